What follows belongs to an exercise in optimizing a design on an open flow for small area, a short achievable clock period and few clock cycles per item; a production flow would make more cautious choices.
Only simulation tests tie the RTL to the original design; equivalence was not proved.
Runs are listed by start time; runs that overlapped did not see each other's results, and the first one shown may already differ from the original design.
The series may have gaps, and a smaller design here may also do less where the tests do not look.

===== design.v =====
module multiplierBlock #(
    parameter int WIDTH = 16,
    parameter int N = 3
)(
    input  logic [N*WIDTH-1:0]   a,
    input  logic [N*WIDTH-1:0]   b,
    output logic [2*WIDTH-1:0]   dot
);
logic signed [WIDTH-1:0]   x [N];
logic signed [WIDTH-1:0]   y [N];
logic signed [2*WIDTH-1:0] p [N];
always_comb begin
    for (int k = 0; k < N; k++) begin
        x[k] = a[k*WIDTH +: WIDTH];
        y[k] = b[k*WIDTH +: WIDTH];
        p[k] = x[k] * y[k];
    end
    dot = p[0] + p[1] + p[2];
end
endmodule
module systolicArray #(
    parameter int WIDTH = 16,
    parameter int N = 3
) (
    input  logic [N*N*WIDTH-1:0]   matrixA,
    input  logic [N*N*WIDTH-1:0]   matrixB,
    output logic [N*N*2*WIDTH-1:0] product
);
genvar i, j;
generate
    for (i = 0; i < N; i = i + 1) begin : row_loop
        for (j = 0; j < N; j = j + 1) begin : col_loop
            multiplierBlock #(
                .WIDTH(WIDTH),
                .N(N)
            ) mb (
                .a   (matrixA[i*N*WIDTH +: N*WIDTH]),
                .b   ({matrixB[(2*N+j)*WIDTH +: WIDTH], matrixB[(1*N+j)*WIDTH +: WIDTH], matrixB[(0*N+j)*WIDTH +: WIDTH]}),
                .dot (product[(i*N+j)*2*WIDTH +: 2*WIDTH])
            );
        end
    end
endgenerate
endmodule
module dataOrchestrator;
endmodule
module matrixMultiplierSmall #(
    parameter int WIDTH = 16,
    parameter int N = 3
)(
    input  logic        clk,
    input  logic        rst_n,
    input  logic        start,
    input  logic [N*N*WIDTH-1:0] matrixA,
    input  logic [N*N*WIDTH-1:0] matrixB,
    output logic [N*N*2*WIDTH-1:0] resultMatrix,
    output logic        done
);
    logic [N*N*2*WIDTH-1:0] product;
    systolicArray #(
        .WIDTH(WIDTH),
        .N(N)
    ) systolicArr (
        .matrixA (matrixA),
        .matrixB (matrixB),
        .product (product)
    );
    always_ff @(posedge clk) begin
        done <= start & rst_n;
        if (start)
            resultMatrix <= product;
    end
endmodule

===== run.sh =====
#!/bin/bash
# synth_recipe.tcl (not shown) runs the flow's synth.tcl, then flattens the netlist and writes it again
# the make line also repeats each setting of config.mk as NAME=value (left out here)
make -C /OpenROAD-flow-scripts/flow DESIGN_CONFIG=/design/flow/config.mk WORK_HOME=/design/flow/orfs CLKGATE_MAP_FILE= SYNTH_SCRIPT=/design/flow/synth_recipe.tcl finish

===== config.mk =====
export PLATFORM = sky130hd
export DESIGN_NAME = matrixMultiplierSmall
export DESIGN_NICKNAME = matrixMultiplierSmall
export VERILOG_FILES = /design/flow/design.v
export SDC_FILE = /design/flow/constraint.sdc
export NUM_CORES = 4
export LEC_CHECK = 0
export CAP_MARGIN = 20
export CORE_MARGIN = 2
export CORE_UTILIZATION = 40
export PLACE_DENSITY = 0.6
export SLEW_MARGIN = 20

===== constraint.sdc =====
create_clock -name core_clock -period 8.0 [get_ports {clk}]
set_input_delay 1.6000 -clock core_clock [delete_from_list [all_inputs] [get_ports {clk}]]
set_output_delay 1.6000 -clock core_clock [all_outputs]
set_load 0.01 [all_outputs]

==> results of run 1 <==
[what timing repair did]
action	in CTS	in global routing
buffers inserted	236	84
setup endpoints to repair	159	170
cloned	49	3
pin swaps	492	312
resized for setup	1001	327
[how the worst min path moves through the flow]
stage               slack [ps]  depth (start not counted)          endpoint  start
finish                    1180                          1  resultMatrix[84]  start
global route              1160                          1  resultMatrix[84]  start
CTS                       1170                          1  resultMatrix[85]  start
detailed placement        2060                          1  resultMatrix[85]  start
global placement          2050                          1  resultMatrix[84]  start
floorplan                 1710                          0   resultMatrix[0]  start
[cell usage after synthesis (4+ instances only)]
library cell / number / area share, %
sky130_fd_sc_hd__o21a_1: 35 / 0.094
sky130_fd_sc_hd__o211ai_1: 12 / 0.032
sky130_fd_sc_hd__buf_1: 10 / 0.013
sky130_fd_sc_hd__a31o_2: 9 / 0.028
sky130_fd_sc_hd__nor2_1: 196 / 0.26
sky130_fd_sc_hd__a21boi_0: 4 / 0.011
sky130_fd_sc_hd__o31ai_1: 4 / 0.011
sky130_fd_sc_hd__ha_1: 1764 / 7.9
sky130_fd_sc_hd__a221oi_1: 4 / 0.013
sky130_fd_sc_hd__or3_1: 13 / 0.029
sky130_fd_sc_hd__xnor2_1: 488 / 1.5
sky130_fd_sc_hd__o21bai_1: 41 / 0.11
sky130_fd_sc_hd__a21oi_1: 170 / 0.31
sky130_fd_sc_hd__a211o_1: 14 / 0.044
sky130_fd_sc_hd__a21o_1: 90 / 0.24
sky130_fd_sc_hd__fa_1: 8085 / 58
sky130_fd_sc_hd__clkbuf_1: 1431 / 1.9
sky130_fd_sc_hd__o21ai_0: 96 / 0.17
sky130_fd_sc_hd__nor3_1: 38 / 0.068
sky130_fd_sc_hd__edfxtp_1: 288 / 3.1
sky130_fd_sc_hd__a311oi_1: 5 / 0.016
sky130_fd_sc_hd__a2111oi_0: 4 / 0.013
sky130_fd_sc_hd__a211oi_1: 27 / 0.073
sky130_fd_sc_hd__inv_1: 9397 / 13
sky130_fd_sc_hd__and3_1: 22 / 0.049
sky130_fd_sc_hd__and2_1: 2985 / 6.7
sky130_fd_sc_hd__a31oi_1: 23 / 0.052
sky130_fd_sc_hd__nand4_1: 7 / 0.016
sky130_fd_sc_hd__nor2b_1: 158 / 0.36
sky130_fd_sc_hd__or2_2: 6 / 0.013
sky130_fd_sc_hd__nand2_1: 3578 / 4.8
sky130_fd_sc_hd__nand2b_1: 236 / 0.53
sky130_fd_sc_hd__xor2_1: 85 / 0.27
sky130_fd_sc_hd__nand3_1: 35 / 0.063
sky130_fd_sc_hd__or4_1: 4 / 0.011
[per-stage QoR]
step                      std cells  worst slack, ps  area (µm²)  util, %  hold slack, ps
after floorplan               29430            -1002      285300        -            1713
after global placement        40850            -2051      319700    46.08            2049
after detailed placement      40850            -2095      319700    46.08            2058
after CTS                     41200           -797.9      328400    47.34            1172
after global routing          41320           -883.4      330300    47.61            1162
final                         41360           -774.8      330400    47.62            1183
[layout make-up]
type / count / area (µm²)
fillers: 65000 / 363400
clock buffers: 47 / 1176
repair buffers: 3958 / 39550
inverters: 9400 / 35310
flip-flops and latches: 289 / 8668
well taps: 9240 / 11560
clock inverters: 37 / 312.8
multi-input cells: 18300 / 233600
diodes: 83 / 207.7
[per-layer routing]
metal | share of wire, % | track usage (%) | vias up
met4 | 5.8 | 12.07 | 34
li1 | - | - | 85970
met1 | 40 | 34.72 | 104900
met3 | 7.5 | 4.906 | 1277
met2 | 47 | 43.02 | 5760
met5 | 0.024 | 0 | -
[flip-flops by register name, summed over array words and instances (netlist names)]
register	count
resultMatrix	288
done	1
[logic make-up after synthesis]
family	share of synthesized area, %
multiplexers	0.003596
flip-flops	3.114
XOR/XNOR	1.803
buffers and inverters	14.62
AO/OA/AOI/OAI	1.408
AND/OR/NAND/NOR	12.97
adder cells (fa/ha/maj)	66.08
[cells in the final DEF, fill, tap and decap left out, types with 99 or more instances in the layout]
cell type / synthesis / layout
sky130_fd_sc_hd__and2_1: 2985 / 2902
sky130_fd_sc_hd__buf_12: 0 / 510
sky130_fd_sc_hd__buf_2: 0 / 163
sky130_fd_sc_hd__buf_4: 0 / 2636
sky130_fd_sc_hd__buf_6: 0 / 203
sky130_fd_sc_hd__clkdlybuf4s50_1: 0 / 290
sky130_fd_sc_hd__edfxtp_1: 288 / 288
sky130_fd_sc_hd__fa_1: 8085 / 7854
sky130_fd_sc_hd__fa_2: 0 / 231
sky130_fd_sc_hd__ha_1: 1764 / 1653
sky130_fd_sc_hd__ha_4: 0 / 99
sky130_fd_sc_hd__inv_1: 9397 / 9242
sky130_fd_sc_hd__inv_2: 0 / 149
sky130_fd_sc_hd__nand2_1: 3578 / 3479
sky130_fd_sc_hd__nand2b_1: 236 / 235
sky130_fd_sc_hd__nor2_1: 196 / 180
sky130_fd_sc_hd__nor2b_1: 158 / 149
sky130_fd_sc_hd__xnor2_1: 488 / 461
==> summary.txt, run 1 <==
Run status
  • Result of the run: complete, but fails checks
  • Reasons for failing layout checks: negative setup slack

Drt
  • Vias: between 150k and 200k
  • First-pass detailed-route iteration total: 8
  • WL per Instance: 21.92 µm
  • Via density per instance: 4.787
  • Antenna violation net count after detailed routing: 0
  • Drt initial violations: between 10,000 and 15,000
  • Total wirelength of the detailed-routed design: 906.3 mm
  • DR DRC count: 0

STA
  • Period utilisation layout: 109.7%
  • Total negative slack for setup checks: -46,180 ps
  • Transition time at the pin with the least slew margin: 1117 ps
  • F_max: 114.0 MHz
  • Pins over their slew limit: 0
  • Unrepaired setup endpoints after global routing: true
  • Post-layout minimum cycle time: just under 9000 ps
  • Slack of the critical path: -774.8 ps
  • Number of failing hold endpoints at the final stage: 0
  • Max-Slew Margin vs Limit: about a quarter
  • Setup-violating endpoint count in the final report: about 140

CTS
  • Root buffer cell: sky130_fd_sc_hd__clkbuf_16
  • Clock slew at the register clock pins of the worst setup and hold paths: 60 ps
  • Count of H-tree levels built during CTS: 2
  • Clk sinks: 289
  • CTS tree: built
  • Clock buffer count from CTS: 45
  • CTS hold repair buffers: 0
  • Maximum root-to-sink buffer count: 3

Finish
  • Fraction of layout cells with a size suffix above 1: ~15%
  • Number of nets in the finished design: around 42,000
  • Layout-stage area growth over the synthesis result: 18.69%

GRT
  • Via count of the first global-routing pass: around 220k
  • Largest net degree at the start of global routing: roughly 80
  • Initial antenna violation count: between 100 and 150
  • First-pass GRT wire length: between 1000 and 1500 mm
  • Total GRT Usage: about a quarter
  • GR Overflow Total: 0

Floorplan
  • DIE WIDTH: between 800 and 900 µm
  • Placeable Area: 0.6938 mm²
  • Number of rows created at floorplan: between 300 and 400
  • Floorplan die area: 0.7026 mm²
  • Initial Util: about two fifths
  • Number of I/O pins: 580
  • Floorplan die height: roughly 840 µm

Worst setup path
  • Type of the worst setup path: input port to register
  • Critical path fanouts, max: 9
  • CP delay by family, top: adder cells
  • Slowest stage delay, CP: 570 ps
  • Buffering stage count on the worst path with inverters included: 7
  • Capturing instance or port of the critical path: resultMatrix[158]
  • Kind of end point of the critical path: register
  • Arrival time worst endpoint: 9350 ps
  • Startpoint type of the worst setup path: input port
  • CP required: 8580 ps
  • Critical path launch point: matrixB[115]
  • Most repeated library cell on the critical path: sky130_fd_sc_hd__fa_1
  • Path length in cells of the critical path: 28
  • Critical Path Slowest Stage Cell: sky130_fd_sc_hd__fa_1

Placed design
  • Routability Congestion: between 0.9 and 1
  • Port buffer count: just under 600
  • Detailed-placement wirelength estimate: 796.3 mm

Yosys
  • Synthesized area: 0.2783 mm²
  • Number of warnings reported in the yosys synthesis log: 5
  • Gate Count Post-Synth: approximately 29,000
  • Share of the yosys chip area belonging to registers: a little over 3%
  • Number of enable-type register cells in the synthesized netlist: about 290
  • Async set-reset flop share out of synthesis: 0%
  • Number of library cell types mapped by synthesis: 79
  • Average size of a mapped cell: approximately 9.5 µm²
  • Post-synth top flop: sky130_fd_sc_hd__edfxtp_1
  • Register bit total from synthesis: 289

Job
  • Max-capacitance violation count: 0

Worst hold path
  • Hold WC Path Type: input port to register
Testbench counts, summed over its fixed seeds: cycles 1,608, items 1,600.
Power of run 1 is left out: the tool's default activity adds up to more than one toggle a clock period on the data nets, which glitch-free logic cannot reach.
--- run 2: outline of the changes from run 1 ---
design.v: 73 -> 2871 lines; modules unchanged: 2
  multiplierBlock: edited, 20 -> 2751 lines, shown in part
  boothEnc: new, 8 lines
  boothXor: new, 6 lines
  boothSel: new, 6 lines
  boothSelN: new, 6 lines
  fullAdder: new, 7 lines
  halfAdder: new, 7 lines
  halfAdderOne: new, 7 lines
  systolicArray: edited, 24 -> 44 lines
==> module multiplierBlock, changes in run 2, first 128 of 2762 lines <==
@@ -3,18 +3,2749 @@
     parameter int N = 3
 )(
     input  logic [N*WIDTH-1:0]   a,
-    input  logic [N*WIDTH-1:0]   b,
+    input  logic [N*WIDTH/2-1:0] one,
+    input  logic [N*WIDTH/2-1:0] two,
+    input  logic [N*WIDTH/2-1:0] neg,
+    input  logic [N*WIDTH/2-1:0] b2,
     output logic [2*WIDTH-1:0]   dot
 );
-logic signed [WIDTH-1:0]   x [N];
-logic signed [WIDTH-1:0]   y [N];
-logic signed [2*WIDTH-1:0] p [N];
-always_comb begin
-    for (int k = 0; k < N; k++) begin
-        x[k] = a[k*WIDTH +: WIDTH];
-        y[k] = b[k*WIDTH +: WIDTH];
-        p[k] = x[k] * y[k];
-    end
-    dot = p[0] + p[1] + p[2];
-end
+wire t1;
+wire t2;
+wire t3;
+wire t4;
+wire t5;
+wire t6;
+wire t7;
+wire t8;
+wire t9;
+wire t10;
+wire t11;
+wire t12;
+wire t13;
+wire t14;
+wire t15;
+wire t16;
+wire p17;
+wire p18;
+wire p19;
+wire p20;
+wire p21;
+wire p22;
+wire p23;
+wire p24;
+wire p25;
+wire p26;
+wire p27;
+wire p28;
+wire p29;
+wire p30;
+wire p31;
+wire p32;
+wire p33;
+wire t34;
+wire t35;
+wire t36;
+wire t37;
+wire t38;
+wire t39;
+wire t40;
+wire t41;
+wire t42;
+wire t43;
+wire t44;
+wire t45;
+wire t46;
+wire t47;
+wire t48;
+wire t49;
+wire p50;
+wire p51;
+wire p52;
+wire p53;
+wire p54;
+wire p55;
+wire p56;
+wire p57;
+wire p58;
+wire p59;
+wire p60;
+wire p61;
+wire p62;
+wire p63;
+wire p64;
+wire p65;
+wire p66;
+wire t67;
+wire t68;
+wire t69;
+wire t70;
+wire t71;
+wire t72;
+wire t73;
+wire t74;
+wire t75;
+wire t76;
+wire t77;
+wire t78;
+wire t79;
+wire t80;
+wire t81;
+wire t82;
+wire p83;
+wire p84;
+wire p85;
+wire p86;
+wire p87;
+wire p88;
+wire p89;
+wire p90;
+wire p91;
+wire p92;
+wire p93;
+wire p94;
+wire p95;
+wire p96;
+wire p97;
+wire p98;
+wire p99;
+wire t100;
+wire t101;
+wire t102;
+wire t103;
+wire t104;
+wire t105;
+wire t106;
==> module boothEnc as of run 2 <==
module boothEnc (
    input  logic b2, b1, b0,
    output logic one, two, neg
);
assign one = b1 ^ b0;
assign two = (b2 & ~b1 & ~b0) | (~b2 & b1 & b0);
assign neg = b2 & ~(b1 & b0);
endmodule
==> module boothXor as of run 2 <==
module boothXor (
    input  logic a, neg,
    output logic t
);
assign t = a ^ neg;
endmodule
==> module boothSel as of run 2 <==
module boothSel (
    input  logic one, two, x, y,
    output logic p
);
assign p = (one & x) | (two & y);
endmodule
==> module boothSelN as of run 2 <==
module boothSelN (
    input  logic one, two, x, y,
    output logic p
);
assign p = ~((one & x) | (two & y));
endmodule
==> module fullAdder as of run 2 <==
module fullAdder (
    input  logic x, y, z,
    output logic s, c
);
assign s = x ^ y ^ z;
assign c = (x & y) | (x & z) | (y & z);
endmodule
==> module halfAdder as of run 2 <==
module halfAdder (
    input  logic x, y,
    output logic s, c
);
assign s = x ^ y;
assign c = x & y;
endmodule
==> module halfAdderOne as of run 2 <==
module halfAdderOne (
    input  logic x, y,
    output logic s, c
);
assign s = ~(x ^ y);
assign c = x | y;
endmodule
==> module systolicArray as of run 2 <==
module systolicArray #(
    parameter int WIDTH = 16,
    parameter int N = 3
) (
    input  logic [N*N*WIDTH-1:0]   matrixA,
    input  logic [N*N*WIDTH-1:0]   matrixB,
    output logic [N*N*2*WIDTH-1:0] product
);
localparam int D = WIDTH / 2;    
logic [N*N*D-1:0] one, two, neg, b2;
genvar i, j, k, d;
generate
    for (k = 0; k < N; k = k + 1) begin : enc_row
        for (j = 0; j < N; j = j + 1) begin : enc_col
            for (d = 0; d < D; d = d + 1) begin : enc_digit
                assign b2[(k*N+j)*D + d] = matrixB[(k*N+j)*WIDTH + 2*d + 1];
                boothEnc be (
                    .b2  (matrixB[(k*N+j)*WIDTH + 2*d + 1]),
                    .b1  (matrixB[(k*N+j)*WIDTH + 2*d]),
                    .b0  (d == 0 ? 1'b0 : matrixB[(k*N+j)*WIDTH + 2*d - 1]),
                    .one (one[(k*N+j)*D + d]),
                    .two (two[(k*N+j)*D + d]),
                    .neg (neg[(k*N+j)*D + d])
                );
            end
        end
    end
    for (i = 0; i < N; i = i + 1) begin : row_loop
        for (j = 0; j < N; j = j + 1) begin : col_loop
            multiplierBlock #(
                .WIDTH(WIDTH),
                .N(N)
            ) mb (
                .a   (matrixA[i*N*WIDTH +: N*WIDTH]),
                .one ({one[(2*N+j)*D +: D], one[(1*N+j)*D +: D], one[(0*N+j)*D +: D]}),
                .two ({two[(2*N+j)*D +: D], two[(1*N+j)*D +: D], two[(0*N+j)*D +: D]}),
                .neg ({neg[(2*N+j)*D +: D], neg[(1*N+j)*D +: D], neg[(0*N+j)*D +: D]}),
                .b2  ({b2[(2*N+j)*D +: D], b2[(1*N+j)*D +: D], b2[(0*N+j)*D +: D]}),
                .dot (product[(i*N+j)*2*WIDTH +: 2*WIDTH])
            );
        end
    end
endgenerate
endmodule
--- a/config.mk
+++ b/config.mk
@@ -10,3 +10,4 @@
 export CORE_UTILIZATION = 40
 export PLACE_DENSITY = 0.6
 export SLEW_MARGIN = 20
+export SYNTH_HIERARCHICAL = 1
==> summary.txt, run 2 <==
Floorplan
  • Number of rows created at floorplan: 230
  • Initial Util: approximately 40%
  • Number of I/O pins: a little under 600
  • DIE WIDTH: 632.6 µm
  • Floorplan die area: between 0.4 and 0.5 mm²
  • Floorplan die height: ~630 µm
  • Placeable Area: between 0.3 and 0.4 mm²

Finish
  • Filler-free cell count of the finished design: ~23,000
  • Fraction of layout cells with a size suffix above 1: 28.94%
  • Flip-flop count of the largest register, all copies and words added: ~290
  • Most used cells in the layout excluding fill and tap cells: sky130_fd_sc_hd__buf_4, sky130_fd_sc_hd__xor2_1, sky130_fd_sc_hd__a22o_1, sky130_fd_sc_hd__fa_1, sky130_fd_sc_hd__buf_12
  • Largest registers: resultMatrix: 288 flops, done: 1 flops
  • Register name with the most flops: resultMatrix
  • Layout fillers: roughly 35,000
  • Layout-stage area growth over the synthesis result: 34.67%
  • Commonest non-fill, non-tap cell in the layout: sky130_fd_sc_hd__buf_4
  • Number of nets in the finished design: approximately 22,000

STA
  • Setup-violating endpoint count in the final report: 15
  • Post-layout minimum cycle time: 8130 ps
  • Pins over their slew limit: 0
  • Unrepaired setup endpoints after global routing: true
  • Slack of the critical path: -129.8 ps
  • Transition time at the pin with the least slew margin: ~1100 ps
  • F_max: roughly 120 MHz
  • Max-Slew Margin vs Limit: a little over a quarter
  • Number of failing hold endpoints at the final stage: 0
  • Period utilisation layout: 101.6%

CTS
  • Root buffer cell: sky130_fd_sc_hd__clkbuf_16
  • Clk sinks: about 290
  • Clock buffer count from CTS: 45
  • CTS tree: built
  • Count of H-tree levels built during CTS: 2
  • Clock slew at the register clock pins of the worst setup and hold paths: around 80 ps
  • Maximum root-to-sink buffer count: 3

GRT
  • M3 GR Usage: approximately a quarter
  • GR Overflow Total: 0
  • Total GRT Usage: roughly half
  • Fraction of met1 tracks used by global routing: between 60% and 70%
  • GR peak layer: met1
  • Initial antenna violation count: 90
  • Met2 Usage GRT: approximately 58%
  • Via count of the first global-routing pass: around 150k
  • First-pass GRT wire length: 1321 mm
  • Largest net degree at the start of global routing: between 100 and 150

Yosys
  • Top post-synthesis cells by area: sky130_fd_sc_hd__fa_1, sky130_fd_sc_hd__xor2_1, sky130_fd_sc_hd__a22o_1
  • Number of enable-type register cells in the synthesized netlist: approximately 290
  • Most frequent cell after synthesis: sky130_fd_sc_hd__xor2_1
  • Post-synth top flop: sky130_fd_sc_hd__edfxtp_1
  • Yosys top cell area share: 42.29%
  • Number of warnings reported in the yosys synthesis log: 7
  • Register bit total from synthesis: a little under 300
  • Gate Count Post-Synth: 13,290
  • Async set-reset flop share out of synthesis: 0%
  • Synthesized area: about 0.16 mm²
  • Average size of a mapped cell: approximately 12 µm²
  • Number of library cell types mapped by synthesis: 51
  • Commonest cells post-synth: sky130_fd_sc_hd__xor2_1, sky130_fd_sc_hd__a22o_1, sky130_fd_sc_hd__fa_1
  • Biggest area consumer among synthesized cells: sky130_fd_sc_hd__fa_1
  • Share of the yosys chip area belonging to registers: under 10%

Drt
  • Vias: 155,000
  • First-pass detailed-route iteration total: 9
  • Antenna violation net count after detailed routing: 0
  • Via density per instance: approximately 6.6
  • WL per Instance: ~43 µm
  • Total wirelength of the detailed-routed design: about 1000 mm
  • DR DRC count: 0
  • Drt initial violations: 26,100

Placed design
  • Detailed-placement wirelength estimate: between 800 and 900 mm
  • Dpl cells: between 20,000 and 25,000
  • Port buffer count: 579
  • Routability Congestion: 1.138

Worst setup path
  • Kind of end point of the critical path: register
  • Type of the worst setup path: input port to register
  • Startpoint type of the worst setup path: input port
  • Critical path fanouts, max: 8
  • CP required: between 8000 and 9000 ps
  • Arrival time worst endpoint: ~8700 ps

Run status
  • Result of the run: complete, but fails checks
  • Reasons for failing layout checks: negative setup slack

Job
  • Max-capacitance violation count: 0

Worst hold path
  • Hold WC Path Type: input port to register
## run 2: what timing repair did
item	4_1_cts	5_1_grt
gates resized for setup	153	375
hold buffers	0	0
pin swaps	37	118
buffers inserted	48	48
gates cloned	2	8
endpoints found under the setup margin	128	123
## run 2: final timing paths
path              cells past startpoint          from  slack (ps)                end
setup / recovery                     24  matrixB[104]        -130  resultMatrix[113]
hold / removal                        1         start        1260   resultMatrix[84]
## run 2: logic make-up after synthesis
family                     share of synthesized area [%]
AOI/OAI and AO/OA                                  24.87
xor gates and xnor gates                           20.60
adders and majority gates                          45.93
buffers and inverters                             0.3919
DFF                                                5.484
muxes                                            0.06412
other                                           0.002373
and+or+nand+nor                                    2.669
## run 2: through the flow
stage / hold WS [ps] / setup TNS (ps) / worst slack [ps] / util, % / cell area [µm²]
after floorplan: 1713 / 0 / 9.154 / - / 158900
after global routing: 1295 / -339.3 / -76.66 / 54.15 / 212700
after detailed placement: 2088 / -170050 / -2154 / 52.79 / 207400
after global placement: 2076 / -169490 / -2453 / 52.79 / 207400
final: 1264 / -480.1 / -129.8 / 54.18 / 212800
after CTS: 1261 / 0 / 0.1421 / 53.51 / 210200
## run 2: cell type report
type	instances	area (µm²)	share of cell area [%]
clock inverters	31	366.6	0.1722
flip-flops and latches	289	8668	4.073
diodes	98	245.2	0.1152
inverters	99	371.6	0.1746
repair buffers	4745	43870	20.61
multi-input cells	12860	151600	71.23
clock buffers	51	1191	0.5596
well taps	5220	6531	3.069
## run 2: Yosys stat by module, one instance, submodules excluded, excerpt
| module | times used | area (µm²) | cells | flops+latches |
|---|---|---|---|---|
| matrixMultiplierSmall | 1 | 8675 | 290 | 289 |
| boothEnc | 72 | 41.29 | 5 | 0 |
| halfAdderOne | 9 | 27.53 | 5 | 0 |
| fullAdder | 3330 | 20.02 | 1 | 0 |
| boothSelN | 216 | 12.51 | 1 | 0 |
| halfAdder | 117 | 12.51 | 1 | 0 |
| boothSel | 3456 | 8.758 | 1 | 0 |
| boothXor | 3456 | 8.758 | 1 | 0 |
## run 2: routing by layer
layer	vias to the layer above	routed length [µm]	part of all wire, %
met5	-	1778	0.18
met4	76	60590	6.1
met3	1613	169700	17
met2	13190	348100	35
met1	80680	420600	42
li1	59420	-	-
## run 2: critical path: stages
cell and delay, ps:
sky130_fd_sc_hd__clkdlybuf4s50_1 490, sky130_fd_sc_hd__buf_4 180, sky130_fd_sc_hd__ha_4 440, sky130_fd_sc_hd__buf_6 200
sky130_fd_sc_hd__a22o_1 180, sky130_fd_sc_hd__fa_2 480, sky130_fd_sc_hd__fa_1 560, sky130_fd_sc_hd__fa_2 470
sky130_fd_sc_hd__fa_2 380, sky130_fd_sc_hd__fa_1 520, sky130_fd_sc_hd__fa_2 660, sky130_fd_sc_hd__ha_4 240
sky130_fd_sc_hd__ha_1 290, sky130_fd_sc_hd__nand4_1 100, sky130_fd_sc_hd__buf_4 200, sky130_fd_sc_hd__a211oi_2 60
sky130_fd_sc_hd__o31a_1 180, sky130_fd_sc_hd__buf_12 180, sky130_fd_sc_hd__nor2_2 420, sky130_fd_sc_hd__nand2_1 150
sky130_fd_sc_hd__buf_4 170, sky130_fd_sc_hd__a31oi_1 270, sky130_fd_sc_hd__xnor2_1 120, sky130_fd_sc_hd__buf_4 140
Testbench counts for the RTL of run 2, summed over its fixed seeds: cycles 1,608, items 1,600.
Power of run 2 is left out for the same reason.
==> run 3, diff against run 2 <==
==> flow/run.sh (new file) <==
#!/bin/bash
# The standard layout, with the ports buffered by buf_4 cells instead of the
# slow delay buffers buffer_ports picks by default.
set -e
cp standard.sh standard.sh.txt
echo "export BUFFER_PORTS_ARGS = -buffer_cell sky130_fd_sc_hd__buf_4" >> "$FLOW_CONFIG"
bash standard.sh > standard.log 2>&1
==> standard.sh (new file) <==
#!/bin/bash
# synth_recipe.tcl (not shown) runs the flow's synth.tcl, then flattens the netlist and writes it again
# the make line also repeats each setting of config.mk as NAME=value (left out here)
make -C /OpenROAD-flow-scripts/flow DESIGN_CONFIG=/design/flow/config.mk WORK_HOME=/design/flow/orfs CLKGATE_MAP_FILE= SYNTH_SCRIPT=/design/flow/synth_recipe.tcl "${@:-finish}"
--- a/config.mk
+++ b/config.mk
@@ -11,3 +11,4 @@
 export PLACE_DENSITY = 0.6
 export SLEW_MARGIN = 20
 export SYNTH_HIERARCHICAL = 1
+export BUFFER_PORTS_ARGS = -buffer_cell sky130_fd_sc_hd__buf_4
removed: run.sh
==> summary.txt, run 3 <==
Run status
  • Result of the run: complete, but fails checks
  • Reasons for failing layout checks: negative setup slack

STA
  • Total negative slack for setup checks: -1246 ps
  • Period utilisation layout: 102.2%
  • F_max: about 120 MHz
  • Transition time at the pin with the least slew margin: 1174 ps
  • Slack of the critical path: -172.7 ps
  • Number of failing hold endpoints at the final stage: 0
  • Pins over their slew limit: 0
  • Setup-violating endpoint count in the final report: 18
  • Max-Slew Margin vs Limit: roughly 21%
  • Post-layout minimum cycle time: ~8200 ps

Yosys
  • Number of enable-type register cells in the synthesized netlist: 288
  • Number of library cell types mapped by synthesis: 51
  • Yosys top cell area share: a little over two fifths
  • Synthesized area: approximately 0.16 mm²
  • Async set-reset flop share out of synthesis: 0%
  • Register bit total from synthesis: 289
  • Post-synth top flop: sky130_fd_sc_hd__edfxtp_1
  • Biggest area consumer among synthesized cells: sky130_fd_sc_hd__fa_1
  • Average size of a mapped cell: ~12 µm²
  • Most frequent cell after synthesis: sky130_fd_sc_hd__xor2_1
  • Top post-synthesis cells by area: sky130_fd_sc_hd__fa_1, sky130_fd_sc_hd__xor2_1, sky130_fd_sc_hd__a22o_1
  • Gate Count Post-Synth: about 13,000
  • Share of the yosys chip area belonging to registers: 5.484%
  • Number of warnings reported in the yosys synthesis log: 7
  • Commonest cells post-synth: sky130_fd_sc_hd__xor2_1, sky130_fd_sc_hd__a22o_1, sky130_fd_sc_hd__fa_1

Floorplan
  • Initial Util: between 40% and 50%
  • Floorplan die height: 632.6 µm
  • Placeable Area: 0.3928 mm²
  • Number of I/O pins: 580
  • DIE WIDTH: 632.6 µm
  • Number of rows created at floorplan: between 200 and 250
  • Floorplan die area: between 0.4 and 0.5 mm²

Drt
  • Total wirelength of the detailed-routed design: roughly 960 mm
  • Vias: 153,000
  • First-pass detailed-route iteration total: 6
  • Antenna violation net count after detailed routing: 0
  • Via density per instance: 6.600
  • Drt initial violations: between 20,000 and 30,000
  • DR DRC count: 0
  • WL per Instance: 41.21 µm

Job
  • Max-capacitance violation count: 0

Finish
  • Most used cells in the layout excluding fill and tap cells: sky130_fd_sc_hd__buf_4, sky130_fd_sc_hd__xor2_1, sky130_fd_sc_hd__a22o_1, sky130_fd_sc_hd__fa_1, sky130_fd_sc_hd__buf_12
  • Flip-flop count of the largest register, all copies and words added: 288
  • Fraction of layout cells with a size suffix above 1: 29.27%
  • Number of nets in the finished design: around 22,000
  • Commonest non-fill, non-tap cell in the layout: sky130_fd_sc_hd__buf_4
  • Register name with the most flops: resultMatrix
  • Largest registers: resultMatrix: 288 flops, done: 1 flops
  • Layout-stage area growth over the synthesis result: 31.78%
  • Filler-free cell count of the finished design: roughly 23,000

GRT
  • Total GRT Usage: between 40% and 50%
  • Largest net degree at the start of global routing: roughly 110
  • Initial antenna violation count: 74
  • First-pass GRT wire length: ~1300 mm
  • GR Overflow Total: 0
  • Via count of the first global-routing pass: ~150k

Worst setup path
  • Startpoint type of the worst setup path: input port
  • CP required: roughly 8600 ps
  • Arrival time worst endpoint: approximately 8700 ps
  • Kind of end point of the critical path: register
  • Critical path fanouts, max: 11
  • Type of the worst setup path: input port to register

CTS
  • Clock slew at the register clock pins of the worst setup and hold paths: about 60 ps
  • Clk sinks: around 290
  • Maximum root-to-sink buffer count: 3
  • Count of H-tree levels built during CTS: 2
  • Clock buffer count from CTS: 46
  • CTS tree: built
  • Root buffer cell: sky130_fd_sc_hd__clkbuf_16
  • CTS hold repair buffers: 0

Worst hold path
  • Worst Hold Path EP: done
  • Hold path startpoint: rst_n
  • Hold WC Path Type: input port to register
  • Count of cells along the worst hold path: 2

Placed design
  • Detailed-placement wirelength estimate: between 800 and 900 mm
  • Dpl cells: 23,020
  • Routability Congestion: between 1 and 1.5
  • Port buffer count: 579
run 3: cell counts after synthesis:
No cell type changed its count.
run 3: per-layer routing:
metal,share of wire [%],up-vias,global-route usage [%]
met5,0.084,-,0.8092
met4,6.9,46,25.98
met3,16,1683,23.69
met2,35,13120,56.14
met1,41,79140,65.97
li1,-,59050,-
run 3: worst max path at each step:
stage | slack [ps] | cells past startpoint | endpoint | from
6_report | -170 | 20 | resultMatrix[112] | matrixB[49]
5_1_grt | -40 | 23 | resultMatrix[159] | matrixB[21]
4_1_cts | 0.03 | 26 | resultMatrix[125] | matrixB[101]
3_5_place_dp | -1450 | 23 | resultMatrix[155] | matrixB[121]
3_3_place_gp | -1850 | 24 | resultMatrix[255] | matrixA[102]
2_1_floorplan | 9 | 19 | resultMatrix[125] | matrixB[48]
run 3: critical path: stages:
cell	delay (ps)
sky130_fd_sc_hd__buf_4	120
sky130_fd_sc_hd__buf_4	160
sky130_fd_sc_hd__buf_12	190
sky130_fd_sc_hd__buf_4	350
sky130_fd_sc_hd__xor2_1	340
sky130_fd_sc_hd__a22o_1	230
sky130_fd_sc_hd__fa_1	450
sky130_fd_sc_hd__fa_2	780
sky130_fd_sc_hd__fa_2	500
sky130_fd_sc_hd__fa_1	620
sky130_fd_sc_hd__fa_1	650
sky130_fd_sc_hd__ha_1	360
sky130_fd_sc_hd__ha_1	350
sky130_fd_sc_hd__buf_4	270
sky130_fd_sc_hd__nand3_1	170
sky130_fd_sc_hd__buf_4	160
sky130_fd_sc_hd__o21ai_0	630
sky130_fd_sc_hd__buf_4	220
sky130_fd_sc_hd__nand2_1	60
sky130_fd_sc_hd__xnor2_1	440
run 3: cells by family (layout without fill, tap and decap cells):
logic type / count (synthesis) / count (layout) / synth area share [%]
muxes: 9 / 9 / 0.06412
and+or+nand+nor: 802 / 802 / 2.669
xor gates and xnor gates: 3717 / 3717 / 20.60
other: 1 / 82 / 0.002373
AOI/OAI and AO/OA: 4509 / 4509 / 24.87
buffers and inverters: 162 / 4760 / 0.3919
adders and majority gates: 3798 / 3798 / 45.93
DFF: 289 / 289 / 5.484
run 3: layout make-up:
cell class / count / area [µm²]
diodes: 55 / 137.6
clock buffers: 54 / 1245
clock inverters: 29 / 286.5
fillers: 35470 / 184500
inverters: 99 / 371.6
multi-input cells: 12860 / 150300
flip-flops and latches: 289 / 8668
well taps: 5220 / 6531
repair buffers: 4578 / 40750
run 3: metrics by stage:
stage | setup slack (ps) | hold WS, ps | util, % | area (µm²)
after CTS | 0.02665 | 985.9 | 52.72 | 207100
after global placement | -1848 | 1801 | 52.26 | 205300
after floorplan | 9.154 | 1713 | - | 158900
after global routing | -37.47 | 1025 | 52.99 | 208200
after detailed placement | -1450 | 1809 | 52.28 | 205400
final | -172.7 | 1038 | 53.02 | 208300
run 3: what timing repair did:
| item | in CTS | in global routing |
|---|---|---|
| cloned | 0 | 2 |
| endpoints found under the setup margin | 52 | 108 |
| resized for setup | 32 | 176 |
| pin swaps | 4 | 25 |
| buffers inserted | 5 | 22 |
run 3: per-module statistics from Yosys (local to each module, per instance), excerpt:
module / cell area (µm²) / flip-flops and latches / times used
matrixMultiplierSmall: 8675 / 289 / 1
boothEnc: 41.29 / 0 / 72
boothSelN: 12.51 / 0 / 216
boothXor: 8.758 / 0 / 3456
halfAdder: 12.51 / 0 / 117
fullAdder: 20.02 / 0 / 3330
boothSel: 8.758 / 0 / 3456
halfAdderOne: 27.53 / 0 / 9
Power of run 3 is left out for the same reason.
--- run 4: outline of the changes from run 3 ---
design.v: 2871 -> 3415 lines; modules unchanged: 5
  multiplierBlock: edited, 2751 -> 3276 lines, shown in part
  boothEnc: edited, 8 -> 8 lines
  boothSelN: edited, 6 -> 6 lines
  boothSel: edited, 6 -> 6 lines
  gpA: new, 7 lines
  gA: new, 6 lines
  gpO: new, 7 lines
  gO: new, 6 lines
  systolicArray: edited, 44 -> 44 lines
  removed: halfAdderOne
==> module multiplierBlock, changes in run 4, first 117 of 2300 lines <==
@@ -3,9 +3,9 @@
     parameter int N = 3
 )(
     input  logic [N*WIDTH-1:0]   a,
-    input  logic [N*WIDTH/2-1:0] one,
-    input  logic [N*WIDTH/2-1:0] two,
-    input  logic [N*WIDTH/2-1:0] neg,
+    input  logic [N*WIDTH/2-1:0] onen,
+    input  logic [N*WIDTH/2-1:0] twon,
+    input  logic [N*WIDTH/2-1:0] lsbn,
     input  logic [N*WIDTH/2-1:0] b2,
     output logic [2*WIDTH-1:0]   dot
 );
@@ -1569,6 +1569,319 @@
 wire c1558;
 wire s1559;
 wire c1560;
+wire s1561;
+wire c1562;
+wire s1563;
+wire c1564;
+wire s1565;
+wire c1566;
+wire s1567;
+wire c1568;
+wire s1569;
+wire c1570;
+wire s1571;
+wire c1572;
+wire k1573;
+wire pp1574;
+wire k1575;
+wire pp1576;
+wire k1577;
+wire pp1578;
+wire k1579;
+wire pp1580;
+wire k1581;
+wire pp1582;
+wire k1583;
+wire pp1584;
+wire k1585;
+wire pp1586;
+wire k1587;
+wire pp1588;
+wire k1589;
+wire pp1590;
+wire k1591;
+wire pp1592;
+wire k1593;
+wire pp1594;
+wire k1595;
+wire pp1596;
+wire k1597;
+wire pp1598;
+wire k1599;
+wire pp1600;
+wire k1601;
+wire pp1602;
+wire k1603;
+wire pp1604;
+wire k1605;
+wire pp1606;
+wire k1607;
+wire pp1608;
+wire k1609;
+wire pp1610;
+wire k1611;
+wire pp1612;
+wire k1613;
+wire pp1614;
+wire k1615;
+wire pp1616;
+wire k1617;
+wire pp1618;
+wire k1619;
+wire pp1620;
+wire k1621;
+wire pp1622;
+wire k1623;
+wire pp1624;
+wire G1625;
+wire i1626;
+wire P1627;
+wire i1628;
+wire G1629;
+wire i1630;
+wire P1631;
+wire i1632;
+wire G1633;
+wire i1634;
+wire P1635;
+wire i1636;
+wire G1637;
+wire i1638;
+wire P1639;
+wire i1640;
+wire G1641;
+wire P1642;
+wire i1643;
+wire G1644;
+wire P1645;
+wire G1646;
+wire P1647;
+wire G1648;
+wire P1649;
+wire G1650;
+wire P1651;
+wire G1652;
+wire P1653;
+wire G1654;
+wire P1655;
+wire G1656;
+wire P1657;
+wire G1658;
+wire P1659;
+wire G1660;
==> module boothEnc as of run 4 <==
module boothEnc (
    input  logic b2, b1, b0,
    output logic onen, twon, lsbn
);
assign onen = ~(b1 ^ b0);
assign twon = ~((b2 & ~b1 & ~b0) | (~b2 & b1 & b0));
assign lsbn = ~b2 & (b1 | b0);
endmodule
==> module boothSelN as of run 4 <==
module boothSelN (
    input  logic onen, twon, x, y,
    output logic p
);
assign p = ~((onen | x) & (twon | y));
endmodule
==> module boothSel as of run 4 <==
module boothSel (
    input  logic onen, twon, x, y,
    output logic p
);
assign p = (onen | x) & (twon | y);
endmodule
==> module gpA as of run 4 <==
module gpA (
    input  logic gh, ph, gl, pl,
    output logic g, p
);
assign g = ~(gh | (ph & gl));
assign p = ~(ph & pl);
endmodule
==> module gA as of run 4 <==
module gA (
    input  logic gh, ph, gl,
    output logic g
);
assign g = ~(gh | (ph & gl));
endmodule
==> module gpO as of run 4 <==
module gpO (
    input  logic gh, ph, gl, pl,
    output logic g, p
);
assign g = ~(gh & (ph | gl));
assign p = ~(ph | pl);
endmodule
==> module gO as of run 4 <==
module gO (
    input  logic gh, ph, gl,
    output logic g
);
assign g = ~(gh & (ph | gl));
endmodule
==> module systolicArray as of run 4 <==
module systolicArray #(
    parameter int WIDTH = 16,
    parameter int N = 3
) (
    input  logic [N*N*WIDTH-1:0]   matrixA,
    input  logic [N*N*WIDTH-1:0]   matrixB,
    output logic [N*N*2*WIDTH-1:0] product
);
localparam int D = WIDTH / 2;    
logic [N*N*D-1:0] onen, twon, lsbn, b2;
genvar i, j, k, d;
generate
    for (k = 0; k < N; k = k + 1) begin : enc_row
        for (j = 0; j < N; j = j + 1) begin : enc_col
            for (d = 0; d < D; d = d + 1) begin : enc_digit
                assign b2[(k*N+j)*D + d] = matrixB[(k*N+j)*WIDTH + 2*d + 1];
                boothEnc be (
                    .b2  (matrixB[(k*N+j)*WIDTH + 2*d + 1]),
                    .b1  (matrixB[(k*N+j)*WIDTH + 2*d]),
                    .b0  (d == 0 ? 1'b0 : matrixB[(k*N+j)*WIDTH + 2*d - 1]),
                    .onen (onen[(k*N+j)*D + d]),
                    .twon (twon[(k*N+j)*D + d]),
                    .lsbn (lsbn[(k*N+j)*D + d])
                );
            end
        end
    end
    for (i = 0; i < N; i = i + 1) begin : row_loop
        for (j = 0; j < N; j = j + 1) begin : col_loop
            multiplierBlock #(
                .WIDTH(WIDTH),
                .N(N)
            ) mb (
                .a   (matrixA[i*N*WIDTH +: N*WIDTH]),
                .onen ({onen[(2*N+j)*D +: D], onen[(1*N+j)*D +: D], onen[(0*N+j)*D +: D]}),
                .twon ({twon[(2*N+j)*D +: D], twon[(1*N+j)*D +: D], twon[(0*N+j)*D +: D]}),
                .lsbn ({lsbn[(2*N+j)*D +: D], lsbn[(1*N+j)*D +: D], lsbn[(0*N+j)*D +: D]}),
                .b2  ({b2[(2*N+j)*D +: D], b2[(1*N+j)*D +: D], b2[(0*N+j)*D +: D]}),
                .dot (product[(i*N+j)*2*WIDTH +: 2*WIDTH])
            );
        end
    end
endgenerate
endmodule
--- a/config.mk
+++ b/config.mk
@@ -8,7 +8,9 @@
 export CAP_MARGIN = 20
 export CORE_MARGIN = 2
 export CORE_UTILIZATION = 40
+export GPL_TIMING_DRIVEN = 0
 export PLACE_DENSITY = 0.6
+export SETUP_SLACK_MARGIN = 0.3
 export SLEW_MARGIN = 20
 export SYNTH_HIERARCHICAL = 1
 export BUFFER_PORTS_ARGS = -buffer_cell sky130_fd_sc_hd__buf_4
==> summary.txt, run 4 <==
Drt
  • Antenna violation net count after detailed routing: 0
  • Total wirelength of the detailed-routed design: approximately 800 mm
  • WL per Instance: ~39 µm
  • DR DRC count: 0
  • Drt initial violations: around 22,000
  • Topmost layer with routed signal wires: met5
  • Met2 wire length: between 300 and 400 mm
  • Via density per instance: slightly above 7
  • Met3 wirelength from detailed routing: 123.1 mm
  • First-pass detailed-route iteration total: 17
  • Vias: between 100k and 150k
  • Met1 Wirelength: 258.1 mm

Run status
  • Result of the run: complete, no violations

Yosys
  • Share of the synthesized area in compound gates (AO/OA/AOI/OAI): 21.25%
  • Share of synthesized cell area in and, or, nand and nor gates: under 10%
  • Register bit total from synthesis: ~290
  • Most frequent cell after synthesis: sky130_fd_sc_hd__xor2_1
  • Number of enable-type register cells in the synthesized netlist: roughly 290
  • Number of library cell types mapped by synthesis: 20
  • Async set-reset flop share out of synthesis: 0%
  • Post-synth top flop: sky130_fd_sc_hd__edfxtp_1
  • Gate Count Post-Synth: 14,090
  • Commonest cells post-synth: sky130_fd_sc_hd__xor2_1, sky130_fd_sc_hd__fa_1, sky130_fd_sc_hd__o22ai_1
  • Multiplexer fraction of the synthesized cell area: 0%
  • Synthesized area: roughly 0.15 mm²
  • Yosys top cell area share: 45.50%
  • Number of warnings reported in the yosys synthesis log: 7
  • Share of the yosys chip area belonging to registers: under 10%
  • Main combinational cell family by area after synthesis: adder cells
  • Parity-gate share of the synthesized area counting xor and xnor cells: about a fifth
  • Post-Synth Adder-Cell Area: 48.06%
  • Top post-synthesis cells by area: sky130_fd_sc_hd__fa_1, sky130_fd_sc_hd__xor2_1, sky130_fd_sc_hd__o22ai_1
  • Average size of a mapped cell: ~11 µm²
  • Biggest area consumer among synthesized cells: sky130_fd_sc_hd__fa_1

Worst setup path
  • CP required: between 8000 and 9000 ps
  • Critical path launch point: matrixB[65]
  • Kind of end point of the critical path: register
  • Arrival time worst endpoint: ~8300 ps
  • Critical path fanouts, max: 29
  • Startpoint type of the worst setup path: input port
  • Capturing instance or port of the critical path: resultMatrix[60]
  • Type of the worst setup path: input port to register

Floorplan
  • Initial Util: between 40% and 50%
  • Floorplan die height: between 600 and 700 µm
  • Placeable Area: ~0.38 mm²
  • Number of I/O pins: between 500 and 600
  • Number of rows created at floorplan: 227
  • DIE WIDTH: between 600 and 700 µm
  • Floorplan die area: slightly below 0.4 mm²

Finish
  • Seq. cell area: around 0.0087 mm²
  • Flip-flop count of the largest register, all copies and words added: roughly 290
  • Layout-stage area growth over the synthesis result: 17.65%
  • Most used cells in the layout excluding fill and tap cells: sky130_fd_sc_hd__xor2_1, sky130_fd_sc_hd__fa_1, sky130_fd_sc_hd__o22ai_1, sky130_fd_sc_hd__buf_4, sky130_fd_sc_hd__a21oi_2
  • Commonest non-fill, non-tap cell in the layout: sky130_fd_sc_hd__xor2_1
  • Largest registers: resultMatrix: 288 flops, done: 1 flops
  • Area of the multi-input gates: 0.1468 mm²
  • Post-Route Utilization: ~47%
  • Fraction of layout cells with a size suffix above 1: roughly 17%
  • Register name with the most flops: resultMatrix
  • Layout fillers: 35,580
  • Number of nets in the finished design: ~20,000

CTS
  • Count of H-tree levels built during CTS: 2
  • CTS tree: built
  • Root buffer cell: sky130_fd_sc_hd__clkbuf_16
  • CTS hold repair buffers: 0
  • Clock slew at the register clock pins of the worst setup and hold paths: roughly 60 ps
  • Clk sinks: slightly below 300
  • Maximum root-to-sink buffer count: 3
  • Clock buffer count from CTS: 38

GRT
  • Total GRT Usage: between 30% and 40%
  • First-pass GRT wire length: approximately 1100 mm
  • Via count of the first global-routing pass: ~150k
  • GR Overflow Total: 0
  • Initial antenna violation count: a little over 40
  • Largest net degree at the start of global routing: 89

STA
  • Period utilisation layout: between 90% and 100%
  • Post-layout minimum cycle time: 7797 ps
  • Setup-violating endpoint count in the final report: 0
  • Number of failing hold endpoints at the final stage: 0
  • Unrepaired setup endpoints after global routing: true
  • F_max: approximately 130 MHz
  • Pins over their slew limit: 0
  • Post-route worst hold slack: about 1100 ps
  • Transition time at the pin with the least slew margin: about 1100 ps
  • Max-Slew Margin vs Limit: 28.84%

Worst hold path
  • Count of cells along the worst hold path: 2
  • Hold WC Path Type: input port to register

Placed design
  • Detailed-placement wirelength estimate: about 540 mm
  • Port buffer count: about 580
  • Routability Congestion: approximately 1.0

Job
  • Max-capacitance violation count: 0
run 4: cell count changes in the layout (fill, tap and decap cells not counted), moves of 216 or more:
cell	before	now
sky130_fd_sc_hd__a22o_1	3455	0
sky130_fd_sc_hd__a22oi_2	216	0
sky130_fd_sc_hd__nand2_1	243	496
sky130_fd_sc_hd__o21ai_2	2	390
sky130_fd_sc_hd__o22a_1	0	216
sky130_fd_sc_hd__nor2_1	98	472
sky130_fd_sc_hd__o22ai_1	8	3443
sky130_fd_sc_hd__buf_4	4024	772
sky130_fd_sc_hd__buf_12	483	96
sky130_fd_sc_hd__a21oi_2	6	589
sky130_fd_sc_hd__buf_16	0	216
run 4: through the flow:
step,setup WS [ps],cells,cell area [µm²],setup TNS [ps]
floorplan,305.2,14240,155500,0
global placement,-3141,19860,166200,-483680
detailed placement,-2371,20050,171400,-336180
CTS,231.2,20420,177600,0
global route,212.8,20590,181200,0
finish,202.9,20610,181200,0
run 4: cell families after synthesis:
group                    Yosys count
flip-flops                       289
buffers and inverters            342
AND/OR/NAND/NOR                 1135
AO/OA/AOI/OAI                   4779
other                             10
XOR/XNOR                        3717
adder cells (fa/ha/maj)         3816
run 4: per-layer routing:
metal	GRT usage, %	vias to the layer above
met3	17.79	4573
met5	0.4075	-
met4	31.74	36
met1	42.99	73010
met2	56.71	13510
li1	-	54400
run 4: final cells by class:
| type | instances | area share (%) |
|---|---|---|
| Buffer | 18 | 0.07456 |
| Antenna cell | 30 | 0.04142 |
| Timing Repair Buffer | 1164 | 8.728 |
| Multi-Input combinational cell | 13610 | 80.98 |
| Sequential cell | 289 | 4.783 |
| Timing Repair inverter | 64 | 0.2582 |
| Clock inverter | 22 | 0.1374 |
| Clock buffer | 45 | 0.5392 |
| Inverter | 324 | 0.9796 |
| Tap cell | 5038 | 3.478 |
run 4: critical path, cell delays in order:
cell and delay, ps:
sky130_fd_sc_hd__buf_16 200, sky130_fd_sc_hd__inv_1 120, sky130_fd_sc_hd__ha_4 310, sky130_fd_sc_hd__buf_12 130, sky130_fd_sc_hd__clkinvlp_2 780, sky130_fd_sc_hd__o22ai_1 520
sky130_fd_sc_hd__fa_1 530, sky130_fd_sc_hd__fa_1 490, sky130_fd_sc_hd__fa_1 490, sky130_fd_sc_hd__fa_1 450, sky130_fd_sc_hd__fa_1 560, sky130_fd_sc_hd__fa_1 410
sky130_fd_sc_hd__ha_1 400, sky130_fd_sc_hd__nand2_1 140, sky130_fd_sc_hd__nor2_1 290, sky130_fd_sc_hd__nand2_1 120, sky130_fd_sc_hd__o21ai_1 320, sky130_fd_sc_hd__a21oi_2 160
sky130_fd_sc_hd__xor2_1 180
run 4: Yosys stat by module (local to each module, per instance), excerpt:
module / area [µm²] / cells inside / flops+latches
gpO: 12.51 / 2 / 0
boothEnc: 45.04 / 8 / 0
gpA: 12.51 / 2 / 0
boothXor: 8.758 / 1 / 0
boothSel: 8.758 / 1 / 0
fullAdder: 20.02 / 1 / 0
halfAdder: 12.51 / 1 / 0
gO: 5.005 / 1 / 0
gA: 8.758 / 1 / 0
boothSelN: 6.256 / 1 / 0
matrixMultiplierSmall: 8675 / 290 / 289
run 4: repair_timing:
action	CTS	global route
resized for setup	439	277
cloned	84	52
setup endpoints to repair	226	183
setup buffers	219	100
pin swaps	16	36
run 4: worst min path at each step:
stage / from / end / slack, ps
2_1_floorplan: start / resultMatrix[0] / 1710
3_3_place_gp: rst_n / done / 1800
3_5_place_dp: rst_n / done / 1810
4_1_cts: rst_n / done / 1050
5_1_grt: rst_n / done / 1080
6_report: rst_n / done / 1090
Testbench counts for the RTL of run 4, summed over its fixed seeds: cycles 1,608, items 1,600.
Power of run 4 is left out for the same reason.
## Run 5: large edit since run 4, in outline
design.v: 3415 -> 3488 lines; modules unchanged: 12
  multiplierBlock: edited, 3276 -> 3369 lines, shown in part
  systolicArray: edited, 44 -> 24 lines
==> module multiplierBlock, changes in run 5, first 137 of 4517 lines <==
@@ -3,15 +3,12 @@
     parameter int N = 3
 )(
     input  logic [N*WIDTH-1:0]   a,
-    input  logic [N*WIDTH/2-1:0] onen,
-    input  logic [N*WIDTH/2-1:0] twon,
-    input  logic [N*WIDTH/2-1:0] lsbn,
-    input  logic [N*WIDTH/2-1:0] b2,
+    input  logic [N*WIDTH-1:0]   b,
     output logic [2*WIDTH-1:0]   dot
 );
-wire t1;
-wire t2;
-wire t3;
+wire onen1;
+wire twon2;
+wire lsbn3;
 wire t4;
 wire t5;
 wire t6;
@@ -25,9 +22,9 @@
 wire t14;
 wire t15;
 wire t16;
-wire p17;
-wire p18;
-wire p19;
+wire t17;
+wire t18;
+wire t19;
 wire p20;
 wire p21;
 wire p22;
@@ -42,12 +39,12 @@
 wire p31;
 wire p32;
 wire p33;
-wire t34;
-wire t35;
-wire t36;
-wire t37;
-wire t38;
-wire t39;
+wire p34;
+wire p35;
+wire p36;
+wire onen37;
+wire twon38;
+wire lsbn39;
 wire t40;
 wire t41;
 wire t42;
@@ -58,12 +55,12 @@
 wire t47;
 wire t48;
 wire t49;
-wire p50;
-wire p51;
-wire p52;
-wire p53;
-wire p54;
-wire p55;
+wire t50;
+wire t51;
+wire t52;
+wire t53;
+wire t54;
+wire t55;
 wire p56;
 wire p57;
 wire p58;
@@ -75,15 +72,15 @@
 wire p64;
 wire p65;
 wire p66;
-wire t67;
-wire t68;
-wire t69;
-wire t70;
-wire t71;
-wire t72;
-wire t73;
-wire t74;
-wire t75;
+wire p67;
+wire p68;
+wire p69;
+wire p70;
+wire p71;
+wire p72;
+wire onen73;
+wire twon74;
+wire lsbn75;
 wire t76;
 wire t77;
 wire t78;
@@ -91,15 +88,15 @@
 wire t80;
 wire t81;
 wire t82;
-wire p83;
-wire p84;
-wire p85;
-wire p86;
-wire p87;
-wire p88;
-wire p89;
-wire p90;
-wire p91;
+wire t83;
+wire t84;
+wire t85;
+wire t86;
+wire t87;
+wire t88;
+wire t89;
+wire t90;
+wire t91;
 wire p92;
 wire p93;
 wire p94;
@@ -108,171 +105,171 @@
 wire p97;
 wire p98;
 wire p99;
-wire t100;
-wire t101;
-wire t102;
-wire t103;
-wire t104;
-wire t105;
-wire t106;
-wire t107;
-wire t108;
-wire t109;
-wire t110;
-wire t111;
==> module systolicArray as of run 5 <==
module systolicArray #(
    parameter int WIDTH = 16,
    parameter int N = 3
) (
    input  logic [N*N*WIDTH-1:0]   matrixA,
    input  logic [N*N*WIDTH-1:0]   matrixB,
    output logic [N*N*2*WIDTH-1:0] product
);
genvar i, j;
generate
    for (i = 0; i < N; i = i + 1) begin : row_loop
        for (j = 0; j < N; j = j + 1) begin : col_loop
            multiplierBlock #(
                .WIDTH(WIDTH),
                .N(N)
            ) mb (
                .a   (matrixA[i*N*WIDTH +: N*WIDTH]),
                .b   ({matrixB[(2*N+j)*WIDTH +: WIDTH], matrixB[(1*N+j)*WIDTH +: WIDTH], matrixB[(0*N+j)*WIDTH +: WIDTH]}),
                .dot (product[(i*N+j)*2*WIDTH +: 2*WIDTH])
            );
        end
    end
endgenerate
endmodule
==> summary.txt, run 5 <==
Run status
  • Result of the run: complete, no violations

Worst hold path
  • Hold WC Path Type: input port to register
  • Count of cells along the worst hold path: 2

Worst setup path
  • Startpoint type of the worst setup path: input port
  • Slowest stage delay, CP: around 1100 ps
  • Critical path fanouts, max: 17
  • Most repeated library cell on the critical path: sky130_fd_sc_hd__fa_1
  • Critical Path Slowest Stage Cell: sky130_fd_sc_hd__xor2_1
  • CP delay by family, top: adder cells
  • Buffering stage count on the worst path with inverters included: 2
  • Type of the worst setup path: input port to register
  • Critical-path cell list: buf_4 -> nor2_1 -> a21oi_2 -> o22ai_1 -> fa_1 -> fa_1 -> fa_1 -> fa_1 -> fa_1 -> fa_1 -> fa_1 -> inv_1 -> a21oi_2 -> o21ai_2 -> a21oi_2 -> xor2_1
  • Kind of end point of the critical path: register
  • Path length in cells of the critical path: 16
  • CP required: around 8400 ps
  • Arrival time worst endpoint: approximately 8000 ps

STA
  • Number of failing hold endpoints at the final stage: 0
  • Post-route worst hold slack: 1058 ps
  • Max-Slew Margin vs Limit: under 10%
  • Setup-violating endpoint count in the final report: 0
  • Period utilisation layout: a little over nine tenths
  • Slack of the critical path: 318.8 ps
  • Pins over their slew limit: 0
  • Unrepaired setup endpoints after global routing: true
  • F_max: between 100 and 150 MHz
  • Post-layout minimum cycle time: a little under 8000 ps
  • Transition time at the pin with the least slew margin: approximately 1400 ps

Floorplan
  • Placeable Area: approximately 0.40 mm²
  • Floorplan die area: between 0.4 and 0.5 mm²
  • Number of rows created at floorplan: between 200 and 250
  • Initial Util: 40.20%
  • Floorplan die height: 637.6 µm
  • Number of I/O pins: between 500 and 600
  • DIE WIDTH: 637.6 µm

Drt
  • Vias: ~140k
  • WL per Instance: 31.62 µm
  • Total wirelength of the detailed-routed design: around 700 mm
  • Via density per instance: roughly 6.5
  • Antenna violation net count after detailed routing: 0
  • Drt initial violations: between 15,000 and 20,000
  • First-pass detailed-route iteration total: 6
  • DR DRC count: 0

CTS
  • Clock slew at the register clock pins of the worst setup and hold paths: around 60 ps
  • CTS tree: built
  • Root buffer cell: sky130_fd_sc_hd__clkbuf_16
  • Clock buffer count from CTS: 41
  • Count of H-tree levels built during CTS: 2
  • Maximum root-to-sink buffer count: 3
  • Clk sinks: 289

Finish
  • Most used cells in the layout excluding fill and tap cells: sky130_fd_sc_hd__xor2_1, sky130_fd_sc_hd__fa_1, sky130_fd_sc_hd__o22ai_1, sky130_fd_sc_hd__buf_4, sky130_fd_sc_hd__nor2_1
  • Layout-stage area growth over the synthesis result: 14.94%
  • Commonest non-fill, non-tap cell in the layout: sky130_fd_sc_hd__xor2_1
  • Number of nets in the finished design: about 21,000
  • Flip-flop count of the largest register, all copies and words added: approximately 290
  • Register name with the most flops: resultMatrix
  • Fraction of layout cells with a size suffix above 1: approximately 17%
  • Largest registers: resultMatrix: 288 flops, done: 1 flops

Yosys
  • Async set-reset flop share out of synthesis: 0%
  • Share of the yosys chip area belonging to registers: between 5 and 6%
  • Gate Count Post-Synth: between 15,000 and 20,000
  • Yosys top cell area share: between 40 and 50%
  • Biggest area consumer among synthesized cells: sky130_fd_sc_hd__fa_1
  • Number of warnings reported in the yosys synthesis log: 7
  • Number of enable-type register cells in the synthesized netlist: 288
  • Number of library cell types mapped by synthesis: 20
  • Top post-synthesis cells by area: sky130_fd_sc_hd__fa_1, sky130_fd_sc_hd__xor2_1, sky130_fd_sc_hd__o22ai_1
  • Average size of a mapped cell: between 10 and 15 µm²
  • Commonest cells post-synth: sky130_fd_sc_hd__xor2_1, sky130_fd_sc_hd__fa_1, sky130_fd_sc_hd__o22ai_1
  • Most frequent cell after synthesis: sky130_fd_sc_hd__xor2_1
  • Register bit total from synthesis: between 200 and 300
  • Post-synth top flop: sky130_fd_sc_hd__edfxtp_1
  • Synthesized area: 0.1606 mm²

GRT
  • Total GRT Usage: 32.53%
  • First-pass GRT wire length: a little under 1000 mm
  • GR Overflow Total: 0
  • Via count of the first global-routing pass: 144,800
  • Largest net degree at the start of global routing: between 80 and 90
  • Initial antenna violation count: 42

Placed design
  • Worst-case setup slack after placement: -1821 ps
  • Detailed-placement wirelength estimate: 534.3 mm
  • Routability Congestion: about 0.99
  • Port buffer count: 579

Job
  • Max-capacitance violation count: 0
-- run 5: repair_timing --
item                                    CTS  global route
setup buffers                            78           482
pin swaps                                 0             8
gates cloned                              3            24
resized for setup                       326           372
endpoints found under the setup margin  185           164
hold buffers                              0             0
-- run 5: modules after synthesis, one instance, submodules excluded, a selection --
module	flip-flops and latches	cells	times used
boothSel	0	1	216
matrixMultiplierSmall	289	290	1
gA	0	1	135
gpA	0	2	468
fullAdder	0	1	3501
boothXor	0	1	3456
halfAdder	0	1	243
gpO	0	2	378
boothSelN	0	1	3456
boothEnc	0	8	216
gO	0	1	54
-- run 5: cell families (layout without fill, tap and decap cells) --
group | after synthesis | after routing | share of synthesized area, %
xor+xnor | 3717 | 3717 | 20.28
buf+inv | 774 | 2095 | 1.852
flops | 289 | 289 | 5.399
other cells | 18 | 251 | 0.04208
compound gates | 4923 | 4923 | 20.84
fa+ha+maj | 3960 | 3960 | 47.23
simple gates | 1567 | 1567 | 4.366
-- run 5: area by class of cell --
cell class | instances | area (µm²)
Clock inverter | 25 | 261.5
Fill cell | 38300 | 214900
Multi-Input combinational cell | 14380 | 152300
Sequential cell | 289 | 8668
Tap cell | 5265 | 6588
Antenna cell | 35 | 87.58
Timing Repair Buffer | 1247 | 11920
Clock buffer | 49 | 1077
Buffer | 18 | 135.1
Inverter | 756 | 3521
-- run 5: final timing paths --
path	from	end	slack (ps)
setup / recovery	matrixB[0]	resultMatrix[8]	320
hold / removal	rst_n	done	1060
-- run 5: stage by stage --
| stage | utilization, % | cells | cell area [µm²] | TNS (ps) |
|---|---|---|---|---|
| finish | 46.20 | 22070 | 184600 | 0 |
| CTS | 44.54 | 21530 | 177900 | 0 |
| global route | 46.20 | 22060 | 184500 | 0 |
| global placement | 43.12 | 21290 | 172200 | -344680 |
| floorplan | - | 15450 | 161300 | 0 |
| detailed placement | 43.63 | 21370 | 174300 | -191150 |
-- run 5: routing by layer --
metal  global-route usage [%]  wire length (µm)
met5                        0               296
met4                    16.99             49070
met3                    9.826             84730
met2                    49.41            302500
met1                    41.75            261300
Testbench counts for the RTL of run 5, summed over its fixed seeds: cycles 1,608, items 1,600.
Power of run 5 is left out for the same reason.
==> run 6, diff against run 5 <==
--- a/config.mk
+++ b/config.mk
@@ -10,7 +10,7 @@
 export CORE_UTILIZATION = 40
 export GPL_TIMING_DRIVEN = 0
 export PLACE_DENSITY = 0.6
-export SETUP_SLACK_MARGIN = 0.3
+export SETUP_SLACK_MARGIN = 0.6
 export SLEW_MARGIN = 20
 export SYNTH_HIERARCHICAL = 1
 export BUFFER_PORTS_ARGS = -buffer_cell sky130_fd_sc_hd__buf_4
==> summary.txt, run 6 <==
Run status
  • Result of the run: complete, no violations

Job
  • Max-capacitance violation count: 0

Finish
  • Commonest non-fill, non-tap cell in the layout: sky130_fd_sc_hd__xor2_1
  • Most used cells in the layout excluding fill and tap cells: sky130_fd_sc_hd__xor2_1, sky130_fd_sc_hd__fa_1, sky130_fd_sc_hd__o22ai_1, sky130_fd_sc_hd__buf_4, sky130_fd_sc_hd__nor2_1
  • Number of nets in the finished design: 21,380
  • Largest registers: resultMatrix: 288 flops, done: 1 flops
  • Register name with the most flops: resultMatrix
  • Filler-free cell count of the finished design: ~22,000
  • Fraction of layout cells with a size suffix above 1: about 21%
  • Flip-flop count of the largest register, all copies and words added: 288
  • Layout-stage area growth over the synthesis result: 19.44%

CTS
  • Clk sinks: between 200 and 300
  • Clock buffer count from CTS: 42
  • Root buffer cell: sky130_fd_sc_hd__clkbuf_16
  • Maximum root-to-sink buffer count: 3
  • CTS tree: built
  • Count of H-tree levels built during CTS: 2
  • Clock slew at the register clock pins of the worst setup and hold paths: roughly 60 ps

Yosys
  • Number of enable-type register cells in the synthesized netlist: about 290
  • Share of the yosys chip area belonging to registers: 5.399%
  • Synthesized area: around 0.16 mm²
  • Biggest area consumer among synthesized cells: sky130_fd_sc_hd__fa_1
  • Register bit total from synthesis: approximately 290
  • Yosys top cell area share: a little over two fifths
  • Average size of a mapped cell: around 11 µm²
  • Commonest cells post-synth: sky130_fd_sc_hd__xor2_1, sky130_fd_sc_hd__fa_1, sky130_fd_sc_hd__o22ai_1
  • Top post-synthesis cells by area: sky130_fd_sc_hd__fa_1, sky130_fd_sc_hd__xor2_1, sky130_fd_sc_hd__o22ai_1
  • Post-synth top flop: sky130_fd_sc_hd__edfxtp_1
  • Async set-reset flop share out of synthesis: 0%
  • Gate Count Post-Synth: 15,250
  • Number of warnings reported in the yosys synthesis log: 7
  • Most frequent cell after synthesis: sky130_fd_sc_hd__xor2_1
  • Number of library cell types mapped by synthesis: 20

GRT
  • First-pass GRT wire length: ~1000 mm
  • Largest net degree at the start of global routing: 85
  • Total GRT Usage: approximately a third
  • GR Overflow Total: 0
  • Via count of the first global-routing pass: approximately 150k
  • Initial antenna violation count: just over 40

STA
  • Post-layout minimum cycle time: 7488 ps
  • Unrepaired setup endpoints after global routing: true
  • Transition time at the pin with the least slew margin: ~1200 ps
  • F_max: approximately 130 MHz
  • Period utilisation layout: 93.60%
  • Setup-violating endpoint count in the final report: 0
  • Pins over their slew limit: 0
  • Max-Slew Margin vs Limit: roughly 18%
  • Number of failing hold endpoints at the final stage: 0
  • Slack of the critical path: between 500 and 600 ps

Worst setup path
  • Arrival time worst endpoint: just under 8000 ps
  • Most repeated library cell on the critical path: sky130_fd_sc_hd__fa_1
  • CP delay by family, top: adder cells
  • Critical Path Slowest Stage Cell: sky130_fd_sc_hd__xnor2_1
  • Startpoint type of the worst setup path: input port
  • Critical-path cell list: buf_16 -> inv_1 -> ha_1 -> clkinvlp_4 -> buf_4 -> o22ai_1 -> fa_1 -> fa_1 -> fa_1 -> fa_1 -> fa_1 -> fa_1 -> fa_1 -> ha_1 -> a21oi_2 -> o21ai_2 -> a21oi_2 -> o21ai_2 -> xnor2_1
  • Critical path fanouts, max: 18
  • Slowest stage delay, CP: 760 ps
  • Kind of end point of the critical path: register
  • Buffering stage count on the worst path with inverters included: 4
  • CP required: 8410 ps
  • Type of the worst setup path: input port to register

Drt
  • Met3 wirelength from detailed routing: between 90 and 100 mm
  • Via density per instance: 6.573
  • Antenna violation net count after detailed routing: 0
  • Drt initial violations: ~19,000
  • WL per Instance: roughly 33 µm
  • Met2 wire length: 319.5 mm
  • DR DRC count: 0
  • Topmost layer with routed signal wires: met5
  • Met1 Wirelength: ~260 mm
  • Vias: around 150k
  • First-pass detailed-route iteration total: 10
  • Total wirelength of the detailed-routed design: ~740 mm

Placed design
  • Routability Congestion: ~0.99
  • Worst-case setup slack after placement: -1642 ps
  • Detailed-placement wirelength estimate: roughly 530 mm
  • Dpl cells: 21,320
  • Port buffer count: just under 600

Floorplan
  • Initial Util: 40.20%
  • Placeable Area: approximately 0.4 mm²
  • DIE WIDTH: around 640 µm
  • Floorplan die area: 0.4065 mm²
  • Number of I/O pins: 580
  • Floorplan die height: approximately 640 µm
  • Number of rows created at floorplan: roughly 230

Worst hold path
  • Hold WC Path Type: input port to register
[run 6: cell counts after synthesis]
Identical to the previous run, type by type.
[run 6: routing by layer]
layer,vias up,track usage (%)
met1,74580,41.30
li1,58740,-
met2,11230,51.78
met5,-,0.09453
met4,67,21.86
met3,2903,11.46
[run 6: modules after synthesis, one instance, submodules excluded, excerpt]
module / cell area [µm²] / cells inside / times used / flops+latches
boothEnc: 45.04 / 8 / 216 / 0
boothSel: 8.758 / 1 / 216 / 0
boothSelN: 6.256 / 1 / 3456 / 0
boothXor: 8.758 / 1 / 3456 / 0
fullAdder: 20.02 / 1 / 3501 / 0
gA: 8.758 / 1 / 135 / 0
gO: 5.005 / 1 / 54 / 0
gpA: 12.51 / 2 / 468 / 0
gpO: 12.51 / 2 / 378 / 0
halfAdder: 12.51 / 1 / 243 / 0
matrixMultiplierSmall: 8675 / 290 / 1 / 289
[run 6: repair_timing]
action / 4_1_cts / 5_1_grt
gates cloned: 36 / 60
setup buffers: 606 / 337
endpoints found under the hold margin: 0 / 0
pin swaps: 25 / 59
resized for setup: 717 / 553
hold buffers: 0 / 0
endpoints found under the setup margin: 217 / 179
[run 6: worst paths after layout]
kind,startpoint,cells past startpoint,endpoint
hold / removal,rst_n,2,done
setup / recovery,matrixB[1],19,resultMatrix[11]
[run 6: metrics by stage]
step	hold WS, ps	area, µm²	TNS [ps]	util, %
after global routing	1029	191800	0	48.01
after CTS	999.0	185100	0	46.34
after detailed placement	1821	173500	-218340	43.44
after floorplan	1713	161900	0	-
final	1066	191800	0	48.01
after global placement	1807	172800	-261810	43.27
[run 6: kinds of logic (layout without fill, tap and decap cells)]
group	Yosys count	in the layout	synth area share (%)
buffers and inverters	774	2495	1.852
AO/OA/AOI/OAI	4923	4923	20.84
AND/OR/NAND/NOR	1567	1567	4.366
XOR/XNOR	3717	3717	20.28
flip-flops	289	289	5.399
adder cells (fa/ha/maj)	3960	3960	47.23
other	18	228	0.04208
[run 6: cell type report]
class | count | area (µm²)
antenna | 12 | 30.03
buffer | 18 | 135.1
timing repair inverter | 14 | 82.58
sequential | 289 | 8668
clock buffer | 50 | 1081
fill | 37350 | 207600
multi-input combinational | 14380 | 154500
clock inverter | 28 | 296.5
tap | 5265 | 6588
inverter | 756 | 3649
timing repair buffer | 1629 | 16760
Power of run 6 is left out for the same reason.
==> run 7, diff against run 6 <==
--- a/design.v
+++ b/design.v
@@ -1650,77 +1650,77 @@
 wire c1642;
 wire s1643;
 wire c1644;
-wire k1645;
-wire pp1646;
-wire k1647;
-wire pp1648;
-wire k1649;
-wire pp1650;
-wire k1651;
-wire pp1652;
-wire k1653;
-wire pp1654;
-wire k1655;
-wire pp1656;
-wire k1657;
-wire pp1658;
-wire k1659;
-wire pp1660;
-wire k1661;
-wire pp1662;
-wire k1663;
-wire pp1664;
-wire k1665;
-wire pp1666;
-wire k1667;
-wire pp1668;
-wire k1669;
-wire pp1670;
-wire k1671;
-wire pp1672;
-wire k1673;
-wire pp1674;
-wire k1675;
-wire pp1676;
-wire k1677;
-wire pp1678;
-wire k1679;
-wire pp1680;
-wire k1681;
-wire pp1682;
-wire k1683;
-wire pp1684;
-wire k1685;
-wire pp1686;
-wire k1687;
-wire pp1688;
-wire k1689;
-wire pp1690;
-wire k1691;
-wire pp1692;
-wire k1693;
-wire pp1694;
-wire k1695;
-wire pp1696;
+wire kn1645;
+wire pn1646;
+wire kn1647;
+wire pn1648;
+wire kn1649;
+wire pn1650;
+wire kn1651;
+wire pn1652;
+wire kn1653;
+wire pn1654;
+wire kn1655;
+wire pn1656;
+wire kn1657;
+wire pn1658;
+wire kn1659;
+wire pn1660;
+wire kn1661;
+wire pn1662;
+wire kn1663;
+wire pn1664;
+wire kn1665;
+wire pn1666;
+wire kn1667;
+wire pn1668;
+wire kn1669;
+wire pn1670;
+wire kn1671;
+wire pn1672;
+wire kn1673;
+wire pn1674;
+wire kn1675;
+wire pn1676;
+wire kn1677;
+wire pn1678;
+wire kn1679;
+wire pn1680;
+wire kn1681;
+wire pn1682;
+wire kn1683;
+wire pn1684;
+wire kn1685;
+wire pn1686;
+wire kn1687;
+wire pn1688;
+wire kn1689;
+wire pn1690;
+wire kn1691;
+wire pn1692;
+wire kn1693;
+wire pn1694;
+wire kn1695;
+wire pn1696;
 wire G1697;
 wire i1698;
-wire P1699;
-wire i1700;
+wire i1699;
+wire P1700;
 wire G1701;
 wire i1702;
-wire P1703;
-wire i1704;
+wire i1703;
+wire P1704;
 wire G1705;
 wire i1706;
-wire P1707;
-wire i1708;
+wire i1707;
+wire P1708;
 wire G1709;
 wire i1710;
-wire P1711;
-wire i1712;
+wire i1711;
+wire P1712;
 wire G1713;
-wire P1714;
-wire i1715;
+wire i1714;
+wire P1715;
 wire G1716;
 wire P1717;
 wire G1718;
@@ -1772,11 +1772,11 @@
 wire G1764;
 wire P1765;
 wire o1766;
-wire i1767;
-wire i1768;
-wire o1769;
-wire i1770;
-wire i1771;
+wire o1767;
+wire G1768;
+wire P1769;
+wire G1770;
+wire P1771;
 wire G1772;
 wire P1773;
 wire G1774;
@@ -1829,16 +1829,16 @@
 wire P1821;
 wire G1822;
 wire P1823;
-wire G1824;
-wire P1825;
-wire G1826;
-wire P1827;
-wire o1828;
-wire o1829;
+wire o1824;
+wire i1825;
+wire i1826;
+wire o1827;
+wire i1828;
+wire i1829;
 wire G1830;
-wire G1831;
+wire i1831;
 wire G1832;
-wire P1833;
+wire i1833;
 wire G1834;
 wire P1835;
 wire G1836;
@@ -1885,22 +1885,22 @@
 wire P1877;
 wire G1878;
 wire P1879;
-wire o1880;
-wire i1881;
-wire i1882;
+wire G1880;
+wire P1881;
+wire o1882;
 wire o1883;
-wire i1884;
-wire i1885;
+wire G1884;
+wire G1885;
 wire G1886;
-wire i1887;
+wire G1887;
 wire G1888;
-wire i1889;
+wire G1889;
 wire G1890;
-wire i1891;
+wire P1891;
 wire G1892;
-wire i1893;
+wire P1893;
 wire G1894;
-wire G1895;
+wire P1895;
 wire G1896;
 wire P1897;
 wire G1898;
@@ -1927,30 +1927,34 @@
 wire P1919;
 wire G1920;
 wire P1921;
-wire G1922;
-wire P1923;
-wire G1924;
-wire P1925;
-wire G1926;
-wire P1927;
-wire o1928;
-wire o1929;
+wire o1922;
+wire i1923;
+wire i1924;
+wire o1925;
+wire i1926;
+wire i1927;
+wire G1928;
+wire i1929;
 wire G1930;
-wire G1931;
+wire i1931;
 wire G1932;
-wire G1933;
+wire i1933;
 wire G1934;
 wire i1935;
 wire G1936;
 wire i1937;
 wire G1938;
-wire G1939;
+wire i1939;
 wire G1940;
-wire G1941;
+wire i1941;
 wire G1942;
-wire G1943;
+wire i1943;
 wire G1944;
 wire G1945;
+wire G1946;
+wire G1947;
+wire G1948;
+wire G1949;
 boothEnc beonen1 (.b2(b[1]), .b1(b[0]), .b0(1'b0), .onen(onen1), .twon(twon2), .lsbn(lsbn3));
 boothXor bxt4 (.a(a[0]), .neg(b[1]), .t(t4));
 boothXor bxt5 (.a(a[1]), .neg(b[1]), .t(t5));
@@ -3157,215 +3161,245 @@
 fullAdder fa387 (.x(c1632), .y(c1630), .z(s1637), .s(s1639), .c(c1640));
 fullAdder fa388 (.x(p864), .y(p288), .z(p576), .s(s1641), .c(c1642));
 fullAdder fa389 (.x(c1638), .y(c1636), .z(s1641), .s(s1643), .c(c1644));
-halfAdder pgk1645 (.x(c936), .y(s957), .s(pp1646), .c(k1645));
-halfAdder pgk1647 (.x(c958), .y(s979), .s(pp1648), .c(k1647));
-halfAdder pgk1649 (.x(c980), .y(s1007), .s(pp1650), .c(k1649));
-halfAdder pgk1651 (.x(c1008), .y(s1035), .s(pp1652), .c(k1651));
-halfAdder pgk1653 (.x(c1036), .y(s1069), .s(pp1654), .c(k1653));
-halfAdder pgk1655 (.x(c1070), .y(s1103), .s(pp1656), .c(k1655));
-halfAdder pgk1657 (.x(c1104), .y(s1143), .s(pp1658), .c(k1657));
-halfAdder pgk1659 (.x(c1144), .y(s1183), .s(pp1660), .c(k1659));
-halfAdder pgk1661 (.x(c1184), .y(s1229), .s(pp1662), .c(k1661));
-halfAdder pgk1663 (.x(c1230), .y(s1275), .s(pp1664), .c(k1663));
-halfAdder pgk1665 (.x(c1276), .y(s1321), .s(pp1666), .c(k1665));
-halfAdder pgk1667 (.x(c1322), .y(s1363), .s(pp1668), .c(k1667));
-halfAdder pgk1669 (.x(c1364), .y(s1403), .s(pp1670), .c(k1669));
-halfAdder pgk1671 (.x(c1404), .y(s1439), .s(pp1672), .c(k1671));
-halfAdder pgk1673 (.x(c1440), .y(s1473), .s(pp1674), .c(k1673));
-halfAdder pgk1675 (.x(c1474), .y(s1503), .s(pp1676), .c(k1675));
-halfAdder pgk1677 (.x(c1504), .y(s1531), .s(pp1678), .c(k1677));
-halfAdder pgk1679 (.x(c1532), .y(s1555), .s(pp1680), .c(k1679));
-halfAdder pgk1681 (.x(c1556), .y(s1577), .s(pp1682), .c(k1681));
-halfAdder pgk1683 (.x(c1578), .y(s1595), .s(pp1684), .c(k1683));
-halfAdder pgk1685 (.x(c1596), .y(s1611), .s(pp1686), .c(k1685));
-halfAdder pgk1687 (.x(c1612), .y(s1623), .s(pp1688), .c(k1687));
-halfAdder pgk1689 (.x(c1624), .y(s1633), .s(pp1690), .c(k1689));
-halfAdder pgk1691 (.x(c1634), .y(s1639), .s(pp1692), .c(k1691));
-halfAdder pgk1693 (.x(c1640), .y(s1643), .s(pp1694), .c(k1693));
-halfAdder pgk1695 (.x(c1642), .y(c1644), .s(pp1696), .c(k1695));
-gpA mG1697 (.gh(s887), .ph(i1698), .gl(s875), .pl(i1700), .g(G1697), .p(P1699));
-gpA mG1701 (.gh(s899), .ph(i1702), .gl(s887), .pl(i1704), .g(G1701), .p(P1703));
-gpA mG1705 (.gh(s917), .ph(i1706), .gl(s899), .pl(i1708), .g(G1705), .p(P1707));
-gpA mG1709 (.gh(s935), .ph(i1710), .gl(s917), .pl(i1712), .g(G1709), .p(P1711));
-gpA mG1713 (.gh(k1645), .ph(pp1646), .gl(s935), .pl(i1715), .g(G1713), .p(P1714));
-gpA mG1716 (.gh(k1647), .ph(pp1648), .gl(k1645), .pl(pp1646), .g(G1716), .p(P1717));
-gpA mG1718 (.gh(k1649), .ph(pp1650), .gl(k1647), .pl(pp1648), .g(G1718), .p(P1719));
-gpA mG1720 (.gh(k1651), .ph(pp1652), .gl(k1649), .pl(pp1650), .g(G1720), .p(P1721));
-gpA mG1722 (.gh(k1653), .ph(pp1654), .gl(k1651), .pl(pp1652), .g(G1722), .p(P1723));
-gpA mG1724 (.gh(k1655), .ph(pp1656), .gl(k1653), .pl(pp1654), .g(G1724), .p(P1725));
-gpA mG1726 (.gh(k1657), .ph(pp1658), .gl(k1655), .pl(pp1656), .g(G1726), .p(P1727));
-gpA mG1728 (.gh(k1659), .ph(pp1660), .gl(k1657), .pl(pp1658), .g(G1728), .p(P1729));
-gpA mG1730 (.gh(k1661), .ph(pp1662), .gl(k1659), .pl(pp1660), .g(G1730), .p(P1731));
-gpA mG1732 (.gh(k1663), .ph(pp1664), .gl(k1661), .pl(pp1662), .g(G1732), .p(P1733));
-gpA mG1734 (.gh(k1665), .ph(pp1666), .gl(k1663), .pl(pp1664), .g(G1734), .p(P1735));
-gpA mG1736 (.gh(k1667), .ph(pp1668), .gl(k1665), .pl(pp1666), .g(G1736), .p(P1737));
-gpA mG1738 (.gh(k1669), .ph(pp1670), .gl(k1667), .pl(pp1668), .g(G1738), .p(P1739));
-gpA mG1740 (.gh(k1671), .ph(pp1672), .gl(k1669), .pl(pp1670), .g(G1740), .p(P1741));
-gpA mG1742 (.gh(k1673), .ph(pp1674), .gl(k1671), .pl(pp1672), .g(G1742), .p(P1743));
-gpA mG1744 (.gh(k1675), .ph(pp1676), .gl(k1673), .pl(pp1674), .g(G1744), .p(P1745));
-gpA mG1746 (.gh(k1677), .ph(pp1678), .gl(k1675), .pl(pp1676), .g(G1746), .p(P1747));
-gpA mG1748 (.gh(k1679), .ph(pp1680), .gl(k1677), .pl(pp1678), .g(G1748), .p(P1749));
-gpA mG1750 (.gh(k1681), .ph(pp1682), .gl(k1679), .pl(pp1680), .g(G1750), .p(P1751));
-gpA mG1752 (.gh(k1683), .ph(pp1684), .gl(k1681), .pl(pp1682), .g(G1752), .p(P1753));
-gpA mG1754 (.gh(k1685), .ph(pp1686), .gl(k1683), .pl(pp1684), .g(G1754), .p(P1755));
-gpA mG1756 (.gh(k1687), .ph(pp1688), .gl(k1685), .pl(pp1686), .g(G1756), .p(P1757));
-gpA mG1758 (.gh(k1689), .ph(pp1690), .gl(k1687), .pl(pp1688), .g(G1758), .p(P1759));
-gpA mG1760 (.gh(k1691), .ph(pp1692), .gl(k1689), .pl(pp1690), .g(G1760), .p(P1761));
-gpA mG1762 (.gh(k1693), .ph(pp1694), .gl(k1691), .pl(pp1692), .g(G1762), .p(P1763));
-gpA mG1764 (.gh(k1695), .ph(pp1696), .gl(k1693), .pl(pp1694), .g(G1764), .p(P1765));
-gpO mG1772 (.gh(G1705), .ph(P1707), .gl(G1697), .pl(P1699), .g(G1772), .p(P1773));
-gpO mG1774 (.gh(G1709), .ph(P1711), .gl(G1701), .pl(P1703), .g(G1774), .p(P1775));
-gpO mG1776 (.gh(G1713), .ph(P1714), .gl(G1705), .pl(P1707), .g(G1776), .p(P1777));
-gpO mG1778 (.gh(G1716), .ph(P1717), .gl(G1709), .pl(P1711), .g(G1778), .p(P1779));
-gpO mG1780 (.gh(G1718), .ph(P1719), .gl(G1713), .pl(P1714), .g(G1780), .p(P1781));
-gpO mG1782 (.gh(G1720), .ph(P1721), .gl(G1716), .pl(P1717), .g(G1782), .p(P1783));
-gpO mG1784 (.gh(G1722), .ph(P1723), .gl(G1718), .pl(P1719), .g(G1784), .p(P1785));
-gpO mG1786 (.gh(G1724), .ph(P1725), .gl(G1720), .pl(P1721), .g(G1786), .p(P1787));
-gpO mG1788 (.gh(G1726), .ph(P1727), .gl(G1722), .pl(P1723), .g(G1788), .p(P1789));
-gpO mG1790 (.gh(G1728), .ph(P1729), .gl(G1724), .pl(P1725), .g(G1790), .p(P1791));
-gpO mG1792 (.gh(G1730), .ph(P1731), .gl(G1726), .pl(P1727), .g(G1792), .p(P1793));
-gpO mG1794 (.gh(G1732), .ph(P1733), .gl(G1728), .pl(P1729), .g(G1794), .p(P1795));
-gpO mG1796 (.gh(G1734), .ph(P1735), .gl(G1730), .pl(P1731), .g(G1796), .p(P1797));
-gpO mG1798 (.gh(G1736), .ph(P1737), .gl(G1732), .pl(P1733), .g(G1798), .p(P1799));
-gpO mG1800 (.gh(G1738), .ph(P1739), .gl(G1734), .pl(P1735), .g(G1800), .p(P1801));
-gpO mG1802 (.gh(G1740), .ph(P1741), .gl(G1736), .pl(P1737), .g(G1802), .p(P1803));
-gpO mG1804 (.gh(G1742), .ph(P1743), .gl(G1738), .pl(P1739), .g(G1804), .p(P1805));
-gpO mG1806 (.gh(G1744), .ph(P1745), .gl(G1740), .pl(P1741), .g(G1806), .p(P1807));
-gpO mG1808 (.gh(G1746), .ph(P1747), .gl(G1742), .pl(P1743), .g(G1808), .p(P1809));
-gpO mG1810 (.gh(G1748), .ph(P1749), .gl(G1744), .pl(P1745), .g(G1810), .p(P1811));
-gpO mG1812 (.gh(G1750), .ph(P1751), .gl(G1746), .pl(P1747), .g(G1812), .p(P1813));
-gpO mG1814 (.gh(G1752), .ph(P1753), .gl(G1748), .pl(P1749), .g(G1814), .p(P1815));
-gpO mG1816 (.gh(G1754), .ph(P1755), .gl(G1750), .pl(P1751), .g(G1816), .p(P1817));
-gpO mG1818 (.gh(G1756), .ph(P1757), .gl(G1752), .pl(P1753), .g(G1818), .p(P1819));
-gpO mG1820 (.gh(G1758), .ph(P1759), .gl(G1754), .pl(P1755), .g(G1820), .p(P1821));
-gpO mG1822 (.gh(G1760), .ph(P1761), .gl(G1756), .pl(P1757), .g(G1822), .p(P1823));
-gpO mG1824 (.gh(G1762), .ph(P1763), .gl(G1758), .pl(P1759), .g(G1824), .p(P1825));
-gpO mG1826 (.gh(G1764), .ph(P1765), .gl(G1760), .pl(P1761), .g(G1826), .p(P1827));
-gA mG1830 (.gh(G1776), .ph(P1777), .gl(o1766), .g(G1830));
-gA mG1831 (.gh(G1778), .ph(P1779), .gl(o1769), .g(G1831));
-gpA mG1832 (.gh(G1780), .ph(P1781), .gl(G1772), .pl(P1773), .g(G1832), .p(P1833));
-gpA mG1834 (.gh(G1782), .ph(P1783), .gl(G1774), .pl(P1775), .g(G1834), .p(P1835));
-gpA mG1836 (.gh(G1784), .ph(P1785), .gl(G1776), .pl(P1777), .g(G1836), .p(P1837));
-gpA mG1838 (.gh(G1786), .ph(P1787), .gl(G1778), .pl(P1779), .g(G1838), .p(P1839));
-gpA mG1840 (.gh(G1788), .ph(P1789), .gl(G1780), .pl(P1781), .g(G1840), .p(P1841));
-gpA mG1842 (.gh(G1790), .ph(P1791), .gl(G1782), .pl(P1783), .g(G1842), .p(P1843));
-gpA mG1844 (.gh(G1792), .ph(P1793), .gl(G1784), .pl(P1785), .g(G1844), .p(P1845));
-gpA mG1846 (.gh(G1794), .ph(P1795), .gl(G1786), .pl(P1787), .g(G1846), .p(P1847));
-gpA mG1848 (.gh(G1796), .ph(P1797), .gl(G1788), .pl(P1789), .g(G1848), .p(P1849));
-gpA mG1850 (.gh(G1798), .ph(P1799), .gl(G1790), .pl(P1791), .g(G1850), .p(P1851));
-gpA mG1852 (.gh(G1800), .ph(P1801), .gl(G1792), .pl(P1793), .g(G1852), .p(P1853));
-gpA mG1854 (.gh(G1802), .ph(P1803), .gl(G1794), .pl(P1795), .g(G1854), .p(P1855));
-gpA mG1856 (.gh(G1804), .ph(P1805), .gl(G1796), .pl(P1797), .g(G1856), .p(P1857));
-gpA mG1858 (.gh(G1806), .ph(P1807), .gl(G1798), .pl(P1799), .g(G1858), .p(P1859));
-gpA mG1860 (.gh(G1808), .ph(P1809), .gl(G1800), .pl(P1801), .g(G1860), .p(P1861));
-gpA mG1862 (.gh(G1810), .ph(P1811), .gl(G1802), .pl(P1803), .g(G1862), .p(P1863));
-gpA mG1864 (.gh(G1812), .ph(P1813), .gl(G1804), .pl(P1805), .g(G1864), .p(P1865));
-gpA mG1866 (.gh(G1814), .ph(P1815), .gl(G1806), .pl(P1807), .g(G1866), .p(P1867));
-gpA mG1868 (.gh(G1816), .ph(P1817), .gl(G1808), .pl(P1809), .g(G1868), .p(P1869));
-gpA mG1870 (.gh(G1818), .ph(P1819), .gl(G1810), .pl(P1811), .g(G1870), .p(P1871));
-gpA mG1872 (.gh(G1820), .ph(P1821), .gl(G1812), .pl(P1813), .g(G1872), .p(P1873));
-gpA mG1874 (.gh(G1822), .ph(P1823), .gl(G1814), .pl(P1815), .g(G1874), .p(P1875));
-gpA mG1876 (.gh(G1824), .ph(P1825), .gl(G1816), .pl(P1817), .g(G1876), .p(P1877));
-gpA mG1878 (.gh(G1826), .ph(P1827), .gl(G1818), .pl(P1819), .g(G1878), .p(P1879));
-gO mG1886 (.gh(G1836), .ph(P1837), .gl(i1887), .g(G1886));
-gO mG1888 (.gh(G1838), .ph(P1839), .gl(i1889), .g(G1888));
-gO mG1890 (.gh(G1840), .ph(P1841), .gl(i1891), .g(G1890));
-gO mG1892 (.gh(G1842), .ph(P1843), .gl(i1893), .g(G1892));
-gO mG1894 (.gh(G1844), .ph(P1845), .gl(G1830), .g(G1894));
-gO mG1895 (.gh(G1846), .ph(P1847), .gl(G1831), .g(G1895));
-gpO mG1896 (.gh(G1848), .ph(P1849), .gl(G1832), .pl(P1833), .g(G1896), .p(P1897));
-gpO mG1898 (.gh(G1850), .ph(P1851), .gl(G1834), .pl(P1835), .g(G1898), .p(P1899));
-gpO mG1900 (.gh(G1852), .ph(P1853), .gl(G1836), .pl(P1837), .g(G1900), .p(P1901));
-gpO mG1902 (.gh(G1854), .ph(P1855), .gl(G1838), .pl(P1839), .g(G1902), .p(P1903));
-gpO mG1904 (.gh(G1856), .ph(P1857), .gl(G1840), .pl(P1841), .g(G1904), .p(P1905));
-gpO mG1906 (.gh(G1858), .ph(P1859), .gl(G1842), .pl(P1843), .g(G1906), .p(P1907));
-gpO mG1908 (.gh(G1860), .ph(P1861), .gl(G1844), .pl(P1845), .g(G1908), .p(P1909));
-gpO mG1910 (.gh(G1862), .ph(P1863), .gl(G1846), .pl(P1847), .g(G1910), .p(P1911));
-gpO mG1912 (.gh(G1864), .ph(P1865), .gl(G1848), .pl(P1849), .g(G1912), .p(P1913));
-gpO mG1914 (.gh(G1866), .ph(P1867), .gl(G1850), .pl(P1851), .g(G1914), .p(P1915));
-gpO mG1916 (.gh(G1868), .ph(P1869), .gl(G1852), .pl(P1853), .g(G1916), .p(P1917));
-gpO mG1918 (.gh(G1870), .ph(P1871), .gl(G1854), .pl(P1855), .g(G1918), .p(P1919));
-gpO mG1920 (.gh(G1872), .ph(P1873), .gl(G1856), .pl(P1857), .g(G1920), .p(P1921));
-gpO mG1922 (.gh(G1874), .ph(P1875), .gl(G1858), .pl(P1859), .g(G1922), .p(P1923));
-gpO mG1924 (.gh(G1876), .ph(P1877), .gl(G1860), .pl(P1861), .g(G1924), .p(P1925));
-gpO mG1926 (.gh(G1878), .ph(P1879), .gl(G1862), .pl(P1863), .g(G1926), .p(P1927));
-gA mG1930 (.gh(G1900), .ph(P1901), .gl(o1766), .g(G1930));
-gA mG1931 (.gh(G1902), .ph(P1903), .gl(o1769), .g(G1931));
-gA mG1932 (.gh(G1904), .ph(P1905), .gl(o1828), .g(G1932));
-gA mG1933 (.gh(G1906), .ph(P1907), .gl(o1829), .g(G1933));
-gA mG1934 (.gh(G1908), .ph(P1909), .gl(i1935), .g(G1934));
-gA mG1936 (.gh(G1910), .ph(P1911), .gl(i1937), .g(G1936));
-gA mG1938 (.gh(G1912), .ph(P1913), .gl(o1880), .g(G1938));
-gA mG1939 (.gh(G1914), .ph(P1915), .gl(o1883), .g(G1939));
-gA mG1940 (.gh(G1916), .ph(P1917), .gl(G1886), .g(G1940));
-gA mG1941 (.gh(G1918), .ph(P1919), .gl(G1888), .g(G1941));
-gA mG1942 (.gh(G1920), .ph(P1921), .gl(G1890), .g(G1942));
-gA mG1943 (.gh(G1922), .ph(P1923), .gl(G1892), .g(G1943));
-gA mG1944 (.gh(G1924), .ph(P1925), .gl(G1894), .g(G1944));
-gA mG1945 (.gh(G1926), .ph(P1927), .gl(G1895), .g(G1945));
+cpaKill ckkn1645 (.x(c936), .y(s957), .kn(kn1645));
+cpaProp cpkn1645 (.x(c936), .y(s957), .pn(pn1646));
+cpaKill ckkn1647 (.x(c958), .y(s979), .kn(kn1647));
+cpaProp cpkn1647 (.x(c958), .y(s979), .pn(pn1648));
+cpaKill ckkn1649 (.x(c980), .y(s1007), .kn(kn1649));
+cpaProp cpkn1649 (.x(c980), .y(s1007), .pn(pn1650));
+cpaKill ckkn1651 (.x(c1008), .y(s1035), .kn(kn1651));
+cpaProp cpkn1651 (.x(c1008), .y(s1035), .pn(pn1652));
+cpaKill ckkn1653 (.x(c1036), .y(s1069), .kn(kn1653));
+cpaProp cpkn1653 (.x(c1036), .y(s1069), .pn(pn1654));
+cpaKill ckkn1655 (.x(c1070), .y(s1103), .kn(kn1655));
+cpaProp cpkn1655 (.x(c1070), .y(s1103), .pn(pn1656));
+cpaKill ckkn1657 (.x(c1104), .y(s1143), .kn(kn1657));
+cpaProp cpkn1657 (.x(c1104), .y(s1143), .pn(pn1658));
+cpaKill ckkn1659 (.x(c1144), .y(s1183), .kn(kn1659));
+cpaProp cpkn1659 (.x(c1144), .y(s1183), .pn(pn1660));
+cpaKill ckkn1661 (.x(c1184), .y(s1229), .kn(kn1661));
+cpaProp cpkn1661 (.x(c1184), .y(s1229), .pn(pn1662));
+cpaKill ckkn1663 (.x(c1230), .y(s1275), .kn(kn1663));
+cpaProp cpkn1663 (.x(c1230), .y(s1275), .pn(pn1664));
+cpaKill ckkn1665 (.x(c1276), .y(s1321), .kn(kn1665));
+cpaProp cpkn1665 (.x(c1276), .y(s1321), .pn(pn1666));
+cpaKill ckkn1667 (.x(c1322), .y(s1363), .kn(kn1667));
+cpaProp cpkn1667 (.x(c1322), .y(s1363), .pn(pn1668));
+cpaKill ckkn1669 (.x(c1364), .y(s1403), .kn(kn1669));
+cpaProp cpkn1669 (.x(c1364), .y(s1403), .pn(pn1670));
+cpaKill ckkn1671 (.x(c1404), .y(s1439), .kn(kn1671));
+cpaProp cpkn1671 (.x(c1404), .y(s1439), .pn(pn1672));
+cpaKill ckkn1673 (.x(c1440), .y(s1473), .kn(kn1673));
+cpaProp cpkn1673 (.x(c1440), .y(s1473), .pn(pn1674));
+cpaKill ckkn1675 (.x(c1474), .y(s1503), .kn(kn1675));
+cpaProp cpkn1675 (.x(c1474), .y(s1503), .pn(pn1676));
+cpaKill ckkn1677 (.x(c1504), .y(s1531), .kn(kn1677));
+cpaProp cpkn1677 (.x(c1504), .y(s1531), .pn(pn1678));
+cpaKill ckkn1679 (.x(c1532), .y(s1555), .kn(kn1679));
+cpaProp cpkn1679 (.x(c1532), .y(s1555), .pn(pn1680));
+cpaKill ckkn1681 (.x(c1556), .y(s1577), .kn(kn1681));
+cpaProp cpkn1681 (.x(c1556), .y(s1577), .pn(pn1682));
+cpaKill ckkn1683 (.x(c1578), .y(s1595), .kn(kn1683));
+cpaProp cpkn1683 (.x(c1578), .y(s1595), .pn(pn1684));
+cpaKill ckkn1685 (.x(c1596), .y(s1611), .kn(kn1685));
+cpaProp cpkn1685 (.x(c1596), .y(s1611), .pn(pn1686));
+cpaKill ckkn1687 (.x(c1612), .y(s1623), .kn(kn1687));
+cpaProp cpkn1687 (.x(c1612), .y(s1623), .pn(pn1688));
+cpaKill ckkn1689 (.x(c1624), .y(s1633), .kn(kn1689));
+cpaProp cpkn1689 (.x(c1624), .y(s1633), .pn(pn1690));
+cpaKill ckkn1691 (.x(c1634), .y(s1639), .kn(kn1691));
+cpaProp cpkn1691 (.x(c1634), .y(s1639), .pn(pn1692));
+cpaKill ckkn1693 (.x(c1640), .y(s1643), .kn(kn1693));
+cpaProp cpkn1693 (.x(c1640), .y(s1643), .pn(pn1694));
+cpaKill ckkn1695 (.x(c1642), .y(c1644), .kn(kn1695));
+cpaProp cpkn1695 (.x(c1642), .y(c1644), .pn(pn1696));
+gpO mG1697 (.gh(i1698), .ph(s887), .gl(i1699), .pl(s875), .g(G1697), .p(P1700));
+gpO mG1701 (.gh(i1702), .ph(s899), .gl(i1703), .pl(s887), .g(G1701), .p(P1704));
+gpO mG1705 (.gh(i1706), .ph(s917), .gl(i1707), .pl(s899), .g(G1705), .p(P1708));
+gpO mG1709 (.gh(i1710), .ph(s935), .gl(i1711), .pl(s917), .g(G1709), .p(P1712));
+gpO mG1713 (.gh(kn1645), .ph(pn1646), .gl(i1714), .pl(s935), .g(G1713), .p(P1715));
+gpO mG1716 (.gh(kn1647), .ph(pn1648), .gl(kn1645), .pl(pn1646), .g(G1716), .p(P1717));
+gpO mG1718 (.gh(kn1649), .ph(pn1650), .gl(kn1647), .pl(pn1648), .g(G1718), .p(P1719));
+gpO mG1720 (.gh(kn1651), .ph(pn1652), .gl(kn1649), .pl(pn1650), .g(G1720), .p(P1721));
+gpO mG1722 (.gh(kn1653), .ph(pn1654), .gl(kn1651), .pl(pn1652), .g(G1722), .p(P1723));
+gpO mG1724 (.gh(kn1655), .ph(pn1656), .gl(kn1653), .pl(pn1654), .g(G1724), .p(P1725));
+gpO mG1726 (.gh(kn1657), .ph(pn1658), .gl(kn1655), .pl(pn1656), .g(G1726), .p(P1727));
+gpO mG1728 (.gh(kn1659), .ph(pn1660), .gl(kn1657), .pl(pn1658), .g(G1728), .p(P1729));
+gpO mG1730 (.gh(kn1661), .ph(pn1662), .gl(kn1659), .pl(pn1660), .g(G1730), .p(P1731));
+gpO mG1732 (.gh(kn1663), .ph(pn1664), .gl(kn1661), .pl(pn1662), .g(G1732), .p(P1733));
+gpO mG1734 (.gh(kn1665), .ph(pn1666), .gl(kn1663), .pl(pn1664), .g(G1734), .p(P1735));
+gpO mG1736 (.gh(kn1667), .ph(pn1668), .gl(kn1665), .pl(pn1666), .g(G1736), .p(P1737));
+gpO mG1738 (.gh(kn1669), .ph(pn1670), .gl(kn1667), .pl(pn1668), .g(G1738), .p(P1739));
+gpO mG1740 (.gh(kn1671), .ph(pn1672), .gl(kn1669), .pl(pn1670), .g(G1740), .p(P1741));
+gpO mG1742 (.gh(kn1673), .ph(pn1674), .gl(kn1671), .pl(pn1672), .g(G1742), .p(P1743));
+gpO mG1744 (.gh(kn1675), .ph(pn1676), .gl(kn1673), .pl(pn1674), .g(G1744), .p(P1745));
+gpO mG1746 (.gh(kn1677), .ph(pn1678), .gl(kn1675), .pl(pn1676), .g(G1746), .p(P1747));
+gpO mG1748 (.gh(kn1679), .ph(pn1680), .gl(kn1677), .pl(pn1678), .g(G1748), .p(P1749));
+gpO mG1750 (.gh(kn1681), .ph(pn1682), .gl(kn1679), .pl(pn1680), .g(G1750), .p(P1751));
+gpO mG1752 (.gh(kn1683), .ph(pn1684), .gl(kn1681), .pl(pn1682), .g(G1752), .p(P1753));
+gpO mG1754 (.gh(kn1685), .ph(pn1686), .gl(kn1683), .pl(pn1684), .g(G1754), .p(P1755));
+gpO mG1756 (.gh(kn1687), .ph(pn1688), .gl(kn1685), .pl(pn1686), .g(G1756), .p(P1757));
+gpO mG1758 (.gh(kn1689), .ph(pn1690), .gl(kn1687), .pl(pn1688), .g(G1758), .p(P1759));
+gpO mG1760 (.gh(kn1691), .ph(pn1692), .gl(kn1689), .pl(pn1690), .g(G1760), .p(P1761));
+gpO mG1762 (.gh(kn1693), .ph(pn1694), .gl(kn1691), .pl(pn1692), .g(G1762), .p(P1763));
+gpO mG1764 (.gh(kn1695), .ph(pn1696), .gl(kn1693), .pl(pn1694), .g(G1764), .p(P1765));
+gpA mG1768 (.gh(G1705), .ph(P1708), .gl(G1697), .pl(P1700), .g(G1768), .p(P1769));
+gpA mG1770 (.gh(G1709), .ph(P1712), .gl(G1701), .pl(P1704), .g(G1770), .p(P1771));
+gpA mG1772 (.gh(G1713), .ph(P1715), .gl(G1705), .pl(P1708), .g(G1772), .p(P1773));
+gpA mG1774 (.gh(G1716), .ph(P1717), .gl(G1709), .pl(P1712), .g(G1774), .p(P1775));
+gpA mG1776 (.gh(G1718), .ph(P1719), .gl(G1713), .pl(P1715), .g(G1776), .p(P1777));
+gpA mG1778 (.gh(G1720), .ph(P1721), .gl(G1716), .pl(P1717), .g(G1778), .p(P1779));
+gpA mG1780 (.gh(G1722), .ph(P1723), .gl(G1718), .pl(P1719), .g(G1780), .p(P1781));
+gpA mG1782 (.gh(G1724), .ph(P1725), .gl(G1720), .pl(P1721), .g(G1782), .p(P1783));
+gpA mG1784 (.gh(G1726), .ph(P1727), .gl(G1722), .pl(P1723), .g(G1784), .p(P1785));
+gpA mG1786 (.gh(G1728), .ph(P1729), .gl(G1724), .pl(P1725), .g(G1786), .p(P1787));
+gpA mG1788 (.gh(G1730), .ph(P1731), .gl(G1726), .pl(P1727), .g(G1788), .p(P1789));
+gpA mG1790 (.gh(G1732), .ph(P1733), .gl(G1728), .pl(P1729), .g(G1790), .p(P1791));
+gpA mG1792 (.gh(G1734), .ph(P1735), .gl(G1730), .pl(P1731), .g(G1792), .p(P1793));
+gpA mG1794 (.gh(G1736), .ph(P1737), .gl(G1732), .pl(P1733), .g(G1794), .p(P1795));
+gpA mG1796 (.gh(G1738), .ph(P1739), .gl(G1734), .pl(P1735), .g(G1796), .p(P1797));
+gpA mG1798 (.gh(G1740), .ph(P1741), .gl(G1736), .pl(P1737), .g(G1798), .p(P1799));
+gpA mG1800 (.gh(G1742), .ph(P1743), .gl(G1738), .pl(P1739), .g(G1800), .p(P1801));
+gpA mG1802 (.gh(G1744), .ph(P1745), .gl(G1740), .pl(P1741), .g(G1802), .p(P1803));
+gpA mG1804 (.gh(G1746), .ph(P1747), .gl(G1742), .pl(P1743), .g(G1804), .p(P1805));
+gpA mG1806 (.gh(G1748), .ph(P1749), .gl(G1744), .pl(P1745), .g(G1806), .p(P1807));
+gpA mG1808 (.gh(G1750), .ph(P1751), .gl(G1746), .pl(P1747), .g(G1808), .p(P1809));
+gpA mG1810 (.gh(G1752), .ph(P1753), .gl(G1748), .pl(P1749), .g(G1810), .p(P1811));
+gpA mG1812 (.gh(G1754), .ph(P1755), .gl(G1750), .pl(P1751), .g(G1812), .p(P1813));
+gpA mG1814 (.gh(G1756), .ph(P1757), .gl(G1752), .pl(P1753), .g(G1814), .p(P1815));
+gpA mG1816 (.gh(G1758), .ph(P1759), .gl(G1754), .pl(P1755), .g(G1816), .p(P1817));
+gpA mG1818 (.gh(G1760), .ph(P1761), .gl(G1756), .pl(P1757), .g(G1818), .p(P1819));
+gpA mG1820 (.gh(G1762), .ph(P1763), .gl(G1758), .pl(P1759), .g(G1820), .p(P1821));
+gpA mG1822 (.gh(G1764), .ph(P1765), .gl(G1760), .pl(P1761), .g(G1822), .p(P1823));
+gO mG1830 (.gh(G1772), .ph(P1773), .gl(i1831), .g(G1830));
+gO mG1832 (.gh(G1774), .ph(P1775), .gl(i1833), .g(G1832));
+gpO mG1834 (.gh(G1776), .ph(P1777), .gl(G1768), .pl(P1769), .g(G1834), .p(P1835));
+gpO mG1836 (.gh(G1778), .ph(P1779), .gl(G1770), .pl(P1771), .g(G1836), .p(P1837));
+gpO mG1838 (.gh(G1780), .ph(P1781), .gl(G1772), .pl(P1773), .g(G1838), .p(P1839));
+gpO mG1840 (.gh(G1782), .ph(P1783), .gl(G1774), .pl(P1775), .g(G1840), .p(P1841));
+gpO mG1842 (.gh(G1784), .ph(P1785), .gl(G1776), .pl(P1777), .g(G1842), .p(P1843));
+gpO mG1844 (.gh(G1786), .ph(P1787), .gl(G1778), .pl(P1779), .g(G1844), .p(P1845));
+gpO mG1846 (.gh(G1788), .ph(P1789), .gl(G1780), .pl(P1781), .g(G1846), .p(P1847));
+gpO mG1848 (.gh(G1790), .ph(P1791), .gl(G1782), .pl(P1783), .g(G1848), .p(P1849));
+gpO mG1850 (.gh(G1792), .ph(P1793), .gl(G1784), .pl(P1785), .g(G1850), .p(P1851));
+gpO mG1852 (.gh(G1794), .ph(P1795), .gl(G1786), .pl(P1787), .g(G1852), .p(P1853));
+gpO mG1854 (.gh(G1796), .ph(P1797), .gl(G1788), .pl(P1789), .g(G1854), .p(P1855));
+gpO mG1856 (.gh(G1798), .ph(P1799), .gl(G1790), .pl(P1791), .g(G1856), .p(P1857));
+gpO mG1858 (.gh(G1800), .ph(P1801), .gl(G1792), .pl(P1793), .g(G1858), .p(P1859));
+gpO mG1860 (.gh(G1802), .ph(P1803), .gl(G1794), .pl(P1795), .g(G1860), .p(P1861));
+gpO mG1862 (.gh(G1804), .ph(P1805), .gl(G1796), .pl(P1797), .g(G1862), .p(P1863));
+gpO mG1864 (.gh(G1806), .ph(P1807), .gl(G1798), .pl(P1799), .g(G1864), .p(P1865));
+gpO mG1866 (.gh(G1808), .ph(P1809), .gl(G1800), .pl(P1801), .g(G1866), .p(P1867));
+gpO mG1868 (.gh(G1810), .ph(P1811), .gl(G1802), .pl(P1803), .g(G1868), .p(P1869));
+gpO mG1870 (.gh(G1812), .ph(P1813), .gl(G1804), .pl(P1805), .g(G1870), .p(P1871));
+gpO mG1872 (.gh(G1814), .ph(P1815), .gl(G1806), .pl(P1807), .g(G1872), .p(P1873));
+gpO mG1874 (.gh(G1816), .ph(P1817), .gl(G1808), .pl(P1809), .g(G1874), .p(P1875));
+gpO mG1876 (.gh(G1818), .ph(P1819), .gl(G1810), .pl(P1811), .g(G1876), .p(P1877));
+gpO mG1878 (.gh(G1820), .ph(P1821), .gl(G1812), .pl(P1813), .g(G1878), .p(P1879));
+gpO mG1880 (.gh(G1822), .ph(P1823), .gl(G1814), .pl(P1815), .g(G1880), .p(P1881));
+gA mG1884 (.gh(G1838), .ph(P1839), .gl(o1766), .g(G1884));
+gA mG1885 (.gh(G1840), .ph(P1841), .gl(o1767), .g(G1885));
+gA mG1886 (.gh(G1842), .ph(P1843), .gl(o1824), .g(G1886));
+gA mG1887 (.gh(G1844), .ph(P1845), .gl(o1827), .g(G1887));
+gA mG1888 (.gh(G1846), .ph(P1847), .gl(G1830), .g(G1888));
+gA mG1889 (.gh(G1848), .ph(P1849), .gl(G1832), .g(G1889));
+gpA mG1890 (.gh(G1850), .ph(P1851), .gl(G1834), .pl(P1835), .g(G1890), .p(P1891));
+gpA mG1892 (.gh(G1852), .ph(P1853), .gl(G1836), .pl(P1837), .g(G1892), .p(P1893));
+gpA mG1894 (.gh(G1854), .ph(P1855), .gl(G1838), .pl(P1839), .g(G1894), .p(P1895));
+gpA mG1896 (.gh(G1856), .ph(P1857), .gl(G1840), .pl(P1841), .g(G1896), .p(P1897));
+gpA mG1898 (.gh(G1858), .ph(P1859), .gl(G1842), .pl(P1843), .g(G1898), .p(P1899));
+gpA mG1900 (.gh(G1860), .ph(P1861), .gl(G1844), .pl(P1845), .g(G1900), .p(P1901));
+gpA mG1902 (.gh(G1862), .ph(P1863), .gl(G1846), .pl(P1847), .g(G1902), .p(P1903));
+gpA mG1904 (.gh(G1864), .ph(P1865), .gl(G1848), .pl(P1849), .g(G1904), .p(P1905));
+gpA mG1906 (.gh(G1866), .ph(P1867), .gl(G1850), .pl(P1851), .g(G1906), .p(P1907));
+gpA mG1908 (.gh(G1868), .ph(P1869), .gl(G1852), .pl(P1853), .g(G1908), .p(P1909));
+gpA mG1910 (.gh(G1870), .ph(P1871), .gl(G1854), .pl(P1855), .g(G1910), .p(P1911));
+gpA mG1912 (.gh(G1872), .ph(P1873), .gl(G1856), .pl(P1857), .g(G1912), .p(P1913));
+gpA mG1914 (.gh(G1874), .ph(P1875), .gl(G1858), .pl(P1859), .g(G1914), .p(P1915));
+gpA mG1916 (.gh(G1876), .ph(P1877), .gl(G1860), .pl(P1861), .g(G1916), .p(P1917));
+gpA mG1918 (.gh(G1878), .ph(P1879), .gl(G1862), .pl(P1863), .g(G1918), .p(P1919));
+gpA mG1920 (.gh(G1880), .ph(P1881), .gl(G1864), .pl(P1865), .g(G1920), .p(P1921));
+gO mG1928 (.gh(G1894), .ph(P1895), .gl(i1929), .g(G1928));
+gO mG1930 (.gh(G1896), .ph(P1897), .gl(i1931), .g(G1930));
+gO mG1932 (.gh(G1898), .ph(P1899), .gl(i1933), .g(G1932));
+gO mG1934 (.gh(G1900), .ph(P1901), .gl(i1935), .g(G1934));
+gO mG1936 (.gh(G1902), .ph(P1903), .gl(i1937), .g(G1936));
+gO mG1938 (.gh(G1904), .ph(P1905), .gl(i1939), .g(G1938));
+gO mG1940 (.gh(G1906), .ph(P1907), .gl(i1941), .g(G1940));
+gO mG1942 (.gh(G1908), .ph(P1909), .gl(i1943), .g(G1942));
+gO mG1944 (.gh(G1910), .ph(P1911), .gl(G1884), .g(G1944));
+gO mG1945 (.gh(G1912), .ph(P1913), .gl(G1885), .g(G1945));
+gO mG1946 (.gh(G1914), .ph(P1915), .gl(G1886), .g(G1946));
+gO mG1947 (.gh(G1916), .ph(P1917), .gl(G1887), .g(G1947));
+gO mG1948 (.gh(G1918), .ph(P1919), .gl(G1888), .g(G1948));
+gO mG1949 (.gh(G1920), .ph(P1921), .gl(G1889), .g(G1949));
 assign i1698 = ~s887;
-assign i1700 = ~s875;
+assign i1699 = ~s875;
 assign i1702 = ~s899;
-assign i1704 = ~s887;
+assign i1703 = ~s887;
 assign i1706 = ~s917;
-assign i1708 = ~s899;
+assign i1707 = ~s899;
 assign i1710 = ~s935;
-assign i1712 = ~s917;
-assign i1715 = ~s935;
-assign i1767 = ~G1697;
-assign i1768 = ~P1699;
-assign o1766 = i1767 | i1768;
-assign i1770 = ~G1701;
-assign i1771 = ~P1703;
-assign o1769 = i1770 | i1771;
-assign o1828 = G1772 | P1773;
-assign o1829 = G1774 | P1775;
-assign i1881 = ~G1832;
-assign i1882 = ~P1833;
-assign o1880 = i1881 | i1882;
-assign i1884 = ~G1834;
-assign i1885 = ~P1835;
-assign o1883 = i1884 | i1885;
-assign i1887 = ~o1766;
-assign i1889 = ~o1769;
-assign i1891 = ~o1828;
-assign i1893 = ~o1829;
-assign o1928 = G1896 | P1897;
-assign o1929 = G1898 | P1899;
-assign i1935 = ~G1830;
-assign i1937 = ~G1831;
+assign i1711 = ~s917;
+assign i1714 = ~s935;
+assign o1766 = G1697 | P1700;
+assign o1767 = G1701 | P1704;
+assign i1825 = ~G1768;
+assign i1826 = ~P1769;
+assign o1824 = i1825 | i1826;
+assign i1828 = ~G1770;
+assign i1829 = ~P1771;
+assign o1827 = i1828 | i1829;
+assign i1831 = ~o1766;
+assign i1833 = ~o1767;
+assign o1882 = G1834 | P1835;
+assign o1883 = G1836 | P1837;
+assign i1923 = ~G1890;
+assign i1924 = ~P1891;
+assign o1922 = i1923 | i1924;
+assign i1926 = ~G1892;
+assign i1927 = ~P1893;
+assign o1925 = i1926 | i1927;
+assign i1929 = ~o1766;
+assign i1931 = ~o1767;
+assign i1933 = ~o1824;
+assign i1935 = ~o1827;
+assign i1937 = ~G1830;
+assign i1939 = ~G1832;
+assign i1941 = ~o1882;
+assign i1943 = ~o1883;
 assign dot[0] = ~s869;
 assign dot[1] = ~s875;
 assign dot[2] = ~s887;
 assign dot[3] = (s899 ^ o1766);
-assign dot[4] = (s917 ^ o1769);
-assign dot[5] = (s935 ^ o1828);
-assign dot[6] = ~(pp1646 ^ o1829);
-assign dot[7] = (pp1648 ^ G1830);
-assign dot[8] = (pp1650 ^ G1831);
-assign dot[9] = ~(pp1652 ^ o1880);
-assign dot[10] = ~(pp1654 ^ o1883);
-assign dot[11] = ~(pp1656 ^ G1886);
-assign dot[12] = ~(pp1658 ^ G1888);
-assign dot[13] = ~(pp1660 ^ G1890);
-assign dot[14] = ~(pp1662 ^ G1892);
-assign dot[15] = ~(pp1664 ^ G1894);
-assign dot[16] = ~(pp1666 ^ G1895);
-assign dot[17] = ~(pp1668 ^ o1928);
-assign dot[18] = ~(pp1670 ^ o1929);
-assign dot[19] = (pp1672 ^ G1930);
-assign dot[20] = (pp1674 ^ G1931);
-assign dot[21] = (pp1676 ^ G1932);
-assign dot[22] = (pp1678 ^ G1933);
-assign dot[23] = (pp1680 ^ G1934);
-assign dot[24] = (pp1682 ^ G1936);
-assign dot[25] = (pp1684 ^ G1938);
-assign dot[26] = (pp1686 ^ G1939);
-assign dot[27] = (pp1688 ^ G1940);
-assign dot[28] = (pp1690 ^ G1941);
-assign dot[29] = (pp1692 ^ G1942);
-assign dot[30] = (pp1694 ^ G1943);
-assign dot[31] = (pp1696 ^ G1944);
+assign dot[4] = (s917 ^ o1767);
+assign dot[5] = (s935 ^ o1824);
+assign dot[6] = (pn1646 ^ o1827);
+assign dot[7] = (pn1648 ^ G1830);
+assign dot[8] = (pn1650 ^ G1832);
+assign dot[9] = (pn1652 ^ o1882);
+assign dot[10] = (pn1654 ^ o1883);
+assign dot[11] = ~(pn1656 ^ G1884);
+assign dot[12] = ~(pn1658 ^ G1885);
+assign dot[13] = ~(pn1660 ^ G1886);
+assign dot[14] = ~(pn1662 ^ G1887);
+assign dot[15] = ~(pn1664 ^ G1888);
+assign dot[16] = ~(pn1666 ^ G1889);
+assign dot[17] = (pn1668 ^ o1922);
+assign dot[18] = (pn1670 ^ o1925);
+assign dot[19] = (pn1672 ^ G1928);
+assign dot[20] = (pn1674 ^ G1930);
+assign dot[21] = (pn1676 ^ G1932);
+assign dot[22] = (pn1678 ^ G1934);
+assign dot[23] = (pn1680 ^ G1936);
+assign dot[24] = (pn1682 ^ G1938);
+assign dot[25] = (pn1684 ^ G1940);
+assign dot[26] = (pn1686 ^ G1942);
+assign dot[27] = (pn1688 ^ G1944);
+assign dot[28] = (pn1690 ^ G1945);
+assign dot[29] = (pn1692 ^ G1946);
+assign dot[30] = (pn1694 ^ G1947);
+assign dot[31] = (pn1696 ^ G1948);
 endmodule
 module boothEnc (
     input  logic b2, b1, b0,
@@ -3393,6 +3427,18 @@
 );
 assign p = (onen | x) & (twon | y);
 endmodule
+module cpaKill (
+    input  logic x, y,
+    output logic kn
+);
+assign kn = ~(x & y);
+endmodule
+module cpaProp (
+    input  logic x, y,
+    output logic pn
+);
+assign pn = ~(x ^ y);
+endmodule
 module gpA (
     input  logic gh, ph, gl, pl,
     output logic g, p
--- a/config.mk
+++ b/config.mk
@@ -10,7 +10,7 @@
 export CORE_UTILIZATION = 40
 export GPL_TIMING_DRIVEN = 0
 export PLACE_DENSITY = 0.6
-export SETUP_SLACK_MARGIN = 0.6
+export SETUP_SLACK_MARGIN = 0.3
 export SLEW_MARGIN = 20
 export SYNTH_HIERARCHICAL = 1
 export BUFFER_PORTS_ARGS = -buffer_cell sky130_fd_sc_hd__buf_4
==> summary.txt, run 7 <==
Run status
  • Result of the run: complete, no violations

STA
  • Pins over their slew limit: 0
  • Transition time at the pin with the least slew margin: 1075 ps
  • Unrepaired setup endpoints after global routing: true
  • Max-Slew Margin vs Limit: 28.31%
  • Number of failing hold endpoints at the final stage: 0
  • F_max: around 130 MHz
  • Setup-violating endpoint count in the final report: 0
  • Total negative slack for setup checks: 0 ps
  • Period utilisation layout: 96.93%
  • Post-layout minimum cycle time: just under 8000 ps

Drt
  • DR DRC count: 0
  • First-pass detailed-route iteration total: 12
  • Drt initial violations: approximately 22,000
  • Vias: about 150k
  • Antenna violation net count after detailed routing: 0
  • Via density per instance: about 6.7
  • Total wirelength of the detailed-routed design: roughly 750 mm
  • WL per Instance: 33.67 µm

Placed design
  • Routability Congestion: ~1.0
  • Detailed-placement wirelength estimate: 547.6 mm
  • Port buffer count: about 580

Yosys
  • Commonest cells post-synth: sky130_fd_sc_hd__xor2_1, sky130_fd_sc_hd__fa_1, sky130_fd_sc_hd__o22ai_1
  • Share of the yosys chip area belonging to registers: between 5 and 6%
  • Synthesized area: between 0.15 and 0.2 mm²
  • Register bit total from synthesis: approximately 290
  • Most frequent cell after synthesis: sky130_fd_sc_hd__xor2_1
  • Post-synth top flop: sky130_fd_sc_hd__edfxtp_1
  • Number of warnings reported in the yosys synthesis log: 7
  • Biggest area consumer among synthesized cells: sky130_fd_sc_hd__fa_1
  • Yosys top cell area share: a little over two fifths
  • Top post-synthesis cells by area: sky130_fd_sc_hd__fa_1, sky130_fd_sc_hd__xor2_1, sky130_fd_sc_hd__o22ai_1
  • Number of enable-type register cells in the synthesized netlist: 288
  • Number of library cell types mapped by synthesis: 20
  • Gate Count Post-Synth: roughly 15,000
  • Average size of a mapped cell: 10.36 µm²
  • Async set-reset flop share out of synthesis: 0%

Floorplan
  • Floorplan die area: around 0.4 mm²
  • Floorplan die height: about 640 µm
  • Initial Util: between 40 and 50%
  • Number of I/O pins: 580
  • Number of rows created at floorplan: roughly 230
  • Placeable Area: around 0.40 mm²
  • DIE WIDTH: around 640 µm

Finish
  • Number of nets in the finished design: ~21,000
  • Most used cells in the layout excluding fill and tap cells: sky130_fd_sc_hd__xor2_1, sky130_fd_sc_hd__fa_1, sky130_fd_sc_hd__o22ai_1, sky130_fd_sc_hd__buf_4, sky130_fd_sc_hd__nor2_1
  • Fraction of layout cells with a size suffix above 1: between 15 and 20%
  • Layout-stage area growth over the synthesis result: 15.09%
  • Commonest non-fill, non-tap cell in the layout: sky130_fd_sc_hd__xor2_1
  • Layout fillers: about 38,000
  • Largest registers: resultMatrix: 288 flops, done: 1 flops
  • Register name with the most flops: resultMatrix
  • Flip-flop count of the largest register, all copies and words added: around 290

CTS
  • Clk sinks: approximately 290
  • Maximum root-to-sink buffer count: 3
  • Count of H-tree levels built during CTS: 2
  • CTS tree: built
  • Clock slew at the register clock pins of the worst setup and hold paths: roughly 50 ps
  • Clock buffer count from CTS: 42
  • Root buffer cell: sky130_fd_sc_hd__clkbuf_16

Worst setup path
  • Critical path fanouts, max: 17
  • CP required: between 8000 and 9000 ps
  • Arrival time worst endpoint: ~8300 ps
  • Type of the worst setup path: input port to register
  • Kind of end point of the critical path: register
  • Startpoint type of the worst setup path: input port
  • Critical path launch point: matrixB[100]

GRT
  • Fraction of met1 tracks used by global routing: around 43%
  • First-pass GRT wire length: 1008 mm
  • GR peak layer: met2
  • M3 GR Usage: 10.94%
  • Initial antenna violation count: roughly 60
  • Via count of the first global-routing pass: 146,700
  • Total GRT Usage: approximately a third
  • Largest net degree at the start of global routing: 81
  • GR Overflow Total: 0
  • Met2 Usage GRT: around 51%

Job
  • Max-capacitance violation count: 0

Worst hold path
  • Count of cells along the worst hold path: 2
  • Hold WC Path Type: input port to register
  • Hold path startpoint: rst_n
run 7: changes by cell type after synthesis, sizes merged:
cell / delta
o21ai: +171
nor2: +90
ha: -234
xnor2: +234
nand2: +135
a21oi: -171
run 7: worst max-delay path, stage by stage:
cell	delay [ps]
sky130_fd_sc_hd__buf_4	340
sky130_fd_sc_hd__inv_1	80
sky130_fd_sc_hd__ha_1	330
sky130_fd_sc_hd__clkinvlp_4	390
sky130_fd_sc_hd__o22ai_1	400
sky130_fd_sc_hd__fa_1	500
sky130_fd_sc_hd__fa_1	410
sky130_fd_sc_hd__fa_1	410
sky130_fd_sc_hd__fa_1	440
sky130_fd_sc_hd__fa_1	390
sky130_fd_sc_hd__fa_1	460
sky130_fd_sc_hd__fa_1	590
sky130_fd_sc_hd__fa_1	500
sky130_fd_sc_hd__xnor2_2	220
sky130_fd_sc_hd__nor2_2	190
sky130_fd_sc_hd__nand2_1	140
sky130_fd_sc_hd__nor2_1	340
sky130_fd_sc_hd__nand2_1	110
sky130_fd_sc_hd__o21ai_1	160
sky130_fd_sc_hd__xor2_1	260
run 7: layer usage:
layer,wire length (µm),part of all wire [%],up-vias
li1,-,-,58270
met2,311500,42,12130
met3,107200,14,2724
met4,60820,8.1,38
met5,637,0.085,-
met1,267300,36,74530
run 7: area by class of cell:
class	instances	area [µm²]	area share, %
Antenna cell	52	130.1	0.07055
Buffer	18	135.1	0.07326
Clock buffer	48	1095	0.5936
Clock inverter	25	200.2	0.1085
Inverter	756	3453	1.872
Multi-Input combinational cell	14610	152600	82.74
Sequential cell	289	8668	4.700
Tap cell	5265	6588	3.572
Timing Repair Buffer	1134	11550	6.261
Timing Repair inverter	3	17.52	0.009497
run 7: modules after synthesis (local to each module, per instance), excerpt:
module / cell area, µm² / times used / cells inside
gpO: 12.51 / 468 / 2
cpaProp: 8.758 / 234 / 1
boothEnc: 45.04 / 216 / 8
fullAdder: 20.02 / 3501 / 1
boothSelN: 6.256 / 3456 / 1
halfAdder: 12.51 / 9 / 1
gA: 8.758 / 54 / 1
matrixMultiplierSmall: 8675 / 1 / 290
gpA: 12.51 / 378 / 2
gO: 5.005 / 135 / 1
boothXor: 8.758 / 3456 / 1
boothSel: 8.758 / 216 / 1
cpaKill: 3.754 / 225 / 1
run 7: cell families (layout without fill, tap and decap cells):
logic type	count (synthesis)	after routing	synth area share, %
AO/OA/AOI/OAI	4923	4923	20.69
adder cells (fa/ha/maj)	3726	3726	45.49
other	18	268	0.04215
flip-flops	289	289	5.409
buffers and inverters	774	1984	1.855
XOR/XNOR	3951	3951	21.59
AND/OR/NAND/NOR	1792	1792	4.929
run 7: final timing paths:
check | slack, ps | to
setup / recovery | 250 | resultMatrix[211]
hold / removal | 1090 | done
run 7: repair_timing:
item,in CTS,in global routing
endpoints found under the setup margin,197,171
pin swaps,0,16
setup buffers,92,340
gates cloned,5,42
resized for setup,347,413
hold buffers,0,0
run 7: metrics by stage:
stage / cell area, µm² / hold slack, ps / util [%] / setup WS (ps) / std cells
final: 184400 / 1091 / 46.21 / 245.8 / 22200
after global routing: 184300 / 1066 / 46.19 / 210.6 / 22160
after CTS: 178200 / 1019 / 44.64 / 269.0 / 21760
after detailed placement: 174100 / 1809 / 43.61 / -1348 / 21590
after global placement: 171900 / 1807 / 43.08 / -2271 / 21520
after floorplan: 161000 / 1713 / - / 461.9 / 15670
Testbench counts for the RTL of run 7, summed over its fixed seeds: cycles 1,608, items 1,600.
Power of run 7 is left out for the same reason.
==> run 8, diff against run 7 <==
--- a/design.v
+++ b/design.v
@@ -1955,7 +1955,7 @@
 wire G1947;
 wire G1948;
 wire G1949;
-boothEnc beonen1 (.b2(b[1]), .b1(b[0]), .b0(1'b0), .onen(onen1), .twon(twon2), .lsbn(lsbn3));
+boothEnc0 beonen1 (.b2(b[1]), .b1(b[0]), .onen(onen1), .twon(twon2), .lsbn(lsbn3));
 boothXor bxt4 (.a(a[0]), .neg(b[1]), .t(t4));
 boothXor bxt5 (.a(a[1]), .neg(b[1]), .t(t5));
 boothXor bxt6 (.a(a[2]), .neg(b[1]), .t(t6));
@@ -2227,7 +2227,7 @@
 boothSelN bsp286 (.onen(onen253), .twon(twon254), .x(t270), .y(t269), .p(p286));
 boothSelN bsp287 (.onen(onen253), .twon(twon254), .x(t271), .y(t270), .p(p287));
 boothSel bsp288 (.onen(onen253), .twon(twon254), .x(t271), .y(t271), .p(p288));
-boothEnc beonen289 (.b2(b[17]), .b1(b[16]), .b0(1'b0), .onen(onen289), .twon(twon290), .lsbn(lsbn291));
+boothEnc0 beonen289 (.b2(b[17]), .b1(b[16]), .onen(onen289), .twon(twon290), .lsbn(lsbn291));
 boothXor bxt292 (.a(a[16]), .neg(b[17]), .t(t292));
 boothXor bxt293 (.a(a[17]), .neg(b[17]), .t(t293));
 boothXor bxt294 (.a(a[18]), .neg(b[17]), .t(t294));
@@ -2499,7 +2499,7 @@
 boothSelN bsp574 (.onen(onen541), .twon(twon542), .x(t558), .y(t557), .p(p574));
 boothSelN bsp575 (.onen(onen541), .twon(twon542), .x(t559), .y(t558), .p(p575));
 boothSel bsp576 (.onen(onen541), .twon(twon542), .x(t559), .y(t559), .p(p576));
-boothEnc beonen577 (.b2(b[33]), .b1(b[32]), .b0(1'b0), .onen(onen577), .twon(twon578), .lsbn(lsbn579));
+boothEnc0 beonen577 (.b2(b[33]), .b1(b[32]), .onen(onen577), .twon(twon578), .lsbn(lsbn579));
 boothXor bxt580 (.a(a[32]), .neg(b[33]), .t(t580));
 boothXor bxt581 (.a(a[33]), .neg(b[33]), .t(t581));
 boothXor bxt582 (.a(a[34]), .neg(b[33]), .t(t582));
@@ -2773,404 +2773,419 @@
 boothSel bsp864 (.onen(onen829), .twon(twon830), .x(t847), .y(t847), .p(p864));
 fullAdder fa1 (.x(lsbn579), .y(lsbn3), .z(lsbn291), .s(s865), .c(c866));
 fullAdder fa2 (.x(p596), .y(p20), .z(p308), .s(s867), .c(c868));
-fullAdder fa3 (.x(s867), .y(1'b1), .z(s865), .s(s869), .c(c870));
-fullAdder fa4 (.x(p597), .y(p21), .z(p309), .s(s871), .c(c872));
-fullAdder fa5 (.x(s871), .y(c866), .z(c868), .s(s873), .c(c874));
-fullAdder fa6 (.x(s873), .y(1'b1), .z(c870), .s(s875), .c(c876));
-fullAdder fa7 (.x(lsbn615), .y(lsbn39), .z(lsbn327), .s(s877), .c(c878));
-fullAdder fa8 (.x(p310), .y(p22), .z(p56), .s(s879), .c(c880));
-fullAdder fa9 (.x(p632), .y(p344), .z(p598), .s(s881), .c(c882));
-fullAdder fa10 (.x(s879), .y(c872), .z(s877), .s(s883), .c(c884));
-fullAdder fa11 (.x(s883), .y(s881), .z(c874), .s(s885), .c(c886));
-fullAdder fa12 (.x(s885), .y(1'b1), .z(c876), .s(s887), .c(c888));
-fullAdder fa13 (.x(p311), .y(p23), .z(p57), .s(s889), .c(c890));
-fullAdder fa14 (.x(p633), .y(p345), .z(p599), .s(s891), .c(c892));
-fullAdder fa15 (.x(c882), .y(c878), .z(c880), .s(s893), .c(c894));
-fullAdder fa16 (.x(c884), .y(s889), .z(s891), .s(s895), .c(c896));
-fullAdder fa17 (.x(s895), .y(s893), .z(c886), .s(s897), .c(c898));
-fullAdder fa18 (.x(s897), .y(1'b1), .z(c888), .s(s899), .c(c900));
-fullAdder fa19 (.x(lsbn651), .y(lsbn75), .z(lsbn363), .s(s901), .c(c902));
-fullAdder fa20 (.x(p92), .y(p24), .z(p58), .s(s903), .c(c904));
-fullAdder fa21 (.x(p380), .y(p312), .z(p346), .s(s905), .c(c906));
-fullAdder fa22 (.x(p668), .y(p600), .z(p634), .s(s907), .c(c908));
-fullAdder fa23 (.x(s901), .y(c890), .z(c892), .s(s909), .c(c910));
-fullAdder fa24 (.x(s907), .y(s903), .z(s905), .s(s911), .c(c912));
-fullAdder fa25 (.x(s911), .y(c894), .z(s909), .s(s913), .c(c914));
-fullAdder fa26 (.x(c898), .y(c896), .z(s913), .s(s915), .c(c916));
-fullAdder fa27 (.x(s915), .y(1'b1), .z(c900), .s(s917), .c(c918));
-fullAdder fa28 (.x(p93), .y(p25), .z(p59), .s(s919), .c(c920));
-fullAdder fa29 (.x(p381), .y(p313), .z(p347), .s(s921), .c(c922));
-fullAdder fa30 (.x(p669), .y(p601), .z(p635), .s(s923), .c(c924));
-fullAdder fa31 (.x(c906), .y(c902), .z(c904), .s(s925), .c(c926));
-fullAdder fa32 (.x(s921), .y(c908), .z(s919), .s(s927), .c(c928));
-fullAdder fa33 (.x(c912), .y(s923), .z(c910), .s(s929), .c(c930));
-fullAdder fa34 (.x(c914), .y(s925), .z(s927), .s(s931), .c(c932));
-fullAdder fa35 (.x(c916), .y(s929), .z(s931), .s(s933), .c(c934));
-fullAdder fa36 (.x(s933), .y(1'b1), .z(c918), .s(s935), .c(c936));
-fullAdder fa37 (.x(lsbn687), .y(lsbn111), .z(lsbn399), .s(s937), .c(c938));
-fullAdder fa38 (.x(p94), .y(p26), .z(p60), .s(s939), .c(c940));
-fullAdder fa39 (.x(p348), .y(p128), .z(p314), .s(s941), .c(c942));
-fullAdder fa40 (.x(p602), .y(p382), .z(p416), .s(s943), .c(c944));
-fullAdder fa41 (.x(p704), .y(p636), .z(p670), .s(s945), .c(c946));
-fullAdder fa42 (.x(c924), .y(c920), .z(c922), .s(s947), .c(c948));
-fullAdder fa43 (.x(s941), .y(s937), .z(s939), .s(s949), .c(c950));
-fullAdder fa44 (.x(c926), .y(s943), .z(s945), .s(s951), .c(c952));
-fullAdder fa45 (.x(s949), .y(c928), .z(s947), .s(s953), .c(c954));
-fullAdder fa46 (.x(s953), .y(c930), .z(s951), .s(s955), .c(c956));
-fullAdder fa47 (.x(c934), .y(c932), .z(s955), .s(s957), .c(c958));
-fullAdder fa48 (.x(p95), .y(p27), .z(p61), .s(s959), .c(c960));
-fullAdder fa49 (.x(p349), .y(p129), .z(p315), .s(s961), .c(c962));
-fullAdder fa50 (.x(p603), .y(p383), .z(p417), .s(s963), .c(c964));
-fullAdder fa51 (.x(p705), .y(p637), .z(p671), .s(s965), .c(c966));
-fullAdder fa52 (.x(c942), .y(c938), .z(c940), .s(s967), .c(c968));
-fullAdder fa53 (.x(s959), .y(c944), .z(c946), .s(s969), .c(c970));
-fullAdder fa54 (.x(s965), .y(s961), .z(s963), .s(s971), .c(c972));
-fullAdder fa55 (.x(s967), .y(c948), .z(c950), .s(s973), .c(c974));
-fullAdder fa56 (.x(c952), .y(s969), .z(s971), .s(s975), .c(c976));
-fullAdder fa57 (.x(s975), .y(c954), .z(s973), .s(s977), .c(c978));
-fullAdder fa58 (.x(s977), .y(1'b1), .z(c956), .s(s979), .c(c980));
-fullAdder fa59 (.x(lsbn723), .y(lsbn147), .z(lsbn435), .s(s981), .c(c982));
-fullAdder fa60 (.x(p96), .y(p28), .z(p62), .s(s983), .c(c984));
-fullAdder fa61 (.x(p316), .y(p130), .z(p164), .s(s985), .c(c986));
-fullAdder fa62 (.x(p418), .y(p350), .z(p384), .s(s987), .c(c988));
-fullAdder fa63 (.x(p638), .y(p452), .z(p604), .s(s989), .c(c990));
-fullAdder fa64 (.x(p740), .y(p672), .z(p706), .s(s991), .c(c992));
-fullAdder fa65 (.x(c964), .y(c960), .z(c962), .s(s993), .c(c994));
-fullAdder fa66 (.x(s983), .y(c966), .z(s981), .s(s995), .c(c996));
-fullAdder fa67 (.x(s989), .y(s985), .z(s987), .s(s997), .c(c998));
-fullAdder fa68 (.x(c970), .y(s991), .z(c968), .s(s999), .c(c1000));
-fullAdder fa69 (.x(s995), .y(c972), .z(s993), .s(s1001), .c(c1002));
-fullAdder fa70 (.x(s999), .y(s997), .z(c974), .s(s1003), .c(c1004));
-fullAdder fa71 (.x(s1003), .y(s1001), .z(c976), .s(s1005), .c(c1006));
-fullAdder fa72 (.x(s1005), .y(1'b1), .z(c978), .s(s1007), .c(c1008));
-fullAdder fa73 (.x(p97), .y(p29), .z(p63), .s(s1009), .c(c1010));
-fullAdder fa74 (.x(p317), .y(p131), .z(p165), .s(s1011), .c(c1012));
-fullAdder fa75 (.x(p419), .y(p351), .z(p385), .s(s1013), .c(c1014));
-fullAdder fa76 (.x(p639), .y(p453), .z(p605), .s(s1015), .c(c1016));
-fullAdder fa77 (.x(p741), .y(p673), .z(p707), .s(s1017), .c(c1018));
-fullAdder fa78 (.x(c986), .y(c982), .z(c984), .s(s1019), .c(c1020));
-fullAdder fa79 (.x(c992), .y(c988), .z(c990), .s(s1021), .c(c1022));
-fullAdder fa80 (.x(s1013), .y(s1009), .z(s1011), .s(s1023), .c(c1024));
-fullAdder fa81 (.x(c994), .y(s1015), .z(s1017), .s(s1025), .c(c1026));
-fullAdder fa82 (.x(s1019), .y(c996), .z(c998), .s(s1027), .c(c1028));
-fullAdder fa83 (.x(c1000), .y(s1021), .z(s1023), .s(s1029), .c(c1030));
-fullAdder fa84 (.x(s1027), .y(s1025), .z(c1002), .s(s1031), .c(c1032));
-fullAdder fa85 (.x(s1031), .y(c1004), .z(s1029), .s(s1033), .c(c1034));
-fullAdder fa86 (.x(s1033), .y(1'b1), .z(c1006), .s(s1035), .c(c1036));
-fullAdder fa87 (.x(lsbn759), .y(lsbn183), .z(lsbn471), .s(s1037), .c(c1038));
-fullAdder fa88 (.x(p98), .y(p30), .z(p64), .s(s1039), .c(c1040));
-fullAdder fa89 (.x(p200), .y(p132), .z(p166), .s(s1041), .c(c1042));
-fullAdder fa90 (.x(p386), .y(p318), .z(p352), .s(s1043), .c(c1044));
-fullAdder fa91 (.x(p488), .y(p420), .z(p454), .s(s1045), .c(c1046));
-fullAdder fa92 (.x(p674), .y(p606), .z(p640), .s(s1047), .c(c1048));
-fullAdder fa93 (.x(p776), .y(p708), .z(p742), .s(s1049), .c(c1050));
-fullAdder fa94 (.x(c1014), .y(c1010), .z(c1012), .s(s1051), .c(c1052));
-fullAdder fa95 (.x(s1037), .y(c1016), .z(c1018), .s(s1053), .c(c1054));
-fullAdder fa96 (.x(s1043), .y(s1039), .z(s1041), .s(s1055), .c(c1056));
-fullAdder fa97 (.x(s1049), .y(s1045), .z(s1047), .s(s1057), .c(c1058));
-fullAdder fa98 (.x(c1024), .y(c1020), .z(c1022), .s(s1059), .c(c1060));
-fullAdder fa99 (.x(s1055), .y(s1051), .z(s1053), .s(s1061), .c(c1062));
-fullAdder fa100 (.x(c1028), .y(s1057), .z(c1026), .s(s1063), .c(c1064));
-fullAdder fa101 (.x(c1030), .y(s1059), .z(s1061), .s(s1065), .c(c1066));
-fullAdder fa102 (.x(s1065), .y(c1032), .z(s1063), .s(s1067), .c(c1068));
-fullAdder fa103 (.x(s1067), .y(1'b1), .z(c1034), .s(s1069), .c(c1070));
-fullAdder fa104 (.x(p99), .y(p31), .z(p65), .s(s1071), .c(c1072));
-fullAdder fa105 (.x(p201), .y(p133), .z(p167), .s(s1073), .c(c1074));
-fullAdder fa106 (.x(p387), .y(p319), .z(p353), .s(s1075), .c(c1076));
-fullAdder fa107 (.x(p489), .y(p421), .z(p455), .s(s1077), .c(c1078));
-fullAdder fa108 (.x(p675), .y(p607), .z(p641), .s(s1079), .c(c1080));
-fullAdder fa109 (.x(p777), .y(p709), .z(p743), .s(s1081), .c(c1082));
-fullAdder fa110 (.x(c1042), .y(c1038), .z(c1040), .s(s1083), .c(c1084));
-fullAdder fa111 (.x(c1048), .y(c1044), .z(c1046), .s(s1085), .c(c1086));
-fullAdder fa112 (.x(s1073), .y(c1050), .z(s1071), .s(s1087), .c(c1088));
-fullAdder fa113 (.x(s1079), .y(s1075), .z(s1077), .s(s1089), .c(c1090));
-fullAdder fa114 (.x(c1054), .y(s1081), .z(c1052), .s(s1091), .c(c1092));
-fullAdder fa115 (.x(s1083), .y(c1056), .z(c1058), .s(s1093), .c(c1094));
-fullAdder fa116 (.x(s1089), .y(s1085), .z(s1087), .s(s1095), .c(c1096));
-fullAdder fa117 (.x(c1062), .y(c1060), .z(s1091), .s(s1097), .c(c1098));
-fullAdder fa118 (.x(c1064), .y(s1093), .z(s1095), .s(s1099), .c(c1100));
-fullAdder fa119 (.x(s1099), .y(s1097), .z(c1066), .s(s1101), .c(c1102));
-fullAdder fa120 (.x(s1101), .y(1'b1), .z(c1068), .s(s1103), .c(c1104));
-fullAdder fa121 (.x(lsbn795), .y(lsbn219), .z(lsbn507), .s(s1105), .c(c1106));
-fullAdder fa122 (.x(p100), .y(p32), .z(p66), .s(s1107), .c(c1108));
-fullAdder fa123 (.x(p202), .y(p134), .z(p168), .s(s1109), .c(c1110));
-fullAdder fa124 (.x(p354), .y(p236), .z(p320), .s(s1111), .c(c1112));
-fullAdder fa125 (.x(p456), .y(p388), .z(p422), .s(s1113), .c(c1114));
-fullAdder fa126 (.x(p608), .y(p490), .z(p524), .s(s1115), .c(c1116));
-fullAdder fa127 (.x(p710), .y(p642), .z(p676), .s(s1117), .c(c1118));
-fullAdder fa128 (.x(p812), .y(p744), .z(p778), .s(s1119), .c(c1120));
-fullAdder fa129 (.x(c1076), .y(c1072), .z(c1074), .s(s1121), .c(c1122));
-fullAdder fa130 (.x(c1082), .y(c1078), .z(c1080), .s(s1123), .c(c1124));
-fullAdder fa131 (.x(s1109), .y(s1105), .z(s1107), .s(s1125), .c(c1126));
-fullAdder fa132 (.x(s1115), .y(s1111), .z(s1113), .s(s1127), .c(c1128));
-fullAdder fa133 (.x(c1084), .y(s1117), .z(s1119), .s(s1129), .c(c1130));
-fullAdder fa134 (.x(c1090), .y(c1086), .z(c1088), .s(s1131), .c(c1132));
-fullAdder fa135 (.x(s1125), .y(s1121), .z(s1123), .s(s1133), .c(c1134));
-fullAdder fa136 (.x(c1094), .y(s1127), .z(c1092), .s(s1135), .c(c1136));
-fullAdder fa137 (.x(s1131), .y(s1129), .z(c1096), .s(s1137), .c(c1138));
-fullAdder fa138 (.x(s1135), .y(s1133), .z(c1098), .s(s1139), .c(c1140));
-fullAdder fa139 (.x(s1139), .y(s1137), .z(c1100), .s(s1141), .c(c1142));
-fullAdder fa140 (.x(s1141), .y(1'b1), .z(c1102), .s(s1143), .c(c1144));
-fullAdder fa141 (.x(p101), .y(p33), .z(p67), .s(s1145), .c(c1146));
-fullAdder fa142 (.x(p203), .y(p135), .z(p169), .s(s1147), .c(c1148));
-fullAdder fa143 (.x(p355), .y(p237), .z(p321), .s(s1149), .c(c1150));
-fullAdder fa144 (.x(p457), .y(p389), .z(p423), .s(s1151), .c(c1152));
-fullAdder fa145 (.x(p609), .y(p491), .z(p525), .s(s1153), .c(c1154));
-fullAdder fa146 (.x(p711), .y(p643), .z(p677), .s(s1155), .c(c1156));
-fullAdder fa147 (.x(p813), .y(p745), .z(p779), .s(s1157), .c(c1158));
-fullAdder fa148 (.x(c1110), .y(c1106), .z(c1108), .s(s1159), .c(c1160));
-fullAdder fa149 (.x(c1116), .y(c1112), .z(c1114), .s(s1161), .c(c1162));
-fullAdder fa150 (.x(s1145), .y(c1118), .z(c1120), .s(s1163), .c(c1164));
-fullAdder fa151 (.x(s1151), .y(s1147), .z(s1149), .s(s1165), .c(c1166));
-fullAdder fa152 (.x(s1157), .y(s1153), .z(s1155), .s(s1167), .c(c1168));
-fullAdder fa153 (.x(c1126), .y(c1122), .z(c1124), .s(s1169), .c(c1170));
-fullAdder fa154 (.x(s1161), .y(c1128), .z(s1159), .s(s1171), .c(c1172));
-fullAdder fa155 (.x(s1167), .y(s1163), .z(s1165), .s(s1173), .c(c1174));
-fullAdder fa156 (.x(c1134), .y(c1130), .z(c1132), .s(s1175), .c(c1176));
-fullAdder fa157 (.x(s1173), .y(s1169), .z(s1171), .s(s1177), .c(c1178));
-fullAdder fa158 (.x(s1175), .y(c1136), .z(c1138), .s(s1179), .c(c1180));
-fullAdder fa159 (.x(s1179), .y(s1177), .z(c1140), .s(s1181), .c(c1182));
-fullAdder fa160 (.x(s1181), .y(1'b1), .z(c1142), .s(s1183), .c(c1184));
-fullAdder fa161 (.x(lsbn831), .y(lsbn255), .z(lsbn543), .s(s1185), .c(c1186));
-fullAdder fa162 (.x(p102), .y(p34), .z(p68), .s(s1187), .c(c1188));
-fullAdder fa163 (.x(p204), .y(p136), .z(p170), .s(s1189), .c(c1190));
-fullAdder fa164 (.x(p322), .y(p238), .z(p272), .s(s1191), .c(c1192));
-fullAdder fa165 (.x(p424), .y(p356), .z(p390), .s(s1193), .c(c1194));
-fullAdder fa166 (.x(p526), .y(p458), .z(p492), .s(s1195), .c(c1196));
-fullAdder fa167 (.x(p644), .y(p560), .z(p610), .s(s1197), .c(c1198));
-fullAdder fa168 (.x(p746), .y(p678), .z(p712), .s(s1199), .c(c1200));
-fullAdder fa169 (.x(p848), .y(p780), .z(p814), .s(s1201), .c(c1202));
-fullAdder fa170 (.x(c1150), .y(c1146), .z(c1148), .s(s1203), .c(c1204));
-fullAdder fa171 (.x(c1156), .y(c1152), .z(c1154), .s(s1205), .c(c1206));
-fullAdder fa172 (.x(s1187), .y(c1158), .z(s1185), .s(s1207), .c(c1208));
-fullAdder fa173 (.x(s1193), .y(s1189), .z(s1191), .s(s1209), .c(c1210));
-fullAdder fa174 (.x(s1199), .y(s1195), .z(s1197), .s(s1211), .c(c1212));
-fullAdder fa175 (.x(c1162), .y(s1201), .z(c1160), .s(s1213), .c(c1214));
-fullAdder fa176 (.x(c1168), .y(c1164), .z(c1166), .s(s1215), .c(c1216));
-fullAdder fa177 (.x(s1207), .y(s1203), .z(s1205), .s(s1217), .c(c1218));
-fullAdder fa178 (.x(c1170), .y(s1209), .z(s1211), .s(s1219), .c(c1220));
-fullAdder fa179 (.x(c1174), .y(c1172), .z(s1213), .s(s1221), .c(c1222));
-fullAdder fa180 (.x(c1176), .y(s1215), .z(s1217), .s(s1223), .c(c1224));
-fullAdder fa181 (.x(s1221), .y(s1219), .z(c1178), .s(s1225), .c(c1226));
-fullAdder fa182 (.x(s1225), .y(c1180), .z(s1223), .s(s1227), .c(c1228));
-fullAdder fa183 (.x(s1227), .y(1'b1), .z(c1182), .s(s1229), .c(c1230));
-fullAdder fa184 (.x(p103), .y(p35), .z(p69), .s(s1231), .c(c1232));
-fullAdder fa185 (.x(p205), .y(p137), .z(p171), .s(s1233), .c(c1234));
-fullAdder fa186 (.x(p323), .y(p239), .z(p273), .s(s1235), .c(c1236));
-fullAdder fa187 (.x(p425), .y(p357), .z(p391), .s(s1237), .c(c1238));
-fullAdder fa188 (.x(p527), .y(p459), .z(p493), .s(s1239), .c(c1240));
-fullAdder fa189 (.x(p645), .y(p561), .z(p611), .s(s1241), .c(c1242));
-fullAdder fa190 (.x(p747), .y(p679), .z(p713), .s(s1243), .c(c1244));
-fullAdder fa191 (.x(p849), .y(p781), .z(p815), .s(s1245), .c(c1246));
-fullAdder fa192 (.x(c1190), .y(c1186), .z(c1188), .s(s1247), .c(c1248));
-fullAdder fa193 (.x(c1196), .y(c1192), .z(c1194), .s(s1249), .c(c1250));
-fullAdder fa194 (.x(c1202), .y(c1198), .z(c1200), .s(s1251), .c(c1252));
-fullAdder fa195 (.x(s1235), .y(s1231), .z(s1233), .s(s1253), .c(c1254));
-fullAdder fa196 (.x(s1241), .y(s1237), .z(s1239), .s(s1255), .c(c1256));
-fullAdder fa197 (.x(c1204), .y(s1243), .z(s1245), .s(s1257), .c(c1258));
-fullAdder fa198 (.x(c1210), .y(c1206), .z(c1208), .s(s1259), .c(c1260));
-fullAdder fa199 (.x(s1249), .y(c1212), .z(s1247), .s(s1261), .c(c1262));
-fullAdder fa200 (.x(s1255), .y(s1251), .z(s1253), .s(s1263), .c(c1264));
-fullAdder fa201 (.x(s1257), .y(c1214), .z(c1216), .s(s1265), .c(c1266));
-fullAdder fa202 (.x(s1261), .y(c1218), .z(s1259), .s(s1267), .c(c1268));
-fullAdder fa203 (.x(c1222), .y(s1263), .z(c1220), .s(s1269), .c(c1270));
-fullAdder fa204 (.x(c1224), .y(s1265), .z(s1267), .s(s1271), .c(c1272));
-fullAdder fa205 (.x(s1271), .y(c1226), .z(s1269), .s(s1273), .c(c1274));
-fullAdder fa206 (.x(s1273), .y(1'b1), .z(c1228), .s(s1275), .c(c1276));
+halfAdderNs hss869 (.x(s865), .y(s867), .s(s869));
+halfAdderNc hcs869 (.x(s865), .y(s867), .c(c870));
+fullAdder fa3 (.x(p597), .y(p21), .z(p309), .s(s871), .c(c872));
+fullAdder fa4 (.x(s871), .y(c866), .z(c868), .s(s873), .c(c874));
+halfAdderNs hss875 (.x(c870), .y(s873), .s(s875));
+halfAdderNc hcs875 (.x(c870), .y(s873), .c(c876));
+fullAdder fa5 (.x(lsbn615), .y(lsbn39), .z(lsbn327), .s(s877), .c(c878));
+fullAdder fa6 (.x(p310), .y(p22), .z(p56), .s(s879), .c(c880));
+fullAdder fa7 (.x(p632), .y(p344), .z(p598), .s(s881), .c(c882));
+fullAdder fa8 (.x(s879), .y(c872), .z(s877), .s(s883), .c(c884));
+fullAdder fa9 (.x(s883), .y(s881), .z(c874), .s(s885), .c(c886));
+halfAdderNs hss887 (.x(c876), .y(s885), .s(s887));
+halfAdderNc hcs887 (.x(c876), .y(s885), .c(c888));
+fullAdder fa10 (.x(p311), .y(p23), .z(p57), .s(s889), .c(c890));
+fullAdder fa11 (.x(p633), .y(p345), .z(p599), .s(s891), .c(c892));
+fullAdder fa12 (.x(c882), .y(c878), .z(c880), .s(s893), .c(c894));
+fullAdder fa13 (.x(c884), .y(s889), .z(s891), .s(s895), .c(c896));
+fullAdder fa14 (.x(s895), .y(s893), .z(c886), .s(s897), .c(c898));
+halfAdderNs hss899 (.x(c888), .y(s897), .s(s899));
+halfAdderNc hcs899 (.x(c888), .y(s897), .c(c900));
+fullAdder fa15 (.x(lsbn651), .y(lsbn75), .z(lsbn363), .s(s901), .c(c902));
+fullAdder fa16 (.x(p92), .y(p24), .z(p58), .s(s903), .c(c904));
+fullAdder fa17 (.x(p380), .y(p312), .z(p346), .s(s905), .c(c906));
+fullAdder fa18 (.x(p668), .y(p600), .z(p634), .s(s907), .c(c908));
+fullAdder fa19 (.x(s901), .y(c890), .z(c892), .s(s909), .c(c910));
+fullAdder fa20 (.x(s907), .y(s903), .z(s905), .s(s911), .c(c912));
+fullAdder fa21 (.x(s911), .y(c894), .z(s909), .s(s913), .c(c914));
+fullAdder fa22 (.x(c898), .y(c896), .z(s913), .s(s915), .c(c916));
+halfAdderNs hss917 (.x(c900), .y(s915), .s(s917));
+halfAdderNc hcs917 (.x(c900), .y(s915), .c(c918));
+fullAdder fa23 (.x(p93), .y(p25), .z(p59), .s(s919), .c(c920));
+fullAdder fa24 (.x(p381), .y(p313), .z(p347), .s(s921), .c(c922));
+fullAdder fa25 (.x(p669), .y(p601), .z(p635), .s(s923), .c(c924));
+fullAdder fa26 (.x(c906), .y(c902), .z(c904), .s(s925), .c(c926));
+fullAdder fa27 (.x(s921), .y(c908), .z(s919), .s(s927), .c(c928));
+fullAdder fa28 (.x(c912), .y(s923), .z(c910), .s(s929), .c(c930));
+fullAdder fa29 (.x(c914), .y(s925), .z(s927), .s(s931), .c(c932));
+fullAdder fa30 (.x(c916), .y(s929), .z(s931), .s(s933), .c(c934));
+halfAdderNs hss935 (.x(c918), .y(s933), .s(s935));
+halfAdderNc hcs935 (.x(c918), .y(s933), .c(c936));
+fullAdder fa31 (.x(lsbn687), .y(lsbn111), .z(lsbn399), .s(s937), .c(c938));
+fullAdder fa32 (.x(p94), .y(p26), .z(p60), .s(s939), .c(c940));
+fullAdder fa33 (.x(p348), .y(p128), .z(p314), .s(s941), .c(c942));
+fullAdder fa34 (.x(p602), .y(p382), .z(p416), .s(s943), .c(c944));
+fullAdder fa35 (.x(p704), .y(p636), .z(p670), .s(s945), .c(c946));
+fullAdder fa36 (.x(c924), .y(c920), .z(c922), .s(s947), .c(c948));
+fullAdder fa37 (.x(s941), .y(s937), .z(s939), .s(s949), .c(c950));
+fullAdder fa38 (.x(c926), .y(s943), .z(s945), .s(s951), .c(c952));
+fullAdder fa39 (.x(s949), .y(c928), .z(s947), .s(s953), .c(c954));
+fullAdder fa40 (.x(s953), .y(c930), .z(s951), .s(s955), .c(c956));
+fullAdder fa41 (.x(c934), .y(c932), .z(s955), .s(s957), .c(c958));
+fullAdder fa42 (.x(p95), .y(p27), .z(p61), .s(s959), .c(c960));
+fullAdder fa43 (.x(p349), .y(p129), .z(p315), .s(s961), .c(c962));
+fullAdder fa44 (.x(p603), .y(p383), .z(p417), .s(s963), .c(c964));
+fullAdder fa45 (.x(p705), .y(p637), .z(p671), .s(s965), .c(c966));
+fullAdder fa46 (.x(c942), .y(c938), .z(c940), .s(s967), .c(c968));
+fullAdder fa47 (.x(s959), .y(c944), .z(c946), .s(s969), .c(c970));
+fullAdder fa48 (.x(s965), .y(s961), .z(s963), .s(s971), .c(c972));
+fullAdder fa49 (.x(s967), .y(c948), .z(c950), .s(s973), .c(c974));
+fullAdder fa50 (.x(c952), .y(s969), .z(s971), .s(s975), .c(c976));
+fullAdder fa51 (.x(s975), .y(c954), .z(s973), .s(s977), .c(c978));
+halfAdderNs hss979 (.x(c956), .y(s977), .s(s979));
+halfAdderNc hcs979 (.x(c956), .y(s977), .c(c980));
+fullAdder fa52 (.x(lsbn723), .y(lsbn147), .z(lsbn435), .s(s981), .c(c982));
+fullAdder fa53 (.x(p96), .y(p28), .z(p62), .s(s983), .c(c984));
+fullAdder fa54 (.x(p316), .y(p130), .z(p164), .s(s985), .c(c986));
+fullAdder fa55 (.x(p418), .y(p350), .z(p384), .s(s987), .c(c988));
+fullAdder fa56 (.x(p638), .y(p452), .z(p604), .s(s989), .c(c990));
+fullAdder fa57 (.x(p740), .y(p672), .z(p706), .s(s991), .c(c992));
+fullAdder fa58 (.x(c964), .y(c960), .z(c962), .s(s993), .c(c994));
+fullAdder fa59 (.x(s983), .y(c966), .z(s981), .s(s995), .c(c996));
+fullAdder fa60 (.x(s989), .y(s985), .z(s987), .s(s997), .c(c998));
+fullAdder fa61 (.x(c970), .y(s991), .z(c968), .s(s999), .c(c1000));
+fullAdder fa62 (.x(s995), .y(c972), .z(s993), .s(s1001), .c(c1002));
+fullAdder fa63 (.x(s999), .y(s997), .z(c974), .s(s1003), .c(c1004));
+fullAdder fa64 (.x(s1003), .y(s1001), .z(c976), .s(s1005), .c(c1006));
+halfAdderNs hss1007 (.x(c978), .y(c980), .s(s1007));
+halfAdderNc hcs1007 (.x(c978), .y(c980), .c(c1008));
+fullAdder fa65 (.x(p97), .y(p29), .z(p63), .s(s1009), .c(c1010));
+fullAdder fa66 (.x(p317), .y(p131), .z(p165), .s(s1011), .c(c1012));
+fullAdder fa67 (.x(p419), .y(p351), .z(p385), .s(s1013), .c(c1014));
+fullAdder fa68 (.x(p639), .y(p453), .z(p605), .s(s1015), .c(c1016));
+fullAdder fa69 (.x(p741), .y(p673), .z(p707), .s(s1017), .c(c1018));
+fullAdder fa70 (.x(c986), .y(c982), .z(c984), .s(s1019), .c(c1020));
+fullAdder fa71 (.x(c992), .y(c988), .z(c990), .s(s1021), .c(c1022));
+fullAdder fa72 (.x(s1013), .y(s1009), .z(s1011), .s(s1023), .c(c1024));
+fullAdder fa73 (.x(c994), .y(s1015), .z(s1017), .s(s1025), .c(c1026));
+fullAdder fa74 (.x(s1019), .y(c996), .z(c998), .s(s1027), .c(c1028));
+fullAdder fa75 (.x(c1000), .y(s1021), .z(s1023), .s(s1029), .c(c1030));
+fullAdder fa76 (.x(s1027), .y(s1025), .z(c1002), .s(s1031), .c(c1032));
+fullAdder fa77 (.x(s1031), .y(c1004), .z(s1029), .s(s1033), .c(c1034));
+halfAdderNs hss1035 (.x(c1006), .y(s1033), .s(s1035));
+halfAdderNc hcs1035 (.x(c1006), .y(s1033), .c(c1036));
+fullAdder fa78 (.x(lsbn759), .y(lsbn183), .z(lsbn471), .s(s1037), .c(c1038));
+fullAdder fa79 (.x(p98), .y(p30), .z(p64), .s(s1039), .c(c1040));
+fullAdder fa80 (.x(p200), .y(p132), .z(p166), .s(s1041), .c(c1042));
+fullAdder fa81 (.x(p386), .y(p318), .z(p352), .s(s1043), .c(c1044));
+fullAdder fa82 (.x(p488), .y(p420), .z(p454), .s(s1045), .c(c1046));
+fullAdder fa83 (.x(p674), .y(p606), .z(p640), .s(s1047), .c(c1048));
+fullAdder fa84 (.x(p776), .y(p708), .z(p742), .s(s1049), .c(c1050));
+fullAdder fa85 (.x(c1014), .y(c1010), .z(c1012), .s(s1051), .c(c1052));
+fullAdder fa86 (.x(s1037), .y(c1016), .z(c1018), .s(s1053), .c(c1054));
+fullAdder fa87 (.x(s1043), .y(s1039), .z(s1041), .s(s1055), .c(c1056));
+fullAdder fa88 (.x(s1049), .y(s1045), .z(s1047), .s(s1057), .c(c1058));
+fullAdder fa89 (.x(c1024), .y(c1020), .z(c1022), .s(s1059), .c(c1060));
+fullAdder fa90 (.x(s1055), .y(s1051), .z(s1053), .s(s1061), .c(c1062));
+fullAdder fa91 (.x(c1028), .y(s1057), .z(c1026), .s(s1063), .c(c1064));
+fullAdder fa92 (.x(c1030), .y(s1059), .z(s1061), .s(s1065), .c(c1066));
+fullAdder fa93 (.x(s1065), .y(c1032), .z(s1063), .s(s1067), .c(c1068));
+halfAdderNs hss1069 (.x(c1034), .y(c1036), .s(s1069));
+halfAdderNc hcs1069 (.x(c1034), .y(c1036), .c(c1070));
+fullAdder fa94 (.x(p99), .y(p31), .z(p65), .s(s1071), .c(c1072));
+fullAdder fa95 (.x(p201), .y(p133), .z(p167), .s(s1073), .c(c1074));
+fullAdder fa96 (.x(p387), .y(p319), .z(p353), .s(s1075), .c(c1076));
+fullAdder fa97 (.x(p489), .y(p421), .z(p455), .s(s1077), .c(c1078));
+fullAdder fa98 (.x(p675), .y(p607), .z(p641), .s(s1079), .c(c1080));
+fullAdder fa99 (.x(p777), .y(p709), .z(p743), .s(s1081), .c(c1082));
+fullAdder fa100 (.x(c1042), .y(c1038), .z(c1040), .s(s1083), .c(c1084));
+fullAdder fa101 (.x(c1048), .y(c1044), .z(c1046), .s(s1085), .c(c1086));
+fullAdder fa102 (.x(s1073), .y(c1050), .z(s1071), .s(s1087), .c(c1088));
+fullAdder fa103 (.x(s1079), .y(s1075), .z(s1077), .s(s1089), .c(c1090));
+fullAdder fa104 (.x(c1054), .y(s1081), .z(c1052), .s(s1091), .c(c1092));
+fullAdder fa105 (.x(s1083), .y(c1056), .z(c1058), .s(s1093), .c(c1094));
+fullAdder fa106 (.x(s1089), .y(s1085), .z(s1087), .s(s1095), .c(c1096));
+fullAdder fa107 (.x(c1062), .y(c1060), .z(s1091), .s(s1097), .c(c1098));
+fullAdder fa108 (.x(c1064), .y(s1093), .z(s1095), .s(s1099), .c(c1100));
+fullAdder fa109 (.x(s1099), .y(s1097), .z(c1066), .s(s1101), .c(c1102));
+halfAdderNs hss1103 (.x(c1068), .y(s1101), .s(s1103));
+halfAdderNc hcs1103 (.x(c1068), .y(s1101), .c(c1104));
+fullAdder fa110 (.x(lsbn795), .y(lsbn219), .z(lsbn507), .s(s1105), .c(c1106));
+fullAdder fa111 (.x(p100), .y(p32), .z(p66), .s(s1107), .c(c1108));
+fullAdder fa112 (.x(p202), .y(p134), .z(p168), .s(s1109), .c(c1110));
+fullAdder fa113 (.x(p354), .y(p236), .z(p320), .s(s1111), .c(c1112));
+fullAdder fa114 (.x(p456), .y(p388), .z(p422), .s(s1113), .c(c1114));
+fullAdder fa115 (.x(p608), .y(p490), .z(p524), .s(s1115), .c(c1116));
+fullAdder fa116 (.x(p710), .y(p642), .z(p676), .s(s1117), .c(c1118));
+fullAdder fa117 (.x(p812), .y(p744), .z(p778), .s(s1119), .c(c1120));
+fullAdder fa118 (.x(c1076), .y(c1072), .z(c1074), .s(s1121), .c(c1122));
+fullAdder fa119 (.x(c1082), .y(c1078), .z(c1080), .s(s1123), .c(c1124));
+fullAdder fa120 (.x(s1109), .y(s1105), .z(s1107), .s(s1125), .c(c1126));
+fullAdder fa121 (.x(s1115), .y(s1111), .z(s1113), .s(s1127), .c(c1128));
+fullAdder fa122 (.x(c1084), .y(s1117), .z(s1119), .s(s1129), .c(c1130));
+fullAdder fa123 (.x(c1090), .y(c1086), .z(c1088), .s(s1131), .c(c1132));
+fullAdder fa124 (.x(s1125), .y(s1121), .z(s1123), .s(s1133), .c(c1134));
+fullAdder fa125 (.x(c1094), .y(s1127), .z(c1092), .s(s1135), .c(c1136));
+fullAdder fa126 (.x(s1131), .y(s1129), .z(c1096), .s(s1137), .c(c1138));
+fullAdder fa127 (.x(s1135), .y(s1133), .z(c1098), .s(s1139), .c(c1140));
+fullAdder fa128 (.x(s1139), .y(s1137), .z(c1100), .s(s1141), .c(c1142));
+halfAdderNs hss1143 (.x(c1102), .y(s1141), .s(s1143));
+halfAdderNc hcs1143 (.x(c1102), .y(s1141), .c(c1144));
+fullAdder fa129 (.x(p101), .y(p33), .z(p67), .s(s1145), .c(c1146));
+fullAdder fa130 (.x(p203), .y(p135), .z(p169), .s(s1147), .c(c1148));
+fullAdder fa131 (.x(p355), .y(p237), .z(p321), .s(s1149), .c(c1150));
+fullAdder fa132 (.x(p457), .y(p389), .z(p423), .s(s1151), .c(c1152));
+fullAdder fa133 (.x(p609), .y(p491), .z(p525), .s(s1153), .c(c1154));
+fullAdder fa134 (.x(p711), .y(p643), .z(p677), .s(s1155), .c(c1156));
+fullAdder fa135 (.x(p813), .y(p745), .z(p779), .s(s1157), .c(c1158));
+fullAdder fa136 (.x(c1110), .y(c1106), .z(c1108), .s(s1159), .c(c1160));
+fullAdder fa137 (.x(c1116), .y(c1112), .z(c1114), .s(s1161), .c(c1162));
+fullAdder fa138 (.x(s1145), .y(c1118), .z(c1120), .s(s1163), .c(c1164));
+fullAdder fa139 (.x(s1151), .y(s1147), .z(s1149), .s(s1165), .c(c1166));
+fullAdder fa140 (.x(s1157), .y(s1153), .z(s1155), .s(s1167), .c(c1168));
+fullAdder fa141 (.x(c1126), .y(c1122), .z(c1124), .s(s1169), .c(c1170));
+fullAdder fa142 (.x(s1161), .y(c1128), .z(s1159), .s(s1171), .c(c1172));
+fullAdder fa143 (.x(s1167), .y(s1163), .z(s1165), .s(s1173), .c(c1174));
+fullAdder fa144 (.x(c1134), .y(c1130), .z(c1132), .s(s1175), .c(c1176));
+fullAdder fa145 (.x(s1173), .y(s1169), .z(s1171), .s(s1177), .c(c1178));
+fullAdder fa146 (.x(s1175), .y(c1136), .z(c1138), .s(s1179), .c(c1180));
+fullAdder fa147 (.x(s1179), .y(s1177), .z(c1140), .s(s1181), .c(c1182));
+halfAdderNs hss1183 (.x(c1142), .y(s1181), .s(s1183));
+halfAdderNc hcs1183 (.x(c1142), .y(s1181), .c(c1184));
+fullAdder fa148 (.x(lsbn831), .y(lsbn255), .z(lsbn543), .s(s1185), .c(c1186));
+fullAdder fa149 (.x(p102), .y(p34), .z(p68), .s(s1187), .c(c1188));
+fullAdder fa150 (.x(p204), .y(p136), .z(p170), .s(s1189), .c(c1190));
+fullAdder fa151 (.x(p322), .y(p238), .z(p272), .s(s1191), .c(c1192));
+fullAdder fa152 (.x(p424), .y(p356), .z(p390), .s(s1193), .c(c1194));
+fullAdder fa153 (.x(p526), .y(p458), .z(p492), .s(s1195), .c(c1196));
+fullAdder fa154 (.x(p644), .y(p560), .z(p610), .s(s1197), .c(c1198));
+fullAdder fa155 (.x(p746), .y(p678), .z(p712), .s(s1199), .c(c1200));
+fullAdder fa156 (.x(p848), .y(p780), .z(p814), .s(s1201), .c(c1202));
+fullAdder fa157 (.x(c1150), .y(c1146), .z(c1148), .s(s1203), .c(c1204));
+fullAdder fa158 (.x(c1156), .y(c1152), .z(c1154), .s(s1205), .c(c1206));
+fullAdder fa159 (.x(s1187), .y(c1158), .z(s1185), .s(s1207), .c(c1208));
+fullAdder fa160 (.x(s1193), .y(s1189), .z(s1191), .s(s1209), .c(c1210));
+fullAdder fa161 (.x(s1199), .y(s1195), .z(s1197), .s(s1211), .c(c1212));
+fullAdder fa162 (.x(c1162), .y(s1201), .z(c1160), .s(s1213), .c(c1214));
+fullAdder fa163 (.x(c1168), .y(c1164), .z(c1166), .s(s1215), .c(c1216));
+fullAdder fa164 (.x(s1207), .y(s1203), .z(s1205), .s(s1217), .c(c1218));
+fullAdder fa165 (.x(c1170), .y(s1209), .z(s1211), .s(s1219), .c(c1220));
+fullAdder fa166 (.x(c1174), .y(c1172), .z(s1213), .s(s1221), .c(c1222));
+fullAdder fa167 (.x(c1176), .y(s1215), .z(s1217), .s(s1223), .c(c1224));
+fullAdder fa168 (.x(s1221), .y(s1219), .z(c1178), .s(s1225), .c(c1226));
+fullAdder fa169 (.x(s1225), .y(c1180), .z(s1223), .s(s1227), .c(c1228));
+halfAdderNs hss1229 (.x(c1182), .y(s1227), .s(s1229));
+halfAdderNc hcs1229 (.x(c1182), .y(s1227), .c(c1230));
+fullAdder fa170 (.x(p103), .y(p35), .z(p69), .s(s1231), .c(c1232));
+fullAdder fa171 (.x(p205), .y(p137), .z(p171), .s(s1233), .c(c1234));
+fullAdder fa172 (.x(p323), .y(p239), .z(p273), .s(s1235), .c(c1236));
+fullAdder fa173 (.x(p425), .y(p357), .z(p391), .s(s1237), .c(c1238));
+fullAdder fa174 (.x(p527), .y(p459), .z(p493), .s(s1239), .c(c1240));
+fullAdder fa175 (.x(p645), .y(p561), .z(p611), .s(s1241), .c(c1242));
+fullAdder fa176 (.x(p747), .y(p679), .z(p713), .s(s1243), .c(c1244));
+fullAdder fa177 (.x(p849), .y(p781), .z(p815), .s(s1245), .c(c1246));
+fullAdder fa178 (.x(c1190), .y(c1186), .z(c1188), .s(s1247), .c(c1248));
+fullAdder fa179 (.x(c1196), .y(c1192), .z(c1194), .s(s1249), .c(c1250));
+fullAdder fa180 (.x(c1202), .y(c1198), .z(c1200), .s(s1251), .c(c1252));
+fullAdder fa181 (.x(s1235), .y(s1231), .z(s1233), .s(s1253), .c(c1254));
+fullAdder fa182 (.x(s1241), .y(s1237), .z(s1239), .s(s1255), .c(c1256));
+fullAdder fa183 (.x(c1204), .y(s1243), .z(s1245), .s(s1257), .c(c1258));
+fullAdder fa184 (.x(c1210), .y(c1206), .z(c1208), .s(s1259), .c(c1260));
+fullAdder fa185 (.x(s1249), .y(c1212), .z(s1247), .s(s1261), .c(c1262));
+fullAdder fa186 (.x(s1255), .y(s1251), .z(s1253), .s(s1263), .c(c1264));
+fullAdder fa187 (.x(s1257), .y(c1214), .z(c1216), .s(s1265), .c(c1266));
+fullAdder fa188 (.x(s1261), .y(c1218), .z(s1259), .s(s1267), .c(c1268));
+fullAdder fa189 (.x(c1222), .y(s1263), .z(c1220), .s(s1269), .c(c1270));
+fullAdder fa190 (.x(c1224), .y(s1265), .z(s1267), .s(s1271), .c(c1272));
+fullAdder fa191 (.x(s1271), .y(c1226), .z(s1269), .s(s1273), .c(c1274));
+halfAdderNs hss1275 (.x(c1228), .y(c1230), .s(s1275));
+halfAdderNc hcs1275 (.x(c1228), .y(c1230), .c(c1276));
 halfAdder ha1 (.x(p36), .y(p70), .s(s1277), .c(c1278));
-fullAdder fa207 (.x(p172), .y(p104), .z(p138), .s(s1279), .c(c1280));
-fullAdder fa208 (.x(p274), .y(p206), .z(p240), .s(s1281), .c(c1282));
-fullAdder fa209 (.x(p392), .y(p324), .z(p358), .s(s1283), .c(c1284));
-fullAdder fa210 (.x(p494), .y(p426), .z(p460), .s(s1285), .c(c1286));
-fullAdder fa211 (.x(p612), .y(p528), .z(p562), .s(s1287), .c(c1288));
-fullAdder fa212 (.x(p714), .y(p646), .z(p680), .s(s1289), .c(c1290));
-fullAdder fa213 (.x(p816), .y(p748), .z(p782), .s(s1291), .c(c1292));
-fullAdder fa214 (.x(c1232), .y(p850), .z(s1277), .s(s1293), .c(c1294));
-fullAdder fa215 (.x(c1238), .y(c1234), .z(c1236), .s(s1295), .c(c1296));
-fullAdder fa216 (.x(c1244), .y(c1240), .z(c1242), .s(s1297), .c(c1298));
-fullAdder fa217 (.x(s1281), .y(c1246), .z(s1279), .s(s1299), .c(c1300));
-fullAdder fa218 (.x(s1287), .y(s1283), .z(s1285), .s(s1301), .c(c1302));
-fullAdder fa219 (.x(c1248), .y(s1289), .z(s1291), .s(s1303), .c(c1304));
-fullAdder fa220 (.x(c1254), .y(c1250), .z(c1252), .s(s1305), .c(c1306));
-fullAdder fa221 (.x(s1295), .y(c1256), .z(s1293), .s(s1307), .c(c1308));
-fullAdder fa222 (.x(s1301), .y(s1297), .z(s1299), .s(s1309), .c(c1310));
-fullAdder fa223 (.x(c1262), .y(c1258), .z(c1260), .s(s1311), .c(c1312));
-fullAdder fa224 (.x(s1305), .y(s1303), .z(c1264), .s(s1313), .c(c1314));
-fullAdder fa225 (.x(c1266), .y(s1307), .z(s1309), .s(s1315), .c(c1316));
-fullAdder fa226 (.x(s1313), .y(c1268), .z(s1311), .s(s1317), .c(c1318));
-fullAdder fa227 (.x(s1317), .y(c1270), .z(s1315), .s(s1319), .c(c1320));
-fullAdder fa228 (.x(c1274), .y(c1272), .z(s1319), .s(s1321), .c(c1322));
-fullAdder fa229 (.x(p139), .y(p71), .z(p105), .s(s1323), .c(c1324));
-fullAdder fa230 (.x(p241), .y(p173), .z(p207), .s(s1325), .c(c1326));
-fullAdder fa231 (.x(p393), .y(p275), .z(p359), .s(s1327), .c(c1328));
-fullAdder fa232 (.x(p495), .y(p427), .z(p461), .s(s1329), .c(c1330));
-fullAdder fa233 (.x(p647), .y(p529), .z(p563), .s(s1331), .c(c1332));
-fullAdder fa234 (.x(p749), .y(p681), .z(p715), .s(s1333), .c(c1334));
-fullAdder fa235 (.x(p851), .y(p783), .z(p817), .s(s1335), .c(c1336));
-fullAdder fa236 (.x(c1282), .y(c1278), .z(c1280), .s(s1337), .c(c1338));
-fullAdder fa237 (.x(c1288), .y(c1284), .z(c1286), .s(s1339), .c(c1340));
-fullAdder fa238 (.x(s1323), .y(c1290), .z(c1292), .s(s1341), .c(c1342));
-fullAdder fa239 (.x(s1329), .y(s1325), .z(s1327), .s(s1343), .c(c1344));
-fullAdder fa240 (.x(s1335), .y(s1331), .z(s1333), .s(s1345), .c(c1346));
-fullAdder fa241 (.x(c1298), .y(c1294), .z(c1296), .s(s1347), .c(c1348));
-fullAdder fa242 (.x(s1337), .y(c1300), .z(c1302), .s(s1349), .c(c1350));
-fullAdder fa243 (.x(s1343), .y(s1339), .z(s1341), .s(s1351), .c(c1352));
-fullAdder fa244 (.x(c1306), .y(s1345), .z(c1304), .s(s1353), .c(c1354));
-fullAdder fa245 (.x(c1310), .y(c1308), .z(s1347), .s(s1355), .c(c1356));
-fullAdder fa246 (.x(c1312), .y(s1349), .z(s1351), .s(s1357), .c(c1358));
-fullAdder fa247 (.x(s1355), .y(c1314), .z(s1353), .s(s1359), .c(c1360));
-fullAdder fa248 (.x(c1318), .y(c1316), .z(s1357), .s(s1361), .c(c1362));
-fullAdder fa249 (.x(s1361), .y(s1359), .z(c1320), .s(s1363), .c(c1364));
-fullAdder fa250 (.x(p140), .y(p72), .z(p106), .s(s1365), .c(c1366));
-fullAdder fa251 (.x(p242), .y(p174), .z(p208), .s(s1367), .c(c1368));
-fullAdder fa252 (.x(p394), .y(p276), .z(p360), .s(s1369), .c(c1370));
-fullAdder fa253 (.x(p496), .y(p428), .z(p462), .s(s1371), .c(c1372));
-fullAdder fa254 (.x(p648), .y(p530), .z(p564), .s(s1373), .c(c1374));
-fullAdder fa255 (.x(p750), .y(p682), .z(p716), .s(s1375), .c(c1376));
-fullAdder fa256 (.x(p852), .y(p784), .z(p818), .s(s1377), .c(c1378));
-fullAdder fa257 (.x(c1328), .y(c1324), .z(c1326), .s(s1379), .c(c1380));
-fullAdder fa258 (.x(c1334), .y(c1330), .z(c1332), .s(s1381), .c(c1382));
-fullAdder fa259 (.x(s1367), .y(c1336), .z(s1365), .s(s1383), .c(c1384));
-fullAdder fa260 (.x(s1373), .y(s1369), .z(s1371), .s(s1385), .c(c1386));
-fullAdder fa261 (.x(c1338), .y(s1375), .z(s1377), .s(s1387), .c(c1388));
-fullAdder fa262 (.x(c1344), .y(c1340), .z(c1342), .s(s1389), .c(c1390));
-fullAdder fa263 (.x(s1381), .y(c1346), .z(s1379), .s(s1391), .c(c1392));
-fullAdder fa264 (.x(c1348), .y(s1383), .z(s1385), .s(s1393), .c(c1394));
-fullAdder fa265 (.x(c1352), .y(c1350), .z(s1387), .s(s1395), .c(c1396));
-fullAdder fa266 (.x(c1354), .y(s1389), .z(s1391), .s(s1397), .c(c1398));
-fullAdder fa267 (.x(s1395), .y(s1393), .z(c1356), .s(s1399), .c(c1400));
-fullAdder fa268 (.x(c1360), .y(c1358), .z(s1397), .s(s1401), .c(c1402));
-fullAdder fa269 (.x(s1401), .y(s1399), .z(c1362), .s(s1403), .c(c1404));
-fullAdder fa270 (.x(p175), .y(p107), .z(p141), .s(s1405), .c(c1406));
-fullAdder fa271 (.x(p277), .y(p209), .z(p243), .s(s1407), .c(c1408));
-fullAdder fa272 (.x(p463), .y(p395), .z(p429), .s(s1409), .c(c1410));
-fullAdder fa273 (.x(p565), .y(p497), .z(p531), .s(s1411), .c(c1412));
-fullAdder fa274 (.x(p751), .y(p683), .z(p717), .s(s1413), .c(c1414));
-fullAdder fa275 (.x(p853), .y(p785), .z(p819), .s(s1415), .c(c1416));
-fullAdder fa276 (.x(c1370), .y(c1366), .z(c1368), .s(s1417), .c(c1418));
-fullAdder fa277 (.x(c1376), .y(c1372), .z(c1374), .s(s1419), .c(c1420));
-fullAdder fa278 (.x(s1407), .y(c1378), .z(s1405), .s(s1421), .c(c1422));
-fullAdder fa279 (.x(s1413), .y(s1409), .z(s1411), .s(s1423), .c(c1424));
-fullAdder fa280 (.x(c1382), .y(s1415), .z(c1380), .s(s1425), .c(c1426));
-fullAdder fa281 (.x(s1417), .y(c1384), .z(c1386), .s(s1427), .c(c1428));
-fullAdder fa282 (.x(s1423), .y(s1419), .z(s1421), .s(s1429), .c(c1430));
-fullAdder fa283 (.x(c1392), .y(c1388), .z(c1390), .s(s1431), .c(c1432));
-fullAdder fa284 (.x(s1429), .y(s1425), .z(s1427), .s(s1433), .c(c1434));
-fullAdder fa285 (.x(s1431), .y(c1394), .z(c1396), .s(s1435), .c(c1436));
-fullAdder fa286 (.x(c1400), .y(s1433), .z(c1398), .s(s1437), .c(c1438));
-fullAdder fa287 (.x(s1437), .y(s1435), .z(c1402), .s(s1439), .c(c1440));
-fullAdder fa288 (.x(p176), .y(p108), .z(p142), .s(s1441), .c(c1442));
-fullAdder fa289 (.x(p278), .y(p210), .z(p244), .s(s1443), .c(c1444));
-fullAdder fa290 (.x(p464), .y(p396), .z(p430), .s(s1445), .c(c1446));
-fullAdder fa291 (.x(p566), .y(p498), .z(p532), .s(s1447), .c(c1448));
-fullAdder fa292 (.x(p752), .y(p684), .z(p718), .s(s1449), .c(c1450));
-fullAdder fa293 (.x(p854), .y(p786), .z(p820), .s(s1451), .c(c1452));
-fullAdder fa294 (.x(c1410), .y(c1406), .z(c1408), .s(s1453), .c(c1454));
-fullAdder fa295 (.x(c1416), .y(c1412), .z(c1414), .s(s1455), .c(c1456));
-fullAdder fa296 (.x(s1445), .y(s1441), .z(s1443), .s(s1457), .c(c1458));
-fullAdder fa297 (.x(s1451), .y(s1447), .z(s1449), .s(s1459), .c(c1460));
-fullAdder fa298 (.x(c1422), .y(c1418), .z(c1420), .s(s1461), .c(c1462));
-fullAdder fa299 (.x(s1455), .y(c1424), .z(s1453), .s(s1463), .c(c1464));
-fullAdder fa300 (.x(c1426), .y(s1457), .z(s1459), .s(s1465), .c(c1466));
-fullAdder fa301 (.x(s1461), .y(c1428), .z(c1430), .s(s1467), .c(c1468));
-fullAdder fa302 (.x(c1432), .y(s1463), .z(s1465), .s(s1469), .c(c1470));
-fullAdder fa303 (.x(c1436), .y(c1434), .z(s1467), .s(s1471), .c(c1472));
-fullAdder fa304 (.x(s1471), .y(s1469), .z(c1438), .s(s1473), .c(c1474));
-fullAdder fa305 (.x(p211), .y(p143), .z(p177), .s(s1475), .c(c1476));
-fullAdder fa306 (.x(p431), .y(p245), .z(p279), .s(s1477), .c(c1478));
-fullAdder fa307 (.x(p533), .y(p465), .z(p499), .s(s1479), .c(c1480));
-fullAdder fa308 (.x(p753), .y(p567), .z(p719), .s(s1481), .c(c1482));
-fullAdder fa309 (.x(p855), .y(p787), .z(p821), .s(s1483), .c(c1484));
-fullAdder fa310 (.x(c1446), .y(c1442), .z(c1444), .s(s1485), .c(c1486));
-fullAdder fa311 (.x(c1452), .y(c1448), .z(c1450), .s(s1487), .c(c1488));
-fullAdder fa312 (.x(s1479), .y(s1475), .z(s1477), .s(s1489), .c(c1490));
-fullAdder fa313 (.x(c1454), .y(s1481), .z(s1483), .s(s1491), .c(c1492));
-fullAdder fa314 (.x(c1460), .y(c1456), .z(c1458), .s(s1493), .c(c1494));
-fullAdder fa315 (.x(s1489), .y(s1485), .z(s1487), .s(s1495), .c(c1496));
-fullAdder fa316 (.x(s1491), .y(c1462), .z(c1464), .s(s1497), .c(c1498));
-fullAdder fa317 (.x(c1466), .y(s1493), .z(s1495), .s(s1499), .c(c1500));
-fullAdder fa318 (.x(s1499), .y(c1468), .z(s1497), .s(s1501), .c(c1502));
-fullAdder fa319 (.x(s1501), .y(c1470), .z(c1472), .s(s1503), .c(c1504));
-fullAdder fa320 (.x(p212), .y(p144), .z(p178), .s(s1505), .c(c1506));
-fullAdder fa321 (.x(p432), .y(p246), .z(p280), .s(s1507), .c(c1508));
-fullAdder fa322 (.x(p534), .y(p466), .z(p500), .s(s1509), .c(c1510));
-fullAdder fa323 (.x(p754), .y(p568), .z(p720), .s(s1511), .c(c1512));
-fullAdder fa324 (.x(p856), .y(p788), .z(p822), .s(s1513), .c(c1514));
-fullAdder fa325 (.x(c1480), .y(c1476), .z(c1478), .s(s1515), .c(c1516));
-fullAdder fa326 (.x(s1505), .y(c1482), .z(c1484), .s(s1517), .c(c1518));
-fullAdder fa327 (.x(s1511), .y(s1507), .z(s1509), .s(s1519), .c(c1520));
-fullAdder fa328 (.x(c1488), .y(s1513), .z(c1486), .s(s1521), .c(c1522));
-fullAdder fa329 (.x(s1517), .y(c1490), .z(s1515), .s(s1523), .c(c1524));
-fullAdder fa330 (.x(c1494), .y(s1519), .z(c1492), .s(s1525), .c(c1526));
-fullAdder fa331 (.x(s1523), .y(s1521), .z(c1496), .s(s1527), .c(c1528));
-fullAdder fa332 (.x(c1500), .y(c1498), .z(s1525), .s(s1529), .c(c1530));
-fullAdder fa333 (.x(s1529), .y(s1527), .z(c1502), .s(s1531), .c(c1532));
-fullAdder fa334 (.x(p247), .y(p179), .z(p213), .s(s1533), .c(c1534));
-fullAdder fa335 (.x(p501), .y(p281), .z(p467), .s(s1535), .c(c1536));
-fullAdder fa336 (.x(p755), .y(p535), .z(p569), .s(s1537), .c(c1538));
-fullAdder fa337 (.x(p857), .y(p789), .z(p823), .s(s1539), .c(c1540));
-fullAdder fa338 (.x(c1510), .y(c1506), .z(c1508), .s(s1541), .c(c1542));
-fullAdder fa339 (.x(s1533), .y(c1512), .z(c1514), .s(s1543), .c(c1544));
-fullAdder fa340 (.x(s1539), .y(s1535), .z(s1537), .s(s1545), .c(c1546));
-fullAdder fa341 (.x(c1520), .y(c1516), .z(c1518), .s(s1547), .c(c1548));
-fullAdder fa342 (.x(s1545), .y(s1541), .z(s1543), .s(s1549), .c(c1550));
-fullAdder fa343 (.x(s1547), .y(c1522), .z(c1524), .s(s1551), .c(c1552));
-fullAdder fa344 (.x(c1528), .y(s1549), .z(c1526), .s(s1553), .c(c1554));
-fullAdder fa345 (.x(s1553), .y(s1551), .z(c1530), .s(s1555), .c(c1556));
-fullAdder fa346 (.x(p248), .y(p180), .z(p214), .s(s1557), .c(c1558));
-fullAdder fa347 (.x(p502), .y(p282), .z(p468), .s(s1559), .c(c1560));
-fullAdder fa348 (.x(p756), .y(p536), .z(p570), .s(s1561), .c(c1562));
-fullAdder fa349 (.x(p858), .y(p790), .z(p824), .s(s1563), .c(c1564));
-fullAdder fa350 (.x(c1538), .y(c1534), .z(c1536), .s(s1565), .c(c1566));
-fullAdder fa351 (.x(s1559), .y(c1540), .z(s1557), .s(s1567), .c(c1568));
-fullAdder fa352 (.x(c1542), .y(s1561), .z(s1563), .s(s1569), .c(c1570));
-fullAdder fa353 (.x(s1565), .y(c1544), .z(c1546), .s(s1571), .c(c1572));
-fullAdder fa354 (.x(s1569), .y(s1567), .z(c1548), .s(s1573), .c(c1574));
-fullAdder fa355 (.x(c1552), .y(c1550), .z(s1571), .s(s1575), .c(c1576));
-fullAdder fa356 (.x(s1575), .y(s1573), .z(c1554), .s(s1577), .c(c1578));
-fullAdder fa357 (.x(p283), .y(p215), .z(p249), .s(s1579), .c(c1580));
-fullAdder fa358 (.x(p571), .y(p503), .z(p537), .s(s1581), .c(c1582));
-fullAdder fa359 (.x(p859), .y(p791), .z(p825), .s(s1583), .c(c1584));
-fullAdder fa360 (.x(c1562), .y(c1558), .z(c1560), .s(s1585), .c(c1586));
-fullAdder fa361 (.x(s1581), .y(c1564), .z(s1579), .s(s1587), .c(c1588));
-fullAdder fa362 (.x(c1568), .y(s1583), .z(c1566), .s(s1589), .c(c1590));
-fullAdder fa363 (.x(c1570), .y(s1585), .z(s1587), .s(s1591), .c(c1592));
-fullAdder fa364 (.x(s1591), .y(c1572), .z(s1589), .s(s1593), .c(c1594));
-fullAdder fa365 (.x(s1593), .y(c1574), .z(c1576), .s(s1595), .c(c1596));
-fullAdder fa366 (.x(p284), .y(p216), .z(p250), .s(s1597), .c(c1598));
-fullAdder fa367 (.x(p572), .y(p504), .z(p538), .s(s1599), .c(c1600));
-fullAdder fa368 (.x(p860), .y(p792), .z(p826), .s(s1601), .c(c1602));
-fullAdder fa369 (.x(c1584), .y(c1580), .z(c1582), .s(s1603), .c(c1604));
-fullAdder fa370 (.x(s1601), .y(s1597), .z(s1599), .s(s1605), .c(c1606));
-fullAdder fa371 (.x(s1603), .y(c1586), .z(c1588), .s(s1607), .c(c1608));
-fullAdder fa372 (.x(s1607), .y(s1605), .z(c1590), .s(s1609), .c(c1610));
-fullAdder fa373 (.x(c1594), .y(c1592), .z(s1609), .s(s1611), .c(c1612));
-fullAdder fa374 (.x(p539), .y(p251), .z(p285), .s(s1613), .c(c1614));
-fullAdder fa375 (.x(p861), .y(p573), .z(p827), .s(s1615), .c(c1616));
-fullAdder fa376 (.x(c1602), .y(c1598), .z(c1600), .s(s1617), .c(c1618));
-fullAdder fa377 (.x(c1604), .y(s1613), .z(s1615), .s(s1619), .c(c1620));
-fullAdder fa378 (.x(c1608), .y(c1606), .z(s1617), .s(s1621), .c(c1622));
-fullAdder fa379 (.x(s1621), .y(s1619), .z(c1610), .s(s1623), .c(c1624));
-fullAdder fa380 (.x(p540), .y(p252), .z(p286), .s(s1625), .c(c1626));
-fullAdder fa381 (.x(p862), .y(p574), .z(p828), .s(s1627), .c(c1628));
-fullAdder fa382 (.x(s1625), .y(c1614), .z(c1616), .s(s1629), .c(c1630));
-fullAdder fa383 (.x(s1629), .y(s1627), .z(c1618), .s(s1631), .c(c1632));
-fullAdder fa384 (.x(c1622), .y(c1620), .z(s1631), .s(s1633), .c(c1634));
-fullAdder fa385 (.x(p863), .y(p287), .z(p575), .s(s1635), .c(c1636));
-fullAdder fa386 (.x(s1635), .y(c1626), .z(c1628), .s(s1637), .c(c1638));
-fullAdder fa387 (.x(c1632), .y(c1630), .z(s1637), .s(s1639), .c(c1640));
-fullAdder fa388 (.x(p864), .y(p288), .z(p576), .s(s1641), .c(c1642));
-fullAdder fa389 (.x(c1638), .y(c1636), .z(s1641), .s(s1643), .c(c1644));
+fullAdder fa192 (.x(p172), .y(p104), .z(p138), .s(s1279), .c(c1280));
+fullAdder fa193 (.x(p274), .y(p206), .z(p240), .s(s1281), .c(c1282));
+fullAdder fa194 (.x(p392), .y(p324), .z(p358), .s(s1283), .c(c1284));
+fullAdder fa195 (.x(p494), .y(p426), .z(p460), .s(s1285), .c(c1286));
+fullAdder fa196 (.x(p612), .y(p528), .z(p562), .s(s1287), .c(c1288));
+fullAdder fa197 (.x(p714), .y(p646), .z(p680), .s(s1289), .c(c1290));
+fullAdder fa198 (.x(p816), .y(p748), .z(p782), .s(s1291), .c(c1292));
+fullAdder fa199 (.x(c1232), .y(p850), .z(s1277), .s(s1293), .c(c1294));
+fullAdder fa200 (.x(c1238), .y(c1234), .z(c1236), .s(s1295), .c(c1296));
+fullAdder fa201 (.x(c1244), .y(c1240), .z(c1242), .s(s1297), .c(c1298));
+fullAdder fa202 (.x(s1281), .y(c1246), .z(s1279), .s(s1299), .c(c1300));
+fullAdder fa203 (.x(s1287), .y(s1283), .z(s1285), .s(s1301), .c(c1302));
+fullAdder fa204 (.x(c1248), .y(s1289), .z(s1291), .s(s1303), .c(c1304));
+fullAdder fa205 (.x(c1254), .y(c1250), .z(c1252), .s(s1305), .c(c1306));
+fullAdder fa206 (.x(s1295), .y(c1256), .z(s1293), .s(s1307), .c(c1308));
+fullAdder fa207 (.x(s1301), .y(s1297), .z(s1299), .s(s1309), .c(c1310));
+fullAdder fa208 (.x(c1262), .y(c1258), .z(c1260), .s(s1311), .c(c1312));
+fullAdder fa209 (.x(s1305), .y(s1303), .z(c1264), .s(s1313), .c(c1314));
+fullAdder fa210 (.x(c1266), .y(s1307), .z(s1309), .s(s1315), .c(c1316));
+fullAdder fa211 (.x(s1313), .y(c1268), .z(s1311), .s(s1317), .c(c1318));
+fullAdder fa212 (.x(s1317), .y(c1270), .z(s1315), .s(s1319), .c(c1320));
+fullAdder fa213 (.x(c1274), .y(c1272), .z(s1319), .s(s1321), .c(c1322));
+fullAdder fa214 (.x(p139), .y(p71), .z(p105), .s(s1323), .c(c1324));
+fullAdder fa215 (.x(p241), .y(p173), .z(p207), .s(s1325), .c(c1326));
+fullAdder fa216 (.x(p393), .y(p275), .z(p359), .s(s1327), .c(c1328));
+fullAdder fa217 (.x(p495), .y(p427), .z(p461), .s(s1329), .c(c1330));
+fullAdder fa218 (.x(p647), .y(p529), .z(p563), .s(s1331), .c(c1332));
+fullAdder fa219 (.x(p749), .y(p681), .z(p715), .s(s1333), .c(c1334));
+fullAdder fa220 (.x(p851), .y(p783), .z(p817), .s(s1335), .c(c1336));
+fullAdder fa221 (.x(c1282), .y(c1278), .z(c1280), .s(s1337), .c(c1338));
+fullAdder fa222 (.x(c1288), .y(c1284), .z(c1286), .s(s1339), .c(c1340));
+fullAdder fa223 (.x(s1323), .y(c1290), .z(c1292), .s(s1341), .c(c1342));
+fullAdder fa224 (.x(s1329), .y(s1325), .z(s1327), .s(s1343), .c(c1344));
+fullAdder fa225 (.x(s1335), .y(s1331), .z(s1333), .s(s1345), .c(c1346));
+fullAdder fa226 (.x(c1298), .y(c1294), .z(c1296), .s(s1347), .c(c1348));
+fullAdder fa227 (.x(s1337), .y(c1300), .z(c1302), .s(s1349), .c(c1350));
+fullAdder fa228 (.x(s1343), .y(s1339), .z(s1341), .s(s1351), .c(c1352));
+fullAdder fa229 (.x(c1306), .y(s1345), .z(c1304), .s(s1353), .c(c1354));
+fullAdder fa230 (.x(c1310), .y(c1308), .z(s1347), .s(s1355), .c(c1356));
+fullAdder fa231 (.x(c1312), .y(s1349), .z(s1351), .s(s1357), .c(c1358));
+fullAdder fa232 (.x(s1355), .y(c1314), .z(s1353), .s(s1359), .c(c1360));
+fullAdder fa233 (.x(c1318), .y(c1316), .z(s1357), .s(s1361), .c(c1362));
+fullAdder fa234 (.x(s1361), .y(s1359), .z(c1320), .s(s1363), .c(c1364));
+fullAdder fa235 (.x(p140), .y(p72), .z(p106), .s(s1365), .c(c1366));
+fullAdder fa236 (.x(p242), .y(p174), .z(p208), .s(s1367), .c(c1368));
+fullAdder fa237 (.x(p394), .y(p276), .z(p360), .s(s1369), .c(c1370));
+fullAdder fa238 (.x(p496), .y(p428), .z(p462), .s(s1371), .c(c1372));
+fullAdder fa239 (.x(p648), .y(p530), .z(p564), .s(s1373), .c(c1374));
+fullAdder fa240 (.x(p750), .y(p682), .z(p716), .s(s1375), .c(c1376));
+fullAdder fa241 (.x(p852), .y(p784), .z(p818), .s(s1377), .c(c1378));
+fullAdder fa242 (.x(c1328), .y(c1324), .z(c1326), .s(s1379), .c(c1380));
+fullAdder fa243 (.x(c1334), .y(c1330), .z(c1332), .s(s1381), .c(c1382));
+fullAdder fa244 (.x(s1367), .y(c1336), .z(s1365), .s(s1383), .c(c1384));
+fullAdder fa245 (.x(s1373), .y(s1369), .z(s1371), .s(s1385), .c(c1386));
+fullAdder fa246 (.x(c1338), .y(s1375), .z(s1377), .s(s1387), .c(c1388));
+fullAdder fa247 (.x(c1344), .y(c1340), .z(c1342), .s(s1389), .c(c1390));
+fullAdder fa248 (.x(s1381), .y(c1346), .z(s1379), .s(s1391), .c(c1392));
+fullAdder fa249 (.x(c1348), .y(s1383), .z(s1385), .s(s1393), .c(c1394));
+fullAdder fa250 (.x(c1352), .y(c1350), .z(s1387), .s(s1395), .c(c1396));
+fullAdder fa251 (.x(c1354), .y(s1389), .z(s1391), .s(s1397), .c(c1398));
+fullAdder fa252 (.x(s1395), .y(s1393), .z(c1356), .s(s1399), .c(c1400));
+fullAdder fa253 (.x(c1360), .y(c1358), .z(s1397), .s(s1401), .c(c1402));
+fullAdder fa254 (.x(s1401), .y(s1399), .z(c1362), .s(s1403), .c(c1404));
+fullAdder fa255 (.x(p175), .y(p107), .z(p141), .s(s1405), .c(c1406));
+fullAdder fa256 (.x(p277), .y(p209), .z(p243), .s(s1407), .c(c1408));
+fullAdder fa257 (.x(p463), .y(p395), .z(p429), .s(s1409), .c(c1410));
+fullAdder fa258 (.x(p565), .y(p497), .z(p531), .s(s1411), .c(c1412));
+fullAdder fa259 (.x(p751), .y(p683), .z(p717), .s(s1413), .c(c1414));
+fullAdder fa260 (.x(p853), .y(p785), .z(p819), .s(s1415), .c(c1416));
+fullAdder fa261 (.x(c1370), .y(c1366), .z(c1368), .s(s1417), .c(c1418));
+fullAdder fa262 (.x(c1376), .y(c1372), .z(c1374), .s(s1419), .c(c1420));
+fullAdder fa263 (.x(s1407), .y(c1378), .z(s1405), .s(s1421), .c(c1422));
+fullAdder fa264 (.x(s1413), .y(s1409), .z(s1411), .s(s1423), .c(c1424));
+fullAdder fa265 (.x(c1382), .y(s1415), .z(c1380), .s(s1425), .c(c1426));
+fullAdder fa266 (.x(s1417), .y(c1384), .z(c1386), .s(s1427), .c(c1428));
+fullAdder fa267 (.x(s1423), .y(s1419), .z(s1421), .s(s1429), .c(c1430));
+fullAdder fa268 (.x(c1392), .y(c1388), .z(c1390), .s(s1431), .c(c1432));
+fullAdder fa269 (.x(s1429), .y(s1425), .z(s1427), .s(s1433), .c(c1434));
+fullAdder fa270 (.x(s1431), .y(c1394), .z(c1396), .s(s1435), .c(c1436));
+fullAdder fa271 (.x(c1400), .y(s1433), .z(c1398), .s(s1437), .c(c1438));
+fullAdder fa272 (.x(s1437), .y(s1435), .z(c1402), .s(s1439), .c(c1440));
+fullAdder fa273 (.x(p176), .y(p108), .z(p142), .s(s1441), .c(c1442));
+fullAdder fa274 (.x(p278), .y(p210), .z(p244), .s(s1443), .c(c1444));
+fullAdder fa275 (.x(p464), .y(p396), .z(p430), .s(s1445), .c(c1446));
+fullAdder fa276 (.x(p566), .y(p498), .z(p532), .s(s1447), .c(c1448));
+fullAdder fa277 (.x(p752), .y(p684), .z(p718), .s(s1449), .c(c1450));
+fullAdder fa278 (.x(p854), .y(p786), .z(p820), .s(s1451), .c(c1452));
+fullAdder fa279 (.x(c1410), .y(c1406), .z(c1408), .s(s1453), .c(c1454));
+fullAdder fa280 (.x(c1416), .y(c1412), .z(c1414), .s(s1455), .c(c1456));
+fullAdder fa281 (.x(s1445), .y(s1441), .z(s1443), .s(s1457), .c(c1458));
+fullAdder fa282 (.x(s1451), .y(s1447), .z(s1449), .s(s1459), .c(c1460));
+fullAdder fa283 (.x(c1422), .y(c1418), .z(c1420), .s(s1461), .c(c1462));
+fullAdder fa284 (.x(s1455), .y(c1424), .z(s1453), .s(s1463), .c(c1464));
+fullAdder fa285 (.x(c1426), .y(s1457), .z(s1459), .s(s1465), .c(c1466));
+fullAdder fa286 (.x(s1461), .y(c1428), .z(c1430), .s(s1467), .c(c1468));
+fullAdder fa287 (.x(c1432), .y(s1463), .z(s1465), .s(s1469), .c(c1470));
+fullAdder fa288 (.x(c1436), .y(c1434), .z(s1467), .s(s1471), .c(c1472));
+fullAdder fa289 (.x(s1471), .y(s1469), .z(c1438), .s(s1473), .c(c1474));
+fullAdder fa290 (.x(p211), .y(p143), .z(p177), .s(s1475), .c(c1476));
+fullAdder fa291 (.x(p431), .y(p245), .z(p279), .s(s1477), .c(c1478));
+fullAdder fa292 (.x(p533), .y(p465), .z(p499), .s(s1479), .c(c1480));
+fullAdder fa293 (.x(p753), .y(p567), .z(p719), .s(s1481), .c(c1482));
+fullAdder fa294 (.x(p855), .y(p787), .z(p821), .s(s1483), .c(c1484));
+fullAdder fa295 (.x(c1446), .y(c1442), .z(c1444), .s(s1485), .c(c1486));
+fullAdder fa296 (.x(c1452), .y(c1448), .z(c1450), .s(s1487), .c(c1488));
+fullAdder fa297 (.x(s1479), .y(s1475), .z(s1477), .s(s1489), .c(c1490));
+fullAdder fa298 (.x(c1454), .y(s1481), .z(s1483), .s(s1491), .c(c1492));
+fullAdder fa299 (.x(c1460), .y(c1456), .z(c1458), .s(s1493), .c(c1494));
+fullAdder fa300 (.x(s1489), .y(s1485), .z(s1487), .s(s1495), .c(c1496));
+fullAdder fa301 (.x(s1491), .y(c1462), .z(c1464), .s(s1497), .c(c1498));
+fullAdder fa302 (.x(c1466), .y(s1493), .z(s1495), .s(s1499), .c(c1500));
+fullAdder fa303 (.x(s1499), .y(c1468), .z(s1497), .s(s1501), .c(c1502));
+fullAdder fa304 (.x(s1501), .y(c1470), .z(c1472), .s(s1503), .c(c1504));
+fullAdder fa305 (.x(p212), .y(p144), .z(p178), .s(s1505), .c(c1506));
+fullAdder fa306 (.x(p432), .y(p246), .z(p280), .s(s1507), .c(c1508));
+fullAdder fa307 (.x(p534), .y(p466), .z(p500), .s(s1509), .c(c1510));
+fullAdder fa308 (.x(p754), .y(p568), .z(p720), .s(s1511), .c(c1512));
+fullAdder fa309 (.x(p856), .y(p788), .z(p822), .s(s1513), .c(c1514));
+fullAdder fa310 (.x(c1480), .y(c1476), .z(c1478), .s(s1515), .c(c1516));
+fullAdder fa311 (.x(s1505), .y(c1482), .z(c1484), .s(s1517), .c(c1518));
+fullAdder fa312 (.x(s1511), .y(s1507), .z(s1509), .s(s1519), .c(c1520));
+fullAdder fa313 (.x(c1488), .y(s1513), .z(c1486), .s(s1521), .c(c1522));
+fullAdder fa314 (.x(s1517), .y(c1490), .z(s1515), .s(s1523), .c(c1524));
+fullAdder fa315 (.x(c1494), .y(s1519), .z(c1492), .s(s1525), .c(c1526));
+fullAdder fa316 (.x(s1523), .y(s1521), .z(c1496), .s(s1527), .c(c1528));
+fullAdder fa317 (.x(c1500), .y(c1498), .z(s1525), .s(s1529), .c(c1530));
+fullAdder fa318 (.x(s1529), .y(s1527), .z(c1502), .s(s1531), .c(c1532));
+fullAdder fa319 (.x(p247), .y(p179), .z(p213), .s(s1533), .c(c1534));
+fullAdder fa320 (.x(p501), .y(p281), .z(p467), .s(s1535), .c(c1536));
+fullAdder fa321 (.x(p755), .y(p535), .z(p569), .s(s1537), .c(c1538));
+fullAdder fa322 (.x(p857), .y(p789), .z(p823), .s(s1539), .c(c1540));
+fullAdder fa323 (.x(c1510), .y(c1506), .z(c1508), .s(s1541), .c(c1542));
+fullAdder fa324 (.x(s1533), .y(c1512), .z(c1514), .s(s1543), .c(c1544));
+fullAdder fa325 (.x(s1539), .y(s1535), .z(s1537), .s(s1545), .c(c1546));
+fullAdder fa326 (.x(c1520), .y(c1516), .z(c1518), .s(s1547), .c(c1548));
+fullAdder fa327 (.x(s1545), .y(s1541), .z(s1543), .s(s1549), .c(c1550));
+fullAdder fa328 (.x(s1547), .y(c1522), .z(c1524), .s(s1551), .c(c1552));
+fullAdder fa329 (.x(c1528), .y(s1549), .z(c1526), .s(s1553), .c(c1554));
+fullAdder fa330 (.x(s1553), .y(s1551), .z(c1530), .s(s1555), .c(c1556));
+fullAdder fa331 (.x(p248), .y(p180), .z(p214), .s(s1557), .c(c1558));
+fullAdder fa332 (.x(p502), .y(p282), .z(p468), .s(s1559), .c(c1560));
+fullAdder fa333 (.x(p756), .y(p536), .z(p570), .s(s1561), .c(c1562));
+fullAdder fa334 (.x(p858), .y(p790), .z(p824), .s(s1563), .c(c1564));
+fullAdder fa335 (.x(c1538), .y(c1534), .z(c1536), .s(s1565), .c(c1566));
+fullAdder fa336 (.x(s1559), .y(c1540), .z(s1557), .s(s1567), .c(c1568));
+fullAdder fa337 (.x(c1542), .y(s1561), .z(s1563), .s(s1569), .c(c1570));
+fullAdder fa338 (.x(s1565), .y(c1544), .z(c1546), .s(s1571), .c(c1572));
+fullAdder fa339 (.x(s1569), .y(s1567), .z(c1548), .s(s1573), .c(c1574));
+fullAdder fa340 (.x(c1552), .y(c1550), .z(s1571), .s(s1575), .c(c1576));
+fullAdder fa341 (.x(s1575), .y(s1573), .z(c1554), .s(s1577), .c(c1578));
+fullAdder fa342 (.x(p283), .y(p215), .z(p249), .s(s1579), .c(c1580));
+fullAdder fa343 (.x(p571), .y(p503), .z(p537), .s(s1581), .c(c1582));
+fullAdder fa344 (.x(p859), .y(p791), .z(p825), .s(s1583), .c(c1584));
+fullAdder fa345 (.x(c1562), .y(c1558), .z(c1560), .s(s1585), .c(c1586));
+fullAdder fa346 (.x(s1581), .y(c1564), .z(s1579), .s(s1587), .c(c1588));
+fullAdder fa347 (.x(c1568), .y(s1583), .z(c1566), .s(s1589), .c(c1590));
+fullAdder fa348 (.x(c1570), .y(s1585), .z(s1587), .s(s1591), .c(c1592));
+fullAdder fa349 (.x(s1591), .y(c1572), .z(s1589), .s(s1593), .c(c1594));
+fullAdder fa350 (.x(s1593), .y(c1574), .z(c1576), .s(s1595), .c(c1596));
+fullAdder fa351 (.x(p284), .y(p216), .z(p250), .s(s1597), .c(c1598));
+fullAdder fa352 (.x(p572), .y(p504), .z(p538), .s(s1599), .c(c1600));
+fullAdder fa353 (.x(p860), .y(p792), .z(p826), .s(s1601), .c(c1602));
+fullAdder fa354 (.x(c1584), .y(c1580), .z(c1582), .s(s1603), .c(c1604));
+fullAdder fa355 (.x(s1601), .y(s1597), .z(s1599), .s(s1605), .c(c1606));
+fullAdder fa356 (.x(s1603), .y(c1586), .z(c1588), .s(s1607), .c(c1608));
+fullAdder fa357 (.x(s1607), .y(s1605), .z(c1590), .s(s1609), .c(c1610));
+fullAdder fa358 (.x(c1594), .y(c1592), .z(s1609), .s(s1611), .c(c1612));
+fullAdder fa359 (.x(p539), .y(p251), .z(p285), .s(s1613), .c(c1614));
+fullAdder fa360 (.x(p861), .y(p573), .z(p827), .s(s1615), .c(c1616));
+fullAdder fa361 (.x(c1602), .y(c1598), .z(c1600), .s(s1617), .c(c1618));
+fullAdder fa362 (.x(c1604), .y(s1613), .z(s1615), .s(s1619), .c(c1620));
+fullAdder fa363 (.x(c1608), .y(c1606), .z(s1617), .s(s1621), .c(c1622));
+fullAdder fa364 (.x(s1621), .y(s1619), .z(c1610), .s(s1623), .c(c1624));
+fullAdder fa365 (.x(p540), .y(p252), .z(p286), .s(s1625), .c(c1626));
+fullAdder fa366 (.x(p862), .y(p574), .z(p828), .s(s1627), .c(c1628));
+fullAdder fa367 (.x(s1625), .y(c1614), .z(c1616), .s(s1629), .c(c1630));
+fullAdder fa368 (.x(s1629), .y(s1627), .z(c1618), .s(s1631), .c(c1632));
+fullAdder fa369 (.x(c1622), .y(c1620), .z(s1631), .s(s1633), .c(c1634));
+fullAdder fa370 (.x(p863), .y(p287), .z(p575), .s(s1635), .c(c1636));
+fullAdder fa371 (.x(s1635), .y(c1626), .z(c1628), .s(s1637), .c(c1638));
+fullAdder fa372 (.x(c1632), .y(c1630), .z(s1637), .s(s1639), .c(c1640));
+fullAdder fa373 (.x(p864), .y(p288), .z(p576), .s(s1641), .c(c1642));
+fullAdder fa374 (.x(c1638), .y(c1636), .z(s1641), .s(s1643), .c(c1644));
 cpaKill ckkn1645 (.x(c936), .y(s957), .kn(kn1645));
 cpaProp cpkn1645 (.x(c936), .y(s957), .pn(pn1646));
 cpaKill ckkn1647 (.x(c958), .y(s979), .kn(kn1647));
 cpaProp cpkn1647 (.x(c958), .y(s979), .pn(pn1648));
-cpaKill ckkn1649 (.x(c980), .y(s1007), .kn(kn1649));
-cpaProp cpkn1649 (.x(c980), .y(s1007), .pn(pn1650));
+cpaKill ckkn1649 (.x(s1005), .y(s1007), .kn(kn1649));
+cpaProp cpkn1649 (.x(s1005), .y(s1007), .pn(pn1650));
 cpaKill ckkn1651 (.x(c1008), .y(s1035), .kn(kn1651));
 cpaProp cpkn1651 (.x(c1008), .y(s1035), .pn(pn1652));
-cpaKill ckkn1653 (.x(c1036), .y(s1069), .kn(kn1653));
-cpaProp cpkn1653 (.x(c1036), .y(s1069), .pn(pn1654));
+cpaKill ckkn1653 (.x(s1067), .y(s1069), .kn(kn1653));
+cpaProp cpkn1653 (.x(s1067), .y(s1069), .pn(pn1654));
 cpaKill ckkn1655 (.x(c1070), .y(s1103), .kn(kn1655));
 cpaProp cpkn1655 (.x(c1070), .y(s1103), .pn(pn1656));
 cpaKill ckkn1657 (.x(c1104), .y(s1143), .kn(kn1657));
@@ -3179,8 +3194,8 @@
 cpaProp cpkn1659 (.x(c1144), .y(s1183), .pn(pn1660));
 cpaKill ckkn1661 (.x(c1184), .y(s1229), .kn(kn1661));
 cpaProp cpkn1661 (.x(c1184), .y(s1229), .pn(pn1662));
-cpaKill ckkn1663 (.x(c1230), .y(s1275), .kn(kn1663));
-cpaProp cpkn1663 (.x(c1230), .y(s1275), .pn(pn1664));
+cpaKill ckkn1663 (.x(s1273), .y(s1275), .kn(kn1663));
+cpaProp cpkn1663 (.x(s1273), .y(s1275), .pn(pn1664));
 cpaKill ckkn1665 (.x(c1276), .y(s1321), .kn(kn1665));
 cpaProp cpkn1665 (.x(c1276), .y(s1321), .pn(pn1666));
 cpaKill ckkn1667 (.x(c1322), .y(s1363), .kn(kn1667));
@@ -3409,6 +3424,14 @@
 assign twon = ~((b2 & ~b1 & ~b0) | (~b2 & b1 & b0));
 assign lsbn = ~b2 & (b1 | b0);
 endmodule
+module boothEnc0 (
+    input  logic b2, b1,
+    output logic onen, twon, lsbn
+);
+assign onen = ~b1;
+assign twon = ~(b2 & ~b1);
+assign lsbn = ~b2 & b1;
+endmodule
 module boothXor (
     input  logic a, neg,
     output logic t
@@ -3465,6 +3488,18 @@
 );
 assign g = ~(gh & (ph | gl));
 endmodule
+module halfAdderNs (
+    input  logic x, y,
+    output logic s
+);
+assign s = ~(x ^ y);
+endmodule
+module halfAdderNc (
+    input  logic x, y,
+    output logic c
+);
+assign c = x | y;
+endmodule
 module fullAdder (
     input  logic x, y, z,
     output logic s, c
==> summary.txt, run 8 <==
Drt
  • Vias: 142,600
  • Via density per instance: approximately 6.5
  • DR DRC count: 0
  • Drt initial violations: around 21,000
  • Total wirelength of the detailed-routed design: slightly above 700 mm
  • Antenna violation net count after detailed routing: 0
  • First-pass detailed-route iteration total: 7
  • WL per Instance: 32.38 µm

Floorplan
  • Initial Util: 40.17%
  • Floorplan die height: roughly 630 µm
  • Number of rows created at floorplan: roughly 230
  • Number of I/O pins: 580
  • DIE WIDTH: approximately 630 µm
  • Floorplan die area: approximately 0.40 mm²
  • Placeable Area: 0.3957 mm²

Finish
  • Filler-free cell count of the finished design: between 20,000 and 25,000
  • Largest registers: resultMatrix: 288 flops, done: 1 flops
  • Layout fillers: roughly 38,000
  • Flip-flop count of the largest register, all copies and words added: 288
  • Register name with the most flops: resultMatrix
  • Fraction of layout cells with a size suffix above 1: between 10% and 20%
  • Area of the multi-input gates: between 0.15 and 0.2 mm²
  • Most used cells in the layout excluding fill and tap cells: sky130_fd_sc_hd__xor2_1, sky130_fd_sc_hd__o22ai_1, sky130_fd_sc_hd__fa_1, sky130_fd_sc_hd__buf_4, sky130_fd_sc_hd__nor2_1
  • Number of nets in the finished design: 20,340
  • Seq. cell area: just under 0.009 mm²
  • Layout-stage area growth over the synthesis result: 13.83%
  • Commonest non-fill, non-tap cell in the layout: sky130_fd_sc_hd__xor2_1

Worst setup path
  • Startpoint type of the worst setup path: input port
  • Type of the worst setup path: input port to register
  • Critical-path cell list: buf_16 -> inv_1 -> ha_1 -> clkinvlp_4 -> buf_4 -> buf_4 -> o22ai_1 -> fa_1 -> fa_1 -> fa_1 -> fa_1 -> fa_1 -> or2_1 -> xnor2_1 -> xnor2_2 -> nor2_1 -> nand2_1 -> nor2_1 -> a21oi_2 -> xnor2_1
  • Slowest stage delay, CP: 800 ps
  • Most repeated library cell on the critical path: sky130_fd_sc_hd__fa_1
  • Arrival time worst endpoint: ~8100 ps
  • Critical path fanouts, max: 66
  • Kind of end point of the critical path: register
  • CP required: ~8400 ps
  • Critical Path Slowest Stage Cell: sky130_fd_sc_hd__xnor2_1

STA
  • Period utilisation layout: between 90 and 100%
  • Max-Slew Margin vs Limit: between 10% and 20%
  • Setup-violating endpoint count in the final report: 0
  • F_max: 129.6 MHz
  • Number of failing hold endpoints at the final stage: 0
  • Pins over their slew limit: 0
  • Post-route worst hold slack: around 1000 ps
  • Unrepaired setup endpoints after global routing: true
  • Total negative slack for setup checks: 0 ps
  • Transition time at the pin with the least slew margin: 1270 ps
  • Post-layout minimum cycle time: 7714 ps

Worst hold path
  • Worst Hold Path EP: done
  • Hold WC Path Type: input port to register
  • Count of cells along the worst hold path: 2
  • Hold path startpoint: rst_n

Yosys
  • Average size of a mapped cell: 10.28 µm²
  • Number of warnings reported in the yosys synthesis log: 7
  • Biggest area consumer among synthesized cells: sky130_fd_sc_hd__fa_1
  • Yosys top cell area share: between 40% and 50%
  • Most frequent cell after synthesis: sky130_fd_sc_hd__xor2_1
  • Async set-reset flop share out of synthesis: 0%
  • Share of the yosys chip area belonging to registers: 5.453%
  • Commonest cells post-synth: sky130_fd_sc_hd__xor2_1, sky130_fd_sc_hd__o22ai_1, sky130_fd_sc_hd__fa_1
  • Number of library cell types mapped by synthesis: 22
  • Number of enable-type register cells in the synthesized netlist: between 200 and 300
  • Synthesized area: between 0.15 and 0.2 mm²
  • Top post-synthesis cells by area: sky130_fd_sc_hd__fa_1, sky130_fd_sc_hd__xor2_1, sky130_fd_sc_hd__o22ai_1
  • Gate Count Post-Synth: 15,460
  • Register bit total from synthesis: just under 300
  • Post-synth top flop: sky130_fd_sc_hd__edfxtp_1

CTS
  • Maximum root-to-sink buffer count: 3
  • Clk sinks: 289
  • CTS tree: built
  • Clock buffer count from CTS: between 40 and 50
  • Root buffer cell: sky130_fd_sc_hd__clkbuf_16
  • Clock slew at the register clock pins of the worst setup and hold paths: roughly 70 ps
  • Count of H-tree levels built during CTS: 2

GRT
  • M3 GR Usage: between 10% and 20%
  • Largest net degree at the start of global routing: between 70 and 80
  • Initial antenna violation count: 63
  • GR Overflow Total: 0
  • First-pass GRT wire length: about 980 mm
  • Total GRT Usage: 33.47%
  • Met2 Usage GRT: 49.45%
  • GR peak layer: met2
  • Fraction of met1 tracks used by global routing: approximately 42%
  • Via count of the first global-routing pass: ~140k

Job
  • Max-capacitance violation count: 0

Placed design
  • Detailed-placement wirelength estimate: 541.9 mm
  • Port buffer count: about 580
  • Dpl cells: between 20,000 and 25,000
  • Routability Congestion: a little under 1

Run status
  • Result of the run: complete, no violations
==> run 8: changes by cell type after synthesis <==
cell / previous run / this run
sky130_fd_sc_hd__a21oi_1: 216 / 189
sky130_fd_sc_hd__and3b_1: 216 / 189
sky130_fd_sc_hd__conb_1: 18 / 0
sky130_fd_sc_hd__fa_1: 3501 / 3366
sky130_fd_sc_hd__ha_1: 225 / 198
sky130_fd_sc_hd__inv_1: 756 / 702
sky130_fd_sc_hd__nand2b_1: 0 / 27
sky130_fd_sc_hd__nor2_1: 900 / 846
sky130_fd_sc_hd__nor2b_4: 0 / 27
sky130_fd_sc_hd__or2_1: 0 / 135
sky130_fd_sc_hd__xnor2_1: 333 / 468
==> run 8: per-layer routing <==
metal | share of wire [%] | up-vias | wire (µm)
li1 | - | 57690 | -
met1 | 37 | 72570 | 260200
met2 | 42 | 10330 | 296500
met3 | 13 | 1993 | 94290
met4 | 7.7 | 46 | 54710
met5 | 0.051 | - | 359
==> run 8: repair_timing <==
action                                  4_1_cts  5_1_grt
gates resized for setup                     373      417
setup buffers                                88      243
gates cloned                                  6       23
endpoints found under the setup margin      169      153
hold buffers                                  0        0
pin swaps                                    10       10
==> run 8: worst max path at each step <==
stage	from	end	slack [ps]	cells after the start
finish	matrixB[49]	resultMatrix[205]	290	20
global route	matrixB[93]	resultMatrix[191]	130	19
CTS	matrixB[55]	resultMatrix[20]	300	20
detailed placement	matrixB[3]	resultMatrix[213]	-1720	19
global placement	matrixB[7]	resultMatrix[213]	-2280	19
floorplan	matrixB[5]	resultMatrix[125]	550	18
==> run 8: final cells by class <==
type | instances | share of cell area, %
multi-input combinational | 14450 | 83.45
timing repair buffer | 982 | 5.519
sequential | 289 | 4.791
tap | 5242 | 3.625
inverter | 702 | 1.749
clock buffer | 48 | 0.5816
clock inverter | 23 | 0.1293
antenna | 55 | 0.07607
buffer | 18 | 0.07469
timing repair inverter | 2 | 0.005532
==> run 8: critical path: cells and delay by family <==
family,cells,cell delay (ps)
fa+ha+maj,6,2810
xor+xnor,3,1330
buf+inv,5,960
simple gates,4,940
compound gates,2,310
==> run 8: cell families after synthesis <==
| group | count (synthesis) | share of synthesized area [%] |
|---|---|---|
| AND/OR/NAND/NOR | 1900 | 5.565 |
| buffers and inverters | 720 | 1.743 |
| XOR/XNOR | 4086 | 22.51 |
| AO/OA/AOI/OAI | 4896 | 20.77 |
| adder cells (fa/ha/maj) | 3564 | 43.95 |
| flip-flops | 289 | 5.453 |
==> run 8: per-stage QoR <==
stage	util [%]	cell area (µm²)	worst slack (ps)
CTS	44.44	175900	300.4
detailed placement	43.35	171500	-1718
finish	45.73	180900	286.0
global placement	42.93	169900	-2277
floorplan	-	159000	551.1
global route	45.70	180800	127.0
==> run 8: Yosys stat by module, one instance, submodules excluded, excerpt <==
module / copies in the design / cells inside / flops+latches
boothEnc: 189 / 8 / 0
boothSel: 216 / 1 / 0
gA: 54 / 1 / 0
gO: 135 / 1 / 0
gpA: 378 / 2 / 0
gpO: 468 / 2 / 0
halfAdderNc: 135 / 1 / 0
halfAdderNs: 135 / 1 / 0
Testbench counts for the RTL of run 8, summed over its fixed seeds: cycles 1,608, items 1,600.
Power of run 8 is left out for the same reason.
==> run 9, diff against run 8 <==
--- a/design.v
+++ b/design.v
@@ -1989,7 +1989,9 @@
 boothSelN bsp34 (.onen(onen1), .twon(twon2), .x(t18), .y(t17), .p(p34));
 boothSelN bsp35 (.onen(onen1), .twon(twon2), .x(t19), .y(t18), .p(p35));
 boothSel bsp36 (.onen(onen1), .twon(twon2), .x(t19), .y(t19), .p(p36));
-boothEnc beonen37 (.b2(b[3]), .b1(b[2]), .b0(b[1]), .onen(onen37), .twon(twon38), .lsbn(lsbn39));
+boothOneN beonen37 (.b1(b[2]), .b0(b[1]), .onen(onen37));
+boothTwoN btonen37 (.b2(b[3]), .b1(b[2]), .b0(b[1]), .twon(twon38));
+boothLsbN blonen37 (.b2(b[3]), .b1(b[2]), .b0(b[1]), .lsbn(lsbn39));
 boothXor bxt40 (.a(a[0]), .neg(b[3]), .t(t40));
 boothXor bxt41 (.a(a[1]), .neg(b[3]), .t(t41));
 boothXor bxt42 (.a(a[2]), .neg(b[3]), .t(t42));
@@ -2023,7 +2025,9 @@
 boothSelN bsp70 (.onen(onen37), .twon(twon38), .x(t54), .y(t53), .p(p70));
 boothSelN bsp71 (.onen(onen37), .twon(twon38), .x(t55), .y(t54), .p(p71));
 boothSel bsp72 (.onen(onen37), .twon(twon38), .x(t55), .y(t55), .p(p72));
-boothEnc beonen73 (.b2(b[5]), .b1(b[4]), .b0(b[3]), .onen(onen73), .twon(twon74), .lsbn(lsbn75));
+boothOneN beonen73 (.b1(b[4]), .b0(b[3]), .onen(onen73));
+boothTwoN btonen73 (.b2(b[5]), .b1(b[4]), .b0(b[3]), .twon(twon74));
+boothLsbN blonen73 (.b2(b[5]), .b1(b[4]), .b0(b[3]), .lsbn(lsbn75));
 boothXor bxt76 (.a(a[0]), .neg(b[5]), .t(t76));
 boothXor bxt77 (.a(a[1]), .neg(b[5]), .t(t77));
 boothXor bxt78 (.a(a[2]), .neg(b[5]), .t(t78));
@@ -2057,7 +2061,9 @@
 boothSelN bsp106 (.onen(onen73), .twon(twon74), .x(t90), .y(t89), .p(p106));
 boothSelN bsp107 (.onen(onen73), .twon(twon74), .x(t91), .y(t90), .p(p107));
 boothSel bsp108 (.onen(onen73), .twon(twon74), .x(t91), .y(t91), .p(p108));
-boothEnc beonen109 (.b2(b[7]), .b1(b[6]), .b0(b[5]), .onen(onen109), .twon(twon110), .lsbn(lsbn111));
+boothOneN beonen109 (.b1(b[6]), .b0(b[5]), .onen(onen109));
+boothTwoN btonen109 (.b2(b[7]), .b1(b[6]), .b0(b[5]), .twon(twon110));
+boothLsbN blonen109 (.b2(b[7]), .b1(b[6]), .b0(b[5]), .lsbn(lsbn111));
 boothXor bxt112 (.a(a[0]), .neg(b[7]), .t(t112));
 boothXor bxt113 (.a(a[1]), .neg(b[7]), .t(t113));
 boothXor bxt114 (.a(a[2]), .neg(b[7]), .t(t114));
@@ -2091,7 +2097,9 @@
 boothSelN bsp142 (.onen(onen109), .twon(twon110), .x(t126), .y(t125), .p(p142));
 boothSelN bsp143 (.onen(onen109), .twon(twon110), .x(t127), .y(t126), .p(p143));
 boothSel bsp144 (.onen(onen109), .twon(twon110), .x(t127), .y(t127), .p(p144));
-boothEnc beonen145 (.b2(b[9]), .b1(b[8]), .b0(b[7]), .onen(onen145), .twon(twon146), .lsbn(lsbn147));
+boothOneN beonen145 (.b1(b[8]), .b0(b[7]), .onen(onen145));
+boothTwoN btonen145 (.b2(b[9]), .b1(b[8]), .b0(b[7]), .twon(twon146));
+boothLsbN blonen145 (.b2(b[9]), .b1(b[8]), .b0(b[7]), .lsbn(lsbn147));
 boothXor bxt148 (.a(a[0]), .neg(b[9]), .t(t148));
 boothXor bxt149 (.a(a[1]), .neg(b[9]), .t(t149));
 boothXor bxt150 (.a(a[2]), .neg(b[9]), .t(t150));
@@ -2125,7 +2133,9 @@
 boothSelN bsp178 (.onen(onen145), .twon(twon146), .x(t162), .y(t161), .p(p178));
 boothSelN bsp179 (.onen(onen145), .twon(twon146), .x(t163), .y(t162), .p(p179));
 boothSel bsp180 (.onen(onen145), .twon(twon146), .x(t163), .y(t163), .p(p180));
-boothEnc beonen181 (.b2(b[11]), .b1(b[10]), .b0(b[9]), .onen(onen181), .twon(twon182), .lsbn(lsbn183));
+boothOneN beonen181 (.b1(b[10]), .b0(b[9]), .onen(onen181));
+boothTwoN btonen181 (.b2(b[11]), .b1(b[10]), .b0(b[9]), .twon(twon182));
+boothLsbN blonen181 (.b2(b[11]), .b1(b[10]), .b0(b[9]), .lsbn(lsbn183));
 boothXor bxt184 (.a(a[0]), .neg(b[11]), .t(t184));
 boothXor bxt185 (.a(a[1]), .neg(b[11]), .t(t185));
 boothXor bxt186 (.a(a[2]), .neg(b[11]), .t(t186));
@@ -2159,7 +2169,9 @@
 boothSelN bsp214 (.onen(onen181), .twon(twon182), .x(t198), .y(t197), .p(p214));
 boothSelN bsp215 (.onen(onen181), .twon(twon182), .x(t199), .y(t198), .p(p215));
 boothSel bsp216 (.onen(onen181), .twon(twon182), .x(t199), .y(t199), .p(p216));
-boothEnc beonen217 (.b2(b[13]), .b1(b[12]), .b0(b[11]), .onen(onen217), .twon(twon218), .lsbn(lsbn219));
+boothOneN beonen217 (.b1(b[12]), .b0(b[11]), .onen(onen217));
+boothTwoN btonen217 (.b2(b[13]), .b1(b[12]), .b0(b[11]), .twon(twon218));
+boothLsbN blonen217 (.b2(b[13]), .b1(b[12]), .b0(b[11]), .lsbn(lsbn219));
 boothXor bxt220 (.a(a[0]), .neg(b[13]), .t(t220));
 boothXor bxt221 (.a(a[1]), .neg(b[13]), .t(t221));
 boothXor bxt222 (.a(a[2]), .neg(b[13]), .t(t222));
@@ -2193,7 +2205,9 @@
 boothSelN bsp250 (.onen(onen217), .twon(twon218), .x(t234), .y(t233), .p(p250));
 boothSelN bsp251 (.onen(onen217), .twon(twon218), .x(t235), .y(t234), .p(p251));
 boothSel bsp252 (.onen(onen217), .twon(twon218), .x(t235), .y(t235), .p(p252));
-boothEnc beonen253 (.b2(b[15]), .b1(b[14]), .b0(b[13]), .onen(onen253), .twon(twon254), .lsbn(lsbn255));
+boothOneN beonen253 (.b1(b[14]), .b0(b[13]), .onen(onen253));
+boothTwoN btonen253 (.b2(b[15]), .b1(b[14]), .b0(b[13]), .twon(twon254));
+boothLsbN blonen253 (.b2(b[15]), .b1(b[14]), .b0(b[13]), .lsbn(lsbn255));
 boothXor bxt256 (.a(a[0]), .neg(b[15]), .t(t256));
 boothXor bxt257 (.a(a[1]), .neg(b[15]), .t(t257));
 boothXor bxt258 (.a(a[2]), .neg(b[15]), .t(t258));
@@ -2261,7 +2275,9 @@
 boothSelN bsp322 (.onen(onen289), .twon(twon290), .x(t306), .y(t305), .p(p322));
 boothSelN bsp323 (.onen(onen289), .twon(twon290), .x(t307), .y(t306), .p(p323));
 boothSel bsp324 (.onen(onen289), .twon(twon290), .x(t307), .y(t307), .p(p324));
-boothEnc beonen325 (.b2(b[19]), .b1(b[18]), .b0(b[17]), .onen(onen325), .twon(twon326), .lsbn(lsbn327));
+boothOneN beonen325 (.b1(b[18]), .b0(b[17]), .onen(onen325));
+boothTwoN btonen325 (.b2(b[19]), .b1(b[18]), .b0(b[17]), .twon(twon326));
+boothLsbN blonen325 (.b2(b[19]), .b1(b[18]), .b0(b[17]), .lsbn(lsbn327));
 boothXor bxt328 (.a(a[16]), .neg(b[19]), .t(t328));
 boothXor bxt329 (.a(a[17]), .neg(b[19]), .t(t329));
 boothXor bxt330 (.a(a[18]), .neg(b[19]), .t(t330));
@@ -2295,7 +2311,9 @@
 boothSelN bsp358 (.onen(onen325), .twon(twon326), .x(t342), .y(t341), .p(p358));
 boothSelN bsp359 (.onen(onen325), .twon(twon326), .x(t343), .y(t342), .p(p359));
 boothSel bsp360 (.onen(onen325), .twon(twon326), .x(t343), .y(t343), .p(p360));
-boothEnc beonen361 (.b2(b[21]), .b1(b[20]), .b0(b[19]), .onen(onen361), .twon(twon362), .lsbn(lsbn363));
+boothOneN beonen361 (.b1(b[20]), .b0(b[19]), .onen(onen361));
+boothTwoN btonen361 (.b2(b[21]), .b1(b[20]), .b0(b[19]), .twon(twon362));
+boothLsbN blonen361 (.b2(b[21]), .b1(b[20]), .b0(b[19]), .lsbn(lsbn363));
 boothXor bxt364 (.a(a[16]), .neg(b[21]), .t(t364));
 boothXor bxt365 (.a(a[17]), .neg(b[21]), .t(t365));
 boothXor bxt366 (.a(a[18]), .neg(b[21]), .t(t366));
@@ -2329,7 +2347,9 @@
 boothSelN bsp394 (.onen(onen361), .twon(twon362), .x(t378), .y(t377), .p(p394));
 boothSelN bsp395 (.onen(onen361), .twon(twon362), .x(t379), .y(t378), .p(p395));
 boothSel bsp396 (.onen(onen361), .twon(twon362), .x(t379), .y(t379), .p(p396));
-boothEnc beonen397 (.b2(b[23]), .b1(b[22]), .b0(b[21]), .onen(onen397), .twon(twon398), .lsbn(lsbn399));
+boothOneN beonen397 (.b1(b[22]), .b0(b[21]), .onen(onen397));
+boothTwoN btonen397 (.b2(b[23]), .b1(b[22]), .b0(b[21]), .twon(twon398));
+boothLsbN blonen397 (.b2(b[23]), .b1(b[22]), .b0(b[21]), .lsbn(lsbn399));
 boothXor bxt400 (.a(a[16]), .neg(b[23]), .t(t400));
 boothXor bxt401 (.a(a[17]), .neg(b[23]), .t(t401));
 boothXor bxt402 (.a(a[18]), .neg(b[23]), .t(t402));
@@ -2363,7 +2383,9 @@
 boothSelN bsp430 (.onen(onen397), .twon(twon398), .x(t414), .y(t413), .p(p430));
 boothSelN bsp431 (.onen(onen397), .twon(twon398), .x(t415), .y(t414), .p(p431));
 boothSel bsp432 (.onen(onen397), .twon(twon398), .x(t415), .y(t415), .p(p432));
-boothEnc beonen433 (.b2(b[25]), .b1(b[24]), .b0(b[23]), .onen(onen433), .twon(twon434), .lsbn(lsbn435));
+boothOneN beonen433 (.b1(b[24]), .b0(b[23]), .onen(onen433));
+boothTwoN btonen433 (.b2(b[25]), .b1(b[24]), .b0(b[23]), .twon(twon434));
+boothLsbN blonen433 (.b2(b[25]), .b1(b[24]), .b0(b[23]), .lsbn(lsbn435));
 boothXor bxt436 (.a(a[16]), .neg(b[25]), .t(t436));
 boothXor bxt437 (.a(a[17]), .neg(b[25]), .t(t437));
 boothXor bxt438 (.a(a[18]), .neg(b[25]), .t(t438));
@@ -2397,7 +2419,9 @@
 boothSelN bsp466 (.onen(onen433), .twon(twon434), .x(t450), .y(t449), .p(p466));
 boothSelN bsp467 (.onen(onen433), .twon(twon434), .x(t451), .y(t450), .p(p467));
 boothSel bsp468 (.onen(onen433), .twon(twon434), .x(t451), .y(t451), .p(p468));
-boothEnc beonen469 (.b2(b[27]), .b1(b[26]), .b0(b[25]), .onen(onen469), .twon(twon470), .lsbn(lsbn471));
+boothOneN beonen469 (.b1(b[26]), .b0(b[25]), .onen(onen469));
+boothTwoN btonen469 (.b2(b[27]), .b1(b[26]), .b0(b[25]), .twon(twon470));
+boothLsbN blonen469 (.b2(b[27]), .b1(b[26]), .b0(b[25]), .lsbn(lsbn471));
 boothXor bxt472 (.a(a[16]), .neg(b[27]), .t(t472));
 boothXor bxt473 (.a(a[17]), .neg(b[27]), .t(t473));
 boothXor bxt474 (.a(a[18]), .neg(b[27]), .t(t474));
@@ -2431,7 +2455,9 @@
 boothSelN bsp502 (.onen(onen469), .twon(twon470), .x(t486), .y(t485), .p(p502));
 boothSelN bsp503 (.onen(onen469), .twon(twon470), .x(t487), .y(t486), .p(p503));
 boothSel bsp504 (.onen(onen469), .twon(twon470), .x(t487), .y(t487), .p(p504));
-boothEnc beonen505 (.b2(b[29]), .b1(b[28]), .b0(b[27]), .onen(onen505), .twon(twon506), .lsbn(lsbn507));
+boothOneN beonen505 (.b1(b[28]), .b0(b[27]), .onen(onen505));
+boothTwoN btonen505 (.b2(b[29]), .b1(b[28]), .b0(b[27]), .twon(twon506));
+boothLsbN blonen505 (.b2(b[29]), .b1(b[28]), .b0(b[27]), .lsbn(lsbn507));
 boothXor bxt508 (.a(a[16]), .neg(b[29]), .t(t508));
 boothXor bxt509 (.a(a[17]), .neg(b[29]), .t(t509));
 boothXor bxt510 (.a(a[18]), .neg(b[29]), .t(t510));
@@ -2465,7 +2491,9 @@
 boothSelN bsp538 (.onen(onen505), .twon(twon506), .x(t522), .y(t521), .p(p538));
 boothSelN bsp539 (.onen(onen505), .twon(twon506), .x(t523), .y(t522), .p(p539));
 boothSel bsp540 (.onen(onen505), .twon(twon506), .x(t523), .y(t523), .p(p540));
-boothEnc beonen541 (.b2(b[31]), .b1(b[30]), .b0(b[29]), .onen(onen541), .twon(twon542), .lsbn(lsbn543));
+boothOneN beonen541 (.b1(b[30]), .b0(b[29]), .onen(onen541));
+boothTwoN btonen541 (.b2(b[31]), .b1(b[30]), .b0(b[29]), .twon(twon542));
+boothLsbN blonen541 (.b2(b[31]), .b1(b[30]), .b0(b[29]), .lsbn(lsbn543));
 boothXor bxt544 (.a(a[16]), .neg(b[31]), .t(t544));
 boothXor bxt545 (.a(a[17]), .neg(b[31]), .t(t545));
 boothXor bxt546 (.a(a[18]), .neg(b[31]), .t(t546));
@@ -2533,7 +2561,9 @@
 boothSelN bsp610 (.onen(onen577), .twon(twon578), .x(t594), .y(t593), .p(p610));
 boothSelN bsp611 (.onen(onen577), .twon(twon578), .x(t595), .y(t594), .p(p611));
 boothSel bsp612 (.onen(onen577), .twon(twon578), .x(t595), .y(t595), .p(p612));
-boothEnc beonen613 (.b2(b[35]), .b1(b[34]), .b0(b[33]), .onen(onen613), .twon(twon614), .lsbn(lsbn615));
+boothOneN beonen613 (.b1(b[34]), .b0(b[33]), .onen(onen613));
+boothTwoN btonen613 (.b2(b[35]), .b1(b[34]), .b0(b[33]), .twon(twon614));
+boothLsbN blonen613 (.b2(b[35]), .b1(b[34]), .b0(b[33]), .lsbn(lsbn615));
 boothXor bxt616 (.a(a[32]), .neg(b[35]), .t(t616));
 boothXor bxt617 (.a(a[33]), .neg(b[35]), .t(t617));
 boothXor bxt618 (.a(a[34]), .neg(b[35]), .t(t618));
@@ -2567,7 +2597,9 @@
 boothSelN bsp646 (.onen(onen613), .twon(twon614), .x(t630), .y(t629), .p(p646));
 boothSelN bsp647 (.onen(onen613), .twon(twon614), .x(t631), .y(t630), .p(p647));
 boothSel bsp648 (.onen(onen613), .twon(twon614), .x(t631), .y(t631), .p(p648));
-boothEnc beonen649 (.b2(b[37]), .b1(b[36]), .b0(b[35]), .onen(onen649), .twon(twon650), .lsbn(lsbn651));
+boothOneN beonen649 (.b1(b[36]), .b0(b[35]), .onen(onen649));
+boothTwoN btonen649 (.b2(b[37]), .b1(b[36]), .b0(b[35]), .twon(twon650));
+boothLsbN blonen649 (.b2(b[37]), .b1(b[36]), .b0(b[35]), .lsbn(lsbn651));
 boothXor bxt652 (.a(a[32]), .neg(b[37]), .t(t652));
 boothXor bxt653 (.a(a[33]), .neg(b[37]), .t(t653));
 boothXor bxt654 (.a(a[34]), .neg(b[37]), .t(t654));
@@ -2601,7 +2633,9 @@
 boothSelN bsp682 (.onen(onen649), .twon(twon650), .x(t666), .y(t665), .p(p682));
 boothSelN bsp683 (.onen(onen649), .twon(twon650), .x(t667), .y(t666), .p(p683));
 boothSel bsp684 (.onen(onen649), .twon(twon650), .x(t667), .y(t667), .p(p684));
-boothEnc beonen685 (.b2(b[39]), .b1(b[38]), .b0(b[37]), .onen(onen685), .twon(twon686), .lsbn(lsbn687));
+boothOneN beonen685 (.b1(b[38]), .b0(b[37]), .onen(onen685));
+boothTwoN btonen685 (.b2(b[39]), .b1(b[38]), .b0(b[37]), .twon(twon686));
+boothLsbN blonen685 (.b2(b[39]), .b1(b[38]), .b0(b[37]), .lsbn(lsbn687));
 boothXor bxt688 (.a(a[32]), .neg(b[39]), .t(t688));
 boothXor bxt689 (.a(a[33]), .neg(b[39]), .t(t689));
 boothXor bxt690 (.a(a[34]), .neg(b[39]), .t(t690));
@@ -2635,7 +2669,9 @@
 boothSelN bsp718 (.onen(onen685), .twon(twon686), .x(t702), .y(t701), .p(p718));
 boothSelN bsp719 (.onen(onen685), .twon(twon686), .x(t703), .y(t702), .p(p719));
 boothSel bsp720 (.onen(onen685), .twon(twon686), .x(t703), .y(t703), .p(p720));
-boothEnc beonen721 (.b2(b[41]), .b1(b[40]), .b0(b[39]), .onen(onen721), .twon(twon722), .lsbn(lsbn723));
+boothOneN beonen721 (.b1(b[40]), .b0(b[39]), .onen(onen721));
+boothTwoN btonen721 (.b2(b[41]), .b1(b[40]), .b0(b[39]), .twon(twon722));
+boothLsbN blonen721 (.b2(b[41]), .b1(b[40]), .b0(b[39]), .lsbn(lsbn723));
 boothXor bxt724 (.a(a[32]), .neg(b[41]), .t(t724));
 boothXor bxt725 (.a(a[33]), .neg(b[41]), .t(t725));
 boothXor bxt726 (.a(a[34]), .neg(b[41]), .t(t726));
@@ -2669,7 +2705,9 @@
 boothSelN bsp754 (.onen(onen721), .twon(twon722), .x(t738), .y(t737), .p(p754));
 boothSelN bsp755 (.onen(onen721), .twon(twon722), .x(t739), .y(t738), .p(p755));
 boothSel bsp756 (.onen(onen721), .twon(twon722), .x(t739), .y(t739), .p(p756));
-boothEnc beonen757 (.b2(b[43]), .b1(b[42]), .b0(b[41]), .onen(onen757), .twon(twon758), .lsbn(lsbn759));
+boothOneN beonen757 (.b1(b[42]), .b0(b[41]), .onen(onen757));
+boothTwoN btonen757 (.b2(b[43]), .b1(b[42]), .b0(b[41]), .twon(twon758));
+boothLsbN blonen757 (.b2(b[43]), .b1(b[42]), .b0(b[41]), .lsbn(lsbn759));
 boothXor bxt760 (.a(a[32]), .neg(b[43]), .t(t760));
 boothXor bxt761 (.a(a[33]), .neg(b[43]), .t(t761));
 boothXor bxt762 (.a(a[34]), .neg(b[43]), .t(t762));
@@ -2703,7 +2741,9 @@
 boothSelN bsp790 (.onen(onen757), .twon(twon758), .x(t774), .y(t773), .p(p790));
 boothSelN bsp791 (.onen(onen757), .twon(twon758), .x(t775), .y(t774), .p(p791));
 boothSel bsp792 (.onen(onen757), .twon(twon758), .x(t775), .y(t775), .p(p792));
-boothEnc beonen793 (.b2(b[45]), .b1(b[44]), .b0(b[43]), .onen(onen793), .twon(twon794), .lsbn(lsbn795));
+boothOneN beonen793 (.b1(b[44]), .b0(b[43]), .onen(onen793));
+boothTwoN btonen793 (.b2(b[45]), .b1(b[44]), .b0(b[43]), .twon(twon794));
+boothLsbN blonen793 (.b2(b[45]), .b1(b[44]), .b0(b[43]), .lsbn(lsbn795));
 boothXor bxt796 (.a(a[32]), .neg(b[45]), .t(t796));
 boothXor bxt797 (.a(a[33]), .neg(b[45]), .t(t797));
 boothXor bxt798 (.a(a[34]), .neg(b[45]), .t(t798));
@@ -2737,7 +2777,9 @@
 boothSelN bsp826 (.onen(onen793), .twon(twon794), .x(t810), .y(t809), .p(p826));
 boothSelN bsp827 (.onen(onen793), .twon(twon794), .x(t811), .y(t810), .p(p827));
 boothSel bsp828 (.onen(onen793), .twon(twon794), .x(t811), .y(t811), .p(p828));
-boothEnc beonen829 (.b2(b[47]), .b1(b[46]), .b0(b[45]), .onen(onen829), .twon(twon830), .lsbn(lsbn831));
+boothOneN beonen829 (.b1(b[46]), .b0(b[45]), .onen(onen829));
+boothTwoN btonen829 (.b2(b[47]), .b1(b[46]), .b0(b[45]), .twon(twon830));
+boothLsbN blonen829 (.b2(b[47]), .b1(b[46]), .b0(b[45]), .lsbn(lsbn831));
 boothXor bxt832 (.a(a[32]), .neg(b[47]), .t(t832));
 boothXor bxt833 (.a(a[33]), .neg(b[47]), .t(t833));
 boothXor bxt834 (.a(a[34]), .neg(b[47]), .t(t834));
@@ -3416,12 +3458,22 @@
 assign dot[30] = (pn1694 ^ G1947);
 assign dot[31] = (pn1696 ^ G1948);
 endmodule
-module boothEnc (
-    input  logic b2, b1, b0,
-    output logic onen, twon, lsbn
+module boothOneN (
+    input  logic b1, b0,
+    output logic onen
 );
 assign onen = ~(b1 ^ b0);
+endmodule
+module boothTwoN (
+    input  logic b2, b1, b0,
+    output logic twon
+);
 assign twon = ~((b2 & ~b1 & ~b0) | (~b2 & b1 & b0));
+endmodule
+module boothLsbN (
+    input  logic b2, b1, b0,
+    output logic lsbn
+);
 assign lsbn = ~b2 & (b1 | b0);
 endmodule
 module boothEnc0 (
==> flow/run.sh (replaced) <==
#!/bin/bash
# The standard layout, with two changes:
# - the ports are buffered by buf_4 cells instead of the slow delay buffers
#   buffer_ports picks by default;
# - after the standard synthesis, the a21oi_2 and o21ai_2 cells that ABC sized
#   up inside the small prefix-merge modules go back to their _1 sizes (the
#   same functions); the layout's timing repair sizes up the ones that need it.
set -e
cp standard.sh standard.sh.txt
echo "export BUFFER_PORTS_ARGS = -buffer_cell sky130_fd_sc_hd__buf_4" >> "$FLOW_CONFIG"
RES="$PWD/orfs/results/$FLOW_PLATFORM/matrixMultiplierSmall/base"
bash standard.sh "$RES/1_2_yosys.v" > synth.log 2>&1
python3 flow/downsize.py "$RES/1_2_yosys.v" > downsize.log 2>&1
bash standard.sh > standard.log 2>&1
==> flow/downsize.py (new file) <==
#!/usr/bin/env python3
"""Swap sized-up AOI/OAI cells in the synthesized netlist for their _1 sizes."""
import re, sys
path = sys.argv[1]
t = open(path).read()
swaps = {'sky130_fd_sc_hd__a21oi_2': 'sky130_fd_sc_hd__a21oi_1',
         'sky130_fd_sc_hd__o21ai_2': 'sky130_fd_sc_hd__o21ai_1'}
for old, new in swaps.items():
    n = len(re.findall(r'\b%s\b' % old, t))
    t = re.sub(r'\b%s\b' % old, new, t)
    print(f'{old} -> {new}: {n}')
open(path, 'w').write(t)
==> summary.txt, run 9 <==
Run status
  • Result of the run: complete, no violations

Placed design
  • Port buffer count: ~580
  • Dpl cells: roughly 21,000
  • Placed inst area: between 0.15 and 0.2 mm²
  • Detailed-placement wirelength estimate: slightly above 500 mm
  • Routability Congestion: 0.9765

Worst setup path
  • Critical-path cell list: buf_12 -> nor3b_1 -> a21oi_2 -> buf_6 -> o22ai_1 -> fa_1 -> fa_1 -> fa_1 -> fa_1 -> fa_1 -> fa_1 -> fa_1 -> fa_1 -> xnor2_2 -> nor2_1 -> nand2_1 -> nor2_1 -> nand2_1 -> o21ai_1 -> xor2_1
  • Type of the worst setup path: input port to register
  • Most repeated library cell on the critical path: sky130_fd_sc_hd__fa_1
  • CP required: around 8500 ps
  • Arrival time worst endpoint: 8180 ps
  • Buffering stage count on the worst path with inverters included: 2
  • Path length in cells of the critical path: 20
  • Slowest stage delay, CP: between 500 and 600 ps
  • Kind of end point of the critical path: register
  • Critical Path Slowest Stage Cell: sky130_fd_sc_hd__fa_1
  • Critical path fanouts, max: 72
  • CP delay by family, top: adder cells
  • Startpoint type of the worst setup path: input port

STA
  • Transition time at the pin with the least slew margin: ~1300 ps
  • Post-layout minimum cycle time: about 7700 ps
  • Total negative slack for setup checks: 0 ps
  • Pins over their slew limit: 0
  • Number of failing hold endpoints at the final stage: 0
  • Setup-violating endpoint count in the final report: 0
  • Max-Slew Margin vs Limit: about 16%
  • Unrepaired setup endpoints after global routing: true
  • F_max: 130.4 MHz
  • Period utilisation layout: ~96%

CTS
  • Clock buffer count from CTS: 40
  • Maximum root-to-sink buffer count: 3
  • Clock slew at the register clock pins of the worst setup and hold paths: about 50 ps
  • Root buffer cell: sky130_fd_sc_hd__clkbuf_16
  • Count of H-tree levels built during CTS: 2
  • CTS tree: built
  • CTS hold repair buffers: 0
  • Clk sinks: a little under 300

Drt
  • WL per Instance: 31.62 µm
  • Vias: 138,100
  • DR DRC count: 0
  • Antenna violation net count after detailed routing: 0
  • First-pass detailed-route iteration total: 7
  • Via density per instance: approximately 6.6
  • Total wirelength of the detailed-routed design: about 660 mm
  • Drt initial violations: 17,620

Finish
  • Flip-flop count of the largest register, all copies and words added: 288
  • Filler-free cell count of the finished design: around 21,000
  • Register name with the most flops: resultMatrix
  • Summed area of non-filler cells in the final layout: roughly 0.17 mm²
  • Number of nets in the finished design: slightly below 20,000
  • Layout fillers: approximately 36,000
  • Layout-stage area growth over the synthesis result: 13.48%
  • Fraction of layout cells with a size suffix above 1: 9.520%
  • Most used cells in the layout excluding fill and tap cells: sky130_fd_sc_hd__xor2_1, sky130_fd_sc_hd__o22ai_1, sky130_fd_sc_hd__fa_1, sky130_fd_sc_hd__buf_4, sky130_fd_sc_hd__nand2_1
  • Largest registers: resultMatrix: 288 flops, done: 1 flops
  • Commonest non-fill, non-tap cell in the layout: sky130_fd_sc_hd__xor2_1

GRT
  • First-pass GRT wire length: 944.9 mm
  • GR Overflow Total: 0
  • Via count of the first global-routing pass: approximately 140k
  • Largest net degree at the start of global routing: 91
  • Total GRT Usage: between 30 and 40%
  • Initial antenna violation count: 49

Yosys
  • Gate Count Post-Synth: ~15,000
  • Average size of a mapped cell: 10.35 µm²
  • Number of warnings reported in the yosys synthesis log: 7
  • Synthesized area: ~0.15 mm²

Floorplan
  • Number of I/O pins: 580
  • Placeable Area: around 0.38 mm²
  • Floorplan die height: ~620 µm
  • Initial Util: 40.26%
  • DIE WIDTH: 624.8 µm
  • Number of rows created at floorplan: ~230
  • Floorplan die area: a little under 0.4 mm²

Worst hold path
  • Hold WC Path Type: input port to register
  • Count of cells along the worst hold path: 2

Job
  • Max-capacitance violation count: 0
[run 9: cell type report]
type	instances	area, µm²	area share (%)
diodes	22	55.05	0.03147
plain buffers	18	135.1	0.07725
clock buffers	45	1020	0.5829
clock inverters	25	342.8	0.1960
inverters	135	506.7	0.2897
multi-input cells	14450	149600	85.50
flip-flops and latches	289	8668	4.955
well taps	5038	6304	3.603
repair buffers	871	8342	4.768
[run 9: path summary, 6_finish.rpt]
path / from / endpoint
max: matrixB[41] / resultMatrix[287]
min: rst_n / done
[run 9: timing repair]
item                       CTS  global route
setup endpoints to repair  159           148
pin swaps                    8            58
gates cloned                 0            11
buffers inserted            19           165
gates resized for setup    258           260
[run 9: stage by stage]
stage,hold slack (ps),util (%),setup WS (ps)
6_report,1066,45.69,331.2
5_1_grt,1068,45.69,269.2
2_1_floorplan,1713,-,631.5
4_1_cts,1000,44.78,283.3
3_5_place_dp,1807,43.98,-1494
3_3_place_gp,1807,43.05,-2265
[run 9: routing by layer]
metal  vias up  share of wire, %  track usage (%)
li1      56320                 -                -
met1     70080                38            42.25
met2      9828                43            49.25
met3      1821                12            10.28
met4        56               6.3            16.35
met5         -             0.055                0
Testbench counts for the RTL of run 9, summed over its fixed seeds: cycles 1,608, items 1,600.
Power of run 9 is left out for the same reason.
==> run 10, diff against run 9 <==
--- a/config.mk
+++ b/config.mk
@@ -8,7 +8,7 @@
 export CAP_MARGIN = 20
 export CORE_MARGIN = 2
 export CORE_UTILIZATION = 40
-export GPL_TIMING_DRIVEN = 0
+export GPL_TIMING_DRIVEN = 1
 export PLACE_DENSITY = 0.6
 export SETUP_SLACK_MARGIN = 0.3
 export SLEW_MARGIN = 20
==> summary.txt, run 10 <==
CTS
  • Maximum root-to-sink buffer count: 3
  • CTS tree: built
  • Post-CTS setup buffer count: 0
  • Clock slew at the register clock pins of the worst setup and hold paths: around 60 ps
  • Clk sinks: 289
  • Count of H-tree levels built during CTS: 2
  • Root buffer cell: sky130_fd_sc_hd__clkbuf_16
  • Clock buffer count from CTS: 43

STA
  • Max-Slew Margin vs Limit: 21.24%
  • Transition time at the pin with the least slew margin: approximately 1200 ps
  • Setup-violating endpoint count in the final report: 0
  • Period utilisation layout: 94.15%
  • Post-layout minimum cycle time: around 7500 ps
  • Pins over their slew limit: 0
  • Number of failing hold endpoints at the final stage: 0
  • Unrepaired setup endpoints after global routing: false
  • F_max: between 100 and 150 MHz

Worst setup path
  • Critical path fanouts, max: 12
  • Most repeated library cell on the critical path: sky130_fd_sc_hd__fa_1
  • Critical-path cell list: buf_4 -> xnor2_1 -> o22ai_1 -> fa_1 -> fa_1 -> fa_1 -> fa_1 -> fa_1 -> fa_1 -> fa_1 -> fa_1 -> xnor2_1 -> nor2_1 -> a21oi_1 -> o21ai_1 -> a21oi_1 -> o21ai_1 -> xor2_1 -> buf_4
  • Slowest stage delay, CP: 860 ps
  • Capturing instance or port of the critical path: resultMatrix[181]
  • Critical Path Slowest Stage Cell: sky130_fd_sc_hd__xnor2_1
  • Arrival time worst endpoint: about 8100 ps
  • Kind of end point of the critical path: register
  • Type of the worst setup path: input port to register
  • Startpoint type of the worst setup path: input port
  • CP required: 8520 ps
  • Critical path launch point: matrixB[39]

Placed design
  • Dpl cells: ~22,000
  • Detailed-placement wirelength estimate: around 610 mm
  • Routability Congestion: approximately 1.0
  • Port buffer count: 579

GRT
  • First-pass GRT wire length: 1012 mm
  • Initial antenna violation count: 28
  • GR Overflow Total: 0
  • GR peak layer: met2
  • Fraction of met1 tracks used by global routing: around 46%
  • Largest net degree at the start of global routing: 112
  • Via count of the first global-routing pass: around 140k
  • Total GRT Usage: roughly 36%
  • M3 GR Usage: 9.845%
  • Met2 Usage GRT: a little over half

Floorplan
  • Floorplan die area: just under 0.4 mm²
  • Placeable Area: 0.3829 mm²
  • Initial Util: between 40% and 50%
  • Number of I/O pins: 580
  • Floorplan die height: around 620 µm
  • Number of rows created at floorplan: 227
  • DIE WIDTH: around 620 µm

Drt
  • Drt initial violations: 17,370
  • WL per Instance: around 32 µm
  • DR DRC count: 0
  • First-pass detailed-route iteration total: 6
  • Antenna violation net count after detailed routing: 0
  • Total wirelength of the detailed-routed design: ~700 mm
  • Vias: 141,800
  • Via density per instance: 6.373

Yosys
  • Gate Count Post-Synth: 14,890
  • Average size of a mapped cell: between 10 and 15 µm²
  • Number of warnings reported in the yosys synthesis log: 7
  • Synthesized area: ~0.15 mm²

Finish
  • Post-Route Utilization: 47.12%
  • Flip-flop count of the largest register, all copies and words added: between 200 and 300
  • Register name with the most flops: resultMatrix
  • Largest registers: resultMatrix: 288 flops, done: 1 flops
  • Layout-stage area growth over the synthesis result: 17.03%
  • Filler-free cell count of the finished design: ~22,000
  • Most used cells in the layout excluding fill and tap cells: sky130_fd_sc_hd__xor2_1, sky130_fd_sc_hd__o22ai_1, sky130_fd_sc_hd__fa_1, sky130_fd_sc_hd__buf_4, sky130_fd_sc_hd__xnor2_1
  • Commonest non-fill, non-tap cell in the layout: sky130_fd_sc_hd__xor2_1
  • Number of nets in the finished design: roughly 21,000
  • Fraction of layout cells with a size suffix above 1: between 10% and 20%

Worst hold path
  • Count of cells along the worst hold path: 2
  • Hold path startpoint: rst_n
  • Hold WC Path Type: input port to register

Run status
  • Result of the run: complete, no violations

Job
  • Max-capacitance violation count: 0
==> run 10: timing repair <==
action                                  CTS  global route
resized for setup                         0             7
endpoints found under the setup margin    0            26
hold buffers                              0             0
==> run 10: final cells by class <==
| type | instances | area, µm² |
|---|---|---|
| Inverter | 135 | 506.7 |
| Fill cell | 36850 | 202500 |
| Tap cell | 5038 | 6304 |
| Clock buffer | 47 | 1091 |
| Sequential cell | 289 | 8668 |
| Multi-Input combinational cell | 14450 | 144900 |
| Timing Repair Buffer | 2241 | 18550 |
| Clock inverter | 31 | 301.5 |
| Antenna cell | 22 | 55.05 |
==> run 10: worst min path at each step <==
stage | end | slack, ps
2_1_floorplan | resultMatrix[0] | 1710
3_3_place_gp | done | 1810
3_5_place_dp | done | 1810
4_1_cts | done | 990
5_1_grt | done | 1050
6_report | done | 1050
==> run 10: metrics by stage <==
stage / TNS (ps) / hold WS, ps / setup WS [ps] / cell area [µm²]
final: 0 / 1053 / 467.7 / 180400
after global placement: -23790 / 1806 / -971.7 / 178900
after CTS: 0 / 988.6 / 503.7 / 180300
after floorplan: 0 / 1713 / 631.5 / 154200
after detailed placement: -11430 / 1807 / -313.2 / 178900
after global routing: 0 / 1050 / 312.3 / 180400
==> run 10: worst max-delay path, delay by kind of cell <==
kind            cells  cell delay [ps]
compound gates      5              800
xor+xnor            3             1460
fa+ha+maj           8             3640
simple gates        1              170
buf+inv             2              360
==> run 10: layer usage <==
metal,share of wire [%],vias to the layer above
met5,0.013,-
li1,-,59040
met3,11,1613
met2,43,8860
met1,39,72260
met4,6.6,12
Power of run 10 is left out for the same reason.
==> run 11, diff against run 10 <==
==> flow/run.sh (replaced) <==
#!/bin/bash
# The standard layout, with two changes:
# - the ports are buffered by buf_2 cells instead of the slow delay buffers
#   buffer_ports picks by default;
# - after the standard synthesis, the a21oi_2, o21ai_2 and a few NOR cells that
#   ABC sized up inside the small modules go back to their _1 sizes (the same
#   functions); the layout's timing repair sizes up the ones that need it.
set -e
cp standard.sh standard.sh.txt
echo "export BUFFER_PORTS_ARGS = -buffer_cell sky130_fd_sc_hd__buf_2" >> "$FLOW_CONFIG"
RES="$PWD/orfs/results/$FLOW_PLATFORM/matrixMultiplierSmall/base"
bash standard.sh "$RES/1_2_yosys.v" > synth.log 2>&1
python3 flow/downsize.py "$RES/1_2_yosys.v" > downsize.log 2>&1
bash standard.sh > standard.log 2>&1
--- a/flow/downsize.py
+++ b/flow/downsize.py
@@ -4,7 +4,9 @@
 path = sys.argv[1]
 t = open(path).read()
 swaps = {'sky130_fd_sc_hd__a21oi_2': 'sky130_fd_sc_hd__a21oi_1',
-         'sky130_fd_sc_hd__o21ai_2': 'sky130_fd_sc_hd__o21ai_1'}
+         'sky130_fd_sc_hd__o21ai_2': 'sky130_fd_sc_hd__o21ai_1',
+         'sky130_fd_sc_hd__nor2b_4': 'sky130_fd_sc_hd__nor2b_1',
+         'sky130_fd_sc_hd__nor2_2': 'sky130_fd_sc_hd__nor2_1'}
 for old, new in swaps.items():
     n = len(re.findall(r'\b%s\b' % old, t))
     t = re.sub(r'\b%s\b' % old, new, t)
--- a/config.mk
+++ b/config.mk
@@ -8,9 +8,9 @@
 export CAP_MARGIN = 20
 export CORE_MARGIN = 2
 export CORE_UTILIZATION = 40
-export GPL_TIMING_DRIVEN = 1
+export GPL_TIMING_DRIVEN = 0
 export PLACE_DENSITY = 0.6
 export SETUP_SLACK_MARGIN = 0.3
 export SLEW_MARGIN = 20
 export SYNTH_HIERARCHICAL = 1
-export BUFFER_PORTS_ARGS = -buffer_cell sky130_fd_sc_hd__buf_4
+export BUFFER_PORTS_ARGS = -buffer_cell sky130_fd_sc_hd__buf_2
==> summary.txt, run 11 <==
Run status
  • Result of the run: complete, no violations

STA
  • Period utilisation layout: 96.08%
  • Pins over their slew limit: 0
  • Post-layout minimum cycle time: approximately 7700 ps
  • Unrepaired setup endpoints after global routing: true
  • Max-Slew Margin vs Limit: between 10 and 15%
  • Post-route worst hold slack: ~1100 ps
  • Number of failing hold endpoints at the final stage: 0
  • Setup-violating endpoint count in the final report: 0
  • Transition time at the pin with the least slew margin: roughly 1300 ps
  • F_max: about 130 MHz
  • Total negative slack for setup checks: 0 ps

Yosys
  • Gate Count Post-Synth: 14,890
  • Average size of a mapped cell: 10.33 µm²
  • Synthesized area: ~0.15 mm²
  • Number of warnings reported in the yosys synthesis log: 7

CTS
  • Clk sinks: just under 300
  • Clock slew at the register clock pins of the worst setup and hold paths: approximately 60 ps
  • Count of H-tree levels built during CTS: 2
  • Root buffer cell: sky130_fd_sc_hd__clkbuf_16
  • CTS tree: built
  • Maximum root-to-sink buffer count: 3
  • Clock buffer count from CTS: 44

Finish
  • Flip-flop count of the largest register, all copies and words added: around 290
  • Register name with the most flops: resultMatrix
  • Commonest non-fill, non-tap cell in the layout: sky130_fd_sc_hd__xor2_1
  • Area of the multi-input gates: about 0.15 mm²
  • Fraction of layout cells with a size suffix above 1: approximately a tenth
  • Most used cells in the layout excluding fill and tap cells: sky130_fd_sc_hd__xor2_1, sky130_fd_sc_hd__o22ai_1, sky130_fd_sc_hd__fa_1, sky130_fd_sc_hd__nand2_1, sky130_fd_sc_hd__o21ai_1
  • Seq. cell area: 0.008668 mm²
  • Number of nets in the finished design: ~20,000
  • Largest registers: resultMatrix: 288 flops, done: 1 flops
  • Layout-stage area growth over the synthesis result: 15.58%
  • Layout fillers: between 30,000 and 40,000

Drt
  • Via density per instance: 6.707
  • Drt initial violations: 19,800
  • Antenna violation net count after detailed routing: 0
  • Vias: approximately 140k
  • WL per Instance: 32.74 µm
  • Total wirelength of the detailed-routed design: roughly 700 mm
  • First-pass detailed-route iteration total: 8
  • DR DRC count: 0

Worst hold path
  • Hold path startpoint: rst_n
  • Hold WC Path Type: input port to register

Worst setup path
  • Most repeated library cell on the critical path: sky130_fd_sc_hd__fa_1
  • Type of the worst setup path: input port to register
  • Critical path fanouts, max: 24
  • Startpoint type of the worst setup path: input port
  • CP required: roughly 8400 ps
  • Kind of end point of the critical path: register
  • Critical path launch point: matrixA[56]
  • Critical Path Slowest Stage Cell: sky130_fd_sc_hd__fa_1
  • Arrival time worst endpoint: approximately 8100 ps
  • Slowest stage delay, CP: between 600 and 700 ps
  • Critical-path cell list: buf_4 -> xor2_1 -> o22ai_1 -> fa_1 -> fa_1 -> fa_1 -> fa_1 -> fa_1 -> fa_1 -> or2_1 -> xnor2_1 -> xnor2_2 -> o21ai_1 -> a21oi_1 -> o21ai_1 -> a21oi_1 -> o21ai_1 -> xor2_1

Floorplan
  • Initial Util: 40.22%
  • Placeable Area: around 0.38 mm²
  • DIE WIDTH: between 600 and 700 µm
  • Floorplan die area: about 0.39 mm²
  • Number of rows created at floorplan: around 230
  • Number of I/O pins: between 500 and 600
  • Floorplan die height: roughly 620 µm

Placed design
  • Routability Congestion: about 0.98
  • Port buffer count: about 580
  • Detailed-placement wirelength estimate: 531.9 mm

GRT
  • First-pass GRT wire length: ~960 mm
  • Total GRT Usage: approximately a third
  • Largest net degree at the start of global routing: 86
  • Via count of the first global-routing pass: about 140k
  • Initial antenna violation count: 62
  • GR Overflow Total: 0

Job
  • Max-capacitance violation count: 0
[run 11: metrics by stage]
| step | cells | utilization (%) | instance area (µm²) | setup slack, ps |
|---|---|---|---|---|
| final | 21120 | 46.48 | 177800 | 313.8 |
| after global placement | 20510 | 42.62 | 163100 | -2835 |
| after floorplan | 14890 | - | 153900 | 631.5 |
| after global routing | 21120 | 46.48 | 177800 | 250.0 |
| after CTS | 20820 | 44.99 | 172100 | 265.0 |
| after detailed placement | 20700 | 44.24 | 169300 | -1272 |
[run 11: cell type report]
type / count / share of cell area (%)
multi-input combinational: 14460 / 84.34
timing repair buffer: 1073 / 6.022
sequential: 289 / 4.874
tap: 5038 / 3.545
clock buffer: 48 / 0.6276
inverter: 135 / 0.2850
clock inverter: 33 / 0.1822
buffer: 18 / 0.07599
antenna: 33 / 0.04644
[run 11: path summary, 6_finish.rpt]
check	end	slack, ps	cells after the start
max	resultMatrix[154]	310	18
min	done	1080	2
[run 11: critical path: cells and delay by family]
kind,cells,cell delay [ps]
xor gates and xnor gates,4,1340
adders and majority gates,6,2970
buffers and inverters,1,600
AOI/OAI and AO/OA,6,1180
and+or+nand+nor,1,290
[run 11: repair_timing]
action / in CTS / in global routing
hold buffers: 0 / 0
endpoints found under the hold margin: 0 / 0
pin swaps: 5 / 76
cloned: 0 / 48
resized for setup: 159 / 402
endpoints found under the setup margin: 144 / 155
buffers inserted: 30 / 217
[run 11: per-layer routing]
| metal | GRT usage [%] | wire length, µm | vias to the layer above | share of wire, % |
|---|---|---|---|---|
| met2 | 50.87 | 301200 | 10780 | 44 |
| met3 | 9.587 | 82430 | 2291 | 12 |
| met4 | 19.07 | 53270 | 42 | 7.7 |
| li1 | - | - | 56810 | - |
| met1 | 42.39 | 254200 | 71740 | 37 |
| met5 | 0 | 370 | - | 0.054 |
Power of run 11 is left out for the same reason.
==> run 12, diff against run 11 <==
==> flow/run.sh (replaced) <==
#!/bin/bash
# The standard layout, with two changes:
# - the ports are buffered by buf_4 cells instead of the slow delay buffers
#   buffer_ports picks by default;
# - after the standard synthesis, the a21oi_2 and o21ai_2 cells that ABC sized
#   up inside the small prefix-merge modules go back to their _1 sizes (the
#   same functions); the layout's timing repair sizes up the ones that need it.
set -e
cp standard.sh standard.sh.txt
echo "export BUFFER_PORTS_ARGS = -buffer_cell sky130_fd_sc_hd__buf_4" >> "$FLOW_CONFIG"
RES="$PWD/orfs/results/$FLOW_PLATFORM/matrixMultiplierSmall/base"
bash standard.sh "$RES/1_2_yosys.v" > synth.log 2>&1
python3 flow/downsize.py "$RES/1_2_yosys.v" > downsize.log 2>&1
bash standard.sh > standard.log 2>&1
==> flow/downsize.py (replaced) <==
#!/usr/bin/env python3
"""Swap sized-up AOI/OAI cells in the synthesized netlist for their _1 sizes."""
import re, sys
path = sys.argv[1]
t = open(path).read()
swaps = {'sky130_fd_sc_hd__a21oi_2': 'sky130_fd_sc_hd__a21oi_1',
         'sky130_fd_sc_hd__o21ai_2': 'sky130_fd_sc_hd__o21ai_1'}
for old, new in swaps.items():
    n = len(re.findall(r'\b%s\b' % old, t))
    t = re.sub(r'\b%s\b' % old, new, t)
    print(f'{old} -> {new}: {n}')
open(path, 'w').write(t)
--- a/config.mk
+++ b/config.mk
@@ -7,10 +7,10 @@
 export LEC_CHECK = 0
 export CAP_MARGIN = 20
 export CORE_MARGIN = 2
-export CORE_UTILIZATION = 40
+export CORE_UTILIZATION = 46
 export GPL_TIMING_DRIVEN = 0
 export PLACE_DENSITY = 0.6
 export SETUP_SLACK_MARGIN = 0.3
 export SLEW_MARGIN = 20
 export SYNTH_HIERARCHICAL = 1
-export BUFFER_PORTS_ARGS = -buffer_cell sky130_fd_sc_hd__buf_2
+export BUFFER_PORTS_ARGS = -buffer_cell sky130_fd_sc_hd__buf_4
==> summary.txt, run 12 <==
Drt
  • Vias: 140,300
  • Via density per instance: 6.900
  • First-pass detailed-route iteration total: 10
  • Antenna violation net count after detailed routing: 0
  • WL per Instance: 33.48 µm
  • Total wirelength of the detailed-routed design: about 680 mm
  • Drt initial violations: 20,500
  • DR DRC count: 0

Floorplan
  • Placeable Area: between 0.3 and 0.4 mm²
  • DIE WIDTH: slightly below 600 µm
  • Number of I/O pins: 580
  • Number of rows created at floorplan: 212
  • Floorplan die height: between 500 and 600 µm
  • Floorplan die area: between 0.3 and 0.4 mm²
  • Initial Util: a little under half

STA
  • Setup-violating endpoint count in the final report: 0
  • Max-Slew Margin vs Limit: approximately 10%
  • Transition time at the pin with the least slew margin: approximately 1300 ps
  • F_max: between 100 and 150 MHz
  • Post-layout minimum cycle time: a little under 8000 ps
  • Number of failing hold endpoints at the final stage: 0
  • Period utilisation layout: between 90% and 100%
  • Pins over their slew limit: 0
  • Unrepaired setup endpoints after global routing: true

Worst setup path
  • Arrival time worst endpoint: around 8000 ps
  • Slowest stage delay, CP: 620 ps
  • Critical Path Slowest Stage Cell: sky130_fd_sc_hd__xnor2_4
  • Most repeated library cell on the critical path: sky130_fd_sc_hd__fa_1
  • CP required: between 8000 and 9000 ps
  • Buffering stage count on the worst path with inverters included: 1
  • Startpoint type of the worst setup path: input port
  • CP delay by family, top: adder cells
  • Kind of end point of the critical path: register
  • Type of the worst setup path: input port to register
  • Critical-path cell list: buf_16 -> xnor2_4 -> o22ai_1 -> fa_1 -> fa_1 -> fa_1 -> fa_1 -> fa_1 -> fa_1 -> fa_1 -> fa_1 -> xnor2_2 -> nor2_1 -> nand2_1 -> o21ai_1 -> a21oi_1 -> o21ai_1 -> xor2_2
  • Critical path fanouts, max: ~70

GRT
  • Largest net degree at the start of global routing: 99
  • Total GRT Usage: about two fifths
  • Via count of the first global-routing pass: 140,600
  • Initial antenna violation count: 52
  • GR Overflow Total: 0
  • First-pass GRT wire length: about 970 mm

Finish
  • Most used cells in the layout excluding fill and tap cells: sky130_fd_sc_hd__xor2_1, sky130_fd_sc_hd__o22ai_1, sky130_fd_sc_hd__fa_1, sky130_fd_sc_hd__buf_4, sky130_fd_sc_hd__nand2_1
  • Fraction of layout cells with a size suffix above 1: roughly 10%
  • Commonest non-fill, non-tap cell in the layout: sky130_fd_sc_hd__xor2_1
  • Register name with the most flops: resultMatrix
  • Post-Route Utilization: between 50% and 60%
  • Largest registers: resultMatrix: 288 flops, done: 1 flops
  • Layout-stage area growth over the synthesis result: 13.95%
  • Summed area of non-filler cells in the final layout: approximately 0.18 mm²
  • Flip-flop count of the largest register, all copies and words added: roughly 290
  • Number of nets in the finished design: a little under 20,000

CTS
  • Maximum root-to-sink buffer count: 3
  • Count of H-tree levels built during CTS: 2
  • Clock buffer count from CTS: 38
  • CTS tree: built
  • Clock slew at the register clock pins of the worst setup and hold paths: ~70 ps
  • Clk sinks: 289
  • Root buffer cell: sky130_fd_sc_hd__clkbuf_16

Yosys
  • Synthesized area: roughly 0.15 mm²
  • Average size of a mapped cell: 10.35 µm²
  • Number of warnings reported in the yosys synthesis log: 7
  • Gate Count Post-Synth: 14,890

Placed design
  • Routability Congestion: between 0.9 and 1
  • Placed inst area: 0.1675 mm²
  • Detailed-placement wirelength estimate: between 500 and 600 mm
  • Port buffer count: between 500 and 600

Run status
  • Result of the run: complete, no violations

Worst hold path
  • Hold WC Path Type: input port to register

Job
  • Max-capacitance violation count: 0
## run 12: path summary, 6_finish.rpt
kind	start	to	slack [ps]	depth (start not counted)
max	matrixB[69]	resultMatrix[251]	250	18
min	rst_n	done	1050	2
## run 12: timing repair
action,CTS,global route
gates resized for setup,340,282
buffers inserted,42,236
hold buffers,0,0
pin swaps,10,103
endpoints found under the setup margin,153,150
cloned,0,12
## run 12: per-layer routing
metal | up-vias | wire [µm] | share of wire [%] | global-route usage, %
li1 | 56480 | - | - | -
met1 | 71210 | 259900 | 38 | 51.07
met2 | 10710 | 288200 | 42 | 57.57
met3 | 1872 | 87700 | 13 | 12.03
met4 | 18 | 44750 | 6.6 | 19.91
met5 | - | 132 | 0.019 | 0.1276
## run 12: per-stage QoR
stage	worst slack [ps]	instances	hold slack, ps	TNS [ps]
floorplan	631.5	14890	1713	0
CTS	237.0	20050	1004	0
detailed placement	-1447	19940	1806	-151540
finish	253.3	20330	1048	0
global placement	-2095	19850	1801	-302220
global route	251.0	20310	1028	0
## run 12: cell type report
type                    count  area, µm²
diodes                     28      70.07
plain buffers              18      135.1
clock buffers              40      979.7
clock inverters            28      277.8
fillers                 30580     157800
inverters                 135      506.7
multi-input cells       14450     150500
flip-flops and latches    289       8668
well taps                4387       5489
repair buffers            953       9057
Power of run 12 is left out for the same reason.
==> run 13, diff against run 12 <==
--- a/config.mk
+++ b/config.mk
@@ -7,10 +7,10 @@
 export LEC_CHECK = 0
 export CAP_MARGIN = 20
 export CORE_MARGIN = 2
-export CORE_UTILIZATION = 46
+export CORE_UTILIZATION = 40
 export GPL_TIMING_DRIVEN = 0
 export PLACE_DENSITY = 0.6
-export SETUP_SLACK_MARGIN = 0.3
+export SETUP_SLACK_MARGIN = 0.45
 export SLEW_MARGIN = 20
 export SYNTH_HIERARCHICAL = 1
 export BUFFER_PORTS_ARGS = -buffer_cell sky130_fd_sc_hd__buf_4
==> summary.txt, run 13 <==
Finish
  • Largest registers: resultMatrix: 288 flops, done: 1 flops
  • Commonest non-fill, non-tap cell in the layout: sky130_fd_sc_hd__xor2_1
  • Summed area of non-filler cells in the final layout: around 0.18 mm²
  • Layout-stage area growth over the synthesis result: 15.16%
  • Flip-flop count of the largest register, all copies and words added: about 290
  • Post-Route Utilization: roughly 46%
  • Number of nets in the finished design: between 15,000 and 20,000
  • Fraction of layout cells with a size suffix above 1: 10.71%
  • Most used cells in the layout excluding fill and tap cells: sky130_fd_sc_hd__xor2_1, sky130_fd_sc_hd__o22ai_1, sky130_fd_sc_hd__fa_1, sky130_fd_sc_hd__buf_4, sky130_fd_sc_hd__nand2_1
  • Register name with the most flops: resultMatrix

Floorplan
  • Initial Util: around two fifths
  • DIE WIDTH: around 620 µm
  • Number of I/O pins: between 500 and 600
  • Floorplan die area: 0.3904 mm²
  • Placeable Area: 0.3829 mm²
  • Floorplan die height: between 600 and 700 µm
  • Number of rows created at floorplan: around 230

STA
  • Number of failing hold endpoints at the final stage: 0
  • F_max: roughly 130 MHz
  • Unrepaired setup endpoints after global routing: true
  • Total negative slack for setup checks: 0 ps
  • Post-layout minimum cycle time: 7589 ps
  • Transition time at the pin with the least slew margin: roughly 1200 ps
  • Max-Slew Margin vs Limit: roughly a fifth
  • Pins over their slew limit: 0
  • Period utilisation layout: between 90% and 100%
  • Setup-violating endpoint count in the final report: 0

Drt
  • Via density per instance: around 6.6
  • Drt initial violations: 17,910
  • Topmost layer with routed signal wires: met5
  • Met2 wire length: about 290 mm
  • Met3 wirelength from detailed routing: between 80 and 90 mm
  • First-pass detailed-route iteration total: 10
  • Met1 Wirelength: approximately 250 mm
  • Total wirelength of the detailed-routed design: approximately 670 mm
  • Antenna violation net count after detailed routing: 0
  • DR DRC count: 0
  • Vias: 139,300
  • WL per Instance: approximately 32 µm

Placed design
  • Placed inst area: 0.1684 mm²
  • Port buffer count: 579
  • Detailed-placement wirelength estimate: ~520 mm
  • Routability Congestion: roughly 0.98

Yosys
  • Number of warnings reported in the yosys synthesis log: 7
  • Gate Count Post-Synth: 14,890
  • Average size of a mapped cell: 10.35 µm²
  • Synthesized area: between 0.15 and 0.2 mm²

CTS
  • Clock slew at the register clock pins of the worst setup and hold paths: about 60 ps
  • Clk sinks: approximately 290
  • Clock buffer count from CTS: 40
  • Count of H-tree levels built during CTS: 2
  • Root buffer cell: sky130_fd_sc_hd__clkbuf_16
  • CTS tree: built
  • Maximum root-to-sink buffer count: 3
  • CTS hold repair buffers: 0

Job
  • Max-capacitance violation count: 0

Worst setup path
  • Critical Path Slowest Stage Cell: sky130_fd_sc_hd__fa_1
  • Most repeated library cell on the critical path: sky130_fd_sc_hd__fa_1
  • Type of the worst setup path: input port to register
  • CP delay by family, top: adder cells
  • Buffering stage count on the worst path with inverters included: 2
  • Startpoint type of the worst setup path: input port
  • CP required: between 8000 and 9000 ps
  • Kind of end point of the critical path: register
  • Critical-path cell list: buf_16 -> nor3b_2 -> a21oi_4 -> buf_6 -> o22ai_1 -> fa_1 -> fa_1 -> fa_1 -> fa_1 -> fa_1 -> fa_1 -> fa_1 -> fa_1 -> xnor2_2 -> nor2_2 -> nand2_1 -> nor2_1 -> nand2_1 -> o21ai_1 -> xor2_2
  • Slowest stage delay, CP: roughly 530 ps
  • Critical path fanouts, max: 36
  • Arrival time worst endpoint: about 8000 ps

Run status
  • Result of the run: complete, no violations

GRT
  • First-pass GRT wire length: around 950 mm
  • Largest net degree at the start of global routing: about 90
  • Total GRT Usage: between 30% and 40%
  • Via count of the first global-routing pass: ~140k
  • GR Overflow Total: 0
  • Initial antenna violation count: 50

Worst hold path
  • Hold WC Path Type: input port to register
run 13: cell types whose count changed in the layout (fill, tap and decap cells not counted), sizes merged:
cell,delta
a21oi,-2
buf,+36
bufbuf,+1
bufinv,+4
clkbuf,+13
clkinv,-4
diode,-1
inv,-3
run 13: cell type report:
type | count | area, µm²
Tap cell | 5038 | 6304
Multi-Input combinational cell | 14450 | 150700
Antenna cell | 27 | 67.56
Inverter | 135 | 506.7
Clock buffer | 45 | 1020
Clock inverter | 25 | 342.8
Timing Repair Buffer | 998 | 9816
Fill cell | 36310 | 205300
Sequential cell | 289 | 8668
Buffer | 18 | 135.1
run 13: routing by layer:
layer,track usage (%),vias up
li1,-,56620
met4,16.22,52
met1,42.37,70700
met5,0,-
met3,10.29,1931
met2,49.45,9996
run 13: final timing paths:
path,start,to,slack (ps),depth (start not counted)
worst min-delay path,rst_n,done,1060,2
worst max-delay path,matrixB[91],resultMatrix[179],410,20
run 13: stage by stage:
step                worst slack [ps]  cells  hold WS [ps]
finish                         410.7  21030          1060
global route                   391.8  21010          1068
CTS                            450.7  20740          1000
detailed placement             -1494  20600          1807
global placement               -2265  20510          1807
floorplan                      631.5  14890          1713
run 13: timing repair:
action / in CTS / in global routing
buffers inserted: 64 / 242
gates cloned: 1 / 18
resized for setup: 346 / 335
endpoints found under the setup margin: 185 / 149
pin swaps: 24 / 89
Power of run 13 is left out for the same reason.

[static timing again, ports no longer ideal]
The results above use ideal ports. As a check the final layouts listed here were re-extracted and re-timed, cells and wires unchanged. Step 1 sets driving cells, clkbuf_16 on the clock port and buf_2 on the other inputs (assumed; they add their load-dependent delay and slew). Step 2 moves the port delays by t, midway between the first and last clock arrival at a register: inputs arrive t later, outputs are due t later. That takes back most of the time a late clock gives input paths. Three values: ideal ports, drivers, drivers and shift; two values: the first two.
| run | t, ns | setup slack, ns | worst setup path after step 2 | worst data-port slew with drivers (ns) |
|---|---|---|---|---|
| run 1 | 0.935 | -0.775 / -0.876 / -1.812 | input to register | 0.35 |
| run 2 | 0.890 | -0.130 / -0.131 / -1.021 | input to register | 0.39 |
| run 3 | 0.908 | -0.173 / -0.174 / -1.082 | input to register | 0.35 |
| run 4 | 0.829 | 0.203 / 0.057 / -0.772 | input to register | 0.46 |
| run 5 | 0.892 | 0.319 / 0.119 / -0.773 | input to register | 0.54 |
| run 6 | 0.861 | 0.512 / 0.272 / -0.588 | input to register | 0.49 |
| run 7 | 0.857 | 0.246 / 0.133 / -0.724 | input to register | 0.48 |
| run 8 | 0.869 | 0.286 / 0.179 / -0.690 | input to register | 0.52 |
| run 9 | 0.845 | 0.331 / 0.230 / -0.616 | input to register | 0.36 |
| run 10 | 0.875 | 0.468 / 0.561 / -0.314 | input to register | 0.25 |
| run 11 | 0.851 | 0.314 / 0.274 / -0.577 | input to register | 0.25 |
| run 12 | 0.831 | 0.253 / 0.190 / -0.640 | input to register | 0.28 |
| run 13 | 0.851 | 0.411 / 0.254 / -0.598 | input to register | 0.43 |
With both steps, setup timing fails in 10 of these runs, where it was met with ideal ports. For run 6, which loses most, drivers alone change the setup slack by -0.240 ns; drivers and shift together by -1.100 ns.
